Background: an optimization exercise with open tools, aiming at small area. Do not read the settings as production practice.
RTL that was checked went through simulation tests only; none was proved equivalent to the original.
Runs are listed by start time; runs that overlapped did not see each other's results, and the first one shown may already differ from the original design.
The series may have gaps, and a smaller design here may also do less where the tests do not look.
For runs 2, 3 and 5 to 8, only the layout was checked, not whether the RTL still works.
Power and IR drop assume default switching activity.

`design/flow/design.v`:
```
`timescale 1ns / 1ps
module full_adder(a,b,c,s,cout
    );
        input a,b,c;
        output s,cout;
        wire s,cout;
        assign s=a^b^c;
        assign cout=(a&b)|(b&c)|(c&a);
endmodule
`timescale 1ns / 1ps
module sixteen_arithmetic(A,B,op,R
    );
        input [15:0]A;
        input [15:0]B;
        input op;
        output [15:0]R;
        wire [15:0]R;
        wire [15:0]C;
        full_adder F00(A[0],op^B[0],op,R[0],C[0]);
        full_adder F01(A[1],op^B[1],C[0],R[1],C[1]);
        full_adder F02(A[2],op^B[2],C[1],R[2],C[2]);
        full_adder F03(A[3],op^B[3],C[2],R[3],C[3]);
        full_adder F04(A[4],op^B[4],C[3],R[4],C[4]);
        full_adder F05(A[5],op^B[5],C[4],R[5],C[5]);
        full_adder F06(A[6],op^B[6],C[5],R[6],C[6]);
        full_adder F07(A[7],op^B[7],C[6],R[7],C[7]);
        full_adder F08(A[8],op^B[8],C[7],R[8],C[8]);
        full_adder F09(A[9],op^B[9],C[8],R[9],C[9]);
        full_adder F10(A[10],op^B[10],C[9],R[10],C[10]);
        full_adder F11(A[11],op^B[11],C[10],R[11],C[11]);
        full_adder F12(A[12],op^B[12],C[11],R[12],C[12]);
        full_adder F13(A[13],op^B[13],C[12],R[13],C[13]);
        full_adder F14(A[14],op^B[14],C[13],R[14],C[14]);
        full_adder F15(A[15],op^B[15],C[14],R[15],C[15]);
endmodule 
`timescale 1ns / 1ps
module left_shift(clk,A,shift,R
    );
        input clk; 
        input [15:0]A;
        input [3:0]shift;
        output [15:0]R;
        reg [15:0]R;
        always@(posedge clk) begin
                if(shift==0) begin
                        R<=A;
                end
                else if(shift==1) begin
                        R[15:1]<=A[14:0];
                        R[0]<=0;
                end
                else if(shift==2) begin
                        R[15:2]<=A[13:0];
                        R[1:0]<=0;
                end
                else if(shift==3) begin
                        R[15:3]<=A[12:0];
                        R[2:0]<=0;
                end
                else if(shift==4) begin
                        R[15:4]<=A[11:0];
                        R[3:0]<=0;
                end
                else if(shift==5) begin
                        R[15:5]<=A[10:0];
                        R[4:0]<=0;
                end
                else if(shift==6) begin
                        R[15:6]<=A[9:0];
                        R[5:0]<=0;
                end
                else if(shift==7) begin
                        R[15:7]<=A[8:0];
                        R[6:0]<=0;
                end
                else if(shift==8) begin
                        R[15:8]<=A[7:0];
                        R[7:0]<=0;
                end
                else if(shift==9) begin
                        R[15:9]<=A[6:0];
                        R[8:0]<=0;
                end
                else if(shift==10) begin
                        R[15:10]<=A[5:0];
                        R[9:0]<=0;
                end
                else if(shift==11) begin
                        R[15:11]<=A[4:0];
                        R[10:0]<=0;
                end
                else if(shift==12) begin
                        R[15:12]<=A[3:0];
                        R[11:0]<=0;
                end
                else if(shift==13) begin
                        R[15:13]<=A[14:0];
                        R[12:0]<=0;
                end
                else if(shift==14) begin
                        R[15:14]<=A[1:0];
                        R[13:0]<=0;
                end
                else if(shift==15) begin
                        R[15]<=A[0];
                        R[14:0]<=0;
                end
        end
endmodule
`timescale 1ns / 1ps
module detector(clk,rot_a,rot_b,rot
    );
        input clk,rot_a,rot_b;
        output rot;
        reg rot;
        always@(posedge clk) begin
                if(rot_a==1'b1 & rot_b==1'b1) begin
                        rot <= 1'b1;
                end
                else if(rot_a==1'b0 & rot_b==1'b0)      begin
                        rot <= 1'b0;
                end
        end
endmodule
`timescale 1ns / 1ps
module rf_interface(bits,clk,rot,reset,line1,line2
    );
        input [3:0]bits;
        input clk,rot,reset;
        output [127:0]line1;
        output [127:0]line2;
        reg [127:0]line1;
        reg [127:0]line2;
        reg prev;
        reg [4:0]state;
        reg [3:0]count;
        reg op;
        reg [15:0]r_data1;
        reg [15:0]r_data2;
        reg [15:0]w_data;
        reg [4:0]r_addr1;
        reg [4:0]r_addr2;
        reg [4:0]w_addr;
        reg [3:0]shift;
        reg [15:0]mem_block[0:31];
        wire [15:0]op_res;
        wire [15:0]s_result;
        always@(posedge clk) begin
                prev<=rot;
                if(reset==1) begin
                        count<=0;
                        state<=0;
                end
                else if(prev==0 & rot==1) begin
                        if(state==0) begin
                                if(bits[2:0]==0) begin
                                        state<=1;
                                end
                                else if(bits[2:0]==1) begin
                                        state<=2;
                                end
                                else if(bits[2:0]==2) begin
                                        state<=3;
                                end
                                else if(bits[2:0]==3) begin
                                        state<=4;
                                end
                                else if(bits[2:0]==4) begin
                                        state<=5;
                                end
                                else if(bits[2:0]==5) begin
                                        state<=6;
                                end
                                else if(bits[2:0]==6) begin
                                        state<=7;
                                end
                                else if(bits[2:0]==7) begin
                                        state<=8;
                                end
                        end
                        else if(state==1) begin
                                if(count==0) begin
                                        w_addr[3:0]<=bits[3:0];
                                        count<=1;
                                end
                                else if(count==1) begin
                                        w_addr[4]<=bits[0];
                                        count<=2;
                                end
                                else if(count==2) begin
                                        w_data[3:0]<=bits[3:0];
                                        count<=3;
                                end
                                else if(count==3) begin
                                        w_data[7:4]<=bits[3:0];
                                        count<=4;
                                end
                                else if(count==4) begin
                                        w_data[11:8]<=bits[3:0];
                                        count<=5;
                                end
                                else if(count==5) begin
                                        w_data[15:12]<=bits[3:0];
                                        count<=0;
                                        state<=9;
                                end
                        end
                        else if(state==2) begin
                                if(count==0) begin
                                        r_addr1[3:0]<=bits[3:0];
                                        count<=1;
                                end
                                if(count==1) begin
                                        r_addr1[4]<=bits[0];
                                        count<=0;
                                        state<=10;
                                end
                        end
                        else if(state==3) begin
                                if(count==0) begin
                                        r_addr1[3:0]<=bits[3:0];
                                        count<=1;
                                end
                                if(count==1) begin
                                        r_addr1[4]<=bits[0];
                                        count<=2;
                                end
                                if(count==2) begin
                                        r_addr2[3:0]<=bits[3:0];
                                        count<=3;
                                end
                                if(count==3) begin
                                        r_addr2[4]<=bits[0];
                                        count<=0;
                                        state<=11;
                                end
                        end
                        else if(state==4) begin
                                if(count==0) begin
                                        r_addr1[3:0]<=bits[3:0];
                                        count<=1;
                                end
                                if(count==1) begin
                                        r_addr1[4]<=bits[0];
                                        count<=2;
                                end
                                if(count==2) begin
                                        w_addr[3:0]<=bits[3:0];
                                        count<=3;
                                end
                                if(count==3) begin
                                        w_addr[4]<=bits[0];
                                        count<=4;
                                end
                                if(count==4) begin
                                        w_data[3:0]<=bits[3:0];
                                        count<=5;
                                end
                                if(count==5) begin
                                        w_data[7:4]<=bits[3:0];
                                        count<=6;
                                end
                                if(count==6) begin
                                        w_data[11:8]<=bits[3:0];
                                        count<=7;
                                end
                                if(count==7) begin
                                        w_data[15:12]<=bits[3:0];
                                        count<=0;
                                        state<=12;
                                end
                        end
                        else if(state==5) begin
                                if(count==0) begin
                                        r_addr1[3:0]<=bits[3:0];
                                        count<=1;
                                end
                                if(count==1) begin
                                        r_addr1[4]<=bits[0];
                                        count<=2;
                                end
                                if(count==2) begin
                                        r_addr2[3:0]<=bits[3:0];
                                        count<=3;
                                end
                                if(count==3) begin
                                        r_addr2[4]<=bits[0];
                                        count<=4;
                                end
                                if(count==4) begin
                                        w_addr[3:0]<=bits[3:0];
                                        count<=5;
                                end
                                if(count==5) begin
                                        w_addr[4]<=bits[0];
                                        count<=6;
                                end
                                if(count==6) begin
                                        w_data[3:0]<=bits[3:0];
                                        count<=7;
                                end
                                if(count==7) begin
                                        w_data[7:4]<=bits[3:0];
                                        count<=8;
                                end
                                if(count==8) begin
                                        w_data[11:8]<=bits[3:0];
                                        count<=9;
                                end
                                if(count==9) begin
                                        w_data[15:12]<=bits[3:0];
                                        count<=0;
                                        state<=13;
                                end
                        end
                        else if(state==6) begin
                                if(count==0) begin
                                        r_addr1[3:0]<=bits[3:0];
                                        count<=1;
                                end
                                if(count==1) begin
                                        r_addr1[4]<=bits[0];
                                        count<=2;
                                end
                                if(count==2) begin
                                        r_addr2[3:0]<=bits[3:0];
                                        count<=3;
                                end
                                if(count==3) begin
                                        r_addr2[4]<=bits[0];
                                        count<=4;
                                end
                                if(count==4) begin
                                        w_addr[3:0]<=bits[3:0];
                                        count<=5;
                                end
                                if(count==5) begin
                                        w_addr[4]<=bits[0];
                                        count<=0;
                                        state<=14;
                                end
                        end
                        else if(state==7) begin
                                if(count==0) begin
                                        r_addr1[3:0]<=bits[3:0];
                                        count<=1;
                                end
                                if(count==1) begin
                                        r_addr1[4]<=bits[0];
                                        count<=2;
                                end
                                if(count==2) begin
                                        r_addr2[3:0]<=bits[3:0];
                                        count<=3;
                                end
                                if(count==3) begin
                                        r_addr2[4]<=bits[0];
                                        count<=4;
                                end
                                if(count==4) begin
                                        w_addr[3:0]<=bits[3:0];
                                        count<=5;
                                end
                                if(count==5) begin
                                        w_addr[4]<=bits[0];
                                        count<=0;
                                        state<=15;
                                end
                        end
                        else if(state==8) begin
                                if(count==0) begin
                                        r_addr1[3:0]<=bits[3:0];
                                        count<=1;
                                end
                                if(count==1) begin
                                        r_addr1[4]<=bits[0];
                                        count<=2;
                                end
                                if(count==2) begin
                                        w_addr[3:0]<=bits[3:0];
                                        count<=3;
                                end
                                if(count==3) begin
                                        w_addr[4]<=bits[0];
                                        count<=4;
                                end
                                if(count==4) begin
                                        shift[3:0]<=bits[3:0];
                                        count<=0;
                                        state<=16;
                                end
                        end
                        else if(state==9) begin
                                mem_block[w_addr]<=w_data;
                                state<=17;
                        end
                        else if(state==10) begin
                                r_data1<=mem_block[r_addr1];
                                state<=18;
                        end
                        else if(state==11) begin
                                r_data1<=mem_block[r_addr1];
                                r_data2<=mem_block[r_addr2];
                                state<=19;
                        end
                        else if(state==12) begin
                                r_data1<=mem_block[r_addr1];
                                mem_block[w_addr]<=w_data;
                                state<=20;
                        end
                        else if(state==13) begin
                                r_data1<=mem_block[r_addr1];
                                r_data2<=mem_block[r_addr2];
                                mem_block[w_addr]<=w_data;
                                state<=21;
                        end
                        else if(state==14) begin
                                r_data1<=mem_block[r_addr1];
                                r_data2<=mem_block[r_addr2];
                                op<=0;
                                state<=22;
                        end
                        else if(state==15) begin
                                r_data1<=mem_block[r_addr1];
                                r_data2<=mem_block[r_addr2];
                                op<=1;
                                state<=23;
                        end
                        else if(state==16) begin
                                r_data1<=mem_block[r_addr1];
                                state<=24;
                        end
                        else if(state==17) begin
                                line1[127:40]<=88'h3030303030303030303030;
                                line1[39:32]<=w_addr[4]?8'b00110001:8'b00110000;
                                line1[31:24]<=w_addr[3]?8'b00110001:8'b00110000;
                                line1[23:16]<=w_addr[2]?8'b00110001:8'b00110000;
                                line1[15:8]<=w_addr[1]?8'b00110001:8'b00110000;
                                line1[7:0]<=w_addr[0]?8'b00110001:8'b00110000;
                                line2[127:120]<=w_data[15]?8'b00110001:8'b00110000;
                                line2[119:112]<=w_data[14]?8'b00110001:8'b00110000;
                                line2[111:104]<=w_data[13]?8'b00110001:8'b00110000;
                                line2[103:96]<=w_data[12]?8'b00110001:8'b00110000;
                                line2[95:88]<=w_data[11]?8'b00110001:8'b00110000;
                                line2[87:80]<=w_data[10]?8'b00110001:8'b00110000;
                                line2[79:72]<=w_data[9]?8'b00110001:8'b00110000;
                                line2[71:64]<=w_data[8]?8'b00110001:8'b00110000;
                                line2[63:56]<=w_data[7]?8'b00110001:8'b00110000;
                                line2[55:48]<=w_data[6]?8'b00110001:8'b00110000;
                                line2[47:40]<=w_data[5]?8'b00110001:8'b00110000;
                                line2[39:32]<=w_data[4]?8'b00110001:8'b00110000;
                                line2[31:24]<=w_data[3]?8'b00110001:8'b00110000;
                                line2[23:16]<=w_data[2]?8'b00110001:8'b00110000;
                                line2[15:8]<=w_data[1]?8'b00110001:8'b00110000;
                                line2[7:0]<=w_data[0]?8'b00110001:8'b00110000;
                                state<=0;
                        end
                        else if(state==18) begin
                                line1[127:40]<=88'h3030303030303030303030;
                                line1[39:32]<=r_addr1[4]?8'b00110001:8'b00110000;
                                line1[31:24]<=r_addr1[3]?8'b00110001:8'b00110000;
                                line1[23:16]<=r_addr1[2]?8'b00110001:8'b00110000;
                                line1[15:8]<=r_addr1[1]?8'b00110001:8'b00110000;
                                line1[7:0]<=r_addr1[0]?8'b00110001:8'b00110000;
                                line2[127:120]<=r_data1[15]?8'b00110001:8'b00110000;
                                line2[119:112]<=r_data1[14]?8'b00110001:8'b00110000;
                                line2[111:104]<=r_data1[13]?8'b00110001:8'b00110000;
                                line2[103:96]<=r_data1[12]?8'b00110001:8'b00110000;
                                line2[95:88]<=r_data1[11]?8'b00110001:8'b00110000;
                                line2[87:80]<=r_data1[10]?8'b00110001:8'b00110000;
                                line2[79:72]<=r_data1[9]?8'b00110001:8'b00110000;
                                line2[71:64]<=r_data1[8]?8'b00110001:8'b00110000;
                                line2[63:56]<=r_data1[7]?8'b00110001:8'b00110000;
                                line2[55:48]<=r_data1[6]?8'b00110001:8'b00110000;
                                line2[47:40]<=r_data1[5]?8'b00110001:8'b00110000;
                                line2[39:32]<=r_data1[4]?8'b00110001:8'b00110000;
                                line2[31:24]<=r_data1[3]?8'b00110001:8'b00110000;
                                line2[23:16]<=r_data1[2]?8'b00110001:8'b00110000;
                                line2[15:8]<=r_data1[1]?8'b00110001:8'b00110000;
                                line2[7:0]<=r_data1[0]?8'b00110001:8'b00110000;
                                state<=0;
                        end
                        else if(state==19) begin
                                line1[127:120]<=r_data1[15]?8'b00110001:8'b00110000;
                                line1[119:112]<=r_data1[14]?8'b00110001:8'b00110000;
                                line1[111:104]<=r_data1[13]?8'b00110001:8'b00110000;
                                line1[103:96]<=r_data1[12]?8'b00110001:8'b00110000;
                                line1[95:88]<=r_data1[11]?8'b00110001:8'b00110000;
                                line1[87:80]<=r_data1[10]?8'b00110001:8'b00110000;
                                line1[79:72]<=r_data1[9]?8'b00110001:8'b00110000;
                                line1[71:64]<=r_data1[8]?8'b00110001:8'b00110000;
                                line1[63:56]<=r_data1[7]?8'b00110001:8'b00110000;
                                line1[55:48]<=r_data1[6]?8'b00110001:8'b00110000;
                                line1[47:40]<=r_data1[5]?8'b00110001:8'b00110000;
                                line1[39:32]<=r_data1[4]?8'b00110001:8'b00110000;
                                line1[31:24]<=r_data1[3]?8'b00110001:8'b00110000;
                                line1[23:16]<=r_data1[2]?8'b00110001:8'b00110000;
                                line1[15:8]<=r_data1[1]?8'b00110001:8'b00110000;
                                line1[7:0]<=r_data1[0]?8'b00110001:8'b00110000;
                                line2[127:120]<=r_data2[15]?8'b00110001:8'b00110000;
                                line2[119:112]<=r_data2[14]?8'b00110001:8'b00110000;
                                line2[111:104]<=r_data2[13]?8'b00110001:8'b00110000;
                                line2[103:96]<=r_data2[12]?8'b00110001:8'b00110000;
                                line2[95:88]<=r_data2[11]?8'b00110001:8'b00110000;
                                line2[87:80]<=r_data2[10]?8'b00110001:8'b00110000;
                                line2[79:72]<=r_data2[9]?8'b00110001:8'b00110000;
                                line2[71:64]<=r_data2[8]?8'b00110001:8'b00110000;
                                line2[63:56]<=r_data2[7]?8'b00110001:8'b00110000;
                                line2[55:48]<=r_data2[6]?8'b00110001:8'b00110000;
                                line2[47:40]<=r_data2[5]?8'b00110001:8'b00110000;
                                line2[39:32]<=r_data2[4]?8'b00110001:8'b00110000;
                                line2[31:24]<=r_data2[3]?8'b00110001:8'b00110000;
                                line2[23:16]<=r_data2[2]?8'b00110001:8'b00110000;
                                line2[15:8]<=r_data2[1]?8'b00110001:8'b00110000;
                                line2[7:0]<=r_data2[0]?8'b00110001:8'b00110000;
                                state<=0;
                        end
                        else if(state==20) begin
                                line1[127:40]<=88'h3030303030303030303030;
                                line1[39:32]<=r_addr1[4]?8'b00110001:8'b00110000;
                                line1[31:24]<=r_addr1[3]?8'b00110001:8'b00110000;
                                line1[23:16]<=r_addr1[2]?8'b00110001:8'b00110000;
                                line1[15:8]<=r_addr1[1]?8'b00110001:8'b00110000;
                                line1[7:0]<=r_addr1[0]?8'b00110001:8'b00110000;
                                line2[127:120]<=r_data1[15]?8'b00110001:8'b00110000;
                                line2[119:112]<=r_data1[14]?8'b00110001:8'b00110000;
                                line2[111:104]<=r_data1[13]?8'b00110001:8'b00110000;
                                line2[103:96]<=r_data1[12]?8'b00110001:8'b00110000;
                                line2[95:88]<=r_data1[11]?8'b00110001:8'b00110000;
                                line2[87:80]<=r_data1[10]?8'b00110001:8'b00110000;
                                line2[79:72]<=r_data1[9]?8'b00110001:8'b00110000;
                                line2[71:64]<=r_data1[8]?8'b00110001:8'b00110000;
                                line2[63:56]<=r_data1[7]?8'b00110001:8'b00110000;
                                line2[55:48]<=r_data1[6]?8'b00110001:8'b00110000;
                                line2[47:40]<=r_data1[5]?8'b00110001:8'b00110000;
                                line2[39:32]<=r_data1[4]?8'b00110001:8'b00110000;
                                line2[31:24]<=r_data1[3]?8'b00110001:8'b00110000;
                                line2[23:16]<=r_data1[2]?8'b00110001:8'b00110000;
                                line2[15:8]<=r_data1[1]?8'b00110001:8'b00110000;
                                line2[7:0]<=r_data1[0]?8'b00110001:8'b00110000;
                                state<=0;
                        end
                        else if(state==21) begin
                                line1[127:120]<=r_data1[15]?8'b00110001:8'b00110000;
                                line1[119:112]<=r_data1[14]?8'b00110001:8'b00110000;
                                line1[111:104]<=r_data1[13]?8'b00110001:8'b00110000;
                                line1[103:96]<=r_data1[12]?8'b00110001:8'b00110000;
                                line1[95:88]<=r_data1[11]?8'b00110001:8'b00110000;
                                line1[87:80]<=r_data1[10]?8'b00110001:8'b00110000;
                                line1[79:72]<=r_data1[9]?8'b00110001:8'b00110000;
                                line1[71:64]<=r_data1[8]?8'b00110001:8'b00110000;
                                line1[63:56]<=r_data1[7]?8'b00110001:8'b00110000;
                                line1[55:48]<=r_data1[6]?8'b00110001:8'b00110000;
                                line1[47:40]<=r_data1[5]?8'b00110001:8'b00110000;
                                line1[39:32]<=r_data1[4]?8'b00110001:8'b00110000;
                                line1[31:24]<=r_data1[3]?8'b00110001:8'b00110000;
                                line1[23:16]<=r_data1[2]?8'b00110001:8'b00110000;
                                line1[15:8]<=r_data1[1]?8'b00110001:8'b00110000;
                                line1[7:0]<=r_data1[0]?8'b00110001:8'b00110000;
                                line2[127:120]<=r_data2[15]?8'b00110001:8'b00110000;
                                line2[119:112]<=r_data2[14]?8'b00110001:8'b00110000;
                                line2[111:104]<=r_data2[13]?8'b00110001:8'b00110000;
                                line2[103:96]<=r_data2[12]?8'b00110001:8'b00110000;
                                line2[95:88]<=r_data2[11]?8'b00110001:8'b00110000;
                                line2[87:80]<=r_data2[10]?8'b00110001:8'b00110000;
                                line2[79:72]<=r_data2[9]?8'b00110001:8'b00110000;
                                line2[71:64]<=r_data2[8]?8'b00110001:8'b00110000;
                                line2[63:56]<=r_data2[7]?8'b00110001:8'b00110000;
                                line2[55:48]<=r_data2[6]?8'b00110001:8'b00110000;
                                line2[47:40]<=r_data2[5]?8'b00110001:8'b00110000;
                                line2[39:32]<=r_data2[4]?8'b00110001:8'b00110000;
                                line2[31:24]<=r_data2[3]?8'b00110001:8'b00110000;
                                line2[23:16]<=r_data2[2]?8'b00110001:8'b00110000;
                                line2[15:8]<=r_data2[1]?8'b00110001:8'b00110000;
                                line2[7:0]<=r_data2[0]?8'b00110001:8'b00110000;
                                state<=0;
                        end
                        else if(state==22) begin
                                mem_block[w_addr]<=op_res;
                                line1[127:40]<=88'h3030303030303030303030;
                                line1[39:32]<=w_addr[4]?8'b00110001:8'b00110000;
                                line1[31:24]<=w_addr[3]?8'b00110001:8'b00110000;
                                line1[23:16]<=w_addr[2]?8'b00110001:8'b00110000;
                                line1[15:8]<=w_addr[1]?8'b00110001:8'b00110000;
                                line1[7:0]<=w_addr[0]?8'b00110001:8'b00110000;
                                line2[127:120]<=op_res[15]?8'b00110001:8'b00110000;
                                line2[119:112]<=op_res[14]?8'b00110001:8'b00110000;
                                line2[111:104]<=op_res[13]?8'b00110001:8'b00110000;
                                line2[103:96]<=op_res[12]?8'b00110001:8'b00110000;
                                line2[95:88]<=op_res[11]?8'b00110001:8'b00110000;
                                line2[87:80]<=op_res[10]?8'b00110001:8'b00110000;
                                line2[79:72]<=op_res[9]?8'b00110001:8'b00110000;
                                line2[71:64]<=op_res[8]?8'b00110001:8'b00110000;
                                line2[63:56]<=op_res[7]?8'b00110001:8'b00110000;
                                line2[55:48]<=op_res[6]?8'b00110001:8'b00110000;
                                line2[47:40]<=op_res[5]?8'b00110001:8'b00110000;
                                line2[39:32]<=op_res[4]?8'b00110001:8'b00110000;
                                line2[31:24]<=op_res[3]?8'b00110001:8'b00110000;
                                line2[23:16]<=op_res[2]?8'b00110001:8'b00110000;
                                line2[15:8]<=op_res[1]?8'b00110001:8'b00110000;
                                line2[7:0]<=op_res[0]?8'b00110001:8'b00110000;
                                state<=0;
                        end
                        else if(state==23) begin
                                mem_block[w_addr]<=op_res;
                                line1[127:40]<=88'h3030303030303030303030;
                                line1[39:32]<=w_addr[4]?8'b00110001:8'b00110000;
                                line1[31:24]<=w_addr[3]?8'b00110001:8'b00110000;
                                line1[23:16]<=w_addr[2]?8'b00110001:8'b00110000;
                                line1[15:8]<=w_addr[1]?8'b00110001:8'b00110000;
                                line1[7:0]<=w_addr[0]?8'b00110001:8'b00110000;
                                line2[127:120]<=op_res[15]?8'b00110001:8'b00110000;
                                line2[119:112]<=op_res[14]?8'b00110001:8'b00110000;
                                line2[111:104]<=op_res[13]?8'b00110001:8'b00110000;
                                line2[103:96]<=op_res[12]?8'b00110001:8'b00110000;
                                line2[95:88]<=op_res[11]?8'b00110001:8'b00110000;
                                line2[87:80]<=op_res[10]?8'b00110001:8'b00110000;
                                line2[79:72]<=op_res[9]?8'b00110001:8'b00110000;
                                line2[71:64]<=op_res[8]?8'b00110001:8'b00110000;
                                line2[63:56]<=op_res[7]?8'b00110001:8'b00110000;
                                line2[55:48]<=op_res[6]?8'b00110001:8'b00110000;
                                line2[47:40]<=op_res[5]?8'b00110001:8'b00110000;
                                line2[39:32]<=op_res[4]?8'b00110001:8'b00110000;
                                line2[31:24]<=op_res[3]?8'b00110001:8'b00110000;
                                line2[23:16]<=op_res[2]?8'b00110001:8'b00110000;
                                line2[15:8]<=op_res[1]?8'b00110001:8'b00110000;
                                line2[7:0]<=op_res[0]?8'b00110001:8'b00110000;
                                state<=0;
                        end
                        else if(state==24) begin
                                mem_block[w_addr]<=s_result;
                                line1[127:40]<=88'h3030303030303030303030;
                                line1[39:32]<=w_addr[4]?8'b00110001:8'b00110000;
                                line1[31:24]<=w_addr[3]?8'b00110001:8'b00110000;
                                line1[23:16]<=w_addr[2]?8'b00110001:8'b00110000;
                                line1[15:8]<=w_addr[1]?8'b00110001:8'b00110000;
                                line1[7:0]<=w_addr[0]?8'b00110001:8'b00110000;
                                line2[127:120]<=s_result[15]?8'b00110001:8'b00110000;
                                line2[119:112]<=s_result[14]?8'b00110001:8'b00110000;
                                line2[111:104]<=s_result[13]?8'b00110001:8'b00110000;
                                line2[103:96]<=s_result[12]?8'b00110001:8'b00110000;
                                line2[95:88]<=s_result[11]?8'b00110001:8'b00110000;
                                line2[87:80]<=s_result[10]?8'b00110001:8'b00110000;
                                line2[79:72]<=s_result[9]?8'b00110001:8'b00110000;
                                line2[71:64]<=s_result[8]?8'b00110001:8'b00110000;
                                line2[63:56]<=s_result[7]?8'b00110001:8'b00110000;
                                line2[55:48]<=s_result[6]?8'b00110001:8'b00110000;
                                line2[47:40]<=s_result[5]?8'b00110001:8'b00110000;
                                line2[39:32]<=s_result[4]?8'b00110001:8'b00110000;
                                line2[31:24]<=s_result[3]?8'b00110001:8'b00110000;
                                line2[23:16]<=s_result[2]?8'b00110001:8'b00110000;
                                line2[15:8]<=s_result[1]?8'b00110001:8'b00110000;
                                line2[7:0]<=s_result[0]?8'b00110001:8'b00110000;
                                state<=0;
                        end
                end
        end
        sixteen_arithmetic S0(r_data1,r_data2,op,op_res);
        left_shift LEFT(clk,r_data1,shift,s_result);
endmodule
module rf_top(clk, reset, rot_a, rot_b, bits, line1, line2);
        input clk, reset, rot_a, rot_b;
        input [3:0] bits;
        output [15:0] line1;
        output [15:0] line2;
        wire rot;
        wire [127:0] text1;
        wire [127:0] text2;
        detector D0(clk, rot_a, rot_b, rot);
        rf_interface I0(bits, clk, rot, reset, text1, text2);
        genvar c;
        generate
                for (c = 0; c < 16; c = c + 1) begin : g_digit
                        assign line1[c] = text1[8*c];
                        assign line2[c] = text2[8*c];
                end
        endgenerate
endmodule
```
`design/flow/run.sh`:
```
#!/bin/bash
# synth_recipe.tcl (not shown) runs the flow's synth.tcl, then flattens the netlist and writes it again
# the make line also repeats each setting of config.mk as NAME=value (left out here)
make -C /OpenROAD-flow-scripts/flow DESIGN_CONFIG=/design/flow/config.mk WORK_HOME=/design/flow/orfs CLKGATE_MAP_FILE= SYNTH_SCRIPT=/design/flow/synth_recipe.tcl finish
```
`design/flow/config.mk`:
```
export PLATFORM = sky130hd
export DESIGN_NAME = rf_top
export DESIGN_NICKNAME = rf_top
export VERILOG_FILES = /design/flow/design.v
export SDC_FILE = /design/flow/constraint.sdc
export NUM_CORES = 4
export LEC_CHECK = 0
export CAP_MARGIN = 20
export CORE_MARGIN = 2
export CORE_UTILIZATION = 40
export SLEW_MARGIN = 20
```
`design/flow/constraint.sdc`:
```
create_clock -name core_clock -period 7.5 [get_ports {clk}]
set_input_delay 1.5000 -clock core_clock [delete_from_list [all_inputs] [get_ports {clk}]]
set_output_delay 1.5000 -clock core_clock [all_outputs]
set_load 0.01 [all_outputs]
```
==> results of run 1 <==
[per-stage QoR]
| step | setup TNS [ns] | cell area [sq um] |
|---|---|---|
| floorplan | 0 | 31800 |
| global placement | -1.83 | 33600 |
| detailed placement | -7.36 | 33600 |
| CTS | 0 | 35900 |
| global route | -0.0909 | 36000 |
| finish | 0 | 36000 |
[cell usage after synthesis (11+ instances only)]
cell type and count:
a211oi_1 27, a21o_1 11, a21oi_1 64, buf_1 25, buf_2 38, clkbuf_1 72, dfxtp_1 21, edfxtp_1 628
fa_1 14, inv_1 28, mux2_2 62, mux2i_1 26, mux4_2 327, nand2_1 49, nand3_1 12, nor2_1 119
nor2b_1 13, nor3_1 14, o21ai_0 34, xnor2_1 20
[cell families (layout without fill, tap and decap cells)]
logic type	after synthesis	in the layout	share of synthesized area
flops	649	649	0.608
mux	417	417	0.263
simple gates	277	277	0.0431
compound gates	228	229	0.0480
buf+inv	170	245	0.0223
xor+xnor	23	23	0.00635
fa+ha+maj	15	15	0.00915
other cells	1	16	0.000118
[sequential cells by signal, indices dropped and copies added, names as in the netlist, 4 cells and up, named ones only]
name          flops
I0.w_addr         5
I0.r_addr2        5
I0.w_data        16
I0.count          4
I0.r_addr1        5
I0.line2         16
I0.r_data2       16
I0.shift          4
I0.state          5
I0.LEFT.R        16
I0.mem_block    512
I0.line1         16
I0.r_data1       16
[timing repair]
| action | 4_1_cts | 5_1_grt |
|---|---|---|
| resized for setup | 1 | 6 |
| setup buffers | 0 | 1 |
| cloned | 0 | 1 |
| endpoints found under the setup margin | 32 | 64 |
| pin swaps | 0 | 3 |
[power breakdown]
group          internal [uW]  switching (uW)  total [uW]
Sequential              3940            39.4        3980
Clock                   1940            1480        3420
Combinational            175             196         371
[critical path, cell delays in order (launching register included)]
cell and delay [ns]:
edfxtp_1 0.42, mux2_2 0.26, fa_1 0.17, inv_1 0.05
fa_1 0.41, fa_1 0.42, fa_1 0.42, fa_1 0.40
fa_1 0.40, fa_1 0.42, fa_2 0.37, fa_1 0.39
fa_1 0.39, fa_1 0.39, fa_1 0.40, fa_1 0.42
fa_1 0.41, xor2_1 0.17, xnor2_1 0.20, nor2_1 0.07
a21oi_2 0.14, a21oi_2 0.09, buf_12 0.20
[metal layers]
metal	up-vias	routed length, microns	track usage
li1	7536	-	-
met1	9709	35400	0.296
met2	855	44000	0.363
met3	151	6850	0.0390
met4	2	2450	0.0666
met5	-	13	0
[worst paths after layout]
kind                                start                            end  slack [ns]  depth (start not counted)
hold / removal        D0.rot$_SDFFE_PP1P_                I0.prev$_DFF_P_        0.41                          0
hold reg to reg       D0.rot$_SDFFE_PP1P_                I0.prev$_DFF_P_        0.41                          0
setup / recovery  I0.r_data2[0]$_DFFE_PP_  I0.mem_block[0][15]$_DFFE_PP_        0.24                         22
setup reg to reg  I0.r_data2[0]$_DFFE_PP_  I0.mem_block[0][15]$_DFFE_PP_        0.24                         22
[cell type report]
| class | count | area [sq um] | share of cell area |
|---|---|---|---|
| Multi-Input combinational cell | 977 | 12200 | 0.338 |
| Tap cell | 1050 | 1310 | 0.0365 |
| Timing Repair Buffer | 87 | 792 | 0.0220 |
| Clock inverter | 39 | 367 | 0.0102 |
| Sequential cell | 649 | 19300 | 0.537 |
| Clock buffer | 90 | 1910 | 0.0532 |
| Inverter | 29 | 109 | 0.00303 |
==> results.cfg, run 1 <==
[logic_synthesis]
ys_seq_area_frac = 0.608
synth_top_cell_area_share = 0.595
synth_edf_count = 628
async_reset_ff_frac = 0
synth.area.top_cells = edfxtp_1 59%, mux4_2 23%, mux2_2 2.2%
synth_top_flop_cell = edfxtp_1
yosysWarnings = 3
synth_area_per_cell_sq_um = 17.8
syn-cell-area_sq_mm = 0.0317
yosysUniqueCellTypes = 78
synth_cells = 1780
yosys.area.top_type = edfxtp_1
ys_ff_latch = 649

[sta]
drv_slew = 0
fin_ws_ns = 0.238
post-route-period-util = 0.968
worst_slew_pin_slew_ns = 1.04
fin_worst_skew_ns = 0.0223
max_freq_ghz = 0.138
hold_ws_ns = 0.407
fin_crit_ns = 7.26
finalSetupViolations = 0
hold_viol = 0
slew_headroom = 0.308

[detailed_routing]
ant_nets = 0
drt_first_pass_iters = 6
first_iter_violations = 1956
routed_wirelength_microns = 88700
route.detailed.drc = 0
viasPerCell = 6.25
wl_per_cell_microns = 30.4
vias = 18253

[grt]
gr-total-overflow = 0
grt_max_degree = 101
antenna_found_initial = 2
grt_pass1_vias = 18507
grt_pass1_wl_microns = 130000
grt_usage = 0.219

[setup_path]
path_class = flop to flop
startpoint_type = flop
cp.required_ns = 7.86
cp_max_fo = 32
cp-end-kind = flop
arrival_ns = 7.62

[final_layout]
instances_no_fill = 2921
utilization = 0.457
final_common_cell = edfxtp_1
layout-drive-gt1-share = 0.330
mostFrequentLayoutCells = 628 x edfxtp_1, 327 x mux4_2, 86 x nor2_1
fill_cells = 6591
nets = 1839
num_antenna_cells = 0
syn2layout_area_growth_pct = 13.4

[clock_network]
cts_made_buffers = 73
path_clk_slew_ns = 0.06
cts_hold_repair.buffers = 0
clockRootBuffer = clkbuf_16
cts_tree = built
cts_buffer_depth = 3
cts.sinks = 649
h-tree-depth = 3
clk_latency_ns = 0.63

[status]
status = timing/DRC/antenna clean

[die]
die_h_microns = 286
core_area_sq_mm = 0.0787
rows = 103
start_util = 0.403
ios = 40
die_x_microns = 286
die-area_sq_mm = 0.0816

[job]
maxCapViolations = 0

[place]
dp_cells = 2789
post-dp-hpwl_microns = 51800
port_buffers = 39
place.gp.congestion = 0.905
post-place-ws_ns = -0.231

[pwr]
power.density_mw_per_mm2 = 216
ir_drop_mv = 0.164
p_total_uw = 7770
p_leak_uw = 0.0111

[min_path]
hold_class = flop to flop
==> run 2, diff against run 1 <==
==> design/flow/design.v (replaced) <==
module full_adder(a, b, c, s, cout);
        input a, b, c;
        output s, cout;
        assign s = a ^ b ^ c;
        assign cout = (a & b) | (b & c) | (c & a);
endmodule
module sixteen_arithmetic(A, B, op, R);
        input [15:0] A;
        input [15:0] B;
        input op;
        output [15:0] R;
        assign R = A + (B ^ {16{op}}) + {15'b0, op};
endmodule
module left_shift(A, shift, R);
        input [15:0] A;
        input [3:0] shift;
        output [15:0] R;
        assign R = A << shift;
endmodule
module detector(clk, rot_a, rot_b, rot);
        input clk, rot_a, rot_b;
        output rot;
        reg rot;
        always @(posedge clk) begin
                if (rot_a & rot_b)
                        rot <= 1'b1;
                else if (~rot_a & ~rot_b)
                        rot <= 1'b0;
        end
endmodule
module rf_interface(bits, clk, rot, reset, line1, line2);
        input [3:0] bits;
        input clk, rot, reset;
        output [15:0] line1;
        output [15:0] line2;
        reg [15:0] line1;
        reg [15:0] line2;
        reg prev;
        reg [3:0] cnt;
        reg [2:0] cmd;
        reg [4:0] fa;
        reg [4:0] ga;
        reg [4:0] ha;
        reg [15:0] d;
        reg [15:0] mem [0:31];
        wire step = rot & ~prev;
        wire c0 = (cmd == 3'd0);
        wire c1 = (cmd == 3'd1);
        wire c2 = (cmd == 3'd2);
        wire c3 = (cmd == 3'd3);
        wire c4 = (cmd == 3'd4);
        wire c56 = (cmd == 3'd5) | (cmd == 3'd6);
        wire c7 = (cmd == 3'd7);
        reg [3:0] ecnt;
        always @(*) begin
                case (cmd)
                        3'd0: ecnt = 4'd7;
                        3'd1: ecnt = 4'd3;
                        3'd2: ecnt = 4'd5;
                        3'd3: ecnt = 4'd9;
                        3'd4: ecnt = 4'd11;
                        3'd7: ecnt = 4'd6;
                        default: ecnt = 4'd7;
                endcase
        end
        wire idle = (cnt == 4'd0);
        wire exec = ~idle & (cnt == ecnt);
        wire disp = ~idle & (cnt == ecnt + 4'd1);
        wire sw = (ga == ha);           
        wire aw = (fa == ha);           
        wire rsel_g = disp ? (c2 | c56 | (c4 & ~sw)) : (c4 & sw);
        wire [4:0] raddr = rsel_g ? ga : fa;
        wire [31:0] rsel = 32'd1 << raddr;
        reg [15:0] rdata;
        integer i;
        always @(*) begin
                rdata = 16'd0;
                for (i = 0; i < 32; i = i + 1)
                        rdata = rdata | (mem[i] & {16{rsel[i]}});
        end
        wire [15:0] sum;
        wire [15:0] shl;
        sixteen_arithmetic S0(d, rdata, ~cmd[0], sum);
        left_shift LEFT(d, ha[3:0], shl);
        wire [15:0] res = c7 ? shl : (c56 ? sum : d);
        wire we = step & ~reset & ((exec & (c0 | c3 | c4)) | (disp & (c56 | c7)));
        wire [4:0] waddr = c0 ? fa : ((c3 | c7) ? ga : ha);
        wire [31:0] wsel = {32{we}} & (32'd1 << waddr);
        wire l1addr = ~(c2 | c4);
        wire [4:0] l1a = (c56 ? ha : (c7 ? ga : fa));
        wire l1r = c4 & sw & ~aw;
        wire l2r = c0 | c2 | (c4 & ~sw);
        always @(posedge clk) begin
                prev <= rot;
                if (reset)
                        cnt <= 4'd0;
                else if (step) begin
                        if (idle) begin
                                cmd <= bits[2:0];
                                cnt <= 4'd1;
                        end else if (disp)
                                cnt <= 4'd0;
                        else
                                cnt <= cnt + 4'd1;
                end
                if (step) begin
                        if (cnt == 4'd1) fa[3:0] <= bits;
                        if (cnt == 4'd2) fa[4] <= bits[0];
                        if (cnt == 4'd3) ga[3:0] <= bits;
                        if (cnt == 4'd4) ga[4] <= bits[0];
                        if (cnt == 4'd5) ha[3:0] <= bits;
                        if (cnt == 4'd6) ha[4] <= bits[0];
                        d <= exec ? rdata : {bits, d[15:4]};
                end
                for (i = 0; i < 32; i = i + 1)
                        mem[i] <= (mem[i] & ~{16{wsel[i]}}) | (res & {16{wsel[i]}});
                if (step & ~reset & disp) begin
                        line1 <= l1addr ? {11'b0, l1a} : (l1r ? rdata : d);
                        line2 <= l2r ? rdata : res;
                end
        end
endmodule
module rf_top(clk, reset, rot_a, rot_b, bits, line1, line2);
        input clk, reset, rot_a, rot_b;
        input [3:0] bits;
        output [15:0] line1;
        output [15:0] line2;
        wire rot;
        detector D0(clk, rot_a, rot_b, rot);
        rf_interface I0(bits, clk, rot, reset, line1, line2);
endmodule
--- a/design/flow/config.mk
+++ b/design/flow/config.mk
@@ -7,2 +7,3 @@
 export LEC_CHECK = 0
+export ABC_AREA = 1
 export CAP_MARGIN = 20
@@ -10,2 +11,5 @@
 export CORE_UTILIZATION = 40
+export CTS_BUF_LIST = sky130_fd_sc_hd__clkbuf_8
+export CTS_CLUSTER_DIAMETER = 80
+export CTS_CLUSTER_SIZE = 14
 export SLEW_MARGIN = 20
==> results.cfg, run 2 <==
[pwr]
ir_drop_mv = 0.114
internal_power_uw = 4450
p_total_uw = 5980
p_switching_uw = 1520
p_comb_frac = 0.095
p_sw_frac = 0.255
pwr-share-clk = 0.286
power.share.sequential = 0.620
power.density_mw_per_mm2 = 215
p_leak_uw = 0.00998

[place]
port_buffers = 39
post-dp-hpwl_microns = 56300
post-place-ws_ns = -0.00790
place.gp.congestion = 0.993
dp_cells = 2881

[logic_synthesis]
yosysWarnings = 3
ys_seq_area_frac = 0.704
synth_edf_count = 578
synth_cells = 2015
synth.area.top_cells = edfxtp_1 70%, nand2_1 7.1%, a22o_1 2.7%
yosysUniqueCellTypes = 53
ys_ff_latch = 584
synth_top_flop_cell = edfxtp_1
yosys.area.top_type = edfxtp_1
yosysMostFrequentCell = edfxtp_1
synth_top_cell_area_share = 0.699
async_reset_ff_frac = 0
synth_area_per_cell_sq_um = 12.3
syn-cell-area_sq_mm = 0.0248
ys_top_cells_by_count = 578 x edfxtp_1, 469 x nand2_1, 132 x inv_1, 129 x nor2_1, 92 x nand3_1

[die]
rows = 91
core_area_sq_mm = 0.0615
die-area_sq_mm = 0.0641
die_x_microns = 253
die_h_microns = 253
start_util = 0.404
ios = 40

[detailed_routing]
route.detailed.drc = 0
ant_nets = 0
routed_wirelength_microns = 83900
drt_first_pass_iters = 6
vias = 17413
wl_per_cell_microns = 28.2
viasPerCell = 5.86
first_iter_violations = 2506

[grt]
grt_pass1_wl_microns = 118000
gr-total-overflow = 0
grt_pass1_vias = 16366
grt_usage = 0.261
grt_max_degree = 34
antenna_found_initial = 0

[sta]
finalSetupViolations = 0
hold_ws_ns = 0.377
max_freq_ghz = 0.144
post-route-period-util = 0.927
worst_slew_pin_slew_ns = 1.18
fin_ws_ns = 0.545
hold_viol = 0
drv_slew = 0
fin_worst_skew_ns = 0.0535
slew_headroom = 0.204
fin_crit_ns = 6.95
rsz0062_at_grt = false

[clock_network]
clk_latency_ns = 0.70
path_clk_slew_ns = 0.09
cts_made_buffers = 49
cts_tree = built
clockRootBuffer = clkbuf_8
cts.sinks = 584
cts_buffer_depth = 3
h-tree-depth = 2
cts_hold_repair.buffers = 0

[setup_path]
crit_buf_inv = 8
path_class = flop to flop
arrival_ns = 7.34
slowest_delay_ns = 0.48
cp_max_fo = 32
reg2reg_slack_ns = 0.55
cp-end-kind = flop
startpoint_type = flop
cp.required_ns = 7.89
cpLargestDelayFamily = simple AND/OR/NAND/NOR gates
critPathSlowestCell = edfxtp_1
cp_common_cell = nand2_1

[final_layout]
final_common_cell = edfxtp_1
syn2layout_area_growth_pct = 12.0
nets = 2185
fill_cells = 5570
layout-drive-gt1-share = 0.131
instances_no_fill = 2973
mostFrequentLayoutCells = 578 x edfxtp_1, 469 x nand2_1, 150 x inv_1
num_antenna_cells = 0

[min_path]
hold_class = flop to flop

[status]
status = timing/DRC/antenna clean

[job]
maxCapViolations = 0
-- run 2: metal layers --
layer  track usage  wire [microns]  share of wire
met5             0               0              0
met3        0.0514            8110          0.097
met2         0.425           39200           0.47
met4        0.0817            2990          0.036
met1         0.354           33600           0.40
-- run 2: power groups by stage --
stage | clock [uW] | combinational, uW | sequential [uW]
2_1_floorplan | 0 | 307 | 3780
3_3_place_gp | 0 | 548 | 3780
3_5_place_dp | 0 | 550 | 3780
4_1_cts | 1730 | 552 | 3700
5_1_grt | 1840 | 610 | 3700
6_report | 1710 | 565 | 3700
-- run 2: layout make-up --
cell class	count	area, sq um	share of cell area
Clock inverter	30	163	0.00585
Timing Repair Buffer	165	1360	0.0488
Clock buffer	49	674	0.0242
Tap cell	790	988	0.0355
Inverter	158	609	0.0219
Sequential cell	584	17500	0.628
Multi-Input combinational cell	1197	6540	0.235
-- run 2: final timing paths --
kind	from	to	depth (start not counted)
worst max-delay path	I0.cmd[1]$_DFFE_PP_	flop	43
worst max register to register	I0.cmd[1]$_DFFE_PP_	flop	43
worst min-delay path	D0.rot$_SDFFE_PP1P_	I0.prev$_DFF_P_	0
worst min register to register	D0.rot$_SDFFE_PP1P_	I0.prev$_DFF_P_	0
-- run 2: timing repair --
action | 4_1_cts | 5_1_grt
pin swaps | 0 | 1
resized for setup | 1 | 24
setup buffers | 0 | 11
setup endpoints to repair | 32 | 197
cloned | 0 | 1
-- run 2: cell families after synthesis --
logic type	count (synthesis)	synth area share
AND/OR/NAND/NOR	807	0.140
flip-flops	584	0.704
AO/OA/AOI/OAI	333	0.0929
buffers and inverters	235	0.0395
XOR/XNOR	30	0.0106
adder cells (fa/ha/maj)	23	0.0118
multiplexers	3	0.00121
-- run 2: worst reg2reg max path: cells and delay by family, from the launching register on --
family	cells	cell delay (ns)
XOR/XNOR	3	0.33
buffers and inverters	8	1.13
adder cells (fa/ha/maj)	2	0.70
AND/OR/NAND/NOR	23	2.75
AO/OA/AOI/OAI	7	1.24
flip-flops	1	0.48
-- run 2: through the flow --
step / util / instance area, sq um / setup TNS [ns]
6_report: 0.452 / 27800 / 0
5_1_grt: 0.452 / 27800 / 0
4_1_cts: 0.449 / 27600 / 0
3_5_place_dp: 0.436 / 26800 / -0.213
3_3_place_gp: 0.435 / 26800 / 0
2_1_floorplan: - / 24800 / 0
==> run 3, diff against run 2 <==
--- a/design/flow/config.mk
+++ b/design/flow/config.mk
@@ -11,5 +11,4 @@
 export CORE_UTILIZATION = 40
-export CTS_BUF_LIST = sky130_fd_sc_hd__clkbuf_8
-export CTS_CLUSTER_DIAMETER = 80
-export CTS_CLUSTER_SIZE = 14
+export CTS_CLUSTER_DIAMETER = 100
+export CTS_CLUSTER_SIZE = 22
 export SLEW_MARGIN = 20
==> results.cfg, run 3 <==
[logic_synthesis]
yosysUniqueCellTypes = 53
ys_seq_area_frac = 0.704
ys_ff_latch = 584
synth_compound_area_frac = 0.0929
synth_area_per_cell_sq_um = 12.3
synth_edf_count = 578
async_reset_ff_frac = 0
synth_top_flop_cell = edfxtp_1
yosysWarnings = 3
synth_top_cell_area_share = 0.699
yosysMostFrequentCell = edfxtp_1
synth-simple-area-share = 0.140
synthAdderAreaFrac = 0.0118
synth.area.top_cells = edfxtp_1 70%, nand2_1 7.1%, a22o_1 2.7%
synth_top_family_by_area = simple AND/OR/NAND/NOR gates
synth-xor-area-share = 0.0106
synth_cells = 2015
ys_top_cells_by_count = 578 x edfxtp_1, 469 x nand2_1, 132 x inv_1, 129 x nor2_1, 92 x nand3_1
syn-cell-area_sq_mm = 0.0248
synth.area.mux_share = 0.00121
yosys.area.top_type = edfxtp_1

[min_path]
hold_class = flop to flop

[pwr]
p_leak_uw = 0.00991
pwr-share-clk = 0.303
power.share.sequential = 0.605
ir_drop_mv = 0.186
p_sw_frac = 0.244
internal_power_uw = 4630
p_total_uw = 6120
p_switching_uw = 1490
p_comb_frac = 0.092
power.density_mw_per_mm2 = 220

[sta]
drv_slew = 0
worst_slew_pin_slew_ns = 1.13
post-route-period-util = 0.933
slew_headroom = 0.240
fin_ws_ns = 0.502
max_freq_ghz = 0.143
finalSetupViolations = 0
hold_ws_ns = 0.377
fin_crit_ns = 7.00
fin_worst_skew_ns = 0.0369
hold_viol = 0

[detailed_routing]
drt_first_pass_iters = 5
routed_wirelength_microns = 83500
viasPerCell = 5.87
first_iter_violations = 2496
route.detailed.drc = 0
ant_nets = 0
vias = 17342
wl_per_cell_microns = 28.3

[status]
status = timing/DRC/antenna clean

[grt]
grt_usage = 0.260
grt_pass1_wl_microns = 118000
antenna_found_initial = 0
grt_max_degree = 34
gr-total-overflow = 0
grt_pass1_vias = 16258

[clock_network]
cts_made_buffers = 31
path_clk_slew_ns = 0.09
cts_buffer_depth = 3
clk_latency_ns = 0.65
clockRootBuffer = clkbuf_16
cts.sinks = 584
cts_hold_repair.buffers = 0
h-tree-depth = 1
cts_tree = built

[die]
die-area_sq_mm = 0.0641
ios = 40
die_x_microns = 253
rows = 91
start_util = 0.404
core_area_sq_mm = 0.0615
die_h_microns = 253

[setup_path]
reg2reg_slack_ns = 0.50
critPathLaunch = I0.cmd[1]$_DFFE_PP_
cp-end-kind = flop
slowest_delay_ns = 0.48
critPathSlowestCell = edfxtp_1
startpoint_type = flop
r2r_cells = 40
r2r_start = I0.cmd[1]$_DFFE_PP_
cp_common_cell = nor2_1
arrival_ns = 7.36
cp_max_fo = 32
path_class = flop to flop
cp.required_ns = 7.86

[final_layout]
final_common_cell = edfxtp_1
num_antenna_cells = 0
fill_cells = 5544
layout-drive-gt1-share = 0.121
instances_no_fill = 2952
multi_input_area_sq_mm = 0.00654
mostFrequentLayoutCells = 578 x edfxtp_1, 469 x nand2_1, 129 x inv_1
fin_area_sq_mm = 0.0279
seq_area_sq_mm = 0.0175
nets = 2168
syn2layout_area_growth_pct = 12.3

[job]
maxCapViolations = 0

[place]
post-place-ws_ns = -0.00790
port_buffers = 39
post-dp-hpwl_microns = 56300
place.gp.congestion = 0.993
place_area_sq_mm = 0.0268
dp_cells = 2881
-- run 3: per-stage QoR --
step / util / TNS [ns]
detailed placement: 0.436 / -0.213
CTS: 0.451 / 0
finish: 0.454 / 0
global placement: 0.435 / 0
global route: 0.454 / -0.991
floorplan: - / 0
-- run 3: power groups by stage --
stage	registers (uW)	clock network, uW	logic, uW
after detailed placement	3780	0	550
final	3700	1860	562
after global placement	3780	0	548
after global routing	3700	1980	609
after floorplan	3780	0	307
after CTS	3700	1880	552
-- run 3: cells by family (layout without fill, tap and decap cells) --
logic type,after synthesis,count (layout)
AOI/OAI and AO/OA,333,334
DFF,584,584
xor gates and xnor gates,30,30
adders and majority gates,23,23
buffers and inverters,235,381
muxes,3,3
and+or+nand+nor,807,807
-- run 3: area by class of cell --
cell class,instances,area share
Clock buffer,53,0.0308
Clock inverter,4,0.00211
Inverter,158,0.0218
Multi-Input combinational cell,1197,0.234
Sequential cell,584,0.627
Tap cell,790,0.0354
Timing Repair Buffer,166,0.0488
-- run 3: metal layers --
metal,part of all wire,vias up,GRT usage
li1,-,7559,-
met1,0.40,8645,0.356
met2,0.47,995,0.426
met3,0.094,143,0.0411
met4,0.035,0,0.0784
met5,0,-,0
-- run 3: repair_timing --
item                       CTS  global route
hold endpoints to repair     0             0
cloned                       0             1
setup endpoints to repair   32           164
gates resized for setup      1            20
buffers inserted             0            12
pin swaps                    0             1
-- run 3: worst min path at each step --
stage                             start         endpoint  slack [ns]  cells after the start
floorplan           D0.rot$_SDFFE_PP1P_  I0.prev$_DFF_P_        0.35                      0
global placement    D0.rot$_SDFFE_PP1P_  I0.prev$_DFF_P_        0.36                      0
detailed placement  D0.rot$_SDFFE_PP1P_  I0.prev$_DFF_P_        0.37                      0
CTS                 D0.rot$_SDFFE_PP1P_  I0.prev$_DFF_P_        0.38                      0
global route        D0.rot$_SDFFE_PP1P_  I0.prev$_DFF_P_        0.39                      0
finish              D0.rot$_SDFFE_PP1P_  I0.prev$_DFF_P_        0.38                      0
-- run 3: critical path: cells and delay by family, from the launching register on --
family	cells	cell delay, ns
DFF	1	0.48
xor gates and xnor gates	3	0.43
buffers and inverters	8	1.22
AOI/OAI and AO/OA	7	1.37
and+or+nand+nor	20	2.55
adders and majority gates	2	0.61
==> run 4, diff against run 3 <==
--- a/design/flow/design.v
+++ b/design/flow/design.v
@@ -11,3 +11,10 @@
         output [15:0] R;
-        assign R = A + (B ^ {16{op}}) + {15'b0, op};
+        wire [16:0] C;
+        assign C[0] = op;
+        genvar i;
+        generate
+                for (i = 0; i < 16; i = i + 1) begin : g_fa
+                        full_adder F(A[i], B[i] ^ op, C[i], R[i], C[i+1]);
+                end
+        endgenerate
 endmodule
@@ -38,2 +45,3 @@
         reg prev;
+        reg par;
         reg [3:0] cnt;
@@ -44,6 +52,4 @@
         reg [15:0] d;
-        reg [15:0] mem [0:31];
         wire step = rot & ~prev;
         wire c0 = (cmd == 3'd0);
-        wire c1 = (cmd == 3'd1);
         wire c2 = (cmd == 3'd2);
@@ -73,9 +79,17 @@
         wire [31:0] rsel = 32'd1 << raddr;
-        reg [15:0] rdata;
-        integer i;
-        always @(*) begin
-                rdata = 16'd0;
-                for (i = 0; i < 32; i = i + 1)
-                        rdata = rdata | (mem[i] & {16{rsel[i]}});
-        end
+        wire [15:0] raw [0:31];
+        wire [15:0] rraw;
+        genvar k, j;
+        generate
+                for (j = 0; j < 16; j = j + 1) begin : g_rd
+                        wire [10:0] n;
+                        for (k = 0; k < 10; k = k + 1) begin : g_t
+                                rd3 U(rsel[3*k], raw[3*k][j], rsel[3*k+1], raw[3*k+1][j],
+                                      rsel[3*k+2], raw[3*k+2][j], n[k]);
+                        end
+                        rd2 V(rsel[30], raw[30][j], rsel[31], raw[31][j], n[10]);
+                        assign rraw[j] = ~&n;
+                end
+        endgenerate
+        wire [15:0] rdata = rraw ^ {16{par}};
         wire [15:0] sum;
@@ -88,2 +102,16 @@
         wire [31:0] wsel = {32{we}} & (32'd1 << waddr);
+        wire [15:0] wcol = res ^ {16{par}};
+        genvar r, b;
+        generate
+                for (r = 0; r < 32; r = r + 1) begin : g_row
+                        reg [15:0] q;
+                        wire [15:0] nxt;
+                        for (b = 0; b < 16; b = b + 1) begin : g_bit
+                                rf_bit U(q[b], wsel[r], ~wsel[r], wcol[b], nxt[b]);
+                        end
+                        always @(posedge clk)
+                                q <= nxt;
+                        assign raw[r] = q;
+                end
+        endgenerate
         wire l1addr = ~(c2 | c4);
@@ -94,2 +122,3 @@
                 prev <= rot;
+                par <= ~par;
                 if (reset)
@@ -114,4 +143,2 @@
                 end
-                for (i = 0; i < 32; i = i + 1)
-                        mem[i] <= (mem[i] & ~{16{wsel[i]}}) | (res & {16{wsel[i]}});
                 if (step & ~reset & disp) begin
@@ -121,2 +148,17 @@
         end
+endmodule
+module rf_bit(q, sel, nsel, c, y);
+        input q, sel, nsel, c;
+        output y;
+        assign y = ~((q | sel) & (nsel | c));
+endmodule
+module rd3(a1, b1, a2, b2, a3, b3, y);
+        input a1, b1, a2, b2, a3, b3;
+        output y;
+        assign y = ~((a1 & b1) | (a2 & b2) | (a3 & b3));
+endmodule
+module rd2(a1, b1, a2, b2, y);
+        input a1, b1, a2, b2;
+        output y;
+        assign y = ~((a1 & b1) | (a2 & b2));
 endmodule
--- a/design/flow/config.mk
+++ b/design/flow/config.mk
@@ -7,3 +7,2 @@
 export LEC_CHECK = 0
-export ABC_AREA = 1
 export CAP_MARGIN = 20
@@ -12,3 +11,4 @@
 export CTS_CLUSTER_DIAMETER = 100
-export CTS_CLUSTER_SIZE = 22
+export CTS_CLUSTER_SIZE = 26
 export SLEW_MARGIN = 20
+export SYNTH_HIERARCHICAL = 1
==> results.cfg, run 4 <==
[status]
status = failed layout checks
violations = setup timing

[setup_path]
startpoint_type = flop
cp_max_fo = 13
slowest_delay_ns = 0.46
cp.required_ns = 7.97
cp_common_cell = fa_2
arrival_ns = 10.84
path_class = flop to flop
critPathSlowestCell = fa_1
cp-end-kind = flop

[logic_synthesis]
synth_top_flop_cell = dfxtp_1
synth.area.mux_share = 0.0502
yosysWarnings = 8
synth.area.top_cells = dfxtp_1 44%, o22ai_1 14%, edfxtp_1 8.4%
ys_seq_area_frac = 0.524
synth_edf_count = 66
ys_top_cells_by_count = 519 x dfxtp_1, 516 x o22ai_1, 160 x a222oi_1, 71 x mux2i_1, 66 x edfxtp_1
synth_cells = 2159
synth-simple-area-share = 0.0689
synth_compound_area_frac = 0.295
syn-cell-area_sq_mm = 0.0236
async_reset_ff_frac = 0
synth_top_cell_area_share = 0.440
yosysUniqueCellTypes = 77
synth-xor-area-share = 0.0250
ys_ff_latch = 585
yosys.area.top_type = dfxtp_1
synth_area_per_cell_sq_um = 10.9
synth_top_family_by_area = compound AO/OA/AOI/OAI gates
synthAdderAreaFrac = 0.0167
yosysMostFrequentCell = dfxtp_1

[sta]
fin_worst_skew_ns = 0.0303
drv_slew = 0
hold_viol = 0
fin_ws_ns = -2.87
setup-tns-final_ns = -455.84
fin_crit_ns = 10.37
hold_ws_ns = 0.395
worst_slew_pin_slew_ns = 1.10
post-route-period-util = 1.38
finalSetupViolations = 309
slew_headroom = 0.267
max_freq_ghz = 0.0964
rsz0062_at_grt = true

[detailed_routing]
routed_wirelength_microns = 84200
drt_first_pass_iters = 8
ant_nets = 0
wl_per_cell_microns = 25.8
vias = 21600
viasPerCell = 6.61
route.detailed.drc = 0
first_iter_violations = 2846

[place]
post-dp-hpwl_microns = 57800
dp_cells = 3222
place_area_sq_mm = 0.0282
port_buffers = 39
place.gp.congestion = 1.01

[final_layout]
syn2layout_area_growth_pct = 23.5
largest_reg_flops = 512
layout-drive-gt1-share = 0.229
instances_no_fill = 3270
num_antenna_cells = 0
fin_area_sq_mm = 0.0292
nets = 2517
fill_cells = 5257
top_register = I0.g_row.q
final_common_cell = dfxtp_1
mostFrequentLayoutCells = 519 x dfxtp_1, 515 x o22ai_1, 323 x buf_4

[die]
core_area_sq_mm = 0.0587
ios = 40
die_h_microns = 247
die-area_sq_mm = 0.0610
die_x_microns = 247
rows = 89
start_util = 0.403

[grt]
grt_pass1_vias = 20916
grt_max_degree = 43
antenna_found_initial = 1
grt_usage = 0.269
gr-total-overflow = 0
grt_pass1_wl_microns = 128000

[pwr]
power.density_mw_per_mm2 = 198
p_leak_uw = 0.0102
ir_drop_mv = 0.179

[clock_network]
cts_tree = built
h-tree-depth = 1
cts.sinks = 585
cts_buffer_depth = 3
path_clk_slew_ns = 0.11
cts_made_buffers = 27
clk_latency_ns = 0.63
clockRootBuffer = clkbuf_16

[min_path]
hold_class = flop to flop

[job]
maxCapViolations = 0
==> run 4: report_power, final <==
part	switching (uW)	internal [uW]	total (uW)
clock	1030	675	1700
sequential	66.8	3260	3330
combinational	427	316	743
==> run 4: final timing paths <==
kind              slack (ns)                          to                start  cells past startpoint
hold / removal          0.39             I0.prev$_DFF_P_  D0.rot$_SDFFE_PP1P_                      0
setup reg to reg       -2.87  I0.g_row[11].q[15]$_DFF_P_  I0.cmd[1]$_DFFE_PP_                     39
setup / recovery       -2.87  I0.g_row[11].q[15]$_DFF_P_  I0.cmd[1]$_DFFE_PP_                     39
hold reg to reg         0.39             I0.prev$_DFF_P_  D0.rot$_SDFFE_PP1P_                      0
==> run 4: metrics by stage <==
stage           util  total power, uW  setup slack, ns
2_1_floorplan      -             3790            -2.81
3_3_place_gp   0.478             4100            -3.32
3_5_place_dp   0.480             4110            -3.44
4_1_cts        0.495             5790            -2.85
5_1_grt        0.497             5970            -3.20
6_report       0.497             5780            -2.87
==> run 4: worst max-delay path, delay by kind of cell (launching register included) <==
| family | cells | cell delay (ns) |
|---|---|---|
| xor gates and xnor gates | 4 | 0.63 |
| and+or+nand+nor | 4 | 0.75 |
| adders and majority gates | 17 | 5.83 |
| buffers and inverters | 6 | 0.81 |
| AOI/OAI and AO/OA | 5 | 1.04 |
| DFF | 1 | 0.45 |
| muxes | 3 | 0.67 |
==> run 4: Yosys stat by module, one instance, submodules excluded, excerpt <==
module | flops+latches | area (sq um)
rd2 | 0 | 12.5
left_shift | 0 | 722
detector | 1 | 31.3
sixteen_arithmetic | 0 | 171
rd3 | 0 | 10.0
full_adder | 0 | 20.0
rf_interface | 584 | 17400
rf_bit | 0 | 6.26
==> run 4: kinds of logic (layout without fill, tap and decap cells) <==
family / count (synthesis) / count (layout)
mux: 111 / 111
simple gates: 310 / 310
fa+ha+maj: 22 / 22
compound gates: 964 / 964
buf+inv: 101 / 439
xor+xnor: 66 / 66
flops: 585 / 585
==> run 4: repair_timing <==
action	CTS	global route
buffers inserted	7	0
endpoints found under the setup margin	362	329
pin swaps	10	3
hold buffers	0	0
cloned	1	0
resized for setup	13	5
endpoints found under the hold margin	0	0
==> run 4: per-layer routing <==
layer / global-route usage / wire, microns / vias up
met5: 0 / 0 / -
met4: 0.0934 / 3090 / 0
met3: 0.0489 / 6860 / 134
met2: 0.408 / 37000 / 995
met1: 0.383 / 37300 / 10741
li1: - / - / 9730
==> run 4: cell type report <==
class	count	area [sq um]	share of cell area
clock inverter	7	75.1	0.00257
tap	773	967	0.0331
sequential	585	12400	0.424
inverter	13	48.8	0.00167
multi-input combinational	1473	11700	0.402
timing repair buffer	388	3300	0.113
clock buffer	31	691	0.0237
==> run 5, diff against run 4 <==
--- a/design/flow/design.v
+++ b/design/flow/design.v
@@ -6,12 +6,14 @@
 endmodule
-module sixteen_arithmetic(A, B, op, R);
-        input [15:0] A;
-        input [15:0] B;
-        input op;
-        output [15:0] R;
-        wire [16:0] C;
-        assign C[0] = op;
+module sixteen_arithmetic(A, B, op, cin, R, cout);
+        input [7:0] A;
+        input [7:0] B;
+        input op, cin;
+        output [7:0] R;
+        output cout;
+        wire [8:0] C;
+        assign C[0] = cin;
+        assign cout = C[8];
         genvar i;
         generate
-                for (i = 0; i < 16; i = i + 1) begin : g_fa
+                for (i = 0; i < 8; i = i + 1) begin : g_fa
                         full_adder F(A[i], B[i] ^ op, C[i], R[i], C[i+1]);
@@ -45,3 +47,4 @@
         reg prev;
-        reg par;
+        reg ex1;
+        reg c8;
         reg [3:0] cnt;
@@ -93,8 +96,12 @@
         endgenerate
-        wire [15:0] rdata = rraw ^ {16{par}};
-        wire [15:0] sum;
+        wire [15:0] rdata = rraw;
+        wire sub = ~cmd[0];
+        wire [7:0] sum_lo;
+        wire [7:0] sum_hi;
+        wire cout_lo, cout_hi;
         wire [15:0] shl;
-        sixteen_arithmetic S0(d, rdata, ~cmd[0], sum);
+        sixteen_arithmetic S0(d[7:0], rdata[7:0], sub, sub, sum_lo, cout_lo);
+        sixteen_arithmetic S1(d[15:8], rdata[15:8], sub, c8, sum_hi, cout_hi);
         left_shift LEFT(d, ha[3:0], shl);
-        wire [15:0] res = c7 ? shl : (c56 ? sum : d);
+        wire [15:0] res = c7 ? shl : (c56 ? {sum_hi, d[7:0]} : d);
         wire we = step & ~reset & ((exec & (c0 | c3 | c4)) | (disp & (c56 | c7)));
@@ -102,3 +109,3 @@
         wire [31:0] wsel = {32{we}} & (32'd1 << waddr);
-        wire [15:0] wcol = res ^ {16{par}};
+        wire [15:0] wcol = res;
         genvar r, b;
@@ -122,3 +129,3 @@
                 prev <= rot;
-                par <= ~par;
+                ex1 <= step & exec;
                 if (reset)
@@ -142,2 +149,5 @@
                         d <= exec ? rdata : {bits, d[15:4]};
+                end else if (ex1 & c56) begin
+                        d[7:0] <= sum_lo;
+                        c8 <= cout_lo;
                 end
@@ -148,7 +158,2 @@
         end
-endmodule
-module rf_bit(q, sel, nsel, c, y);
-        input q, sel, nsel, c;
-        output y;
-        assign y = ~((q | sel) & (nsel | c));
 endmodule
@@ -164,2 +169,7 @@
 endmodule
+module rf_bit(q, sel, nsel, c, y);
+        input q, sel, nsel, c;
+        output y;
+        assign y = (q & nsel) | (c & sel);
+endmodule
 module rf_top(clk, reset, rot_a, rot_b, bits, line1, line2);
==> results.cfg, run 5 <==
[final_layout]
final_common_cell = dfxtp_1
syn2layout_area_growth_pct = 17.3
utilization = 0.476
seq_area_sq_mm = 0.0124
multi_input_area_sq_mm = 0.0124
nets = 2372
mostFrequentLayoutCells = 519 x dfxtp_1, 512 x a22o_1, 208 x buf_4
layout-drive-gt1-share = 0.186
fill_cells = 5489
num_antenna_cells = 0
largest_reg_flops = 512
top_register = I0.g_row.q
instances_no_fill = 3132

[sta]
slew_headroom = 0.157
rsz0062_at_grt = true
fin_ws_ns = -0.290
hold_viol = 0
worst_slew_pin_slew_ns = 1.26
fin_worst_skew_ns = 0.0206
post-route-period-util = 1.04
max_freq_ghz = 0.128
fin_crit_ns = 7.79
drv_slew = 0
finalSetupViolations = 66
setup-tns-final_ns = -10.00

[die]
rows = 90
core_area_sq_mm = 0.0606
ios = 40
die-area_sq_mm = 0.0635
die_h_microns = 252
start_util = 0.406
die_x_microns = 252

[pwr]
internal_power_uw = 4040
pwr-share-clk = 0.316
ir_drop_mv = 0.201
power.density_mw_per_mm2 = 188
p_comb_frac = 0.087
p_switching_uw = 1370
power.share.sequential = 0.597
p_sw_frac = 0.253
p_leak_uw = 0.0105
p_total_uw = 5410

[detailed_routing]
drt_first_pass_iters = 8
routed_wirelength_microns = 88800
wl_per_cell_microns = 28.3
ant_nets = 0
first_iter_violations = 2854
viasPerCell = 6.74
route.detailed.drc = 0
vias = 21100

[setup_path]
cp.required_ns = 8.00
path_class = flop to flop
slowest_delay_ns = 0.46
cp_max_fo = 32
arrival_ns = 8.29
cpLargestDelayFamily = adder cells
crit_buf_inv = 4
critPathSlowestCell = fa_1
startpoint_type = flop
cp-end-kind = flop
cp_common_cell = fa_2

[place]
port_buffers = 39
dp_cells = 3061
post-place-ws_ns = -0.334
place.gp.congestion = 0.998
post-dp-hpwl_microns = 58600

[logic_synthesis]
synth_edf_count = 67
synth.area.mux_share = 0.0599
ys_ff_latch = 586
synth_compound_area_frac = 0.318
ys_top_cells_by_count = 519 x dfxtp_1, 512 x a22o_1, 160 x a222oi_1, 103 x nor2_1, 85 x mux2i_1
yosysWarnings = 8
yosysUniqueCellTypes = 70
synth-xor-area-share = 0.0114
synth_top_cell_area_share = 0.422
synth_area_per_cell_sq_um = 11.6
synthAdderAreaFrac = 0.0160
async_reset_ff_frac = 0
synth_top_flop_cell = dfxtp_1
syn-cell-area_sq_mm = 0.0246
synth-simple-area-share = 0.0717
ys_seq_area_frac = 0.504
synth_cells = 2126
yosysMostFrequentCell = dfxtp_1
synth_top_family_by_area = compound AO/OA/AOI/OAI gates
synth.area.top_cells = dfxtp_1 42%, a22o_1 18%, edfxtp_1 8.2%
yosys.area.top_type = dfxtp_1

[clock_network]
h-tree-depth = 1
cts.sinks = 586
path_clk_slew_ns = 0.10
clockRootBuffer = clkbuf_16
cts_made_buffers = 27
clk_latency_ns = 0.61
cts_tree = built
cts_hold_repair.buffers = 0
cts_buffer_depth = 3

[grt]
grt_usage = 0.271
grt_pass1_vias = 20282
grt_max_degree = 34
grt_pass1_wl_microns = 133000
antenna_found_initial = 0
gr-total-overflow = 0

[job]
maxCapViolations = 0

[status]
status = failed layout checks
violations = setup timing

[min_path]
hold_class = flop to flop
## run 5: cell count changes after synthesis, sizes merged, moves of 21 or more
cell	previous run	this run
o211ai	12	47
a22o	11	512
nor2	50	104
o21ai	62	26
xnor2	44	11
o22ai	517	3
a21boi	23	2
a32oi	26	2
## run 5: stage by stage
stage | hold WS (ns) | instance area, sq um
finish | 0.395 | 28800
global route | 0.398 | 28800
CTS | 0.394 | 28800
detailed placement | 0.379 | 27700
global placement | 0.368 | 27500
floorplan | 0.357 | 24900
## run 5: cells by family after synthesis
logic type      count (synthesis)
simple gates                  352
xor+xnor                       32
flops                         586
mux                           138
compound gates                904
buf+inv                        92
fa+ha+maj                      22
## run 5: power by group through the flow
stage          Sequential, uW  Combinational (uW)  Clock [uW]
6_report                 3230                 473        1710
5_1_grt                  3230                 500        1850
4_1_cts                  3230                 457        1750
3_5_place_dp             3300                 450           0
3_3_place_gp             3300                 438           0
2_1_floorplan            3290                 254           0
## run 5: worst reg2reg max path, cell delays in order (launching register included)
cell	delay [ns]
edfxtp_1	0.41
buf_4	0.19
nand3_2	0.11
ha_4	0.20
xor2_1	0.13
a311o_1	0.31
a311o_1	0.31
or2_4	0.35
buf_4	0.19
mux2i_4	0.19
buf_4	0.19
a222oi_1	0.44
nand4_1	0.34
nor2_2	0.26
nand4_1	0.23
xor2_1	0.24
fa_2	0.39
fa_2	0.35
fa_2	0.35
fa_2	0.34
fa_2	0.36
fa_2	0.36
fa_1	0.46
mux2_4	0.29
a22oi_2	0.18
o21ai_4	0.10
buf_12	0.18
a22o_1	0.23
## run 5: final timing paths
check	from	endpoint	slack (ns)	depth (start not counted)
worst min register to register	D0.rot$_SDFFE_PP1P_	I0.prev$_DFF_P_	0.39	0
worst max-delay path	I0.cmd[1]$_DFFE_PP_	I0.g_row[23].q[15]$_DFF_P_	-0.29	27
worst max register to register	I0.cmd[1]$_DFFE_PP_	I0.g_row[23].q[15]$_DFF_P_	-0.29	27
worst min-delay path	D0.rot$_SDFFE_PP1P_	I0.prev$_DFF_P_	0.39	0
## run 5: per-module statistics from Yosys (local to each module, per instance), a selection
| module | cells inside | flip-flops and latches | area [sq um] | times used |
|---|---|---|---|---|
| rf_interface | 1303 | 585 | 17100 | 1 |
| left_shift | 99 | 0 | 722 | 1 |
| sixteen_arithmetic | 9 | 0 | 81.3 | 2 |
| detector | 2 | 1 | 31.3 | 1 |
| full_adder | 1 | 0 | 20.0 | 16 |
| rd2 | 1 | 0 | 12.5 | 16 |
| rd3 | 1 | 0 | 10.0 | 160 |
| rf_bit | 1 | 0 | 8.76 | 512 |
## run 5: cell type report
type | count | share of cell area
multi-input cells | 1451 | 0.431
inverters | 15 | 0.00195
repair buffers | 262 | 0.0765
clock buffers | 30 | 0.0238
clock inverters | 6 | 0.00304
well taps | 782 | 0.0339
flip-flops and latches | 586 | 0.430
## run 5: timing repair
action | in CTS | in global routing
gates cloned | 2 | 1
endpoints found under the setup margin | 61 | 71
setup buffers | 31 | 5
resized for setup | 10 | 10
pin swaps | 11 | 13
## run 5: layer usage
layer,up-vias,share of wire,global-route usage
met2,1013,0.44,0.417
met3,142,0.078,0.0316
met4,0,0.041,0.102
met1,10635,0.44,0.391
met5,-,0,0
li1,9310,-,-
==> run 6, diff against run 5 <==
--- a/design/flow/design.v
+++ b/design/flow/design.v
@@ -47,2 +47,3 @@
         reg prev;
+        reg par;
         reg ex1;
@@ -96,3 +97,3 @@
         endgenerate
-        wire [15:0] rdata = rraw;
+        wire [15:0] rdata = rraw ^ {16{par}};
         wire sub = ~cmd[0];
@@ -109,3 +110,3 @@
         wire [31:0] wsel = {32{we}} & (32'd1 << waddr);
-        wire [15:0] wcol = res;
+        wire [15:0] wcol = res ^ {16{par}};
         genvar r, b;
@@ -129,2 +130,3 @@
                 prev <= rot;
+                par <= ~par;
                 ex1 <= step & exec;
@@ -172,3 +174,3 @@
         output y;
-        assign y = (q & nsel) | (c & sel);
+        assign y = ~((q | sel) & (nsel | c));
 endmodule
==> results.cfg, run 6 <==
[job]
maxCapViolations = 0

[grt]
use_met2 = 0.418
grt_pass1_wl_microns = 130000
gr-usage-met3 = 0.0307
grt_pass1_vias = 20410
grt_use_met1 = 0.396
grt_usage = 0.276
top_usage_layer = met2
antenna_found_initial = 0
grt_max_degree = 33
gr-total-overflow = 0

[final_layout]
num_antenna_cells = 0
layout-drive-gt1-share = 0.173
largest_reg_flops = 512
syn2layout_area_growth_pct = 19.0
utilization = 0.479
top_register = I0.g_row.q
final_common_cell = dfxtp_1
nets = 2389
mostFrequentLayoutCells = 520 x dfxtp_1, 508 x o22ai_1, 188 x buf_4

[setup_path]
rr_endpoint = I0.g_row[26].q[15]$_DFF_P_
cp_common_cell = fa_2
cp-end-kind = flop
r2r_cells = 29
cp_max_fo = 17
cp.required_ns = 7.97
arrival_ns = 8.14
startpoint_type = flop
critPathSlowestCell = a222oi_1
slowest_delay_ns = 0.48
reg2reg_slack_ns = -0.17
r2r_start = I0.cmd[2]$_DFFE_PP_
path_class = flop to flop

[sta]
worst_slew_pin_slew_ns = 1.16
drv_slew = 0
hold_viol = 0
slew_headroom = 0.224
max_freq_ghz = 0.130
fin_worst_skew_ns = 0.0388
rsz0062_at_grt = true
fin_crit_ns = 7.67
post-route-period-util = 1.02
finalSetupViolations = 32
fin_ws_ns = -0.170

[logic_synthesis]
ys_seq_area_frac = 0.525
synth_edf_count = 67
yosysWarnings = 8
synth_top_cell_area_share = 0.440
async_reset_ff_frac = 0
yosysUniqueCellTypes = 70
synth_top_flop_cell = dfxtp_1
synth_area_per_cell_sq_um = 10.9
ys_top_cells_by_count = 520 x dfxtp_1, 515 x o22ai_1, 160 x a222oi_1, 108 x mux2i_1, 105 x nor2_1
synth.area.top_cells = dfxtp_1 44%, o22ai_1 14%, edfxtp_1 8.5%
ys_ff_latch = 587
synth_cells = 2174
yosysMostFrequentCell = dfxtp_1
syn-cell-area_sq_mm = 0.0237
yosys.area.top_type = dfxtp_1

[place]
post-place-ws_ns = -0.188
port_buffers = 39
post-dp-hpwl_microns = 58400
place.gp.congestion = 0.994

[die]
die_h_microns = 247
die_x_microns = 247
ios = 40
die-area_sq_mm = 0.0611
core_area_sq_mm = 0.0588
start_util = 0.402
rows = 89

[status]
status = failed layout checks
violations = setup timing

[detailed_routing]
wl_per_cell_microns = 27.5
drt_first_pass_iters = 9
first_iter_violations = 3008
route.detailed.drc = 0
vias = 21433
routed_wirelength_microns = 86400
viasPerCell = 6.82
ant_nets = 0

[clock_network]
h-tree-depth = 1
cts_buffer_depth = 3
clk_latency_ns = 0.62
clockRootBuffer = clkbuf_16
cts.sinks = 587
cts_hold_repair.buffers = 0
cts_made_buffers = 28
cts_tree = built
path_clk_slew_ns = 0.10

[min_path]
hold_path_end = I0.prev$_DFF_P_
min_from = D0.rot$_SDFFE_PP1P_
hold_path_depth = 0
hold_class = flop to flop

[pwr]
ir_drop_mv = 0.187
p_leak_uw = 0.00969
power.density_mw_per_mm2 = 204
## run 6: critical path: cells and delay by family, from the launching register on
family	cells	cell delay, ns
AO/OA/AOI/OAI	6	1.27
XOR/XNOR	4	0.68
adder cells (fa/ha/maj)	9	3.21
buffers and inverters	4	0.52
flip-flops	1	0.41
multiplexers	2	0.34
AND/OR/NAND/NOR	4	1.10
## run 6: worst max path at each step
| stage | startpoint | to | slack, ns |
|---|---|---|---|
| floorplan | I0.cmd[2]$_DFFE_PP_ | I0.g_row[10].q[15]$_DFF_P_ | 0.02 |
| global placement | I0.cmd[2]$_DFFE_PP_ | I0.g_row[12].q[15]$_DFF_P_ | -0.08 |
| detailed placement | I0.cmd[2]$_DFFE_PP_ | I0.g_row[29].q[15]$_DFF_P_ | -0.19 |
| CTS | I0.cmd[2]$_DFFE_PP_ | I0.g_row[29].q[15]$_DFF_P_ | -0.13 |
| global route | I0.cmd[2]$_DFFE_PP_ | I0.g_row[26].q[15]$_DFF_P_ | -0.36 |
| finish | I0.cmd[2]$_DFFE_PP_ | I0.g_row[26].q[15]$_DFF_P_ | -0.17 |
## run 6: where the power goes
group          switching, uW  internal [uW]  leakage [uW]
combinational            415            245       0.00401
clock                   1030            758      0.000407
sequential              61.0           3240       0.00528
total                   1510           4250       0.00969
## run 6: stage by stage
stage	TNS, ns	hold WS (ns)	std cells	total power [uW]	area (sq um)
2_1_floorplan	0	0.357	2174	3730	24100
4_1_cts	-3.11	0.434	3138	5770	28000
3_3_place_gp	-2.35	0.418	3092	3990	26900
5_1_grt	-10.85	0.438	3142	5940	28100
6_report	-4.63	0.408	3142	5750	28100
3_5_place_dp	-5.40	0.417	3095	4010	27000
## run 6: cell families (layout without fill, tap and decap cells)
family | Yosys count | count (layout) | share of synthesized area
AO/OA/AOI/OAI | 907 | 907 | 0.278
flip-flops | 587 | 587 | 0.525
adder cells (fa/ha/maj) | 22 | 22 | 0.0167
XOR/XNOR | 65 | 65 | 0.0241
AND/OR/NAND/NOR | 345 | 345 | 0.0721
multiplexers | 140 | 140 | 0.0620
buffers and inverters | 108 | 303 | 0.0218
## run 6: timing repair
item,in CTS,in global routing
gates cloned,1,0
setup endpoints to repair,34,69
buffers inserted,3,4
gates resized for setup,11,16
pin swaps,5,17
## run 6: area by class of cell
| cell class | count | area [sq um] |
|---|---|---|
| clock inverter | 6 | 101 |
| fill | 5320 | 30700 |
| timing repair buffer | 245 | 2130 |
| sequential | 587 | 12400 |
| clock buffer | 33 | 741 |
| inverter | 19 | 71.3 |
| tap | 773 | 967 |
| multi-input combinational | 1479 | 11700 |
## run 6: layer usage
layer	up-vias	routed length, microns
li1	9425	-
met1	10671	37200
met2	1166	37900
met3	171	7010
met4	0	4310
met5	-	0
## run 6: per-module statistics from Yosys, one instance, submodules excluded, a selection
module,area [sq um],flip-flops and latches,times used
rf_interface,17400,586,1
left_shift,722,0,1
rf_bit,6.26,0,512
detector,31.3,1,1
sixteen_arithmetic,81.3,0,2
rd2,12.5,0,16
rd3,10.0,0,160
full_adder,20.0,0,16
==> run 7, diff against run 6 <==
--- a/design/flow/design.v
+++ b/design/flow/design.v
@@ -48,4 +48,5 @@
         reg par;
-        reg ex1;
+        reg stp1;
         reg c8;
+        reg xp, dp, rg;
         reg [3:0] cnt;
@@ -76,8 +77,10 @@
         wire idle = (cnt == 4'd0);
-        wire exec = ~idle & (cnt == ecnt);
-        wire disp = ~idle & (cnt == ecnt + 4'd1);
+        wire [3:0] cnt1 = cnt + 4'd1;
+        wire exec = xp;
+        wire disp = dp;
         wire sw = (ga == ha);           
         wire aw = (fa == ha);           
-        wire rsel_g = disp ? (c2 | c56 | (c4 & ~sw)) : (c4 & sw);
-        wire [4:0] raddr = rsel_g ? ga : fa;
+        wire [4:0] raddr = rg ? ga : fa;
+        wire rg_next = (c2 & (cnt1 == 4'd6)) | (c56 & (cnt1 >= 4'd6)) |
+                       (c4 & (((cnt1 == 4'd11) & sw) | ((cnt1 == 4'd12) & ~sw)));
         wire [31:0] rsel = 32'd1 << raddr;
@@ -106,3 +109,6 @@
         left_shift LEFT(d, ha[3:0], shl);
-        wire [15:0] res = c7 ? shl : (c56 ? {sum_hi, d[7:0]} : d);
+        wire [15:0] res = c7 ? shl : d;
+        wire ld_r = c56 ? (cnt == 4'd5) : exec;
+        wire add_hi = c56 & (cnt == 4'd6);
+        wire hold_d = c56 & exec;
         wire we = step & ~reset & ((exec & (c0 | c3 | c4)) | (disp & (c56 | c7)));
@@ -131,6 +137,8 @@
                 par <= ~par;
-                ex1 <= step & exec;
-                if (reset)
+                stp1 <= step;
+                if (reset) begin
                         cnt <= 4'd0;
-                else if (step) begin
+                        xp <= 1'b0;
+                        dp <= 1'b0;
+                end else if (step) begin
                         if (idle) begin
@@ -141,4 +149,8 @@
                         else
-                                cnt <= cnt + 4'd1;
-                end
+                                cnt <= cnt1;
+                        xp <= ~idle & ~disp & (cnt1 == ecnt);
+                        dp <= exec;
+                end
+                if (step)
+                        rg <= rg_next;
                 if (step) begin
@@ -150,4 +162,9 @@
                         if (cnt == 4'd6) ha[4] <= bits[0];
-                        d <= exec ? rdata : {bits, d[15:4]};
-                end else if (ex1 & c56) begin
+                        if (ld_r)
+                                d <= rdata;
+                        else if (add_hi)
+                                d[15:8] <= sum_hi;
+                        else if (~hold_d)
+                                d <= {bits, d[15:4]};
+                end else if (stp1 & c56 & (cnt == 4'd6)) begin
                         d[7:0] <= sum_lo;
--- a/design/flow/config.mk
+++ b/design/flow/config.mk
@@ -7,3 +7,3 @@
 export LEC_CHECK = 0
-export CAP_MARGIN = 20
+export CAP_MARGIN = 0
 export CORE_MARGIN = 2
@@ -12,3 +12,4 @@
 export CTS_CLUSTER_SIZE = 26
-export SLEW_MARGIN = 20
+export GPL_TIMING_DRIVEN = 0
+export SLEW_MARGIN = 0
 export SYNTH_HIERARCHICAL = 1
==> results.cfg, run 7 <==
[status]
status = timing/DRC/antenna clean

[logic_synthesis]
synth_edf_count = 68
synth_area_per_cell_sq_um = 11.2
yosysWarnings = 8
ys_seq_area_frac = 0.564
ys_top_cells_by_count = 522 x dfxtp_1, 515 x o22ai_1, 160 x a222oi_1, 89 x nor2_1, 68 x edfxtp_1
async_reset_ff_frac = 0
yosysUniqueCellTypes = 73
synth_top_flop_cell = dfxtp_1
syn-cell-area_sq_mm = 0.0222
ys_ff_latch = 590
synth.area.top_cells = dfxtp_1 47%, o22ai_1 15%, edfxtp_1 9.2%
synth_top_cell_area_share = 0.472
yosysMostFrequentCell = dfxtp_1
synth_cells = 1977
yosys.area.top_type = dfxtp_1

[clock_network]
clk_latency_ns = 0.63
cts_tree = built
cts_buffer_depth = 3
cts.sinks = 590
cts_hold_repair.buffers = 0
cts_made_buffers = 27
h-tree-depth = 1
clockRootBuffer = clkbuf_16
path_clk_slew_ns = 0.10

[setup_path]
r2r_cells = 19
r2r_start = I0.rg$_DFFE_PP_
cp-endpoint = I0.d[7]$_DFFE_PP_
rr_endpoint = I0.d[7]$_DFFE_PP_
arrival_ns = 7.71
reg2reg_slack_ns = 0.16
critPathLaunch = I0.rg$_DFFE_PP_
cp-end-kind = flop
cp_max_fo = 16
path_class = flop to flop
startpoint_type = flop
cp.required_ns = 7.86

[sta]
fin_ws_ns = 0.158
slew_headroom = 0.0758
worst_slew_pin_slew_ns = 1.38
hold_ws_ns = 0.401
fin_worst_skew_ns = 0.0247
drv_slew = 0
post-route-period-util = 0.979
rsz0062_at_grt = false
finalSetupViolations = 0
max_freq_ghz = 0.136
hold_viol = 0
fin_crit_ns = 7.34

[die]
start_util = 0.404
die_h_microns = 239
die-area_sq_mm = 0.0573
die_x_microns = 239
rows = 86
core_area_sq_mm = 0.0549
ios = 40

[final_layout]
layout-drive-gt1-share = 0.100
utilization = 0.457
mostFrequentLayoutCells = 522 x dfxtp_1, 515 x o22ai_1, 160 x a222oi_1
largest_reg_flops = 512
final_common_cell = dfxtp_1
syn2layout_area_growth_pct = 13.3
nets = 2109
fin_area_sq_mm = 0.0251
num_antenna_cells = 0
top_register = I0.g_row.q

[detailed_routing]
drt_first_pass_iters = 6
first_iter_violations = 2582
ant_nets = 0
viasPerCell = 6.81
vias = 19001
wl_per_cell_microns = 26.5
route.detailed.drc = 0
routed_wirelength_microns = 74100

[place]
place.gp.congestion = 0.945
port_buffers = 39
place_area_sq_mm = 0.0240
post-dp-hpwl_microns = 51800
post-place-ws_ns = -0.378

[min_path]
hold_class = flop to flop

[grt]
grt_usage = 0.251
grt_max_degree = 28
gr-total-overflow = 0
grt_pass1_vias = 17988
antenna_found_initial = 0
grt_pass1_wl_microns = 111000

[pwr]
power.density_mw_per_mm2 = 221
ir_drop_mv = 0.201
p_total_uw = 5540
p_leak_uw = 0.00874

[job]
maxCapViolations = 0
[run 7: changes by cell type after synthesis, sizes merged, moves of 18 or more]
cell	before	now
clkbuf	37	19
o211ai	39	18
mux2i	108	58
mux2	30	12
a211oi	36	4
buf	52	30
a22oi	38	18
o21ai	29	47
[run 7: final cells by class]
class	count	area (sq um)
Fill cell	5080	29800
Sequential cell	590	12500
Multi-Input combinational cell	1318	9720
Timing Repair Buffer	75	883
Tap cell	704	881
Clock buffer	29	704
Buffer	48	272
Inverter	20	75.1
Clock inverter	6	62.6
[run 7: through the flow]
stage / cells / setup TNS [ns]
after global routing: 2790 / 0
after global placement: 2720 / -992.31
after floorplan: 1977 / 0
final: 2790 / 0
after detailed placement: 2753 / -0.508
after CTS: 2788 / 0
[run 7: worst min-delay path by stage]
stage                        startpoint         endpoint  slack [ns]  depth (start not counted)
floorplan           D0.rot$_SDFFE_PP1P_  I0.prev$_DFF_P_        0.36                          0
global placement    D0.rot$_SDFFE_PP1P_  I0.prev$_DFF_P_        0.38                          0
detailed placement  D0.rot$_SDFFE_PP1P_  I0.prev$_DFF_P_        0.38                          0
CTS                 D0.rot$_SDFFE_PP1P_  I0.prev$_DFF_P_        0.40                          0
global route        D0.rot$_SDFFE_PP1P_  I0.prev$_DFF_P_        0.41                          0
finish              D0.rot$_SDFFE_PP1P_  I0.prev$_DFF_P_        0.40                          0
[run 7: cells by family (layout without fill, tap and decap cells)]
group                    count (synthesis)  after routing  share of synthesized area
AO/OA/AOI/OAI                          840            840                      0.270
flip-flops                             590            590                      0.564
AND/OR/NAND/NOR                        321            321                     0.0727
multiplexers                            72             72                     0.0351
buffers and inverters                   69            178                     0.0156
XOR/XNOR                                63             63                     0.0249
adder cells (fa/ha/maj)                 22             22                     0.0178
[run 7: repair_timing]
item	4_1_cts	5_1_grt
setup endpoints to repair	3	4
pin swaps	0	0
buffers inserted	0	3
resized for setup	49	16
[run 7: per-module statistics from Yosys (local to each module, per instance), excerpt]
module	cell area [sq um]	flops+latches	cells
rf_interface	15900	589	1154
sixteen_arithmetic	81.3	0	9
left_shift	722	0	99
detector	31.3	1	2
full_adder	20.0	0	1
rd2	12.5	0	1
rf_bit	6.26	0	1
rd3	10.0	0	1
[run 7: report_power, final]
part / internal [uW] / switching (uW) / leakage (uW)
logic: 199 / 338 / 0.00304
clock network: 686 / 1000 / 0.000376
registers: 3250 / 58.5 / 0.00533
total: 4140 / 1400 / 0.00874
[run 7: critical path, cell delays in order, from the launching register on]
cell      delay (ns)
edfxtp_1        0.50
clkbuf_4        0.29
a31oi_4         0.45
nand2b_1        0.31
nor2_2          0.21
a222oi_1        0.58
nand4_1         0.34
nor3_1          0.52
xnor2_1         0.32
xor2_1          0.17
fa_1            0.47
fa_1            0.40
fa_1            0.39
fa_1            0.39
fa_1            0.39
fa_1            0.39
fa_1            0.39
fa_1            0.44
nand2_1         0.06
o21ai_0         0.07
[run 7: per-layer routing]
layer  track usage  routed length [microns]  up-vias  share of wire
met5             0                        0        -              0
met4        0.0998                     3130        0          0.042
met3        0.0318                     5650      122          0.076
met2         0.404                    34400      918           0.46
met1         0.343                    30900     9506           0.42
li1              -                        -     8455              -
==> run 8, diff against run 7 <==
--- a/design/flow/config.mk
+++ b/design/flow/config.mk
@@ -7,3 +7,3 @@
 export LEC_CHECK = 0
-export CAP_MARGIN = 0
+export CAP_MARGIN = 20
 export CORE_MARGIN = 2
@@ -12,4 +12,3 @@
 export CTS_CLUSTER_SIZE = 26
-export GPL_TIMING_DRIVEN = 0
-export SLEW_MARGIN = 0
+export SLEW_MARGIN = 20
 export SYNTH_HIERARCHICAL = 1
==> results.cfg, run 8 <==
[status]
status = timing/DRC/antenna clean

[place]
place.gp.congestion = 0.942
port_buffers = 39
place_area_sq_mm = 0.0238
post-dp-hpwl_microns = 49000
post-place-ws_ns = 0.468

[final_layout]
num_antenna_cells = 0
mostFrequentLayoutCells = 521 x dfxtp_1, 515 x o22ai_1, 160 x a222oi_1
fin_area_sq_mm = 0.0246
syn2layout_area_growth_pct = 11.2
final_common_cell = dfxtp_1
nets = 2091
top_register = I0.g_row.q
largest_reg_flops = 512
layout-drive-gt1-share = 0.0938

[setup_path]
cp.required_ns = 7.82
crit_buf_inv = 2
cpLargestDelayFamily = adder cells
cp_cell_sequence = nor3b_1 -> a31oi_1 -> nand2b_1 -> nor2_1 -> buf_4 -> a222oi_1 -> nand4_1 -> nor3_1 -> buf_4 -> xnor2_1 -> xor2_1 -> fa_1 -> fa_1 -> fa_1 -> fa_1 -> fa_1 -> fa_1 -> fa_1 -> fa_1 -> nand2_1 -> o21ai_0
cp_common_cell = fa_1
slowest_delay_ns = 0.55
path_class = flop to flop
cp_max_fo = 15
critPathSlowestCell = a31oi_1
cp-end-kind = flop
startpoint_type = flop
arrival_ns = 7.48

[grt]
gr-total-overflow = 0
grt_max_degree = 34
grt_usage = 0.247
antenna_found_initial = 0
grt_pass1_wl_microns = 110000
grt_pass1_vias = 17854

[logic_synthesis]
yosysMostFrequentCell = dfxtp_1
ys_ff_latch = 590
syn-cell-area_sq_mm = 0.0222
synth_area_per_cell_sq_um = 11.2
synth.area.top_cells = dfxtp_1 47%, o22ai_1 15%, edfxtp_1 9.2%
yosysUniqueCellTypes = 73
async_reset_ff_frac = 0
synth_top_flop_cell = dfxtp_1
synth_top_cell_area_share = 0.472
yosys.area.top_type = dfxtp_1
yosysWarnings = 8
ys_seq_area_frac = 0.564
synth_cells = 1977
synth_edf_count = 68
ys_top_cells_by_count = 522 x dfxtp_1, 515 x o22ai_1, 160 x a222oi_1, 89 x nor2_1, 68 x edfxtp_1

[clock_network]
cts.repair.resized = 0
cts_hold_repair.buffers = 0
clk_latency_ns = 0.61
cts_made_buffers = 27
cts_buffer_depth = 3
h-tree-depth = 1
path_clk_slew_ns = 0.11
post_cts.repair.setup_buffers = 0
clockRootBuffer = clkbuf_16
cts.sinks = 590
cts_tree = built

[pwr]
ir_drop_mv = 0.203
power.share.sequential = 0.601
pwr-share-clk = 0.311
p_total_uw = 5520
p_comb_frac = 0.088
internal_power_uw = 4130
power.density_mw_per_mm2 = 224
p_switching_uw = 1390
p_leak_uw = 0.00866
p_sw_frac = 0.252

[detailed_routing]
routed_wirelength_microns = 72200
first_iter_violations = 2452
drt_first_pass_iters = 6
vias = 18609
ant_nets = 0
viasPerCell = 6.71
route.detailed.drc = 0
wl_per_cell_microns = 26.0

[sta]
finalSetupViolations = 0
post-route-period-util = 0.955
hold_viol = 0
setup-tns-final_ns = 0
rsz0062_at_grt = false
worst_slew_pin_slew_ns = 1.14
fin_worst_skew_ns = 0.0176
fin_ws_ns = 0.336
drv_slew = 0
fin_crit_ns = 7.16
slew_headroom = 0.238
max_freq_ghz = 0.140

[die]
start_util = 0.404
die-area_sq_mm = 0.0573
die_x_microns = 239
core_area_sq_mm = 0.0549
die_h_microns = 239
rows = 86
ios = 40

[min_path]
hold_class = flop to flop

[job]
maxCapViolations = 0
## run 8: final timing paths
kind / depth (start not counted) / startpoint / slack (ns) / endpoint
setup / recovery: 21 / I0.fa[3]$_DFFE_PP_ / 0.34 / I0.d[7]$_DFFE_PP_
hold / removal: 0 / D0.rot$_SDFFE_PP1P_ / 0.40 / I0.prev$_DFF_P_
setup reg to reg: 21 / I0.fa[3]$_DFFE_PP_ / 0.34 / I0.d[7]$_DFFE_PP_
hold reg to reg: 0 / D0.rot$_SDFFE_PP1P_ / 0.40 / I0.prev$_DFF_P_
## run 8: final cells by class
class	count	area, sq um
Clock buffer	31	701
Clock inverter	5	75.1
Fill cell	5155	30200
Inverter	20	75.1
Multi-Input combinational cell	1318	9520
Sequential cell	590	12500
Tap cell	704	881
Timing Repair Buffer	105	890
## run 8: worst reg2reg max path, cell delays in order (launching register included)
cell	delay, ns
edfxtp_1	0.51
nor3b_1	0.20
a31oi_1	0.55
nand2b_1	0.28
nor2_1	0.09
buf_4	0.20
a222oi_1	0.48
nand4_1	0.14
nor3_1	0.49
buf_4	0.21
xnor2_1	0.20
xor2_1	0.15
fa_1	0.44
fa_1	0.39
fa_1	0.39
fa_1	0.39
fa_1	0.40
fa_1	0.40
fa_1	0.39
fa_1	0.44
nand2_1	0.06
o21ai_0	0.09
## run 8: kinds of logic after synthesis
group                      share of synthesized area
muxes                                         0.0351
AOI/OAI and AO/OA                              0.270
buffers and inverters                         0.0156
adders and majority gates                     0.0178
DFF                                            0.564
xor gates and xnor gates                      0.0249
and+or+nand+nor                               0.0727
## run 8: per-module statistics from Yosys (local to each module, per instance), a selection
module / copies in the design / cells inside / flip-flops and latches
rf_interface: 1 / 1154 / 589
left_shift: 1 / 99 / 0
sixteen_arithmetic: 2 / 9 / 0
detector: 1 / 2 / 1
full_adder: 16 / 1 / 0
rd2: 16 / 1 / 0
rd3: 160 / 1 / 0
rf_bit: 512 / 1 / 0
## run 8: per-stage QoR
step / utilization / hold WS (ns) / instances
2_1_floorplan: - / 0.364 / 1977
3_3_place_gp: 0.433 / 0.383 / 2734
3_5_place_dp: 0.434 / 0.396 / 2736
4_1_cts: 0.448 / 0.408 / 2772
5_1_grt: 0.449 / 0.421 / 2773
6_report: 0.449 / 0.402 / 2773
## run 8: per-layer routing
layer  global-route usage  vias up  part of all wire
li1                     -     8396                 -
met1                0.343     9223              0.43
met2                0.392      854              0.45
met3               0.0334      136             0.071
met4               0.0903        0             0.041
met5                    0        -                 0
## run 8: power by group through the flow
stage | Combinational, uW | Sequential [uW] | Clock, uW
after floorplan | 292 | 3360 | 0
after global placement | 464 | 3390 | 0
after detailed placement | 472 | 3390 | 0
after CTS | 474 | 3320 | 1740
after global routing | 515 | 3330 | 1850
final | 483 | 3320 | 1720
==> run 9, diff against run 8 <==
--- a/design/flow/design.v
+++ b/design/flow/design.v
@@ -22,7 +22,7 @@
 endmodule
-module left_shift(A, shift, R);
+module left_shift(A, s, R);
         input [15:0] A;
-        input [3:0] shift;
+        input s;
         output [15:0] R;
-        assign R = A << shift;
+        assign R = s ? {A[7:0], 8'b0} : A;
 endmodule
@@ -105,8 +105,7 @@
         wire cout_lo, cout_hi;
-        wire [15:0] shl;
         sixteen_arithmetic S0(d[7:0], rdata[7:0], sub, sub, sum_lo, cout_lo);
         sixteen_arithmetic S1(d[15:8], rdata[15:8], sub, c8, sum_hi, cout_hi);
-        left_shift LEFT(d, ha[3:0], shl);
-        wire [15:0] res = c7 ? shl : d;
-        wire ld_r = c56 ? (cnt == 4'd5) : exec;
+        wire [15:0] res;
+        left_shift LEFT(d, c7 & ha[3], res);
+        wire ld_r = (c56 | c7) ? (cnt == 4'd5) : exec;
         wire add_hi = c56 & (cnt == 4'd6);
@@ -166,3 +165,5 @@
                                 d[15:8] <= sum_hi;
-                        else if (~hold_d)
+                        else if (c7 & exec) begin
+                                if (ha[1]) d <= {d[13:0], 2'b0};
+                        end else if (~hold_d)
                                 d <= {bits, d[15:4]};
@@ -171,2 +172,6 @@
                         c8 <= cout_lo;
+                end else if (stp1 & c7 & (cnt == 4'd6)) begin
+                        if (ha[0]) d <= {d[14:0], 1'b0};
+                end else if (stp1 & c7 & disp) begin
+                        if (ha[2]) d <= {d[11:0], 4'b0};
                 end
==> results.cfg, run 9 <==
[clock_network]
post_cts.repair.setup_buffers = 0
cts.sinks = 590
path_clk_slew_ns = 0.12
clk_latency_ns = 0.61
cts_hold_repair.buffers = 0
clockRootBuffer = clkbuf_16
cts_buffer_depth = 3
cts_tree = built
cts.repair.resized = 0
cts_made_buffers = 26
h-tree-depth = 1

[sta]
fin_crit_ns = 7.07
rsz0062_at_grt = false
max_freq_ghz = 0.141
worst_slew_pin_slew_ns = 1.15
hold_ws_ns = 0.386
finalSetupViolations = 0
post-route-period-util = 0.943
fin_worst_skew_ns = 0.0232
slew_headroom = 0.230
drv_slew = 0
hold_viol = 0
setup-tns-final_ns = 0

[logic_synthesis]
synth_area_per_cell_sq_um = 11.3
ys_seq_area_frac = 0.575
synth_top_flop_cell = dfxtp_1
synth_edf_count = 68
synth_top_cell_area_share = 0.481
async_reset_ff_frac = 0
synth_cells = 1932
syn-cell-area_sq_mm = 0.0217
yosysWarnings = 8
yosysMostFrequentCell = dfxtp_1
yosys.area.top_type = dfxtp_1
ys_top_cells_by_count = 522 x dfxtp_1, 519 x o22ai_1, 160 x a222oi_1, 108 x nor2_1, 96 x nand2_1
synth.area.top_cells = dfxtp_1 48%, o22ai_1 15%, edfxtp_1 9.4%
ys_ff_latch = 590
yosysUniqueCellTypes = 61

[final_layout]
fill_cells = 4975
mostFrequentLayoutCells = 521 x dfxtp_1, 519 x o22ai_1, 160 x a222oi_1
nets = 2049
final_common_cell = dfxtp_1
layout-drive-gt1-share = 0.0923
fin_area_sq_mm = 0.0244
num_antenna_cells = 0
largest_reg_flops = 512
top_register = I0.g_row.q
syn2layout_area_growth_pct = 12.2

[die]
core_area_sq_mm = 0.0538
die_h_microns = 237
ios = 40
die-area_sq_mm = 0.0562
rows = 85
start_util = 0.404
die_x_microns = 237

[detailed_routing]
vias = 18516
route.detailed.drc = 0
first_iter_violations = 2519
wl_per_cell_microns = 26.2
viasPerCell = 6.80
top_layer = met5
drt_first_pass_iters = 9
ant_nets = 0
routed_wirelength_microns = 71400
detail_route.wirelength.met1_microns = 31200
met2_length_microns = 32100
met3WireLength_microns = 5400

[setup_path]
cp-end-kind = flop
cp_cell_sequence = mux2_2 -> nand2_1 -> nor2_1 -> a222oi_1 -> nand4_1 -> nor3_1 -> xnor2_1 -> xor2_1 -> fa_1 -> fa_1 -> fa_1 -> fa_1 -> fa_1 -> fa_1 -> fa_1 -> fa_1 -> a32oi_1 -> a31oi_1
critPathLaunch = I0.rg$_DFFE_PN_
cp_max_fo = 18
crit_buf_inv = 0
cp_common_cell = fa_1
slowest_delay_ns = 0.71
path_class = flop to flop
arrival_ns = 7.39
critPathSlowestCell = edfxtp_1
cp.required_ns = 7.82
startpoint_type = flop
r2r_start = I0.rg$_DFFE_PN_
cpLargestDelayFamily = adder cells

[place]
port_buffers = 39
place_area_sq_mm = 0.0235
place.gp.congestion = 0.906
post-dp-hpwl_microns = 47800

[job]
maxCapViolations = 0

[grt]
grt_max_degree = 33
gr-total-overflow = 0
grt_pass1_vias = 17255
grt_usage = 0.243
grt_pass1_wl_microns = 107000
antenna_found_initial = 1

[pwr]
p_total_uw = 5230
p_leak_uw = 0.00831
ir_drop_mv = 0.138
power.density_mw_per_mm2 = 215

[min_path]
min_from = D0.rot$_SDFFE_PP1P_
hold_class = flop to flop

[status]
status = timing/DRC/antenna clean
[run 9: cell types whose count changed after synthesis, moves of 9 or more]
cell	previous run	this run
nand2_1	49	96
mux2i_1	57	28
a21oi_1	30	9
nor2_1	89	108
o21ai_0	40	22
xnor2_1	39	23
xor2_1	24	40
mux2_2	11	26
buf_2	19	5
nand2b_1	21	7
o31ai_1	14	2
nand4_1	33	42
[run 9: kinds of logic (layout without fill, tap and decap cells)]
| group | count (synthesis) | in the layout | synth area share |
|---|---|---|---|
| compound gates | 794 | 794 | 0.264 |
| flops | 590 | 590 | 0.575 |
| simple gates | 360 | 360 | 0.0793 |
| xor+xnor | 63 | 63 | 0.0254 |
| mux | 56 | 56 | 0.0277 |
| buf+inv | 47 | 140 | 0.0105 |
| fa+ha+maj | 22 | 22 | 0.0181 |
[run 9: Yosys stat by module, one instance, submodules excluded, a selection]
module,cells,area [sq um]
full_adder,1,20.0
rd2,1,12.5
left_shift,18,194
sixteen_arithmetic,9,81.3
detector,2,31.3
rf_bit,1,6.26
rf_interface,1190,16000
rd3,1,10.0
[run 9: final cells by class]
class,count,area [sq um],share of cell area
clock buffers,31,701,0.0287
well taps,696,871,0.0357
multi-input cells,1295,9390,0.385
clock inverters,2,25.0,0.00103
inverters,12,45.0,0.00185
flip-flops and latches,590,12500,0.512
repair buffers,95,871,0.0357
[run 9: final timing paths]
kind              depth (start not counted)  slack [ns]           endpoint
setup / recovery                         18        0.43  I0.d[7]$_DFFE_PP_
hold / removal                            0        0.39    I0.prev$_DFF_P_
setup reg to reg                         18        0.43  I0.d[7]$_DFFE_PP_
hold reg to reg                           0        0.39    I0.prev$_DFF_P_
[run 9: per-layer routing]
metal  vias up  GRT usage
met1      9289      0.343
met4         2     0.0924
met5         -          0
met2       896      0.376
li1       8215          -
met3       114     0.0379
[run 9: metrics by stage]
| stage | std cells | util | setup WS [ns] |
|---|---|---|---|
| after floorplan | 1932 | - | 0.964 |
| after global placement | 2684 | 0.437 | 0.627 |
| after detailed placement | 2685 | 0.438 | 0.545 |
| after CTS | 2718 | 0.451 | 0.510 |
| after global routing | 2721 | 0.453 | 0.102 |
| final | 2721 | 0.453 | 0.429 |
[run 9: power breakdown]
group / internal (uW) / switching (uW) / total [uW]
clock: 681 / 980 / 1660
combinational: 107 / 226 / 333
sequential: 3210 / 32.9 / 3240
total: 4000 / 1240 / 5230
==> run 10, diff against run 9 <==
--- a/design/flow/design.v
+++ b/design/flow/design.v
@@ -47,3 +47,2 @@
         reg prev;
-        reg par;
         reg stp1;
@@ -100,3 +99,3 @@
         endgenerate
-        wire [15:0] rdata = rraw ^ {16{par}};
+        wire [15:0] rdata = rraw;
         wire sub = ~cmd[0];
@@ -115,3 +114,3 @@
         wire [31:0] wsel = {32{we}} & (32'd1 << waddr);
-        wire [15:0] wcol = res ^ {16{par}};
+        wire [15:0] wcol = res;
         genvar r, b;
@@ -135,3 +134,2 @@
                 prev <= rot;
-                par <= ~par;
                 stp1 <= step;
@@ -196,3 +194,3 @@
         output y;
-        assign y = ~((q | sel) & (nsel | c));
+        assign y = (q & nsel) | (c & sel);
 endmodule
==> results.cfg, run 10 <==
[status]
status = timing/DRC/antenna clean

[die]
die-area_sq_mm = 0.0595
ios = 40
rows = 87
core_area_sq_mm = 0.0566
die_h_microns = 244
start_util = 0.407
die_x_microns = 244

[clock_network]
clockRootBuffer = clkbuf_16
path_clk_slew_ns = 0.11
cts_made_buffers = 27
cts_buffer_depth = 3
cts_tree = built
h-tree-depth = 1
cts.sinks = 589
clk_latency_ns = 0.62

[final_layout]
mostFrequentLayoutCells = 521 x dfxtp_1, 517 x a22o_1, 160 x a222oi_1
utilization = 0.449
final_common_cell = dfxtp_1
layout-drive-gt1-share = 0.0955
largest_reg_flops = 512
syn2layout_area_growth_pct = 10.3
instances_no_fill = 2776
top_register = I0.g_row.q
fill_cells = 5215
num_antenna_cells = 0
fin_area_sq_mm = 0.0254
nets = 2039

[logic_synthesis]
synth_top_cell_area_share = 0.453
synth_area_per_cell_sq_um = 12.0
synth_edf_count = 68
yosys.area.top_type = dfxtp_1
synth_top_flop_cell = dfxtp_1
yosysMostFrequentCell = dfxtp_1
ys_ff_latch = 589
syn-cell-area_sq_mm = 0.0230
async_reset_ff_frac = 0
yosysWarnings = 8
synth_cells = 1919
ys_seq_area_frac = 0.542
ys_top_cells_by_count = 521 x dfxtp_1, 517 x a22o_1, 160 x a222oi_1, 102 x nor2_1, 93 x nand2_1
yosysUniqueCellTypes = 71
synth.area.top_cells = dfxtp_1 45%, a22o_1 20%, edfxtp_1 8.9%

[grt]
antenna_found_initial = 0
gr-total-overflow = 0
grt_usage = 0.241
grt_pass1_vias = 18044
grt_pass1_wl_microns = 113000
grt_max_degree = 35

[detailed_routing]
drt_first_pass_iters = 9
wl_per_cell_microns = 26.7
first_iter_violations = 2673
route.detailed.drc = 0
viasPerCell = 6.71
vias = 18618
routed_wirelength_microns = 74100
ant_nets = 0

[setup_path]
startpoint_type = flop
cp.required_ns = 7.84
cp_max_fo = 16
path_class = flop to flop
cp-end-kind = flop
reg2reg_slack_ns = 0.42
arrival_ns = 7.42

[sta]
rsz0062_at_grt = false
worst_slew_pin_slew_ns = 1.11
hold_ws_ns = 0.391
fin_crit_ns = 7.08
finalSetupViolations = 0
setup-tns-final_ns = 0
post-route-period-util = 0.944
max_freq_ghz = 0.141
fin_worst_skew_ns = 0.0265
slew_headroom = 0.255
drv_slew = 0
hold_viol = 0

[min_path]
hold_class = flop to flop

[place]
place.gp.congestion = 0.967
place_area_sq_mm = 0.0246
port_buffers = 39
dp_cells = 2732
post-dp-hpwl_microns = 48500

[pwr]
power.density_mw_per_mm2 = 205
ir_drop_mv = 0.239
p_leak_uw = 0.00915

[job]
maxCapViolations = 0
## run 10: changes by cell type in the layout (fill, tap and decap cells not counted), moves of 5 or more
cell,delta
xor2_4,-16
mux2i_1,-9
a21oi_1,+23
or3_1,-5
o211ai_1,-8
nor4_1,-5
nand3_1,-18
buf_4,+11
a22o_1,+517
o22ai_1,-516
nor2_2,-8
xnor2_1,-15
nand4_1,+15
nor4_4,+7
## run 10: cell type report
| class | count | area [sq um] | area share |
|---|---|---|---|
| Sequential cell | 589 | 12500 | 0.491 |
| Clock inverter | 6 | 53.8 | 0.00212 |
| Tap cell | 756 | 946 | 0.0372 |
| Multi-Input combinational cell | 1277 | 10300 | 0.406 |
| Clock buffer | 33 | 698 | 0.0275 |
| Timing Repair Buffer | 103 | 871 | 0.0343 |
| Inverter | 12 | 45.0 | 0.00177 |
## run 10: cells by family (layout without fill, tap and decap cells)
logic type               after synthesis  count (layout)  share of synthesized area
buffers and inverters                 53             154                     0.0128
AO/OA/AOI/OAI                        826             826                      0.315
multiplexers                          50              50                     0.0237
XOR/XNOR                              31              31                     0.0118
flip-flops                           589             589                      0.542
adder cells (fa/ha/maj)               22              22                     0.0171
AND/OR/NAND/NOR                      348             348                     0.0779
## run 10: power breakdown
part | switching, uW | internal [uW] | leakage [uW]
sequential | 31.0 | 3200 | 0.00482
combinational | 218 | 67.9 | 0.00396
clock | 1020 | 674 | 0.000366
## run 10: metal layers
metal / vias to the layer above / part of all wire / GRT usage
li1: 8207 / - / -
met1: 9350 / 0.44 / 0.350
met2: 913 / 0.43 / 0.356
met3: 148 / 0.079 / 0.0314
met4: 0 / 0.052 / 0.110
met5: - / 0 / 0
## run 10: worst max-delay path, stage by stage, from the launching register on
cell	delay, ns
edfxtp_1	0.51
nor3b_1	0.20
a31oi_1	0.50
nor2_1	0.42
a222oi_1	0.52
nand4_1	0.22
nor3_2	0.40
inv_1	0.11
xor2_1	0.17
fa_1	0.42
fa_1	0.40
fa_1	0.40
fa_1	0.39
fa_1	0.40
fa_1	0.39
fa_1	0.41
fa_1	0.43
a22o_1	0.20
a221oi_1	0.25
a21oi_1	0.07
## run 10: final timing paths
path,end,depth (start not counted),startpoint
worst max-delay path,I0.d[7]$_DFFE_PP_,19,I0.fa[0]$_DFFE_PP_
worst min-delay path,I0.prev$_DFF_P_,0,D0.rot$_SDFFE_PP1P_
worst max register to register,I0.d[7]$_DFFE_PP_,19,I0.fa[0]$_DFFE_PP_
worst min register to register,I0.prev$_DFF_P_,0,D0.rot$_SDFFE_PP1P_
## run 10: modules after synthesis, one instance, submodules excluded, a selection
| module | flip-flops and latches | cells | copies in the design |
|---|---|---|---|
| rf_interface | 588 | 1177 | 1 |
| left_shift | 0 | 18 | 1 |
| sixteen_arithmetic | 0 | 9 | 2 |
| detector | 1 | 2 | 1 |
| full_adder | 0 | 1 | 16 |
| rd2 | 0 | 1 | 16 |
| rd3 | 0 | 1 | 160 |
| rf_bit | 0 | 1 | 512 |
## run 10: what timing repair did
item	4_1_cts	5_1_grt
buffers inserted	0	5
setup endpoints to repair	0	1
hold buffers	0	0
resized for setup	0	1
## run 10: per-stage QoR
stage / power [uW] / setup slack (ns)
6_report: 5210 / 0.424
3_5_place_dp: 3580 / 0.235
2_1_floorplan: 3460 / 1.01
5_1_grt: 5370 / 0.123
3_3_place_gp: 3580 / 0.291
4_1_cts: 5230 / 0.220
==> run 11, diff against run 10 <==
--- a/design/flow/design.v
+++ b/design/flow/design.v
@@ -47,2 +47,3 @@
         reg prev;
+        reg par;
         reg stp1;
@@ -99,3 +100,3 @@
         endgenerate
-        wire [15:0] rdata = rraw;
+        wire [15:0] rdata = rraw ^ {16{par}};
         wire sub = ~cmd[0];
@@ -114,3 +115,3 @@
         wire [31:0] wsel = {32{we}} & (32'd1 << waddr);
-        wire [15:0] wcol = res;
+        wire [15:0] wcol = res ^ {16{par}};
         genvar r, b;
@@ -134,2 +135,3 @@
                 prev <= rot;
+                par <= ~par;
                 stp1 <= step;
@@ -194,3 +196,3 @@
         output y;
-        assign y = (q & nsel) | (c & sel);
+        assign y = ~((q | sel) & (nsel | c));
 endmodule
==> design/flow/flow/run.sh (new file) <==
#!/bin/bash
# The standard layout (standard.sh), with one change: the ports are
# buffered with sky130_fd_sc_hd__buf_1 instead of the default port buffer.
# make's output goes to make.log here; ORFS keeps each step's own log under
# orfs/logs/.
set -euo pipefail
cd "$(dirname "$0")/.."
bash standard.sh "BUFFER_PORTS_ARGS=-buffer_cell sky130_fd_sc_hd__buf_1" finish > make.log 2>&1
==> design/flow/standard.sh (new file) <==
#!/bin/bash
# synth_recipe.tcl (not shown) runs the flow's synth.tcl, then flattens the netlist and writes it again
# the make line also repeats each setting of config.mk as NAME=value (left out here)
make -C /OpenROAD-flow-scripts/flow DESIGN_CONFIG=/design/flow/config.mk WORK_HOME=/design/flow/orfs CLKGATE_MAP_FILE= SYNTH_SCRIPT=/design/flow/synth_recipe.tcl "${@:-finish}"
removed: design/flow/run.sh
==> results.cfg, run 11 <==
[status]
status = timing/DRC/antenna clean

[clock_network]
cts_made_buffers = 27
cts_buffer_depth = 3
cts_tree = built
post_cts.repair.setup_buffers = 0
clk_latency_ns = 0.61
path_clk_slew_ns = 0.11
h-tree-depth = 1
cts.sinks = 590
cts_hold_repair.buffers = 0
clockRootBuffer = clkbuf_16
cts.repair.resized = 0

[logic_synthesis]
yosysUniqueCellTypes = 61
yosys.area.top_type = dfxtp_1
ys_ff_latch = 590
synth_area_per_cell_sq_um = 11.3
synth_top_cell_area_share = 0.481
async_reset_ff_frac = 0
synth_top_flop_cell = dfxtp_1
synth.area.top_cells = dfxtp_1 48%, o22ai_1 15%, edfxtp_1 9.4%
yosysMostFrequentCell = dfxtp_1
synth_edf_count = 68
yosysWarnings = 8
ys_seq_area_frac = 0.575
syn-cell-area_sq_mm = 0.0217
ys_top_cells_by_count = 522 x dfxtp_1, 519 x o22ai_1, 160 x a222oi_1, 108 x nor2_1, 96 x nand2_1
synth_cells = 1932

[setup_path]
critPathSlowestCell = nor3_1
path_class = flop to flop
cp_max_fo = 15
cp_common_cell = fa_1
cp.required_ns = 7.85
arrival_ns = 7.27
cp_cell_sequence = buf_4 -> a31oi_1 -> buf_4 -> nor2_1 -> buf_4 -> a222oi_1 -> nand4_1 -> nor3_1 -> xnor2_1 -> xor2_1 -> fa_1 -> fa_1 -> fa_1 -> fa_1 -> fa_1 -> fa_1 -> fa_1 -> fa_1 -> a32oi_1 -> a31oi_1
cp-end-kind = flop
slowest_delay_ns = 0.54
startpoint_type = flop

[detailed_routing]
first_iter_violations = 2565
drt_first_pass_iters = 9
viasPerCell = 6.78
routed_wirelength_microns = 69900
ant_nets = 0
route.detailed.drc = 0
wl_per_cell_microns = 25.6
vias = 18479

[place]
dp_cells = 2689
port_buffers = 39
post-place-ws_ns = 0.770
place.gp.congestion = 0.944
post-dp-hpwl_microns = 47200
place_area_sq_mm = 0.0233

[pwr]
ir_drop_mv = 0.180
power.density_mw_per_mm2 = 218
p_leak_uw = 0.00822

[final_layout]
top_register = I0.g_row.q
fin_area_sq_mm = 0.0242
mostFrequentLayoutCells = 521 x dfxtp_1, 519 x o22ai_1, 160 x a222oi_1
syn2layout_area_growth_pct = 11.1
layout-drive-gt1-share = 0.0931
largest_reg_flops = 512
fill_cells = 4993
nets = 2054
multi_input_area_sq_mm = 0.00939
final_common_cell = dfxtp_1
num_antenna_cells = 0
instances_no_fill = 2727
seq_area_sq_mm = 0.0125

[sta]
fin_crit_ns = 6.92
worst_slew_pin_slew_ns = 1.18
slew_headroom = 0.209
fin_worst_skew_ns = 0.0228
fin_ws_ns = 0.583
post-route-period-util = 0.922
rsz0062_at_grt = false
hold_viol = 0
finalSetupViolations = 0
max_freq_ghz = 0.145
setup-tns-final_ns = 0
drv_slew = 0

[grt]
antenna_found_initial = 1
grt_usage = 0.242
gr-total-overflow = 0
grt_pass1_wl_microns = 107000
grt_max_degree = 33
grt_pass1_vias = 17532

[job]
maxCapViolations = 0

[min_path]
hold_class = flop to flop

[die]
die_h_microns = 237
core_area_sq_mm = 0.0538
ios = 40
die_x_microns = 237
rows = 85
start_util = 0.404
die-area_sq_mm = 0.0562
[run 11: cell types whose count changed after synthesis, moves of 15 or more]
cell / change
a22o_1: -517
o22ai_1: +516
a21oi_1: -23
nand3_1: +18
xor2_1: +17
nand4_1: -15
xnor2_1: +15
[run 11: critical path, delay by kind of cell (launching register included)]
| family | cells | cell delay [ns] |
|---|---|---|
| DFF | 1 | 0.49 |
| and+or+nand+nor | 3 | 0.84 |
| xor gates and xnor gates | 2 | 0.45 |
| adders and majority gates | 8 | 3.25 |
| buffers and inverters | 3 | 0.62 |
| AOI/OAI and AO/OA | 4 | 1.00 |
[run 11: final cells by class]
class	instances	share of cell area
clock inverters	5	0.00207
inverters	12	0.00186
multi-input cells	1295	0.389
repair buffers	99	0.0254
flip-flops and latches	590	0.517
clock buffers	30	0.0288
well taps	696	0.0360
[run 11: worst paths after layout]
check / end / start / cells past startpoint / slack [ns]
worst max-delay path: I0.d[7]$_DFFE_PP_ / I0.rg$_DFFE_PN_ / 20 / 0.58
worst min-delay path: I0.prev$_DFF_P_ / D0.rot$_SDFFE_PP1P_ / 0 / 0.38
worst max register to register: I0.d[7]$_DFFE_PP_ / I0.rg$_DFFE_PN_ / 20 / 0.58
worst min register to register: I0.prev$_DFF_P_ / D0.rot$_SDFFE_PP1P_ / 0 / 0.38
[run 11: power by group]
part           switching [uW]  total (uW)  internal, uW
Combinational             228         329           101
Clock                    1010        1690           677
Sequential               31.6        3240          3210
Total                    1270        5260          3990
[run 11: logic make-up after synthesis]
group / after synthesis / share of synthesized area
flip-flops: 590 / 0.575
adder cells (fa/ha/maj): 22 / 0.0181
XOR/XNOR: 63 / 0.0254
multiplexers: 56 / 0.0277
AND/OR/NAND/NOR: 360 / 0.0793
buffers and inverters: 47 / 0.0105
AO/OA/AOI/OAI: 794 / 0.264
[run 11: through the flow]
| step | hold slack, ns | power [uW] | utilization |
|---|---|---|---|
| final | 0.382 | 5260 | 0.449 |
| after global routing | 0.397 | 5410 | 0.449 |
| after CTS | 0.384 | 5270 | 0.447 |
| after detailed placement | 0.369 | 3630 | 0.434 |
| after global placement | 0.366 | 3630 | 0.433 |
| after floorplan | 0.357 | 3490 | - |
[run 11: per-layer routing]
layer / wire length, microns / track usage / up-vias
met4: 3320 / 0.108 / 0
met1: 30400 / 0.343 / 9108
met5: 0 / 0 / -
li1: - / - / 8220
met2: 30500 / 0.366 / 1012
met3: 5690 / 0.0362 / 139
[run 11: Yosys stat by module, one instance, submodules excluded, a selection]
module	cell area, sq um	flops+latches
detector	31.3	1
full_adder	20.0	0
left_shift	194	0
rd2	12.5	0
rf_bit	6.26	0
rf_interface	16000	589
sixteen_arithmetic	81.3	0
==> run 12, diff against run 11 <==
--- a/design/flow/design.v
+++ b/design/flow/design.v
@@ -47,3 +47,2 @@
         reg prev;
-        reg par;
         reg stp1;
@@ -100,3 +99,3 @@
         endgenerate
-        wire [15:0] rdata = rraw ^ {16{par}};
+        wire [15:0] rdata = rraw;
         wire sub = ~cmd[0];
@@ -115,3 +114,3 @@
         wire [31:0] wsel = {32{we}} & (32'd1 << waddr);
-        wire [15:0] wcol = res ^ {16{par}};
+        wire [15:0] wcol = res;
         genvar r, b;
@@ -135,3 +134,2 @@
                 prev <= rot;
-                par <= ~par;
                 stp1 <= step;
@@ -196,3 +194,3 @@
         output y;
-        assign y = ~((q | sel) & (nsel | c));
+        assign y = (q & nsel) | (c & sel);
 endmodule
==> results.cfg, run 12 <==
[clock_network]
cts_buffer_depth = 3
post_cts.repair.setup_buffers = 0
clk_latency_ns = 0.61
path_clk_slew_ns = 0.10
cts_made_buffers = 27
h-tree-depth = 1
clockRootBuffer = clkbuf_16
cts_hold_repair.buffers = 0
cts_tree = built
cts.sinks = 589
cts.repair.resized = 0

[logic_synthesis]
syn-cell-area_sq_mm = 0.0230
yosysWarnings = 8
ys_seq_area_frac = 0.542
async_reset_ff_frac = 0
yosysMostFrequentCell = dfxtp_1
ys_top_cells_by_count = 521 x dfxtp_1, 517 x a22o_1, 160 x a222oi_1, 102 x nor2_1, 93 x nand2_1
yosysUniqueCellTypes = 71
synth_edf_count = 68
synth_top_cell_area_share = 0.453
yosys.area.top_type = dfxtp_1
synth_cells = 1919
ys_ff_latch = 589
synth_area_per_cell_sq_um = 12.0
synth.area.top_cells = dfxtp_1 45%, a22o_1 20%, edfxtp_1 8.9%
synth_top_flop_cell = dfxtp_1

[status]
status = timing/DRC/antenna clean

[place]
port_buffers = 39
post-dp-hpwl_microns = 48500
place.gp.congestion = 0.974

[sta]
rsz0062_at_grt = false
fin_worst_skew_ns = 0.0350
hold_ws_ns = 0.392
hold_viol = 0
worst_slew_pin_slew_ns = 1.10
post-route-period-util = 0.958
max_freq_ghz = 0.139
finalSetupViolations = 0
setup-tns-final_ns = 0
slew_headroom = 0.265
drv_slew = 0
fin_crit_ns = 7.19

[grt]
gr-total-overflow = 0
gr-usage-met3 = 0.0314
top_usage_layer = met2
grt_use_met1 = 0.346
grt_usage = 0.239
grt_pass1_vias = 17738
grt_pass1_wl_microns = 112000
grt_max_degree = 35
use_met2 = 0.360
antenna_found_initial = 0

[die]
start_util = 0.407
die-area_sq_mm = 0.0595
ios = 40
die_h_microns = 244
rows = 87
core_area_sq_mm = 0.0566
die_x_microns = 244

[setup_path]
rr_endpoint = I0.d[7]$_DFFE_PP_
r2r_cells = 19
critPathSlowestCell = edfxtp_1
startpoint_type = flop
cp_common_cell = fa_1
reg2reg_slack_ns = 0.31
r2r_start = I0.rg$_DFFE_PN_
cp_max_fo = 18
cp.required_ns = 7.83
cp-end-kind = flop
path_class = flop to flop
arrival_ns = 7.52
slowest_delay_ns = 0.72
cp_cell_sequence = mux2_2 -> nand2_1 -> nor2_1 -> a222oi_1 -> nand4_1 -> nor3_2 -> inv_1 -> xor2_1 -> fa_1 -> fa_1 -> fa_1 -> fa_1 -> fa_1 -> fa_1 -> fa_1 -> fa_1 -> a22o_1 -> a221oi_1 -> a21oi_1

[pwr]
ir_drop_mv = 0.161
p_leak_uw = 0.00905
power.density_mw_per_mm2 = 208

[final_layout]
num_antenna_cells = 0
final_common_cell = dfxtp_1
nets = 2038
seq_area_sq_mm = 0.0125
largest_reg_flops = 512
top_register = I0.g_row.q
mostFrequentLayoutCells = 521 x dfxtp_1, 517 x a22o_1, 160 x a222oi_1
multi_input_area_sq_mm = 0.0103
utilization = 0.444
fill_cells = 5264
syn2layout_area_growth_pct = 9.24
layout-drive-gt1-share = 0.0938

[detailed_routing]
viasPerCell = 6.72
ant_nets = 0
route.detailed.drc = 0
wl_per_cell_microns = 26.7
drt_first_pass_iters = 8
first_iter_violations = 2471
routed_wirelength_microns = 73900
vias = 18634

[min_path]
min_from = D0.rot$_SDFFE_PP1P_
hold_path_depth = 0
hold_path_end = I0.prev$_DFF_P_
hold_class = flop to flop

[job]
maxCapViolations = 0
## run 12: kinds of logic (layout without fill, tap and decap cells)
family	count (synthesis)	count (layout)	synth area share
mux	50	50	0.0237
simple gates	348	348	0.0779
buf+inv	53	149	0.0128
xor+xnor	31	31	0.0118
fa+ha+maj	22	22	0.0171
flops	589	589	0.542
compound gates	826	826	0.315
## run 12: layer usage
metal / vias up / part of all wire
met5: - / 0
met4: 0 / 0.045
met3: 141 / 0.078
met2: 914 / 0.43
met1: 9383 / 0.44
li1: 8196 / -
## run 12: Yosys stat by module (local to each module, per instance), a selection
module / cells inside / flip-flops and latches
rf_interface: 1177 / 588
left_shift: 18 / 0
sixteen_arithmetic: 9 / 0
detector: 2 / 1
full_adder: 1 / 0
rd2: 1 / 0
rd3: 1 / 0
rf_bit: 1 / 0
## run 12: per-stage QoR
step           power [uW]  instances  cell area [sq um]  setup WS [ns]
3_3_place_gp         3580       2734              24300          0.492
4_1_cts              5240       2771              25100          0.351
5_1_grt              5380       2771              25200         0.0392
3_5_place_dp         3580       2736              24400          0.365
2_1_floorplan        3460       1919              23000           1.01
6_report             5230       2771              25200          0.313
## run 12: where the power goes
group          switching [uW]  internal, uW  leakage [uW]
clock                    1010           710      0.000377
sequential               33.2          3200       0.00482
combinational             217          64.5       0.00385
## run 12: worst max path at each step
stage | startpoint | end | cells past startpoint
finish | I0.rg$_DFFE_PN_ | I0.d[7]$_DFFE_PP_ | 19
global route | I0.rg$_DFFE_PN_ | I0.d[7]$_DFFE_PP_ | 19
CTS | I0.rg$_DFFE_PN_ | I0.d[7]$_DFFE_PP_ | 19
detailed placement | I0.rg$_DFFE_PN_ | I0.d[7]$_DFFE_PP_ | 19
global placement | I0.rg$_DFFE_PN_ | I0.d[7]$_DFFE_PP_ | 19
floorplan | I0.rg$_DFFE_PN_ | I0.d[7]$_DFFE_PP_ | 22
## run 12: cell type report
type	count	share of cell area
inverter	12	0.00179
timing repair buffer	102	0.0246
sequential	589	0.496
tap	756	0.0376
multi-input combinational	1277	0.410
clock inverter	4	0.00274
clock buffer	31	0.0279
## run 12: critical path, delay by kind of cell, from the launching register on
family	cells	cell delay [ns]
mux	1	0.44
xor+xnor	1	0.17
compound gates	4	1.07
fa+ha+maj	8	3.27
simple gates	4	1.14
buf+inv	1	0.11
flops	1	0.72
==> run 13, diff against run 12 <==
--- a/design/flow/design.v
+++ b/design/flow/design.v
@@ -7,13 +7,13 @@
 module sixteen_arithmetic(A, B, op, cin, R, cout);
-        input [7:0] A;
-        input [7:0] B;
+        input [3:0] A;
+        input [3:0] B;
         input op, cin;
-        output [7:0] R;
+        output [3:0] R;
         output cout;
-        wire [8:0] C;
+        wire [4:0] C;
         assign C[0] = cin;
-        assign cout = C[8];
+        assign cout = C[4];
         genvar i;
         generate
-                for (i = 0; i < 8; i = i + 1) begin : g_fa
+                for (i = 0; i < 4; i = i + 1) begin : g_fa
                         full_adder F(A[i], B[i] ^ op, C[i], R[i], C[i+1]);
@@ -47,4 +47,5 @@
         reg prev;
+        reg par;
         reg stp1;
-        reg c8;
+        reg cy;
         reg xp, dp, rg;
@@ -99,9 +100,12 @@
         endgenerate
-        wire [15:0] rdata = rraw;
+        wire [15:0] rdata = rraw ^ {16{par}};
         wire sub = ~cmd[0];
-        wire [7:0] sum_lo;
-        wire [7:0] sum_hi;
-        wire cout_lo, cout_hi;
-        sixteen_arithmetic S0(d[7:0], rdata[7:0], sub, sub, sum_lo, cout_lo);
-        sixteen_arithmetic S1(d[15:8], rdata[15:8], sub, c8, sum_hi, cout_hi);
+        wire nib_hi = cnt[0];           
+        wire [1:0] nk = {nib_hi, step};
+        wire [3:0] ynib = (nk == 2'd0) ? rdata[3:0] : (nk == 2'd1) ? rdata[7:4] :
+                          (nk == 2'd2) ? rdata[11:8] : rdata[15:12];
+        wire [3:0] sum4;
+        wire cout4;
+        sixteen_arithmetic S0(d[3:0], ynib, sub, (nk == 2'd0) ? sub : cy, sum4, cout4);
+        wire add_edge = c56 & ((cnt == 4'd6) | (cnt == 4'd7)) & (step | stp1);
         wire [15:0] res;
@@ -109,4 +113,2 @@
         wire ld_r = (c56 | c7) ? (cnt == 4'd5) : exec;
-        wire add_hi = c56 & (cnt == 4'd6);
-        wire hold_d = c56 & exec;
         wire we = step & ~reset & ((exec & (c0 | c3 | c4)) | (disp & (c56 | c7)));
@@ -114,3 +116,3 @@
         wire [31:0] wsel = {32{we}} & (32'd1 << waddr);
-        wire [15:0] wcol = res;
+        wire [15:0] wcol = res ^ {16{par}};
         genvar r, b;
@@ -134,2 +136,3 @@
                 prev <= rot;
+                par <= ~par;
                 stp1 <= step;
@@ -152,2 +155,4 @@
                         rg <= rg_next;
+                if (add_edge)
+                        cy <= cout4;
                 if (step) begin
@@ -161,11 +166,8 @@
                                 d <= rdata;
-                        else if (add_hi)
-                                d[15:8] <= sum_hi;
                         else if (c7 & exec) begin
                                 if (ha[1]) d <= {d[13:0], 2'b0};
-                        end else if (~hold_d)
-                                d <= {bits, d[15:4]};
-                end else if (stp1 & c56 & (cnt == 4'd6)) begin
-                        d[7:0] <= sum_lo;
-                        c8 <= cout_lo;
+                        end else
+                                d <= {add_edge ? sum4 : bits, d[15:4]};
+                end else if (add_edge) begin
+                        d <= {sum4, d[15:4]};
                 end else if (stp1 & c7 & (cnt == 4'd6)) begin
@@ -194,3 +196,3 @@
         output y;
-        assign y = (q & nsel) | (c & sel);
+        assign y = ~((q | sel) & (nsel | c));
 endmodule
==> results.cfg, run 13 <==
[status]
status = timing/DRC/antenna clean

[logic_synthesis]
synth_compound_area_frac = 0.279
synth_top_flop_cell = dfxtp_1
yosys.area.top_type = dfxtp_1
synth_area_per_cell_sq_um = 11.2
synth_top_family_by_area = compound AO/OA/AOI/OAI gates
synth-xor-area-share = 0.0198
yosysWarnings = 8
synth-simple-area-share = 0.0811
synthAdderAreaFrac = 0.00770
yosysUniqueCellTypes = 66
syn-cell-area_sq_mm = 0.0216
synth_cells = 1934
synth.area.top_cells = dfxtp_1 48%, o22ai_1 15%, edfxtp_1 9.4%
synth.area.mux_share = 0.0234
ys_ff_latch = 590
ys_top_cells_by_count = 522 x dfxtp_1, 514 x o22ai_1, 160 x a222oi_1, 93 x nand2_1, 82 x nor2_1
yosysMostFrequentCell = dfxtp_1
synth_top_cell_area_share = 0.483
ys_seq_area_frac = 0.578
async_reset_ff_frac = 0
synth_edf_count = 68

[setup_path]
slowest_delay_ns = 0.71
cp_common_cell = fa_1
cp_cell_sequence = nor3_1 -> a31oi_1 -> nor2_1 -> a222oi_1 -> nand4_1 -> nor3_1 -> xnor2_1 -> mux4_2 -> xor2_1 -> fa_1 -> fa_1 -> fa_1 -> fa_1 -> and3_1 -> a221oi_1 -> o22ai_1
r2r_start = I0.rg$_DFFE_PP_
path_class = flop to flop
cp-end-kind = flop
cp.required_ns = 7.87
cp_max_fo = 18
critPathLaunch = I0.rg$_DFFE_PP_
arrival_ns = 6.92
startpoint_type = flop
reg2reg_slack_ns = 0.95
critPathSlowestCell = a31oi_1

[grt]
gr-total-overflow = 0
grt_usage = 0.248
grt_max_degree = 46
antenna_found_initial = 0
grt_pass1_vias = 17377
grt_pass1_wl_microns = 110000

[sta]
worst_slew_pin_slew_ns = 1.10
finalSetupViolations = 0
fin_ws_ns = 0.953
post-route-period-util = 0.873
hold_viol = 0
fin_worst_skew_ns = 0.0525
setup-tns-final_ns = 0
rsz0062_at_grt = false
max_freq_ghz = 0.153
hold_ws_ns = 0.385
slew_headroom = 0.261
drv_slew = 0
fin_crit_ns = 6.55

[clock_network]
clockRootBuffer = clkbuf_16
path_clk_slew_ns = 0.12
cts_made_buffers = 27
clk_latency_ns = 0.63
cts.repair.resized = 0
cts_buffer_depth = 3
cts.sinks = 590
h-tree-depth = 1
cts_hold_repair.buffers = 0
cts_tree = built
post_cts.repair.setup_buffers = 0

[final_layout]
final_common_cell = dfxtp_1
top_register = I0.g_row.q
layout-drive-gt1-share = 0.105
fill_cells = 4971
syn2layout_area_growth_pct = 10.6
mostFrequentLayoutCells = 521 x dfxtp_1, 514 x o22ai_1, 160 x a222oi_1
nets = 2008
num_antenna_cells = 0
largest_reg_flops = 512

[die]
die-area_sq_mm = 0.0559
core_area_sq_mm = 0.0536
die_h_microns = 237
die_x_microns = 237
ios = 40
rows = 85
start_util = 0.403

[pwr]
p_sw_frac = 0.244
ir_drop_mv = 0.163
p_comb_frac = 0.062
p_leak_uw = 0.00805
p_total_uw = 5260
power.density_mw_per_mm2 = 220
internal_power_uw = 3980
pwr-share-clk = 0.322
power.share.sequential = 0.616
p_switching_uw = 1280

[min_path]
min_from = D0.rot$_SDFFE_PP1P_
hold_class = flop to flop

[detailed_routing]
wl_per_cell_microns = 26.8
drt_first_pass_iters = 9
first_iter_violations = 2664
route.detailed.drc = 0
met2_length_microns = 32500
ant_nets = 0
routed_wirelength_microns = 72100
detail_route.wirelength.met1_microns = 32000
vias = 18470
met3WireLength_microns = 5380
top_layer = met4
viasPerCell = 6.86

[place]
post-place-ws_ns = 1.10
place.gp.congestion = 0.931
port_buffers = 39
post-dp-hpwl_microns = 48300

[job]
maxCapViolations = 0
## run 13: cell types whose count changed after synthesis, moves of 8 or more
cell,change
a22o_1,-515
a32oi_1,-8
and3_1,+21
fa_1,-12
mux2i_1,-13
nand3_1,+31
nand4_1,-24
nor2_1,-20
nor3_1,-8
o21ai_0,+15
o22ai_1,+511
xnor2_1,+17
## run 13: cell families (layout without fill, tap and decap cells)
family	Yosys count	after routing
multiplexers	41	41
XOR/XNOR	49	49
AO/OA/AOI/OAI	837	837
AND/OR/NAND/NOR	352	352
adder cells (fa/ha/maj)	11	11
buffers and inverters	54	117
flip-flops	590	590
## run 13: modules after synthesis, one instance, submodules excluded, excerpt
module              cell area [sq um]  flops+latches  copies in the design  cells
full_adder                       20.0              0                     4      1
rf_bit                           6.26              0                   512      1
sixteen_arithmetic               35.0              0                     1      4
detector                         31.3              1                     1      2
rd2                              12.5              0                    16      1
rd3                              10.0              0                   160      1
left_shift                        194              0                     1     18
rf_interface                    16300            589                     1   1218
## run 13: area by class of cell
type                       instances  area (sq um)  share of cell area
sequential                       590         12500               0.523
multi-input combinational       1290          9320               0.390
clock buffer                      31           691              0.0289
timing repair buffer              70           439              0.0184
inverter                          11          41.3             0.00173
clock inverter                     5          53.8             0.00225
tap                              696           871              0.0364
## run 13: metrics by stage
step,instance area [sq um],cells,utilization
finish,23900,2693,0.446
global route,23900,2693,0.446
CTS,23800,2688,0.443
detailed placement,23000,2652,0.429
global placement,22900,2649,0.428
floorplan,21600,1934,-
## run 13: critical path: cells and delay by family, from the launching register on
family	cells	cell delay [ns]
adders and majority gates	4	1.66
AOI/OAI and AO/OA	4	1.55
and+or+nand+nor	5	1.51
DFF	1	0.70
muxes	1	0.51
xor gates and xnor gates	2	0.37
## run 13: path summary, 6_finish.rpt
kind | to | cells after the start
hold reg to reg | I0.prev$_DFF_P_ | 0
hold / removal | I0.prev$_DFF_P_ | 0
setup reg to reg | I0.d[15]$_DFFE_PP_ | 16
setup / recovery | I0.d[15]$_DFFE_PP_ | 16
## run 13: power groups by stage
stage | Clock, uW | Combinational (uW) | Sequential [uW]
after global placement | 0 | 305 | 3310
final | 1700 | 324 | 3240
after detailed placement | 0 | 309 | 3310
after global routing | 1830 | 341 | 3240
after CTS | 1720 | 310 | 3240
after floorplan | 0 | 188 | 3300
## run 13: routing by layer
metal	track usage	up-vias
li1	-	8197
met1	0.359	9259
met2	0.385	903
met3	0.0304	111
met4	0.0779	0
met5	0	-
==> run 14, diff against run 13 <==
--- a/design/flow/design.v
+++ b/design/flow/design.v
@@ -47,3 +47,2 @@
         reg prev;
-        reg par;
         reg stp1;
@@ -100,3 +99,3 @@
         endgenerate
-        wire [15:0] rdata = rraw ^ {16{par}};
+        wire [15:0] rdata = rraw;
         wire sub = ~cmd[0];
@@ -116,3 +115,3 @@
         wire [31:0] wsel = {32{we}} & (32'd1 << waddr);
-        wire [15:0] wcol = res ^ {16{par}};
+        wire [15:0] wcol = res;
         genvar r, b;
@@ -136,3 +135,2 @@
                 prev <= rot;
-                par <= ~par;
                 stp1 <= step;
@@ -196,3 +194,3 @@
         output y;
-        assign y = ~((q | sel) & (nsel | c));
+        assign y = (q & nsel) | (c & sel);
 endmodule
==> results.cfg, run 14 <==
[die]
core_area_sq_mm = 0.0554
rows = 86
start_util = 0.407
die-area_sq_mm = 0.0582
die_h_microns = 241
die_x_microns = 241
ios = 40

[sta]
setup-tns-final_ns = 0
post-route-period-util = 0.866
rsz0062_at_grt = false
slew_headroom = 0.203
drv_slew = 0
finalSetupViolations = 0
fin_worst_skew_ns = 0.0292
worst_slew_pin_slew_ns = 1.19
fin_crit_ns = 6.50
hold_viol = 0
max_freq_ghz = 0.154

[pwr]
ir_drop_mv = 0.157
p_total_uw = 5330
power.density_mw_per_mm2 = 217
p_leak_uw = 0.00877

[clock_network]
cts.sinks = 589
clk_latency_ns = 0.63
clockRootBuffer = clkbuf_16
h-tree-depth = 1
cts.repair.resized = 0
path_clk_slew_ns = 0.11
cts_buffer_depth = 3
cts_tree = built
cts_hold_repair.buffers = 0
post_cts.repair.setup_buffers = 0
cts_made_buffers = 28

[logic_synthesis]
synth_cells = 1882
syn-cell-area_sq_mm = 0.0225
async_reset_ff_frac = 0
synth_top_cell_area_share = 0.463
ys_top_cells_by_count = 521 x dfxtp_1, 512 x a22o_1, 160 x a222oi_1, 98 x nand2_1, 97 x nor2_1
synth_top_flop_cell = dfxtp_1
ys_seq_area_frac = 0.554
yosysMostFrequentCell = dfxtp_1
yosysWarnings = 8
yosysUniqueCellTypes = 65
ys_ff_latch = 589
synth_edf_count = 68
yosys.area.top_type = dfxtp_1
synth_area_per_cell_sq_um = 12.0
synth.area.top_cells = dfxtp_1 46%, a22o_1 20%, edfxtp_1 9.1%

[setup_path]
reg2reg_slack_ns = 1.00
cp_max_fo = 18
rr_endpoint = I0.d[15]$_DFFE_PP_
r2r_cells = 15
startpoint_type = flop
cp-end-kind = flop
path_class = flop to flop
cp.required_ns = 7.97
r2r_start = I0.rg$_DFFE_PP_
arrival_ns = 6.97

[grt]
grt_pass1_wl_microns = 115000
antenna_found_initial = 2
grt_usage = 0.258
grt_pass1_vias = 17280
gr-total-overflow = 0
grt_max_degree = 34

[final_layout]
top_register = I0.g_row.q
mostFrequentLayoutCells = 521 x dfxtp_1, 512 x a22o_1, 160 x a222oi_1
largest_reg_flops = 512
fill_cells = 5089
num_antenna_cells = 0
seq_area_sq_mm = 0.0125
syn2layout_area_growth_pct = 9.22
layout-drive-gt1-share = 0.0826
utilization = 0.444
nets = 1971
multi_input_area_sq_mm = 0.00991
final_common_cell = dfxtp_1

[min_path]
hold_path_depth = 0
hold_path_end = I0.prev$_DFF_P_
min_from = D0.rot$_SDFFE_PP1P_
hold_class = flop to flop

[detailed_routing]
vias = 18701
ant_nets = 0
wl_per_cell_microns = 28.5
drt_first_pass_iters = 9
route.detailed.drc = 0
first_iter_violations = 3038
viasPerCell = 6.90
routed_wirelength_microns = 77100

[place]
post-dp-hpwl_microns = 49900
port_buffers = 39
place.gp.congestion = 0.935

[job]
maxCapViolations = 0

[status]
status = timing/DRC/antenna clean
==> run 14: per-stage QoR <==
step | setup slack [ns] | hold WS [ns] | std cells | cell area (sq um)
3_3_place_gp | 1.31 | 0.398 | 2665 | 23700
6_report | 1.00 | 0.399 | 2709 | 24600
4_1_cts | 1.24 | 0.410 | 2704 | 24500
2_1_floorplan | 2.26 | 0.357 | 1882 | 22500
5_1_grt | 0.726 | 0.420 | 2709 | 24600
3_5_place_dp | 1.27 | 0.395 | 2666 | 23700
==> run 14: logic make-up (layout without fill, tap and decap cells) <==
| logic type | after synthesis | after routing | synth area share |
|---|---|---|---|
| xor+xnor | 19 | 19 | 0.00739 |
| mux | 59 | 59 | 0.0304 |
| fa+ha+maj | 11 | 11 | 0.00739 |
| buf+inv | 43 | 122 | 0.00939 |
| simple gates | 358 | 358 | 0.0771 |
| flops | 589 | 589 | 0.554 |
| compound gates | 803 | 803 | 0.315 |
==> run 14: how the worst max path moves through the flow <==
stage                     from                  to  slack, ns  cells past startpoint
6_report       I0.rg$_DFFE_PP_  I0.d[15]$_DFFE_PP_       1.00                     15
5_1_grt        I0.rg$_DFFE_PP_  I0.d[15]$_DFFE_PP_       0.73                     16
4_1_cts        I0.rg$_DFFE_PP_  I0.d[15]$_DFFE_PP_       1.24                     15
3_5_place_dp   I0.rg$_DFFE_PP_  I0.d[15]$_DFFE_PP_       1.27                     15
3_3_place_gp   I0.rg$_DFFE_PP_  I0.d[15]$_DFFE_PP_       1.31                     17
2_1_floorplan  I0.rg$_DFFE_PP_  I0.d[15]$_DFFE_PP_       2.26                     16
==> run 14: per-module statistics from Yosys (local to each module, per instance), excerpt <==
module              times used  cells inside
rf_interface                 1          1166
left_shift                   1            18
sixteen_arithmetic           1             4
detector                     1             2
full_adder                   4             1
rd2                         16             1
rd3                        160             1
rf_bit                     512             1
==> run 14: worst max-delay path, cell delays in order (launching register included) <==
cell and delay, ns:
edfxtp_1 0.69, nor3b_1 0.10, a31oi_1 0.78, nor2_1 0.47, a222oi_1 0.63, nand4_1 0.25, or3_1 0.51, mux4_2 0.50
xor2_1 0.17, fa_1 0.42, fa_1 0.39, fa_1 0.40, fa_1 0.49, nand3_1 0.09, a211o_1 0.28, a32oi_1 0.16
==> run 14: cell type report <==
cell class              count  area share
well taps                 748      0.0380
repair buffers             76      0.0174
clock buffers              32      0.0299
multi-input cells        1250       0.403
flip-flops and latches    589       0.507
inverters                   8     0.00122
clock inverters             6     0.00397
==> run 14: where the power goes <==
group / total (uW) / switching [uW] / leakage (uW) / internal, uW
registers: 3230 / 30.6 / 0.00482 / 3200
clock network: 1820 / 1070 / 0.000408 / 754
logic: 274 / 221 / 0.00354 / 53.2
==> run 14: per-layer routing <==
metal	up-vias	routed length, microns	global-route usage
met1	9391	33700	0.374
met3	151	7340	0.0412
met4	2	2380	0.0761
met5	-	7	0
met2	1128	33700	0.395
li1	8029	-	-
==> run 15, diff against run 14 <==
--- a/design/flow/design.v
+++ b/design/flow/design.v
@@ -47,2 +47,3 @@
         reg prev;
+        reg par;
         reg stp1;
@@ -99,3 +100,3 @@
         endgenerate
-        wire [15:0] rdata = rraw;
+        wire [15:0] rdata = rraw ^ {16{par}};
         wire sub = ~cmd[0];
@@ -115,3 +116,3 @@
         wire [31:0] wsel = {32{we}} & (32'd1 << waddr);
-        wire [15:0] wcol = res;
+        wire [15:0] wcol = res ^ {16{par}};
         genvar r, b;
@@ -135,2 +136,3 @@
                 prev <= rot;
+                par <= ~par;
                 stp1 <= step;
@@ -194,3 +196,3 @@
         output y;
-        assign y = (q & nsel) | (c & sel);
+        assign y = ~((q | sel) & (nsel | c));
 endmodule
--- a/design/flow/config.mk
+++ b/design/flow/config.mk
@@ -12,2 +12,4 @@
 export CTS_CLUSTER_SIZE = 26
+export GPL_ROUTABILITY_DRIVEN = 0
+export PLACE_DENSITY = 0.7
 export SLEW_MARGIN = 20
==> results.cfg, run 15 <==
[final_layout]
largest_reg_flops = 512
layout-drive-gt1-share = 0.0899
nets = 2002
multi_input_area_sq_mm = 0.00926
mostFrequentLayoutCells = 521 x dfxtp_1, 514 x o22ai_1, 160 x a222oi_1
seq_area_sq_mm = 0.0125
fin_area_sq_mm = 0.0237
instances_no_fill = 2686
fill_cells = 4922
top_register = I0.g_row.q
utilization = 0.443
final_common_cell = dfxtp_1
num_antenna_cells = 0
syn2layout_area_growth_pct = 9.78

[sta]
finalSetupViolations = 0
drv_slew = 0
max_freq_ghz = 0.145
worst_slew_pin_slew_ns = 1.27
setup-tns-final_ns = 0
rsz0062_at_grt = false
fin_crit_ns = 6.91
hold_viol = 0
fin_worst_skew_ns = 0.0333
slew_headroom = 0.147
hold_ws_ns = 0.387
post-route-period-util = 0.921

[die]
die_x_microns = 237
start_util = 0.403
rows = 85
die-area_sq_mm = 0.0559
die_h_microns = 237
ios = 40
core_area_sq_mm = 0.0536

[setup_path]
cpLargestDelayFamily = compound AO/OA/AOI/OAI gates
cp_common_cell = fa_1
cp_max_fo = 18
arrival_ns = 7.25
crit_buf_inv = 0
critPathSlowestCell = a31oi_1
startpoint_type = flop
cp.required_ns = 7.85
path_class = flop to flop
cp-end-kind = flop
slowest_delay_ns = 0.93
cp_cell_sequence = nor2_1 -> a31oi_1 -> nor2_1 -> a222oi_1 -> nand3_1 -> nor3_1 -> xnor2_1 -> mux4_2 -> xor2_1 -> fa_1 -> fa_1 -> fa_1 -> fa_1 -> and3_1 -> a221oi_1 -> o22ai_1

[detailed_routing]
drt_first_pass_iters = 9
vias = 18860
ant_nets = 0
route.detailed.drc = 0
viasPerCell = 7.02
routed_wirelength_microns = 68100
wl_per_cell_microns = 25.4
first_iter_violations = 3270

[clock_network]
cts_tree = built
post_cts.repair.setup_buffers = 0
cts.repair.resized = 0
cts_buffer_depth = 3
cts.sinks = 590
cts_made_buffers = 27
cts_hold_repair.buffers = 0
path_clk_slew_ns = 0.11
clockRootBuffer = clkbuf_16
clk_latency_ns = 0.61
h-tree-depth = 1

[logic_synthesis]
async_reset_ff_frac = 0
synth_top_flop_cell = dfxtp_1
syn-cell-area_sq_mm = 0.0216
yosysUniqueCellTypes = 66
yosysMostFrequentCell = dfxtp_1
synth_top_cell_area_share = 0.483
synth_edf_count = 68
synth_cells = 1934
synth.area.top_cells = dfxtp_1 48%, o22ai_1 15%, edfxtp_1 9.4%
ys_top_cells_by_count = 522 x dfxtp_1, 514 x o22ai_1, 160 x a222oi_1, 93 x nand2_1, 82 x nor2_1
ys_ff_latch = 590
yosysWarnings = 8
yosys.area.top_type = dfxtp_1
synth_area_per_cell_sq_um = 11.2
ys_seq_area_frac = 0.578

[grt]
antenna_found_initial = 1
grt_usage = 0.232
grt_pass1_wl_microns = 104000
grt_pass1_vias = 17412
gr-total-overflow = 0
grt_max_degree = 46

[job]
maxCapViolations = 0

[min_path]
hold_class = flop to flop

[pwr]
power.density_mw_per_mm2 = 220
ir_drop_mv = 0.143
p_leak_uw = 0.00799

[status]
status = timing/DRC/antenna clean

[place]
place_area_sq_mm = 0.0229
dp_cells = 2649
post-dp-hpwl_microns = 46100
port_buffers = 39
[run 15: changes by cell type after synthesis, moves of 6 or more]
cell      previous run  this run
nor3_1              11        20
o211ai_1             0         9
clkbuf_1            14        23
xor2_1              12        24
nand3_1             37        48
mux2i_1             25         7
or3_1                9         3
nor2_1              97        82
a22o_1             512         2
xnor2_1              7        25
o22ai_1              2       514
o21ai_0             26        39
nand4_1             44        33
and3_1              19        27
[run 15: routing by layer]
metal | part of all wire | global-route usage
met1 | 0.41 | 0.323
met5 | 0.00018 | 0
met3 | 0.11 | 0.0396
met4 | 0.043 | 0.0848
met2 | 0.44 | 0.362
[run 15: logic make-up after synthesis]
| group | count (synthesis) | synth area share |
|---|---|---|
| adders and majority gates | 11 | 0.00770 |
| and+or+nand+nor | 352 | 0.0811 |
| buffers and inverters | 54 | 0.0117 |
| DFF | 590 | 0.578 |
| muxes | 41 | 0.0234 |
| AOI/OAI and AO/OA | 837 | 0.279 |
| xor gates and xnor gates | 49 | 0.0198 |
[run 15: per-stage QoR]
stage | setup WS [ns] | power [uW]
detailed placement | 1.08 | 3620
floorplan | 1.93 | 3490
global route | 0.586 | 5350
finish | 0.595 | 5220
global placement | 1.17 | 3610
CTS | 1.06 | 5210
[run 15: worst paths after layout]
path | start | to | slack [ns] | depth (start not counted)
setup / recovery | I0.rg$_DFFE_PP_ | I0.d[15]$_DFFE_PP_ | 0.59 | 16
hold / removal | D0.rot$_SDFFE_PP1P_ | I0.prev$_DFF_P_ | 0.39 | 0
setup reg to reg | I0.rg$_DFFE_PP_ | I0.d[15]$_DFFE_PP_ | 0.59 | 16
hold reg to reg | D0.rot$_SDFFE_PP1P_ | I0.prev$_DFF_P_ | 0.39 | 0
[run 15: final cells by class]
| cell class | count | share of cell area |
|---|---|---|
| clock buffers | 32 | 0.0293 |
| clock inverters | 3 | 0.00174 |
| inverters | 11 | 0.00174 |
| multi-input cells | 1290 | 0.390 |
| flip-flops and latches | 590 | 0.526 |
| well taps | 696 | 0.0367 |
| repair buffers | 64 | 0.0141 |
[run 15: modules after synthesis, one instance, submodules excluded, excerpt]
module | cells | flip-flops and latches
detector | 2 | 1
full_adder | 1 | 0
left_shift | 18 | 0
rd2 | 1 | 0
rd3 | 1 | 0
rf_bit | 1 | 0
rf_interface | 1218 | 589
sixteen_arithmetic | 4 | 0
[run 15: power breakdown]
part	switching [uW]	leakage [uW]	internal, uW
Sequential	30.6	0.00540	3210
Clock	999	0.000357	669
Combinational	224	0.00223	91.1
==> run 16, diff against run 15 <==
--- a/design/flow/config.mk
+++ b/design/flow/config.mk
@@ -12,4 +12,3 @@
 export CTS_CLUSTER_SIZE = 26
-export GPL_ROUTABILITY_DRIVEN = 0
-export PLACE_DENSITY = 0.7
+export PLACE_DENSITY = 0.75
 export SLEW_MARGIN = 20
==> results.cfg, run 16 <==
[logic_synthesis]
yosysUniqueCellTypes = 66
synth.area.top_cells = dfxtp_1 48%, o22ai_1 15%, edfxtp_1 9.4%
ys_seq_area_frac = 0.578
ys_ff_latch = 590
synth_edf_count = 68
yosys.area.top_type = dfxtp_1
async_reset_ff_frac = 0
syn-cell-area_sq_mm = 0.0216
ys_top_cells_by_count = 522 x dfxtp_1, 514 x o22ai_1, 160 x a222oi_1, 93 x nand2_1, 82 x nor2_1
synth_top_cell_area_share = 0.483
synth_cells = 1934
synth_area_per_cell_sq_um = 11.2
yosysMostFrequentCell = dfxtp_1
yosysWarnings = 8
synth_top_flop_cell = dfxtp_1

[clock_network]
post_cts.repair.setup_buffers = 0
cts.sinks = 590
clk_latency_ns = 0.62
cts_buffer_depth = 3
clockRootBuffer = clkbuf_16
cts.repair.resized = 0
cts_hold_repair.buffers = 0
cts_made_buffers = 26
cts_tree = built
path_clk_slew_ns = 0.11
h-tree-depth = 1

[detailed_routing]
ant_nets = 0
route.detailed.drc = 0
vias = 18776
routed_wirelength_microns = 68600
first_iter_violations = 2874
viasPerCell = 7.00
wl_per_cell_microns = 25.6
drt_first_pass_iters = 10

[sta]
fin_crit_ns = 6.77
fin_ws_ns = 0.732
post-route-period-util = 0.902
worst_slew_pin_slew_ns = 1.18
slew_headroom = 0.213
drv_slew = 0
rsz0062_at_grt = false
hold_viol = 0
setup-tns-final_ns = 0
finalSetupViolations = 0
max_freq_ghz = 0.148
fin_worst_skew_ns = 0.0188

[setup_path]
cp_cell_sequence = nor3b_1 -> a31oi_1 -> nor2_1 -> a222oi_1 -> nand4_1 -> nor3_1 -> xnor2_1 -> mux4_2 -> xor2_1 -> fa_1 -> fa_1 -> fa_1 -> fa_1 -> and3_1 -> a221oi_1 -> o22ai_1
critPathSlowestCell = a31oi_1
path_class = flop to flop
cp.required_ns = 7.84
critPathLaunch = I0.rg$_DFFE_PP_
cp_max_fo = 18
cp.depth = 16
slowest_delay_ns = 0.75
startpoint_type = flop
cp_common_cell = fa_1
cp-end-kind = flop
reg2reg_slack_ns = 0.73
r2r_cells = 16
r2r_start = I0.rg$_DFFE_PP_
cpLargestDelayFamily = compound AO/OA/AOI/OAI gates
crit_buf_inv = 0
arrival_ns = 7.10
rr_endpoint = I0.d[15]$_DFFE_PP_

[final_layout]
num_antenna_cells = 0
mostFrequentLayoutCells = 521 x dfxtp_1, 514 x o22ai_1, 160 x a222oi_1
utilization = 0.443
nets = 1999
final_common_cell = dfxtp_1
syn2layout_area_growth_pct = 9.70
top_register = I0.g_row.q
fill_cells = 4947
layout-drive-gt1-share = 0.0901
fin_area_sq_mm = 0.0237
largest_reg_flops = 512
instances_no_fill = 2682

[die]
die_h_microns = 237
start_util = 0.403
ios = 40
rows = 85
core_area_sq_mm = 0.0536
die-area_sq_mm = 0.0559
die_x_microns = 237

[pwr]
p_leak_uw = 0.00798
ir_drop_mv = 0.169
power.density_mw_per_mm2 = 219

[job]
maxCapViolations = 0

[grt]
grt_usage = 0.235
grt_max_degree = 46
antenna_found_initial = 0
gr-total-overflow = 0
grt_pass1_wl_microns = 105000
grt_pass1_vias = 17714

[min_path]
hold_path_end = I0.prev$_DFF_P_
hold_path_depth = 0
hold_class = flop to flop
min_from = D0.rot$_SDFFE_PP1P_

[place]
place.gp.congestion = 0.977
post-dp-hpwl_microns = 45700
port_buffers = 39
post-place-ws_ns = 1.05
place_area_sq_mm = 0.0229
dp_cells = 2646

[status]
status = timing/DRC/antenna clean
-- run 16: changes by cell type in the layout (fill, tap and decap cells not counted), sizes merged --
cell    delta
inv        -1
clkbuf     -1
buf        -2
-- run 16: report_power, final --
group | switching [uW] | total (uW) | internal [uW]
sequential | 30.7 | 3240 | 3210
combinational | 225 | 318 | 93.3
clock | 984 | 1630 | 647
-- run 16: per-layer routing --
metal | routed length [microns] | track usage | vias up
li1 | - | - | 8172
met1 | 27900 | 0.324 | 9198
met2 | 30600 | 0.366 | 1205
met3 | 6800 | 0.0382 | 201
met4 | 3250 | 0.0970 | 0
met5 | 0 | 0 | -
-- run 16: how the worst max path moves through the flow --
| stage | endpoint | slack [ns] |
|---|---|---|
| floorplan | I0.d[15]$_DFFE_PP_ | 1.93 |
| global placement | I0.d[15]$_DFFE_PP_ | 1.12 |
| detailed placement | I0.d[15]$_DFFE_PP_ | 1.05 |
| CTS | I0.d[15]$_DFFE_PP_ | 1.02 |
| global route | I0.d[15]$_DFFE_PP_ | 0.56 |
| finish | I0.d[15]$_DFFE_PP_ | 0.73 |
-- run 16: logic make-up after synthesis --
group                    after synthesis  synth area share
flip-flops                           590             0.578
AND/OR/NAND/NOR                      352            0.0811
XOR/XNOR                              49            0.0198
buffers and inverters                 54            0.0117
multiplexers                          41            0.0234
AO/OA/AOI/OAI                        837             0.279
adder cells (fa/ha/maj)               11           0.00770
-- run 16: layout make-up --
cell class / count / area (sq um) / area share
sequential: 590 / 12500 / 0.527
inverter: 11 / 41.3 / 0.00174
multi-input combinational: 1290 / 9270 / 0.391
tap: 696 / 871 / 0.0367
clock buffer: 31 / 679 / 0.0286
timing repair buffer: 62 / 343 / 0.0145
clock inverter: 2 / 22.5 / 0.000949
-- run 16: stage by stage --
stage	power [uW]	hold WS, ns
global route	5320	0.402
floorplan	3490	0.357
finish	5190	0.393
global placement	3610	0.364
detailed placement	3620	0.373
CTS	5180	0.389
-- run 16: per-module statistics from Yosys, one instance, submodules excluded, a selection --
| module | copies in the design | area, sq um |
|---|---|---|
| detector | 1 | 31.3 |
| rf_interface | 1 | 16300 |
| rd3 | 160 | 10.0 |
| left_shift | 1 | 194 |
| rd2 | 16 | 12.5 |
| full_adder | 4 | 20.0 |
| sixteen_arithmetic | 1 | 35.0 |
==> run 17, diff against run 16 <==
--- a/design/flow/design.v
+++ b/design/flow/design.v
@@ -47,3 +47,2 @@
         reg prev;
-        reg par;
         reg stp1;
@@ -100,3 +99,3 @@
         endgenerate
-        wire [15:0] rdata = rraw ^ {16{par}};
+        wire [15:0] rdata = rraw;
         wire sub = ~cmd[0];
@@ -116,3 +115,3 @@
         wire [31:0] wsel = {32{we}} & (32'd1 << waddr);
-        wire [15:0] wcol = res ^ {16{par}};
+        wire [15:0] wcol = res;
         genvar r, b;
@@ -136,3 +135,2 @@
                 prev <= rot;
-                par <= ~par;
                 stp1 <= step;
@@ -196,3 +194,3 @@
         output y;
-        assign y = ~((q | sel) & (nsel | c));
+        assign y = (q & nsel) | (c & sel);
 endmodule
==> results.cfg, run 17 <==
[status]
status = timing/DRC/antenna clean

[final_layout]
final_common_cell = dfxtp_1
top_register = I0.g_row.q
syn2layout_area_growth_pct = 8.11
nets = 1946
utilization = 0.440
layout-drive-gt1-share = 0.0739
instances_no_fill = 2684
largest_reg_flops = 512
mostFrequentLayoutCells = 521 x dfxtp_1, 512 x a22o_1, 160 x a222oi_1
fill_cells = 5115

[logic_synthesis]
synthAdderAreaFrac = 0.00739
yosysWarnings = 8
synth_edf_count = 68
ys_ff_latch = 589
syn-cell-area_sq_mm = 0.0225
async_reset_ff_frac = 0
synth-simple-area-share = 0.0771
yosysMostFrequentCell = dfxtp_1
yosys.area.top_type = dfxtp_1
ys_seq_area_frac = 0.554
synth_top_flop_cell = dfxtp_1
synth_top_family_by_area = compound AO/OA/AOI/OAI gates
synth-xor-area-share = 0.00739
synth_area_per_cell_sq_um = 12.0
synth_cells = 1882
synth_top_cell_area_share = 0.463
yosysUniqueCellTypes = 65
synth_compound_area_frac = 0.315
synth.area.mux_share = 0.0304
ys_top_cells_by_count = 521 x dfxtp_1, 512 x a22o_1, 160 x a222oi_1, 98 x nand2_1, 97 x nor2_1
synth.area.top_cells = dfxtp_1 46%, a22o_1 20%, edfxtp_1 9.1%

[sta]
rsz0062_at_grt = false
hold_viol = 0
finalSetupViolations = 0
max_freq_ghz = 0.149
worst_slew_pin_slew_ns = 1.24
setup-tns-final_ns = 0
fin_worst_skew_ns = 0.0435
fin_crit_ns = 6.73
slew_headroom = 0.167
post-route-period-util = 0.897
drv_slew = 0

[detailed_routing]
drt_first_pass_iters = 12
first_iter_violations = 3193
viasPerCell = 6.96
ant_nets = 0
wl_per_cell_microns = 26.2
route.detailed.drc = 0
vias = 18689
routed_wirelength_microns = 70300

[clock_network]
cts.sinks = 589
path_clk_slew_ns = 0.11
cts_tree = built
post_cts.repair.setup_buffers = 0
cts_hold_repair.buffers = 0
cts_made_buffers = 27
cts_buffer_depth = 3
h-tree-depth = 1
clk_latency_ns = 0.62
cts.repair.resized = 0
clockRootBuffer = clkbuf_16

[setup_path]
cp_max_fo = 18
cp_common_cell = fa_1
critPathSlowestCell = a31oi_1
arrival_ns = 7.20
cpLargestDelayFamily = compound AO/OA/AOI/OAI gates
cp.required_ns = 7.97
cp-end-kind = flop
cp_cell_sequence = nor3b_1 -> a31oi_1 -> nor2_1 -> a222oi_1 -> nand4_1 -> nor2_1 -> nand4_1 -> mux4_2 -> xor2_1 -> fa_1 -> fa_1 -> fa_1 -> fa_1 -> nand3_1 -> a211o_1 -> a32oi_1
path_class = flop to flop
r2r_start = I0.rg$_DFFE_PP_
crit_buf_inv = 0
slowest_delay_ns = 0.92
critPathLaunch = I0.rg$_DFFE_PP_
startpoint_type = flop

[die]
die_h_microns = 241
ios = 40
die_x_microns = 241
die-area_sq_mm = 0.0582
core_area_sq_mm = 0.0554
start_util = 0.407
rows = 86

[min_path]
hold_class = flop to flop
min_from = D0.rot$_SDFFE_PP1P_

[grt]
grt_pass1_vias = 17746
gr-total-overflow = 0
grt_usage = 0.233
antenna_found_initial = 1
grt_max_degree = 34
grt_pass1_wl_microns = 107000

[place]
port_buffers = 39
place.gp.congestion = 0.992
dp_cells = 2646
post-dp-hpwl_microns = 46700

[job]
maxCapViolations = 0

[pwr]
ir_drop_mv = 0.160
p_leak_uw = 0.00858
power.density_mw_per_mm2 = 213
[run 17: changes by cell type after synthesis, moves of 9 or more]
cell / change
o211ai_1: -9
nand4_1: +11
a22o_1: +510
clkbuf_1: -9
nand3_1: -11
nor3_1: -9
nor2_1: +15
o21ai_0: -13
xor2_1: -12
o22ai_1: -512
mux2i_1: +18
xnor2_1: -18
[run 17: logic make-up (layout without fill, tap and decap cells)]
group / after synthesis / in the layout
AO/OA/AOI/OAI: 803 / 803
XOR/XNOR: 19 / 19
adder cells (fa/ha/maj): 11 / 11
buffers and inverters: 43 / 96
flip-flops: 589 / 589
multiplexers: 59 / 59
other: 0 / 1
AND/OR/NAND/NOR: 358 / 358
[run 17: worst register-to-register path: stages, from the launching register on]
cell      delay [ns]
edfxtp_1        0.69
nor3b_1         0.11
a31oi_1         0.92
nor2_1          0.50
a222oi_1        0.62
nand4_1         0.24
nor2_1          0.20
nand4_1         0.30
mux4_2          0.56
xor2_1          0.18
fa_1            0.46
fa_1            0.40
fa_1            0.40
fa_1            0.49
nand3_1         0.09
a211o_1         0.27
a32oi_1         0.15
[run 17: per-stage QoR]
stage          area (sq um)  power [uW]  hold slack, ns  setup slack [ns]
3_3_place_gp          23500        3550           0.370              1.36
3_5_place_dp          23500        3550           0.392              1.23
5_1_grt               24400        5290           0.407             0.630
6_report              24400        5180           0.411             0.771
2_1_floorplan         22500        3440           0.357              2.26
4_1_cts               24300        5170           0.403              1.17
[run 17: layout make-up]
type | count | area, sq um | area share
diodes | 1 | 2.50 | 0.000103
clock buffers | 33 | 698 | 0.0287
clock inverters | 3 | 45.0 | 0.00185
inverters | 8 | 30.0 | 0.00123
multi-input cells | 1250 | 9930 | 0.408
flip-flops and latches | 589 | 12500 | 0.512
well taps | 748 | 936 | 0.0384
repair buffers | 52 | 244 | 0.0100
[run 17: final timing paths]
check / endpoint / slack [ns] / cells past startpoint
hold / removal: I0.prev$_DFF_P_ / 0.41 / 0
hold reg to reg: I0.prev$_DFF_P_ / 0.41 / 0
setup / recovery: I0.d[15]$_DFFE_PP_ / 0.77 / 16
setup reg to reg: I0.d[15]$_DFFE_PP_ / 0.77 / 16
[run 17: Yosys stat by module, one instance, submodules excluded, a selection]
module / flops+latches / times used / cell area [sq um]
left_shift: 0 / 1 / 194
full_adder: 0 / 4 / 20.0
rf_bit: 0 / 512 / 8.76
rf_interface: 588 / 1 / 15900
rd2: 0 / 16 / 12.5
rd3: 0 / 160 / 10.0
[run 17: where the power goes]
part	total [uW]	internal, uW	switching (uW)	leakage, uW
logic	261	52.4	209	0.00340
clock network	1690	672	1020	0.000361
registers	3230	3200	27.8	0.00482
[run 17: per-layer routing]
| metal | vias to the layer above | global-route usage | share of wire |
|---|---|---|---|
| met5 | - | 0 | 0 |
| met4 | 0 | 0.101 | 0.052 |
| met3 | 230 | 0.0326 | 0.096 |
| met2 | 1218 | 0.361 | 0.44 |
| met1 | 9260 | 0.325 | 0.41 |
| li1 | 7981 | - | - |
==> run 18, diff against run 17 <==
--- a/design/flow/design.v
+++ b/design/flow/design.v
@@ -47,2 +47,3 @@
         reg prev;
+        reg par;
         reg stp1;
@@ -99,3 +100,3 @@
         endgenerate
-        wire [15:0] rdata = rraw;
+        wire [15:0] rdata = rraw ^ {16{par}};
         wire sub = ~cmd[0];
@@ -115,3 +116,3 @@
         wire [31:0] wsel = {32{we}} & (32'd1 << waddr);
-        wire [15:0] wcol = res;
+        wire [15:0] wcol = res ^ {16{par}};
         genvar r, b;
@@ -135,2 +136,3 @@
                 prev <= rot;
+                par <= ~par;
                 stp1 <= step;
@@ -194,3 +196,3 @@
         output y;
-        assign y = (q & nsel) | (c & sel);
+        assign y = ~((q | sel) & (nsel | c));
 endmodule
--- a/design/flow/config.mk
+++ b/design/flow/config.mk
@@ -12,3 +12,3 @@
 export CTS_CLUSTER_SIZE = 26
-export PLACE_DENSITY = 0.75
+export PLACE_DENSITY = 0.8
 export SLEW_MARGIN = 20
==> results.cfg, run 18 <==
[final_layout]
num_antenna_cells = 0
fin_area_sq_mm = 0.0237
layout-drive-gt1-share = 0.0833
final_common_cell = dfxtp_1
fill_cells = 4889
seq_area_sq_mm = 0.0125
nets = 2005
syn2layout_area_growth_pct = 9.75
multi_input_area_sq_mm = 0.00922
largest_reg_flops = 512
top_register = I0.g_row.q
mostFrequentLayoutCells = 521 x dfxtp_1, 514 x o22ai_1, 160 x a222oi_1

[logic_synthesis]
ys_ff_latch = 590
yosysUniqueCellTypes = 66
ys_top_cells_by_count = 522 x dfxtp_1, 514 x o22ai_1, 160 x a222oi_1, 93 x nand2_1, 82 x nor2_1
syn-cell-area_sq_mm = 0.0216
synth_edf_count = 68
yosysMostFrequentCell = dfxtp_1
yosysWarnings = 8
synth_top_flop_cell = dfxtp_1
synth_area_per_cell_sq_um = 11.2
synth_cells = 1934
synth_top_cell_area_share = 0.483
async_reset_ff_frac = 0
yosys.area.top_type = dfxtp_1
ys_seq_area_frac = 0.578
synth.area.top_cells = dfxtp_1 48%, o22ai_1 15%, edfxtp_1 9.4%

[setup_path]
cp-endpoint = I0.d[15]$_DFFE_PP_
slowest_delay_ns = 0.82
crit_buf_inv = 0
reg2reg_slack_ns = 0.63
cp-end-kind = flop
r2r_cells = 16
path_class = flop to flop
cp_common_cell = fa_1
critPathSlowestCell = a31oi_1
r2r_start = I0.rg$_DFFE_PP_
cp_max_fo = 18
rr_endpoint = I0.d[15]$_DFFE_PP_
cp_cell_sequence = nor3b_1 -> a31oi_1 -> nor2_1 -> a222oi_1 -> nand4_1 -> nor3_1 -> xnor2_1 -> mux4_2 -> xor2_1 -> fa_1 -> fa_1 -> fa_1 -> fa_1 -> and3_1 -> a221oi_1 -> o22ai_1
critPathLaunch = I0.rg$_DFFE_PP_
cpLargestDelayFamily = compound AO/OA/AOI/OAI gates
startpoint_type = flop
arrival_ns = 7.20
cp.required_ns = 7.83
cp.depth = 16

[pwr]
p_total_uw = 5160
ir_drop_mv = 0.183
power.density_mw_per_mm2 = 218
p_leak_uw = 0.00802

[clock_network]
post_cts.repair.setup_buffers = 0
cts_hold_repair.buffers = 0
h-tree-depth = 1
clk_latency_ns = 0.62
cts.sinks = 590
cts_made_buffers = 26
clockRootBuffer = clkbuf_16
cts_buffer_depth = 3
cts.repair.resized = 0
path_clk_slew_ns = 0.12
cts_tree = built

[grt]
antenna_found_initial = 0
grt_max_degree = 46
grt_usage = 0.229
grt_pass1_wl_microns = 104000
grt_pass1_vias = 17681
gr-total-overflow = 0

[sta]
post-route-period-util = 0.917
slew_headroom = 0.232
setup-tns-final_ns = 0
hold_viol = 0
finalSetupViolations = 0
max_freq_ghz = 0.145
fin_ws_ns = 0.625
hold_ws_ns = 0.384
drv_slew = 0
worst_slew_pin_slew_ns = 1.15
fin_crit_ns = 6.87
rsz0062_at_grt = false
fin_worst_skew_ns = 0.0236

[die]
ios = 40
rows = 85
core_area_sq_mm = 0.0536
start_util = 0.403
die-area_sq_mm = 0.0559
die_x_microns = 237
die_h_microns = 237

[detailed_routing]
first_iter_violations = 3166
drt_first_pass_iters = 11
ant_nets = 0
vias = 19061
viasPerCell = 7.09
wl_per_cell_microns = 24.9
routed_wirelength_microns = 67100
route.detailed.drc = 0

[place]
place.gp.congestion = 0.991
port_buffers = 39
post-place-ws_ns = 1.02
place_area_sq_mm = 0.0229
post-dp-hpwl_microns = 45300

[job]
maxCapViolations = 0

[min_path]
hold_class = flop to flop
min_from = D0.rot$_SDFFE_PP1P_

[status]
status = timing/DRC/antenna clean
## run 18: cell count changes in the layout (fill, tap and decap cells not counted), sizes merged, moves of 15 or more
cell / previous run / this run
mux2i: 25 / 7
buf: 52 / 68
a22o: 512 / 2
nand3: 37 / 52
o22ai: 2 / 514
xnor2: 7 / 25
## run 18: kinds of logic (layout without fill, tap and decap cells)
| family | Yosys count | in the layout | synth area share |
|---|---|---|---|
| compound gates | 837 | 837 | 0.279 |
| xor+xnor | 49 | 49 | 0.0198 |
| fa+ha+maj | 11 | 11 | 0.00770 |
| buf+inv | 54 | 113 | 0.0117 |
| flops | 590 | 590 | 0.578 |
| mux | 41 | 41 | 0.0234 |
| simple gates | 352 | 352 | 0.0811 |
## run 18: per-layer routing
| layer | wire (microns) | GRT usage | share of wire | vias up |
|---|---|---|---|---|
| met2 | 29900 | 0.359 | 0.45 | 1408 |
| met3 | 7560 | 0.0377 | 0.11 | 240 |
| met5 | 0 | 0 | 0 | - |
| li1 | - | - | - | 8195 |
| met4 | 3320 | 0.101 | 0.050 | 0 |
| met1 | 26300 | 0.312 | 0.39 | 9218 |
## run 18: layout make-up
| type | instances | share of cell area |
|---|---|---|
| clock buffer | 31 | 0.0282 |
| sequential | 590 | 0.527 |
| multi-input combinational | 1290 | 0.388 |
| clock inverter | 3 | 0.00121 |
| inverter | 11 | 0.00174 |
| timing repair buffer | 68 | 0.0172 |
| tap | 696 | 0.0367 |
## run 18: per-module statistics from Yosys (local to each module, per instance), excerpt
module | area [sq um] | copies in the design | flip-flops and latches
sixteen_arithmetic | 35.0 | 1 | 0
left_shift | 194 | 1 | 0
rf_interface | 16300 | 1 | 589
rf_bit | 6.26 | 512 | 0
detector | 31.3 | 1 | 1
rd2 | 12.5 | 16 | 0
full_adder | 20.0 | 4 | 0
rd3 | 10.0 | 160 | 0
## run 18: worst min-delay path by stage
| stage | endpoint | slack, ns | cells past startpoint |
|---|---|---|---|
| after global placement | I0.prev$_DFF_P_ | 0.36 | 0 |
| after CTS | I0.prev$_DFF_P_ | 0.40 | 0 |
| after detailed placement | I0.prev$_DFF_P_ | 0.38 | 0 |
| final | I0.prev$_DFF_P_ | 0.38 | 0 |
| after global routing | I0.prev$_DFF_P_ | 0.41 | 0 |
| after floorplan | I0.prev$_DFF_P_ | 0.36 | 0 |
## run 18: report_power, final
part | internal, uW | total [uW] | leakage, uW | switching (uW)
registers | 3210 | 3240 | 0.00540 | 32.8
logic | 94.1 | 312 | 0.00227 | 218
clock network | 638 | 1610 | 0.000337 | 971
total | 3940 | 5160 | 0.00802 | 1220
## run 18: through the flow
step                      cells  utilization
after floorplan            1934            -
after global placement     2645        0.427
after detailed placement   2648        0.428
after CTS                  2682        0.441
after global routing       2689        0.443
final                      2689        0.443
==> run 19, diff against run 18 <==
--- a/design/flow/config.mk
+++ b/design/flow/config.mk
@@ -10,5 +10,5 @@
 export CORE_UTILIZATION = 40
-export CTS_CLUSTER_DIAMETER = 100
-export CTS_CLUSTER_SIZE = 26
-export PLACE_DENSITY = 0.8
+export CTS_CLUSTER_DIAMETER = 110
+export CTS_CLUSTER_SIZE = 29
+export PLACE_DENSITY = 0.75
 export SLEW_MARGIN = 20
==> results.cfg, run 19 <==
[detailed_routing]
wl_per_cell_microns = 25.5
viasPerCell = 7.03
routed_wirelength_microns = 68400
route.detailed.drc = 0
vias = 18826
ant_nets = 0
first_iter_violations = 2944
drt_first_pass_iters = 7

[sta]
worst_slew_pin_slew_ns = 1.14
post-route-period-util = 0.890
fin_ws_ns = 0.823
finalSetupViolations = 0
slew_headroom = 0.237
fin_worst_skew_ns = 0.0201
fin_crit_ns = 6.68
setup-tns-final_ns = 0
rsz0062_at_grt = false
max_freq_ghz = 0.150
hold_viol = 0
drv_slew = 0

[clock_network]
cts.sinks = 590
cts_tree = built
cts.repair.resized = 0
clockRootBuffer = clkbuf_16
cts_hold_repair.buffers = 0
cts_buffer_depth = 3
h-tree-depth = 1
cts_made_buffers = 24
clk_latency_ns = 0.60
post_cts.repair.setup_buffers = 0
path_clk_slew_ns = 0.12

[die]
start_util = 0.403
core_area_sq_mm = 0.0536
die_h_microns = 237
die-area_sq_mm = 0.0559
ios = 40
die_x_microns = 237
rows = 85

[logic_synthesis]
async_reset_ff_frac = 0
ys_seq_area_frac = 0.578
yosysUniqueCellTypes = 66
synth_edf_count = 68
yosys.area.top_type = dfxtp_1
synth.area.top_cells = dfxtp_1 48%, o22ai_1 15%, edfxtp_1 9.4%
yosysMostFrequentCell = dfxtp_1
synth_top_cell_area_share = 0.483
syn-cell-area_sq_mm = 0.0216
synth_cells = 1934
synth_top_flop_cell = dfxtp_1
synth_area_per_cell_sq_um = 11.2
ys_ff_latch = 590
ys_top_cells_by_count = 522 x dfxtp_1, 514 x o22ai_1, 160 x a222oi_1, 93 x nand2_1, 82 x nor2_1
yosysWarnings = 8

[final_layout]
top_register = I0.g_row.q
mostFrequentLayoutCells = 521 x dfxtp_1, 514 x o22ai_1, 160 x a222oi_1
final_common_cell = dfxtp_1
syn2layout_area_growth_pct = 9.47
utilization = 0.442
layout-drive-gt1-share = 0.0888
num_antenna_cells = 0
nets = 1997
largest_reg_flops = 512
instances_no_fill = 2679

[setup_path]
path_class = flop to flop
r2r_cells = 16
cp_cell_sequence = nor3b_1 -> a31oi_1 -> nor2_1 -> a222oi_1 -> nand4_1 -> nor3_1 -> xnor2_1 -> mux4_2 -> xor2_1 -> fa_1 -> fa_1 -> fa_1 -> fa_1 -> and3_1 -> a221oi_1 -> o22ai_1
cp.required_ns = 7.83
cp-endpoint = I0.d[15]$_DFFE_PP_
cp_common_cell = fa_1
r2r_start = I0.rg$_DFFE_PP_
reg2reg_slack_ns = 0.82
cp-end-kind = flop
rr_endpoint = I0.d[15]$_DFFE_PP_
slowest_delay_ns = 0.71
arrival_ns = 7.01
cp_max_fo = 18
startpoint_type = flop
critPathSlowestCell = edfxtp_1
critPathLaunch = I0.rg$_DFFE_PP_

[min_path]
hold_class = flop to flop
min_from = D0.rot$_SDFFE_PP1P_

[status]
status = timing/DRC/antenna clean

[place]
post-place-ws_ns = 1.05
port_buffers = 39
place.gp.congestion = 0.977
dp_cells = 2646
post-dp-hpwl_microns = 45700

[job]
maxCapViolations = 0

[pwr]
p_leak_uw = 0.00795
power.density_mw_per_mm2 = 217
ir_drop_mv = 0.146

[grt]
grt_max_degree = 46
grt_usage = 0.234
grt_pass1_wl_microns = 105000
grt_pass1_vias = 17637
gr-total-overflow = 0
antenna_found_initial = 0
run 19: cell counts after synthesis:
No cell type changed its count.
run 19: worst min path at each step:
| stage | end | slack [ns] | cells past startpoint |
|---|---|---|---|
| 2_1_floorplan | I0.prev$_DFF_P_ | 0.36 | 0 |
| 3_3_place_gp | I0.prev$_DFF_P_ | 0.36 | 0 |
| 3_5_place_dp | I0.prev$_DFF_P_ | 0.37 | 0 |
| 4_1_cts | I0.prev$_DFF_P_ | 0.39 | 0 |
| 5_1_grt | I0.prev$_DFF_P_ | 0.40 | 0 |
| 6_report | I0.prev$_DFF_P_ | 0.39 | 0 |
run 19: per-stage QoR:
step           hold slack, ns  area, sq um  total power (uW)
2_1_floorplan           0.357        21600              3490
3_3_place_gp            0.364        22900              3610
3_5_place_dp            0.373        22900              3620
4_1_cts                 0.391        23600              5120
5_1_grt                 0.404        23700              5270
6_report                0.395        23700              5130
run 19: layout make-up:
cell class                      instances  area [sq um]
Clock buffer                           28           616
Clock inverter                          2          36.3
Fill cell                            4953         29900
Inverter                               11          41.3
Multi-Input combinational cell       1290          9270
Sequential cell                       590         12500
Tap cell                              696           871
Timing Repair Buffer                   62           343
run 19: routing by layer:
metal  share of wire  vias up  wire [microns]  track usage
met5               0        -               0            0
met4           0.048        0            3260        0.104
met3            0.10      181            6850       0.0386
met2            0.45     1271           30600        0.360
met1            0.41     9202           27800        0.323
li1                -     8172               -            -
run 19: Yosys stat by module (local to each module, per instance), excerpt:
| module | times used | area, sq um | flip-flops and latches | cells |
|---|---|---|---|---|
| left_shift | 1 | 194 | 0 | 18 |
| rd2 | 16 | 12.5 | 0 | 1 |
| detector | 1 | 31.3 | 1 | 2 |
| sixteen_arithmetic | 1 | 35.0 | 0 | 4 |
| rf_interface | 1 | 16300 | 589 | 1218 |
| rd3 | 160 | 10.0 | 0 | 1 |
| full_adder | 4 | 20.0 | 0 | 1 |
| rf_bit | 512 | 6.26 | 0 | 1 |
run 19: cells by family after synthesis:
group,share of synthesized area
AND/OR/NAND/NOR,0.0811
multiplexers,0.0234
adder cells (fa/ha/maj),0.00770
XOR/XNOR,0.0198
AO/OA/AOI/OAI,0.279
buffers and inverters,0.0117
flip-flops,0.578
run 19: worst max-delay path: cells and delay by family (launching register included):
family                     cells  cell delay, ns
AOI/OAI and AO/OA              4            1.64
adders and majority gates      4            1.64
and+or+nand+nor                5            1.48
DFF                            1            0.71
muxes                          1            0.54
xor gates and xnor gates       2            0.39
run 19: power by group:
group,internal (uW),total [uW],switching (uW),leakage (uW)
combinational,93.2,318,225,0.00223
clock,598,1570,973,0.000317
sequential,3210,3240,30.3,0.00540
total,3900,5130,1230,0.00795

-- what the ideal ports hide --
No port has a modelled driver above. Below, the same layouts with a new extraction and two added sets of constraints.
Step 1 assumes that a clkbuf_16 drives the clock port and a buf_2 every other input.
Step 2, shift: input delay + t, output delay - t, t = (earliest + latest rising clock arrival at the registers) / 2. This alone moves slack from input paths to output paths.
Three values: ideal, step 1, step 2; two values: the first two.
| run | t (ns) | slack for setup (ns) | worst setup path after step 2 |
|---|---|---|---|
| run 1 | 0.688 | 0.238 / 0.238 / 0.238 | register to register |
| run 2 | 0.728 | 0.545 / 0.545 / 0.545 | register to register |
| run 3 | 0.700 | 0.502 / 0.502 / 0.502 | register to register |
| run 4 | 0.682 | -2.869 / -2.869 / -2.869 | register to register |
| run 5 | 0.664 | -0.290 / -0.290 / -0.290 | register to register |
| run 6 | 0.668 | -0.170 / -0.170 / -0.170 | register to register |
| run 7 | 0.677 | 0.158 / 0.158 / 0.158 | register to register |
| run 8 | 0.653 | 0.336 / 0.336 / 0.336 | register to register |
| run 9 | 0.652 | 0.429 / 0.429 / 0.429 | register to register |
| run 10 | 0.665 | 0.424 / 0.424 / 0.424 | register to register |
| run 11 | 0.657 | 0.583 / 0.583 / 0.583 | register to register |
| run 12 | 0.655 | 0.313 / 0.313 / 0.313 | register to register |
| run 13 | 0.662 | 0.953 / 0.953 / 0.953 | register to register |
| run 14 | 0.673 | 1.005 / 1.005 / 1.005 | register to register |
| run 15 | 0.650 | 0.595 / 0.595 / 0.595 | register to register |
| run 16 | 0.661 | 0.732 / 0.732 / 0.732 | register to register |
| run 17 | 0.656 | 0.771 / 0.771 / 0.771 | register to register |
| run 18 | 0.665 | 0.625 / 0.625 / 0.625 | register to register |
| run 19 | 0.647 | 0.823 / 0.823 / 0.823 | register to register |
